Context: an optimization exercise on an open-source flow, tuned for small area and a short achievable clock period. The choices shown serve that exercise and are no tape-out recipe. RTL that was checked went through simulation tests only; none was proved equivalent to the original. The runs stand in the order in which they began. Some may have run side by side, so a run need not build on the results above it, and the first need not be the original design. Some runs may be left out. An edit can pass the tests and still lose a function that they never use. For run 2, only the layout was checked, not whether the RTL still works. Power is estimated from default activity; no workload was simulated.

$ cat constraint.sdc
create_clock -name core_clock -period 13.0 [get_ports {clk}]
set_input_delay 2.6000 -clock core_clock [delete_from_list [all_inputs] [get_ports {clk}]]
set_output_delay 2.6000 -clock core_clock [all_outputs]
set_load 0.01 [all_outputs]
$ cat run.sh
#!/bin/bash
# synth_recipe.tcl (not shown) runs the flow's synth.tcl, then flattens the netlist and writes it again
# the make line also repeats each setting of config.mk as NAME=value (left out here)
make -C /OpenROAD-flow-scripts/flow DESIGN_CONFIG=/design/flow/config.mk WORK_HOME=/design/flow/orfs CLKGATE_MAP_FILE= SYNTH_SCRIPT=/design/flow/synth_recipe.tcl finish
$ cat design.v
module complex_mult #(
    parameter WIDTH = 16,
    parameter FRAC  = 11
)(
    input  wire signed [WIDTH-1:0] a_re, a_im,
    input  wire signed [WIDTH-1:0] b_re, b_im,
    output reg  signed [WIDTH-1:0] p_re, p_im
);
    wire signed [2*WIDTH-1:0] ac = a_re * b_re;
    wire signed [2*WIDTH-1:0] bd = a_im * b_im;
    wire signed [2*WIDTH-1:0] ad = a_re * b_im;
    wire signed [2*WIDTH-1:0] bc = a_im * b_re;
    wire signed [2*WIDTH:0] re_long = ac - bd;
    wire signed [2*WIDTH:0] im_long = ad + bc;
    wire signed [2*WIDTH:0] re_shifted = re_long >>> FRAC;
    wire signed [2*WIDTH:0] im_shifted = im_long >>> FRAC;
    localparam signed [WIDTH-1:0] MAX_VAL = {1'b0, {(WIDTH-1){1'b1}}};  
    localparam signed [WIDTH-1:0] MIN_VAL = {1'b1, {(WIDTH-1){1'b0}}};  
    always @(*) begin
        if (re_shifted > MAX_VAL)      p_re = MAX_VAL;
        else if (re_shifted < MIN_VAL) p_re = MIN_VAL;
        else                           p_re = re_shifted[WIDTH-1:0];
        if (im_shifted > MAX_VAL)      p_im = MAX_VAL;
        else if (im_shifted < MIN_VAL) p_im = MIN_VAL;
        else                           p_im = im_shifted[WIDTH-1:0];
    end
endmodule
module mimo_zf_2x2 #(
    parameter DATA_W = 16,
    parameter FRAC   = 11
)(
    input  wire                     clk,
    input  wire                     rst_n,
    input  wire                     in_valid,
    input  wire signed [DATA_W-1:0] Y1_re, Y1_im,
    input  wire signed [DATA_W-1:0] Y2_re, Y2_im,
    input  wire signed [DATA_W-1:0] h00_re, h00_im,  
    input  wire signed [DATA_W-1:0] h01_re, h01_im,  
    input  wire signed [DATA_W-1:0] h10_re, h10_im,  
    input  wire signed [DATA_W-1:0] h11_re, h11_im,  
    output reg                      out_valid,
    output reg signed [DATA_W-1:0] X1_re, X1_im,
    output reg signed [DATA_W-1:0] X2_re, X2_im
);
    wire signed [DATA_W-1:0] p00_re, p00_im;
    wire signed [DATA_W-1:0] p01_re, p01_im;
    wire signed [DATA_W-1:0] p10_re, p10_im;
    wire signed [DATA_W-1:0] p11_re, p11_im;
    complex_mult #(.WIDTH(DATA_W), .FRAC(FRAC)) u_mul_00 (
        .a_re(h00_re), .a_im(h00_im), .b_re(Y1_re), .b_im(Y1_im),
        .p_re(p00_re), .p_im(p00_im)
    );
    complex_mult #(.WIDTH(DATA_W), .FRAC(FRAC)) u_mul_01 (
        .a_re(h01_re), .a_im(h01_im), .b_re(Y2_re), .b_im(Y2_im),
        .p_re(p01_re), .p_im(p01_im)
    );
    complex_mult #(.WIDTH(DATA_W), .FRAC(FRAC)) u_mul_10 (
        .a_re(h10_re), .a_im(h10_im), .b_re(Y1_re), .b_im(Y1_im),
        .p_re(p10_re), .p_im(p10_im)
    );
    complex_mult #(.WIDTH(DATA_W), .FRAC(FRAC)) u_mul_11 (
        .a_re(h11_re), .a_im(h11_im), .b_re(Y2_re), .b_im(Y2_im),
        .p_re(p11_re), .p_im(p11_im)
    );
    function signed [DATA_W-1:0] sat_add;
        input signed [DATA_W-1:0] a;
        input signed [DATA_W-1:0] b;
        reg signed [DATA_W:0] sum;  
        reg signed [DATA_W:0] max_limit;
        reg signed [DATA_W:0] min_limit;
        begin
            sum = a + b;
            max_limit = $signed({1'b0, {(DATA_W-1){1'b1}}});  
            min_limit = $signed({1'b1, {(DATA_W-1){1'b0}}});  
            if (sum > max_limit)
                sat_add = max_limit[DATA_W-1:0];
            else if (sum < min_limit)
                sat_add = min_limit[DATA_W-1:0];
            else
                sat_add = sum[DATA_W-1:0];
        end
    endfunction
    always @(posedge clk or negedge rst_n) begin
        if (!rst_n) begin
            out_valid <= 1'b0;
            X1_re <= 0; X1_im <= 0;
            X2_re <= 0; X2_im <= 0;
        end else begin
            out_valid <= in_valid;
            if (in_valid) begin
                X1_re <= sat_add(p00_re, p01_re);
                X1_im <= sat_add(p00_im, p01_im);
                X2_re <= sat_add(p10_re, p11_re);
                X2_im <= sat_add(p10_im, p11_im);
            end else begin
                X1_re <= 0; X1_im <= 0;
                X2_re <= 0; X2_im <= 0;
            end
        end
    end
endmodule
$ cat config.mk
export PLATFORM = sky130hd
export DESIGN_NAME = mimo_zf_2x2
export DESIGN_NICKNAME = mimo_zf_2x2
export VERILOG_FILES = /design/flow/design.v
export SDC_FILE = /design/flow/constraint.sdc
export NUM_CORES = 4
export LEC_CHECK = 0
export CAP_MARGIN = 20
export CORE_MARGIN = 2
export CORE_UTILIZATION = 40
export SLEW_MARGIN = 20
==> results of run 1 <==
final timing paths:
check                           from                   to  slack [ns]  cells past startpoint
hold / removal                 rst_n  out_valid$_DFF_PN0_        2.25                      1
setup / recovery           h00_re[8]   X1_re[6]$_DFF_PN0_        0.19                     52
min in group core_clock     in_valid  out_valid$_DFF_PN0_        2.71                      2
max in group asynchronous      rst_n  X1_im[11]$_DFF_PN0_        9.85                      2
critical path: cells and delay by family:
| family | cells | cell delay [ns] |
|---|---|---|
| simple gates | 1 | 0.17 |
| fa+ha+maj | 10 | 4.35 |
| mux | 1 | 0.19 |
| buf+inv | 24 | 2.89 |
| xor+xnor | 1 | 0.17 |
| compound gates | 15 | 2.70 |
layout by cell type, fill, tap and decap left out, types with 78 or more instances in the layout:
| cell type | n |
|---|---|
| inv_1 | 5218 |
| fa_1 | 4587 |
| and2_1 | 2052 |
| buf_4 | 1921 |
| nand2_1 | 1818 |
| ha_1 | 1233 |
| buf_12 | 306 |
| nor2_1 | 279 |
| xnor2_1 | 254 |
| a21o_1 | 134 |
| a21oi_1 | 119 |
| buf_6 | 111 |
| fa_2 | 105 |
| xor2_1 | 104 |
| nand2b_1 | 102 |
| clkdlybuf4s50_1 | 91 |
| o21ai_0 | 78 |
metal layers:
layer	track usage	share of wire	vias up
li1	-	-	53400
met1	0.338	0.41	62900
met2	0.414	0.47	3473
met3	0.0359	0.064	800
met4	0.0916	0.049	6
met5	0	0.000056	-
metrics by stage:
stage                     setup TNS, ns  utilization  instances  hold slack (ns)
after floorplan                       0            -      17800             2.30
after global placement           -60.89        0.462      24700             2.69
after detailed placement         -63.99        0.462      24700             2.69
after CTS                       -0.0848        0.467      24900             2.24
after global routing              -8.52        0.478      25100             2.26
final                                 0        0.478      25100             2.25
cells in the mapped netlist (all sizes together) (35+ instances only):
library cell / count
and2: 2094
buf: 81
clkbuf: 784
o21a: 35
dfrtp: 65
nand3: 38
xor2: 108
nor3: 39
o21ai: 143
nor2b: 41
ha: 1272
nand2b: 106
xnor2: 266
a21o: 135
fa: 4692
nor2: 292
nand2: 1838
a21oi: 168
inv: 5278
cell type report:
class / instances / area, um2
Timing Repair Buffer: 2649 / 25600
Clock inverter: 5 / 55.1
Clock buffer: 11 / 243
Fill cell: 39100 / 216000
Sequential cell: 65 / 1630
Inverter: 5278 / 19800
Tap cell: 5474 / 6850
Multi-Input combinational cell: 11600 / 143000
Antenna cell: 26 / 65.1
cell families (layout without fill, tap and decap cells):
group                    after synthesis  in the layout
AO/OA/AOI/OAI                        689            689
AND/OR/NAND/NOR                     4538           4538
multiplexers                           8              8
other                                  0             26
buffers and inverters               6143           7943
XOR/XNOR                             374            374
flip-flops                            65             65
adder cells (fa/ha/maj)             5965           5965
sequential cells by signal (all words and copies together), names as in the netlist:
register,flops
out_valid,1
X1_re,16
X2_im,16
X1_im,16
X2_re,16
timing repair:
item | CTS | global route
hold buffers | 0 | 0
pin swaps | 127 | 372
endpoints found under the setup margin | 64 | 64
gates cloned | 11 | 23
setup buffers | 121 | 164
resized for setup | 298 | 737
==> flow_metrics.env, run 1 <==
export IMPL_status="complete, no violations"
export IMPL_synth_area_per_cell_um2=9.32
export IMPL_synthTopCellsByArea="fa_1, inv_1, ha_1"
export IMPL_vias=121000
export IMPL_drt_iter0_drc=7203
export IMPL_worst_path_largest_cell_delay_ns=0.53
export IMPL_synth_compound_area_share=0.0282
export IMPL_antenna_found_initial=37
export IMPL_overflow=0
export IMPL_crit_slowest_cell="fa_1"
export IMPL_fp_dieW_um=648
export IMPL_die_area_mm2=0.419
export IMPL_ys_seq_area_frac=0.00982
export IMPL_yosys_area_share_simple=0.139
export IMPL_root_buffer="clkbuf_16"
export IMPL_htree_levels=3
export IMPL_drt_antenna_violating_nets=0
export IMPL_core_area_mm2=0.413
export IMPL_crit_type="in -> reg"
export IMPL_die_y_um=648
export IMPL_area_delta_synth_final_pct=19.1
export IMPL_crit_arrival_ns=13.10
export IMPL_cp_max_fo=6
export IMPL_async_reset_ff_frac=1.00
export IMPL_cts_sinks=65
export IMPL_yosysUniqueCellTypes=95
export IMPL_drcViolationCount=0
export IMPL_synthAdderAreaFrac=0.663
export IMPL_grt_first_pass_wirelength_um=797000
export IMPL_synth_warnings=2
export IMPL_numCtsBuffers=9
export IMPL_synth_mux_area_fraction=0.000566
export IMPL_ys_seq_elements=65
export IMPL_synth_nets=23900
export IMPL_pre_cts_ws_ns=-1.20
export IMPL_finalHoldViolations=0
export IMPL_period_minus_slack_ns=12.81
export IMPL_relSlewSlack=0.430
export IMPL_hold_path_class="in -> async"
export IMPL_cp_start_kind="primary input"
export IMPL_ys_flop_type="dfrtp_1"
export IMPL_synth_top_family_by_area="adder cells"
export IMPL_synth_top_cell_by_area="fa_1"
export IMPL_grt_max_degree=38
export IMPL_cts_buffer_depth=2
export IMPL_slew_violations=0
export IMPL_end_kind="flop"
export IMPL_grt_pass1_vias=133000
export IMPL_dpl_instance_area_mm2=0.191
export IMPL_totalWireLength_um=513000
export IMPL_rsz0062_at_grt="yes"
export IMPL_maxCapViolations=0
export IMPL_tightest_slew_ns=0.848
export IMPL_nets=25700
export IMPL_start_util=0.401
export IMPL_syn_area_mm2=0.166
export IMPL_final_cell_area_mm2=0.197
export IMPL_track_usage=0.251
export IMPL_ios=260
export IMPL_fin_crit_sh=0.986
export IMPL_synth_xor_area_frac=0.0198
export IMPL_max_freq_ghz=0.0781
export IMPL_drive_above_1_share=0.152
export IMPL_dp_hpwl_um=440000
export IMPL_synth_top_area_share=0.567
export IMPL_synth_edf_count=0
export IMPL_portBuffers=259
export IMPL_cp_common_cell="buf_4"
export IMPL_setup_viol=0
export IMPL_wl_per_cell_um=20.5
export IMPL_syn_inst=17800
export IMPL_routed_via_density=4.81
export IMPL_cts_tree="yes"
export IMPL_first_pass_iters=6
export IMPL_clk_pin_slew_ns=0.08
export IMPL_finalWorstSetupSlack_ns=0.188
export IMPL_critPathRequiredTime_ns=13.29
export IMPL_place_congestion=0.972
export IMPL_fp_row_count=236
Power of run 1 is left out: the tool's default activity adds up to more than one toggle a clock period on the data nets, which glitch-free logic cannot reach.
==> inputs of run 2 (changes only) <==
==> design.v (replaced) <==
module zf_dot (
  input  wire [15:0] a, b,
  input  wire [7:0] ea_one, ea_two, ea_neg,
  input  wire [7:0] eb_one, eb_two, eb_neg,
  output wire [31:0] s0, s1
);
  wire pp0 = (ea_one[0] & a[0]) ^ ea_neg[0];
  wire pp1 = ((ea_one[0] & a[1]) | (ea_two[0] & a[0])) ^ ea_neg[0];
  wire pp2 = ((ea_one[0] & a[2]) | (ea_two[0] & a[1])) ^ ea_neg[0];
  wire pp3 = ((ea_one[0] & a[3]) | (ea_two[0] & a[2])) ^ ea_neg[0];
  wire pp4 = ((ea_one[0] & a[4]) | (ea_two[0] & a[3])) ^ ea_neg[0];
  wire pp5 = ((ea_one[0] & a[5]) | (ea_two[0] & a[4])) ^ ea_neg[0];
  wire pp6 = ((ea_one[0] & a[6]) | (ea_two[0] & a[5])) ^ ea_neg[0];
  wire pp7 = ((ea_one[0] & a[7]) | (ea_two[0] & a[6])) ^ ea_neg[0];
  wire pp8 = ((ea_one[0] & a[8]) | (ea_two[0] & a[7])) ^ ea_neg[0];
  wire pp9 = ((ea_one[0] & a[9]) | (ea_two[0] & a[8])) ^ ea_neg[0];
  wire pp10 = ((ea_one[0] & a[10]) | (ea_two[0] & a[9])) ^ ea_neg[0];
  wire pp11 = ((ea_one[0] & a[11]) | (ea_two[0] & a[10])) ^ ea_neg[0];
  wire pp12 = ((ea_one[0] & a[12]) | (ea_two[0] & a[11])) ^ ea_neg[0];
  wire pp13 = ((ea_one[0] & a[13]) | (ea_two[0] & a[12])) ^ ea_neg[0];
  wire pp14 = ((ea_one[0] & a[14]) | (ea_two[0] & a[13])) ^ ea_neg[0];
  wire pp15 = ((ea_one[0] & a[15]) | (ea_two[0] & a[14])) ^ ea_neg[0];
  wire pp16 = ~(((ea_one[0] & a[15]) | (ea_two[0] & a[15])) ^ ea_neg[0]);
  wire pp17 = (ea_one[1] & a[0]) ^ ea_neg[1];
  wire pp18 = ((ea_one[1] & a[1]) | (ea_two[1] & a[0])) ^ ea_neg[1];
  wire pp19 = ((ea_one[1] & a[2]) | (ea_two[1] & a[1])) ^ ea_neg[1];
  wire pp20 = ((ea_one[1] & a[3]) | (ea_two[1] & a[2])) ^ ea_neg[1];
  wire pp21 = ((ea_one[1] & a[4]) | (ea_two[1] & a[3])) ^ ea_neg[1];
  wire pp22 = ((ea_one[1] & a[5]) | (ea_two[1] & a[4])) ^ ea_neg[1];
  wire pp23 = ((ea_one[1] & a[6]) | (ea_two[1] & a[5])) ^ ea_neg[1];
  wire pp24 = ((ea_one[1] & a[7]) | (ea_two[1] & a[6])) ^ ea_neg[1];
  wire pp25 = ((ea_one[1] & a[8]) | (ea_two[1] & a[7])) ^ ea_neg[1];
  wire pp26 = ((ea_one[1] & a[9]) | (ea_two[1] & a[8])) ^ ea_neg[1];
  wire pp27 = ((ea_one[1] & a[10]) | (ea_two[1] & a[9])) ^ ea_neg[1];
  wire pp28 = ((ea_one[1] & a[11]) | (ea_two[1] & a[10])) ^ ea_neg[1];
  wire pp29 = ((ea_one[1] & a[12]) | (ea_two[1] & a[11])) ^ ea_neg[1];
  wire pp30 = ((ea_one[1] & a[13]) | (ea_two[1] & a[12])) ^ ea_neg[1];
  wire pp31 = ((ea_one[1] & a[14]) | (ea_two[1] & a[13])) ^ ea_neg[1];
  wire pp32 = ((ea_one[1] & a[15]) | (ea_two[1] & a[14])) ^ ea_neg[1];
  wire pp33 = ~(((ea_one[1] & a[15]) | (ea_two[1] & a[15])) ^ ea_neg[1]);
  wire pp34 = (ea_one[2] & a[0]) ^ ea_neg[2];
  wire pp35 = ((ea_one[2] & a[1]) | (ea_two[2] & a[0])) ^ ea_neg[2];
  wire pp36 = ((ea_one[2] & a[2]) | (ea_two[2] & a[1])) ^ ea_neg[2];
  wire pp37 = ((ea_one[2] & a[3]) | (ea_two[2] & a[2])) ^ ea_neg[2];
  wire pp38 = ((ea_one[2] & a[4]) | (ea_two[2] & a[3])) ^ ea_neg[2];
  wire pp39 = ((ea_one[2] & a[5]) | (ea_two[2] & a[4])) ^ ea_neg[2];
  wire pp40 = ((ea_one[2] & a[6]) | (ea_two[2] & a[5])) ^ ea_neg[2];
  wire pp41 = ((ea_one[2] & a[7]) | (ea_two[2] & a[6])) ^ ea_neg[2];
  wire pp42 = ((ea_one[2] & a[8]) | (ea_two[2] & a[7])) ^ ea_neg[2];
  wire pp43 = ((ea_one[2] & a[9]) | (ea_two[2] & a[8])) ^ ea_neg[2];
  wire pp44 = ((ea_one[2] & a[10]) | (ea_two[2] & a[9])) ^ ea_neg[2];
  wire pp45 = ((ea_one[2] & a[11]) | (ea_two[2] & a[10])) ^ ea_neg[2];
  wire pp46 = ((ea_one[2] & a[12]) | (ea_two[2] & a[11])) ^ ea_neg[2];
  wire pp47 = ((ea_one[2] & a[13]) | (ea_two[2] & a[12])) ^ ea_neg[2];
  wire pp48 = ((ea_one[2] & a[14]) | (ea_two[2] & a[13])) ^ ea_neg[2];
  wire pp49 = ((ea_one[2] & a[15]) | (ea_two[2] & a[14])) ^ ea_neg[2];
  wire pp50 = ~(((ea_one[2] & a[15]) | (ea_two[2] & a[15])) ^ ea_neg[2]);
  wire pp51 = (ea_one[3] & a[0]) ^ ea_neg[3];
  wire pp52 = ((ea_one[3] & a[1]) | (ea_two[3] & a[0])) ^ ea_neg[3];
  wire pp53 = ((ea_one[3] & a[2]) | (ea_two[3] & a[1])) ^ ea_neg[3];
  wire pp54 = ((ea_one[3] & a[3]) | (ea_two[3] & a[2])) ^ ea_neg[3];
  wire pp55 = ((ea_one[3] & a[4]) | (ea_two[3] & a[3])) ^ ea_neg[3];
  wire pp56 = ((ea_one[3] & a[5]) | (ea_two[3] & a[4])) ^ ea_neg[3];
  wire pp57 = ((ea_one[3] & a[6]) | (ea_two[3] & a[5])) ^ ea_neg[3];
  wire pp58 = ((ea_one[3] & a[7]) | (ea_two[3] & a[6])) ^ ea_neg[3];
  wire pp59 = ((ea_one[3] & a[8]) | (ea_two[3] & a[7])) ^ ea_neg[3];
  wire pp60 = ((ea_one[3] & a[9]) | (ea_two[3] & a[8])) ^ ea_neg[3];
  wire pp61 = ((ea_one[3] & a[10]) | (ea_two[3] & a[9])) ^ ea_neg[3];
  wire pp62 = ((ea_one[3] & a[11]) | (ea_two[3] & a[10])) ^ ea_neg[3];
  wire pp63 = ((ea_one[3] & a[12]) | (ea_two[3] & a[11])) ^ ea_neg[3];
  wire pp64 = ((ea_one[3] & a[13]) | (ea_two[3] & a[12])) ^ ea_neg[3];
  wire pp65 = ((ea_one[3] & a[14]) | (ea_two[3] & a[13])) ^ ea_neg[3];
  wire pp66 = ((ea_one[3] & a[15]) | (ea_two[3] & a[14])) ^ ea_neg[3];
  wire pp67 = ~(((ea_one[3] & a[15]) | (ea_two[3] & a[15])) ^ ea_neg[3]);
  wire pp68 = (ea_one[4] & a[0]) ^ ea_neg[4];
  wire pp69 = ((ea_one[4] & a[1]) | (ea_two[4] & a[0])) ^ ea_neg[4];
  wire pp70 = ((ea_one[4] & a[2]) | (ea_two[4] & a[1])) ^ ea_neg[4];
  wire pp71 = ((ea_one[4] & a[3]) | (ea_two[4] & a[2])) ^ ea_neg[4];
  wire pp72 = ((ea_one[4] & a[4]) | (ea_two[4] & a[3])) ^ ea_neg[4];
  wire pp73 = ((ea_one[4] & a[5]) | (ea_two[4] & a[4])) ^ ea_neg[4];
  wire pp74 = ((ea_one[4] & a[6]) | (ea_two[4] & a[5])) ^ ea_neg[4];
  wire pp75 = ((ea_one[4] & a[7]) | (ea_two[4] & a[6])) ^ ea_neg[4];
  wire pp76 = ((ea_one[4] & a[8]) | (ea_two[4] & a[7])) ^ ea_neg[4];
  wire pp77 = ((ea_one[4] & a[9]) | (ea_two[4] & a[8])) ^ ea_neg[4];
  wire pp78 = ((ea_one[4] & a[10]) | (ea_two[4] & a[9])) ^ ea_neg[4];
  wire pp79 = ((ea_one[4] & a[11]) | (ea_two[4] & a[10])) ^ ea_neg[4];
  wire pp80 = ((ea_one[4] & a[12]) | (ea_two[4] & a[11])) ^ ea_neg[4];
  wire pp81 = ((ea_one[4] & a[13]) | (ea_two[4] & a[12])) ^ ea_neg[4];
  wire pp82 = ((ea_one[4] & a[14]) | (ea_two[4] & a[13])) ^ ea_neg[4];
  wire pp83 = ((ea_one[4] & a[15]) | (ea_two[4] & a[14])) ^ ea_neg[4];
  wire pp84 = ~(((ea_one[4] & a[15]) | (ea_two[4] & a[15])) ^ ea_neg[4]);
  wire pp85 = (ea_one[5] & a[0]) ^ ea_neg[5];
  wire pp86 = ((ea_one[5] & a[1]) | (ea_two[5] & a[0])) ^ ea_neg[5];
  wire pp87 = ((ea_one[5] & a[2]) | (ea_two[5] & a[1])) ^ ea_neg[5];
  wire pp88 = ((ea_one[5] & a[3]) | (ea_two[5] & a[2])) ^ ea_neg[5];
  wire pp89 = ((ea_one[5] & a[4]) | (ea_two[5] & a[3])) ^ ea_neg[5];
  wire pp90 = ((ea_one[5] & a[5]) | (ea_two[5] & a[4])) ^ ea_neg[5];
  wire pp91 = ((ea_one[5] & a[6]) | (ea_two[5] & a[5])) ^ ea_neg[5];
  wire pp92 = ((ea_one[5] & a[7]) | (ea_two[5] & a[6])) ^ ea_neg[5];
  wire pp93 = ((ea_one[5] & a[8]) | (ea_two[5] & a[7])) ^ ea_neg[5];
  wire pp94 = ((ea_one[5] & a[9]) | (ea_two[5] & a[8])) ^ ea_neg[5];
  wire pp95 = ((ea_one[5] & a[10]) | (ea_two[5] & a[9])) ^ ea_neg[5];
  wire pp96 = ((ea_one[5] & a[11]) | (ea_two[5] & a[10])) ^ ea_neg[5];
  wire pp97 = ((ea_one[5] & a[12]) | (ea_two[5] & a[11])) ^ ea_neg[5];
  wire pp98 = ((ea_one[5] & a[13]) | (ea_two[5] & a[12])) ^ ea_neg[5];
  wire pp99 = ((ea_one[5] & a[14]) | (ea_two[5] & a[13])) ^ ea_neg[5];
  wire pp100 = ((ea_one[5] & a[15]) | (ea_two[5] & a[14])) ^ ea_neg[5];
  wire pp101 = ~(((ea_one[5] & a[15]) | (ea_two[5] & a[15])) ^ ea_neg[5]);
  wire pp102 = (ea_one[6] & a[0]) ^ ea_neg[6];
  wire pp103 = ((ea_one[6] & a[1]) | (ea_two[6] & a[0])) ^ ea_neg[6];
  wire pp104 = ((ea_one[6] & a[2]) | (ea_two[6] & a[1])) ^ ea_neg[6];
  wire pp105 = ((ea_one[6] & a[3]) | (ea_two[6] & a[2])) ^ ea_neg[6];
  wire pp106 = ((ea_one[6] & a[4]) | (ea_two[6] & a[3])) ^ ea_neg[6];
  wire pp107 = ((ea_one[6] & a[5]) | (ea_two[6] & a[4])) ^ ea_neg[6];
  wire pp108 = ((ea_one[6] & a[6]) | (ea_two[6] & a[5])) ^ ea_neg[6];
  wire pp109 = ((ea_one[6] & a[7]) | (ea_two[6] & a[6])) ^ ea_neg[6];
  wire pp110 = ((ea_one[6] & a[8]) | (ea_two[6] & a[7])) ^ ea_neg[6];
  wire pp111 = ((ea_one[6] & a[9]) | (ea_two[6] & a[8])) ^ ea_neg[6];
  wire pp112 = ((ea_one[6] & a[10]) | (ea_two[6] & a[9])) ^ ea_neg[6];
  wire pp113 = ((ea_one[6] & a[11]) | (ea_two[6] & a[10])) ^ ea_neg[6];
  wire pp114 = ((ea_one[6] & a[12]) | (ea_two[6] & a[11])) ^ ea_neg[6];
  wire pp115 = ((ea_one[6] & a[13]) | (ea_two[6] & a[12])) ^ ea_neg[6];
  wire pp116 = ((ea_one[6] & a[14]) | (ea_two[6] & a[13])) ^ ea_neg[6];
  wire pp117 = ((ea_one[6] & a[15]) | (ea_two[6] & a[14])) ^ ea_neg[6];
  wire pp118 = ~(((ea_one[6] & a[15]) | (ea_two[6] & a[15])) ^ ea_neg[6]);
  wire pp119 = (ea_one[7] & a[0]) ^ ea_neg[7];
  wire pp120 = ((ea_one[7] & a[1]) | (ea_two[7] & a[0])) ^ ea_neg[7];
  wire pp121 = ((ea_one[7] & a[2]) | (ea_two[7] & a[1])) ^ ea_neg[7];
  wire pp122 = ((ea_one[7] & a[3]) | (ea_two[7] & a[2])) ^ ea_neg[7];
  wire pp123 = ((ea_one[7] & a[4]) | (ea_two[7] & a[3])) ^ ea_neg[7];
  wire pp124 = ((ea_one[7] & a[5]) | (ea_two[7] & a[4])) ^ ea_neg[7];
  wire pp125 = ((ea_one[7] & a[6]) | (ea_two[7] & a[5])) ^ ea_neg[7];
  wire pp126 = ((ea_one[7] & a[7]) | (ea_two[7] & a[6])) ^ ea_neg[7];
  wire pp127 = ((ea_one[7] & a[8]) | (ea_two[7] & a[7])) ^ ea_neg[7];
  wire pp128 = ((ea_one[7] & a[9]) | (ea_two[7] & a[8])) ^ ea_neg[7];
  wire pp129 = ((ea_one[7] & a[10]) | (ea_two[7] & a[9])) ^ ea_neg[7];
  wire pp130 = ((ea_one[7] & a[11]) | (ea_two[7] & a[10])) ^ ea_neg[7];
  wire pp131 = ((ea_one[7] & a[12]) | (ea_two[7] & a[11])) ^ ea_neg[7];
  wire pp132 = ((ea_one[7] & a[13]) | (ea_two[7] & a[12])) ^ ea_neg[7];
  wire pp133 = ((ea_one[7] & a[14]) | (ea_two[7] & a[13])) ^ ea_neg[7];
  wire pp134 = ((ea_one[7] & a[15]) | (ea_two[7] & a[14])) ^ ea_neg[7];
  wire pp135 = ~(((ea_one[7] & a[15]) | (ea_two[7] & a[15])) ^ ea_neg[7]);
  wire pp136 = (eb_one[0] & b[0]) ^ eb_neg[0];
  wire pp137 = ((eb_one[0] & b[1]) | (eb_two[0] & b[0])) ^ eb_neg[0];
  wire pp138 = ((eb_one[0] & b[2]) | (eb_two[0] & b[1])) ^ eb_neg[0];
  wire pp139 = ((eb_one[0] & b[3]) | (eb_two[0] & b[2])) ^ eb_neg[0];
  wire pp140 = ((eb_one[0] & b[4]) | (eb_two[0] & b[3])) ^ eb_neg[0];
  wire pp141 = ((eb_one[0] & b[5]) | (eb_two[0] & b[4])) ^ eb_neg[0];
  wire pp142 = ((eb_one[0] & b[6]) | (eb_two[0] & b[5])) ^ eb_neg[0];
  wire pp143 = ((eb_one[0] & b[7]) | (eb_two[0] & b[6])) ^ eb_neg[0];
  wire pp144 = ((eb_one[0] & b[8]) | (eb_two[0] & b[7])) ^ eb_neg[0];
  wire pp145 = ((eb_one[0] & b[9]) | (eb_two[0] & b[8])) ^ eb_neg[0];
  wire pp146 = ((eb_one[0] & b[10]) | (eb_two[0] & b[9])) ^ eb_neg[0];
  wire pp147 = ((eb_one[0] & b[11]) | (eb_two[0] & b[10])) ^ eb_neg[0];
  wire pp148 = ((eb_one[0] & b[12]) | (eb_two[0] & b[11])) ^ eb_neg[0];
  wire pp149 = ((eb_one[0] & b[13]) | (eb_two[0] & b[12])) ^ eb_neg[0];
  wire pp150 = ((eb_one[0] & b[14]) | (eb_two[0] & b[13])) ^ eb_neg[0];
  wire pp151 = ((eb_one[0] & b[15]) | (eb_two[0] & b[14])) ^ eb_neg[0];
  wire pp152 = ~(((eb_one[0] & b[15]) | (eb_two[0] & b[15])) ^ eb_neg[0]);
  wire pp153 = (eb_one[1] & b[0]) ^ eb_neg[1];
  wire pp154 = ((eb_one[1] & b[1]) | (eb_two[1] & b[0])) ^ eb_neg[1];
  wire pp155 = ((eb_one[1] & b[2]) | (eb_two[1] & b[1])) ^ eb_neg[1];
  wire pp156 = ((eb_one[1] & b[3]) | (eb_two[1] & b[2])) ^ eb_neg[1];
  wire pp157 = ((eb_one[1] & b[4]) | (eb_two[1] & b[3])) ^ eb_neg[1];
  wire pp158 = ((eb_one[1] & b[5]) | (eb_two[1] & b[4])) ^ eb_neg[1];
  wire pp159 = ((eb_one[1] & b[6]) | (eb_two[1] & b[5])) ^ eb_neg[1];
  wire pp160 = ((eb_one[1] & b[7]) | (eb_two[1] & b[6])) ^ eb_neg[1];
  wire pp161 = ((eb_one[1] & b[8]) | (eb_two[1] & b[7])) ^ eb_neg[1];
  wire pp162 = ((eb_one[1] & b[9]) | (eb_two[1] & b[8])) ^ eb_neg[1];
  wire pp163 = ((eb_one[1] & b[10]) | (eb_two[1] & b[9])) ^ eb_neg[1];
  wire pp164 = ((eb_one[1] & b[11]) | (eb_two[1] & b[10])) ^ eb_neg[1];
  wire pp165 = ((eb_one[1] & b[12]) | (eb_two[1] & b[11])) ^ eb_neg[1];
  wire pp166 = ((eb_one[1] & b[13]) | (eb_two[1] & b[12])) ^ eb_neg[1];
  wire pp167 = ((eb_one[1] & b[14]) | (eb_two[1] & b[13])) ^ eb_neg[1];
  wire pp168 = ((eb_one[1] & b[15]) | (eb_two[1] & b[14])) ^ eb_neg[1];
  wire pp169 = ~(((eb_one[1] & b[15]) | (eb_two[1] & b[15])) ^ eb_neg[1]);
  wire pp170 = (eb_one[2] & b[0]) ^ eb_neg[2];
  wire pp171 = ((eb_one[2] & b[1]) | (eb_two[2] & b[0])) ^ eb_neg[2];
  wire pp172 = ((eb_one[2] & b[2]) | (eb_two[2] & b[1])) ^ eb_neg[2];
  wire pp173 = ((eb_one[2] & b[3]) | (eb_two[2] & b[2])) ^ eb_neg[2];
  wire pp174 = ((eb_one[2] & b[4]) | (eb_two[2] & b[3])) ^ eb_neg[2];
  wire pp175 = ((eb_one[2] & b[5]) | (eb_two[2] & b[4])) ^ eb_neg[2];
  wire pp176 = ((eb_one[2] & b[6]) | (eb_two[2] & b[5])) ^ eb_neg[2];
  wire pp177 = ((eb_one[2] & b[7]) | (eb_two[2] & b[6])) ^ eb_neg[2];
  wire pp178 = ((eb_one[2] & b[8]) | (eb_two[2] & b[7])) ^ eb_neg[2];
  wire pp179 = ((eb_one[2] & b[9]) | (eb_two[2] & b[8])) ^ eb_neg[2];
  wire pp180 = ((eb_one[2] & b[10]) | (eb_two[2] & b[9])) ^ eb_neg[2];
  wire pp181 = ((eb_one[2] & b[11]) | (eb_two[2] & b[10])) ^ eb_neg[2];
  wire pp182 = ((eb_one[2] & b[12]) | (eb_two[2] & b[11])) ^ eb_neg[2];
  wire pp183 = ((eb_one[2] & b[13]) | (eb_two[2] & b[12])) ^ eb_neg[2];
  wire pp184 = ((eb_one[2] & b[14]) | (eb_two[2] & b[13])) ^ eb_neg[2];
  wire pp185 = ((eb_one[2] & b[15]) | (eb_two[2] & b[14])) ^ eb_neg[2];
  wire pp186 = ~(((eb_one[2] & b[15]) | (eb_two[2] & b[15])) ^ eb_neg[2]);
  wire pp187 = (eb_one[3] & b[0]) ^ eb_neg[3];
  wire pp188 = ((eb_one[3] & b[1]) | (eb_two[3] & b[0])) ^ eb_neg[3];
  wire pp189 = ((eb_one[3] & b[2]) | (eb_two[3] & b[1])) ^ eb_neg[3];
  wire pp190 = ((eb_one[3] & b[3]) | (eb_two[3] & b[2])) ^ eb_neg[3];
  wire pp191 = ((eb_one[3] & b[4]) | (eb_two[3] & b[3])) ^ eb_neg[3];
  wire pp192 = ((eb_one[3] & b[5]) | (eb_two[3] & b[4])) ^ eb_neg[3];
  wire pp193 = ((eb_one[3] & b[6]) | (eb_two[3] & b[5])) ^ eb_neg[3];
  wire pp194 = ((eb_one[3] & b[7]) | (eb_two[3] & b[6])) ^ eb_neg[3];
  wire pp195 = ((eb_one[3] & b[8]) | (eb_two[3] & b[7])) ^ eb_neg[3];
  wire pp196 = ((eb_one[3] & b[9]) | (eb_two[3] & b[8])) ^ eb_neg[3];
  wire pp197 = ((eb_one[3] & b[10]) | (eb_two[3] & b[9])) ^ eb_neg[3];
  wire pp198 = ((eb_one[3] & b[11]) | (eb_two[3] & b[10])) ^ eb_neg[3];
  wire pp199 = ((eb_one[3] & b[12]) | (eb_two[3] & b[11])) ^ eb_neg[3];
  wire pp200 = ((eb_one[3] & b[13]) | (eb_two[3] & b[12])) ^ eb_neg[3];
  wire pp201 = ((eb_one[3] & b[14]) | (eb_two[3] & b[13])) ^ eb_neg[3];
  wire pp202 = ((eb_one[3] & b[15]) | (eb_two[3] & b[14])) ^ eb_neg[3];
  wire pp203 = ~(((eb_one[3] & b[15]) | (eb_two[3] & b[15])) ^ eb_neg[3]);
  wire pp204 = (eb_one[4] & b[0]) ^ eb_neg[4];
  wire pp205 = ((eb_one[4] & b[1]) | (eb_two[4] & b[0])) ^ eb_neg[4];
  wire pp206 = ((eb_one[4] & b[2]) | (eb_two[4] & b[1])) ^ eb_neg[4];
  wire pp207 = ((eb_one[4] & b[3]) | (eb_two[4] & b[2])) ^ eb_neg[4];
  wire pp208 = ((eb_one[4] & b[4]) | (eb_two[4] & b[3])) ^ eb_neg[4];
  wire pp209 = ((eb_one[4] & b[5]) | (eb_two[4] & b[4])) ^ eb_neg[4];
  wire pp210 = ((eb_one[4] & b[6]) | (eb_two[4] & b[5])) ^ eb_neg[4];
  wire pp211 = ((eb_one[4] & b[7]) | (eb_two[4] & b[6])) ^ eb_neg[4];
  wire pp212 = ((eb_one[4] & b[8]) | (eb_two[4] & b[7])) ^ eb_neg[4];
  wire pp213 = ((eb_one[4] & b[9]) | (eb_two[4] & b[8])) ^ eb_neg[4];
  wire pp214 = ((eb_one[4] & b[10]) | (eb_two[4] & b[9])) ^ eb_neg[4];
  wire pp215 = ((eb_one[4] & b[11]) | (eb_two[4] & b[10])) ^ eb_neg[4];
  wire pp216 = ((eb_one[4] & b[12]) | (eb_two[4] & b[11])) ^ eb_neg[4];
  wire pp217 = ((eb_one[4] & b[13]) | (eb_two[4] & b[12])) ^ eb_neg[4];
  wire pp218 = ((eb_one[4] & b[14]) | (eb_two[4] & b[13])) ^ eb_neg[4];
  wire pp219 = ((eb_one[4] & b[15]) | (eb_two[4] & b[14])) ^ eb_neg[4];
  wire pp220 = ~(((eb_one[4] & b[15]) | (eb_two[4] & b[15])) ^ eb_neg[4]);
  wire pp221 = (eb_one[5] & b[0]) ^ eb_neg[5];
  wire pp222 = ((eb_one[5] & b[1]) | (eb_two[5] & b[0])) ^ eb_neg[5];
  wire pp223 = ((eb_one[5] & b[2]) | (eb_two[5] & b[1])) ^ eb_neg[5];
  wire pp224 = ((eb_one[5] & b[3]) | (eb_two[5] & b[2])) ^ eb_neg[5];
  wire pp225 = ((eb_one[5] & b[4]) | (eb_two[5] & b[3])) ^ eb_neg[5];
  wire pp226 = ((eb_one[5] & b[5]) | (eb_two[5] & b[4])) ^ eb_neg[5];
  wire pp227 = ((eb_one[5] & b[6]) | (eb_two[5] & b[5])) ^ eb_neg[5];
  wire pp228 = ((eb_one[5] & b[7]) | (eb_two[5] & b[6])) ^ eb_neg[5];
  wire pp229 = ((eb_one[5] & b[8]) | (eb_two[5] & b[7])) ^ eb_neg[5];
  wire pp230 = ((eb_one[5] & b[9]) | (eb_two[5] & b[8])) ^ eb_neg[5];
  wire pp231 = ((eb_one[5] & b[10]) | (eb_two[5] & b[9])) ^ eb_neg[5];
  wire pp232 = ((eb_one[5] & b[11]) | (eb_two[5] & b[10])) ^ eb_neg[5];
  wire pp233 = ((eb_one[5] & b[12]) | (eb_two[5] & b[11])) ^ eb_neg[5];
  wire pp234 = ((eb_one[5] & b[13]) | (eb_two[5] & b[12])) ^ eb_neg[5];
  wire pp235 = ((eb_one[5] & b[14]) | (eb_two[5] & b[13])) ^ eb_neg[5];
  wire pp236 = ((eb_one[5] & b[15]) | (eb_two[5] & b[14])) ^ eb_neg[5];
  wire pp237 = ~(((eb_one[5] & b[15]) | (eb_two[5] & b[15])) ^ eb_neg[5]);
  wire pp238 = (eb_one[6] & b[0]) ^ eb_neg[6];
  wire pp239 = ((eb_one[6] & b[1]) | (eb_two[6] & b[0])) ^ eb_neg[6];
  wire pp240 = ((eb_one[6] & b[2]) | (eb_two[6] & b[1])) ^ eb_neg[6];
  wire pp241 = ((eb_one[6] & b[3]) | (eb_two[6] & b[2])) ^ eb_neg[6];
  wire pp242 = ((eb_one[6] & b[4]) | (eb_two[6] & b[3])) ^ eb_neg[6];
  wire pp243 = ((eb_one[6] & b[5]) | (eb_two[6] & b[4])) ^ eb_neg[6];
  wire pp244 = ((eb_one[6] & b[6]) | (eb_two[6] & b[5])) ^ eb_neg[6];
  wire pp245 = ((eb_one[6] & b[7]) | (eb_two[6] & b[6])) ^ eb_neg[6];
  wire pp246 = ((eb_one[6] & b[8]) | (eb_two[6] & b[7])) ^ eb_neg[6];
  wire pp247 = ((eb_one[6] & b[9]) | (eb_two[6] & b[8])) ^ eb_neg[6];
  wire pp248 = ((eb_one[6] & b[10]) | (eb_two[6] & b[9])) ^ eb_neg[6];
  wire pp249 = ((eb_one[6] & b[11]) | (eb_two[6] & b[10])) ^ eb_neg[6];
  wire pp250 = ((eb_one[6] & b[12]) | (eb_two[6] & b[11])) ^ eb_neg[6];
  wire pp251 = ((eb_one[6] & b[13]) | (eb_two[6] & b[12])) ^ eb_neg[6];
  wire pp252 = ((eb_one[6] & b[14]) | (eb_two[6] & b[13])) ^ eb_neg[6];
  wire pp253 = ((eb_one[6] & b[15]) | (eb_two[6] & b[14])) ^ eb_neg[6];
  wire pp254 = ~(((eb_one[6] & b[15]) | (eb_two[6] & b[15])) ^ eb_neg[6]);
  wire pp255 = (eb_one[7] & b[0]) ^ eb_neg[7];
  wire pp256 = ((eb_one[7] & b[1]) | (eb_two[7] & b[0])) ^ eb_neg[7];
  wire pp257 = ((eb_one[7] & b[2]) | (eb_two[7] & b[1])) ^ eb_neg[7];
  wire pp258 = ((eb_one[7] & b[3]) | (eb_two[7] & b[2])) ^ eb_neg[7];
  wire pp259 = ((eb_one[7] & b[4]) | (eb_two[7] & b[3])) ^ eb_neg[7];
  wire pp260 = ((eb_one[7] & b[5]) | (eb_two[7] & b[4])) ^ eb_neg[7];
  wire pp261 = ((eb_one[7] & b[6]) | (eb_two[7] & b[5])) ^ eb_neg[7];
  wire pp262 = ((eb_one[7] & b[7]) | (eb_two[7] & b[6])) ^ eb_neg[7];
  wire pp263 = ((eb_one[7] & b[8]) | (eb_two[7] & b[7])) ^ eb_neg[7];
  wire pp264 = ((eb_one[7] & b[9]) | (eb_two[7] & b[8])) ^ eb_neg[7];
  wire pp265 = ((eb_one[7] & b[10]) | (eb_two[7] & b[9])) ^ eb_neg[7];
  wire pp266 = ((eb_one[7] & b[11]) | (eb_two[7] & b[10])) ^ eb_neg[7];
  wire pp267 = ((eb_one[7] & b[12]) | (eb_two[7] & b[11])) ^ eb_neg[7];
  wire pp268 = ((eb_one[7] & b[13]) | (eb_two[7] & b[12])) ^ eb_neg[7];
  wire pp269 = ((eb_one[7] & b[14]) | (eb_two[7] & b[13])) ^ eb_neg[7];
  wire pp270 = ((eb_one[7] & b[15]) | (eb_two[7] & b[14])) ^ eb_neg[7];
  wire pp271 = ~(((eb_one[7] & b[15]) | (eb_two[7] & b[15])) ^ eb_neg[7]);
  wire s272 = ea_neg[5] ^ eb_neg[5] ^ pp10;
  wire c273 = (ea_neg[5] & eb_neg[5]) | (ea_neg[5] & pp10) | (eb_neg[5] & pp10);
  wire s274 = ea_neg[6] ^ eb_neg[6] ^ pp102;
  wire c275 = (ea_neg[6] & eb_neg[6]) | (ea_neg[6] & pp102) | (eb_neg[6] & pp102);
  wire s276 = pp12 ^ pp148 ^ pp163;
  wire c277 = (pp12 & pp148) | (pp12 & pp163) | (pp148 & pp163);
  wire s278 = pp103 ^ pp13 ^ pp149;
  wire c279 = (pp103 & pp13) | (pp103 & pp149) | (pp13 & pp149);
  wire s280 = pp164 ^ pp179 ^ pp194;
  wire c281 = (pp164 & pp179) | (pp164 & pp194) | (pp179 & pp194);
  wire s282 = ea_neg[7] ^ eb_neg[7] ^ pp104;
  wire c283 = (ea_neg[7] & eb_neg[7]) | (ea_neg[7] & pp104) | (eb_neg[7] & pp104);
  wire s284 = pp119 ^ pp14 ^ pp150;
  wire c285 = (pp119 & pp14) | (pp119 & pp150) | (pp14 & pp150);
  wire s286 = pp165 ^ pp180 ^ pp195;
  wire c287 = (pp165 & pp180) | (pp165 & pp195) | (pp180 & pp195);
  wire s288 = pp210 ^ pp225 ^ pp240;
  wire c289 = (pp210 & pp225) | (pp210 & pp240) | (pp225 & pp240);
  wire s290 = pp105 ^ pp120 ^ pp15;
  wire c291 = (pp105 & pp120) | (pp105 & pp15) | (pp120 & pp15);
  wire s292 = pp151 ^ pp166 ^ pp181;
  wire c293 = (pp151 & pp166) | (pp151 & pp181) | (pp166 & pp181);
  wire s294 = pp196 ^ pp211 ^ pp226;
  wire c295 = (pp196 & pp211) | (pp196 & pp226) | (pp211 & pp226);
  wire s296 = pp241 ^ pp256 ^ pp30;
  wire c297 = (pp241 & pp256) | (pp241 & pp30) | (pp256 & pp30);
  wire s298 = pp106 ^ pp121 ^ pp152;
  wire c299 = (pp106 & pp121) | (pp106 & pp152) | (pp121 & pp152);
  wire s300 = pp16 ^ pp167 ^ pp182;
  wire c301 = (pp16 & pp167) | (pp16 & pp182) | (pp167 & pp182);
  wire s302 = pp197 ^ pp212 ^ pp227;
  wire c303 = (pp197 & pp212) | (pp197 & pp227) | (pp212 & pp227);
  wire s304 = pp242 ^ pp257 ^ pp31;
  wire c305 = (pp242 & pp257) | (pp242 & pp31) | (pp257 & pp31);
  wire s306 = pp107 ^ pp122 ^ pp168;
  wire c307 = (pp107 & pp122) | (pp107 & pp168) | (pp122 & pp168);
  wire s308 = pp183 ^ pp198 ^ pp213;
  wire c309 = (pp183 & pp198) | (pp183 & pp213) | (pp198 & pp213);
  wire s310 = pp228 ^ pp243 ^ pp258;
  wire c311 = (pp228 & pp243) | (pp228 & pp258) | (pp243 & pp258);
  wire s312 = pp108 ^ pp123 ^ pp169;
  wire c313 = (pp108 & pp123) | (pp108 & pp169) | (pp123 & pp169);
  wire s314 = pp184 ^ pp199 ^ pp214;
  wire c315 = (pp184 & pp199) | (pp184 & pp214) | (pp199 & pp214);
  wire s316 = pp109 ^ pp124 ^ pp185;
  wire c317 = (pp109 & pp124) | (pp109 & pp185) | (pp124 & pp185);
  wire s318 = ea_neg[3] ^ eb_neg[3] ^ pp142;
  wire c319 = (ea_neg[3] & eb_neg[3]) | (ea_neg[3] & pp142) | (eb_neg[3] & pp142);
  wire s320 = ea_neg[4] ^ eb_neg[4] ^ pp144;
  wire c321 = (ea_neg[4] & eb_neg[4]) | (ea_neg[4] & pp144) | (eb_neg[4] & pp144);
  wire s322 = pp159 ^ pp174 ^ pp189;
  wire c323 = (pp159 & pp174) | (pp159 & pp189) | (pp174 & pp189);
  wire s324 = pp145 ^ pp160 ^ pp175;
  wire c325 = (pp145 & pp160) | (pp145 & pp175) | (pp160 & pp175);
  wire s326 = pp190 ^ pp205 ^ pp24;
  wire c327 = (pp190 & pp205) | (pp190 & pp24) | (pp205 & pp24);
  wire s328 = pp146 ^ pp161 ^ pp176;
  wire c329 = (pp146 & pp161) | (pp146 & pp176) | (pp161 & pp176);
  wire s330 = pp191 ^ pp206 ^ pp221;
  wire c331 = (pp191 & pp206) | (pp191 & pp221) | (pp206 & pp221);
  wire s332 = pp25 ^ pp40 ^ pp55;
  wire c333 = (pp25 & pp40) | (pp25 & pp55) | (pp40 & pp55);
  wire s334 = pp11 ^ pp147 ^ pp162;
  wire c335 = (pp11 & pp147) | (pp11 & pp162) | (pp147 & pp162);
  wire s336 = pp177 ^ pp192 ^ pp207;
  wire c337 = (pp177 & pp192) | (pp177 & pp207) | (pp192 & pp207);
  wire s338 = pp222 ^ pp26 ^ pp41;
  wire c339 = (pp222 & pp26) | (pp222 & pp41) | (pp26 & pp41);
  wire s340 = pp56 ^ pp71 ^ pp86;
  wire c341 = (pp56 & pp71) | (pp56 & pp86) | (pp71 & pp86);
  wire s342 = pp178 ^ pp193 ^ pp208;
  wire c343 = (pp178 & pp193) | (pp178 & pp208) | (pp193 & pp208);
  wire s344 = pp223 ^ pp238 ^ pp27;
  wire c345 = (pp223 & pp238) | (pp223 & pp27) | (pp238 & pp27);
  wire s346 = pp42 ^ pp57 ^ pp72;
  wire c347 = (pp42 & pp57) | (pp42 & pp72) | (pp57 & pp72);
  wire s348 = pp87 ^ s274 ^ s276;
  wire c349 = (pp87 & s274) | (pp87 & s276) | (s274 & s276);
  wire s350 = pp209 ^ pp224 ^ pp239;
  wire c351 = (pp209 & pp224) | (pp209 & pp239) | (pp224 & pp239);
  wire s352 = pp28 ^ pp43 ^ pp58;
  wire c353 = (pp28 & pp43) | (pp28 & pp58) | (pp43 & pp58);
  wire s354 = pp73 ^ pp88 ^ c275;
  wire c355 = (pp73 & pp88) | (pp73 & c275) | (pp88 & c275);
  wire s356 = c277 ^ s278 ^ s280;
  wire c357 = (c277 & s278) | (c277 & s280) | (s278 & s280);
  wire s358 = pp255 ^ pp29 ^ pp44;
  wire c359 = (pp255 & pp29) | (pp255 & pp44) | (pp29 & pp44);
  wire s360 = pp59 ^ pp74 ^ pp89;
  wire c361 = (pp59 & pp74) | (pp59 & pp89) | (pp74 & pp89);
  wire s362 = c279 ^ c281 ^ s282;
  wire c363 = (c279 & c281) | (c279 & s282) | (c281 & s282);
  wire s364 = s284 ^ s286 ^ s288;
  wire c365 = (s284 & s286) | (s284 & s288) | (s286 & s288);
  wire s366 = pp45 ^ pp60 ^ pp75;
  wire c367 = (pp45 & pp60) | (pp45 & pp75) | (pp60 & pp75);
  wire s368 = pp90 ^ c283 ^ c285;
  wire c369 = (pp90 & c283) | (pp90 & c285) | (c283 & c285);
  wire s370 = c287 ^ c289 ^ s290;
  wire c371 = (c287 & c289) | (c287 & s290) | (c289 & s290);
  wire s372 = s292 ^ s294 ^ s296;
  wire c373 = (s292 & s294) | (s292 & s296) | (s294 & s296);
  wire s374 = pp46 ^ pp61 ^ pp76;
  wire c375 = (pp46 & pp61) | (pp46 & pp76) | (pp61 & pp76);
  wire s376 = pp91 ^ c291 ^ c293;
  wire c377 = (pp91 & c291) | (pp91 & c293) | (c291 & c293);
  wire s378 = c295 ^ c297 ^ s298;
  wire c379 = (c295 & c297) | (c295 & s298) | (c297 & s298);
  wire s380 = s300 ^ s302 ^ s304;
  wire c381 = (s300 & s302) | (s300 & s304) | (s302 & s304);
  wire s382 = pp32 ^ pp47 ^ pp62;
  wire c383 = (pp32 & pp47) | (pp32 & pp62) | (pp47 & pp62);
  wire s384 = pp77 ^ pp92 ^ c299;
  wire c385 = (pp77 & pp92) | (pp77 & c299) | (pp92 & c299);
  wire s386 = c301 ^ c303 ^ c305;
  wire c387 = (c301 & c303) | (c301 & c305) | (c303 & c305);
  wire s388 = s306 ^ s308 ^ s310;
  wire c389 = (s306 & s308) | (s306 & s310) | (s308 & s310);
  wire s390 = pp229 ^ pp244 ^ pp259;
  wire c391 = (pp229 & pp244) | (pp229 & pp259) | (pp244 & pp259);
  wire s392 = pp33 ^ pp48 ^ pp63;
  wire c393 = (pp33 & pp48) | (pp33 & pp63) | (pp48 & pp63);
  wire s394 = pp78 ^ pp93 ^ c307;
  wire c395 = (pp78 & pp93) | (pp78 & c307) | (pp93 & c307);
  wire s396 = c309 ^ c311 ^ s312;
  wire c397 = (c309 & c311) | (c309 & s312) | (c311 & s312);
  wire s398 = pp200 ^ pp215 ^ pp230;
  wire c399 = (pp200 & pp215) | (pp200 & pp230) | (pp215 & pp230);
  wire s400 = pp245 ^ pp260 ^ pp49;
  wire c401 = (pp245 & pp260) | (pp245 & pp49) | (pp260 & pp49);
  wire s402 = pp64 ^ pp79 ^ pp94;
  wire c403 = (pp64 & pp79) | (pp64 & pp94) | (pp79 & pp94);
  wire s404 = c313 ^ c315 ^ s316;
  wire c405 = (c313 & c315) | (c313 & s316) | (c315 & s316);
  wire s406 = pp110 ^ pp125 ^ pp186;
  wire c407 = (pp110 & pp125) | (pp110 & pp186) | (pp125 & pp186);
  wire s408 = pp201 ^ pp216 ^ pp231;
  wire c409 = (pp201 & pp216) | (pp201 & pp231) | (pp216 & pp231);
  wire s410 = pp246 ^ pp261 ^ pp50;
  wire c411 = (pp246 & pp261) | (pp246 & pp50) | (pp261 & pp50);
  wire s412 = pp65 ^ pp80 ^ pp95;
  wire c413 = (pp65 & pp80) | (pp65 & pp95) | (pp80 & pp95);
  wire s414 = pp111 ^ pp126 ^ pp202;
  wire c415 = (pp111 & pp126) | (pp111 & pp202) | (pp126 & pp202);
  wire s416 = pp217 ^ pp232 ^ pp247;
  wire c417 = (pp217 & pp232) | (pp217 & pp247) | (pp232 & pp247);
  wire s418 = pp262 ^ pp66 ^ pp81;
  wire c419 = (pp262 & pp66) | (pp262 & pp81) | (pp66 & pp81);
  wire s420 = pp112 ^ pp127 ^ pp203;
  wire c421 = (pp112 & pp127) | (pp112 & pp203) | (pp127 & pp203);
  wire s422 = pp218 ^ pp233 ^ pp248;
  wire c423 = (pp218 & pp233) | (pp218 & pp248) | (pp233 & pp248);
  wire s424 = pp113 ^ pp128 ^ pp219;
  wire c425 = (pp113 & pp128) | (pp113 & pp219) | (pp128 & pp219);
  wire s426 = ea_neg[2] ^ eb_neg[2] ^ pp140;
  wire c427 = (ea_neg[2] & eb_neg[2]) | (ea_neg[2] & pp140) | (eb_neg[2] & pp140);
  wire s428 = pp141 ^ pp156 ^ pp171;
  wire c429 = (pp141 & pp156) | (pp141 & pp171) | (pp156 & pp171);
  wire s430 = pp157 ^ pp172 ^ pp187;
  wire c431 = (pp157 & pp172) | (pp157 & pp187) | (pp172 & pp187);
  wire s432 = pp21 ^ pp36 ^ pp51;
  wire c433 = (pp21 & pp36) | (pp21 & pp51) | (pp36 & pp51);
  wire s434 = pp143 ^ pp158 ^ pp173;
  wire c435 = (pp143 & pp158) | (pp143 & pp173) | (pp158 & pp173);
  wire s436 = pp188 ^ pp22 ^ pp37;
  wire c437 = (pp188 & pp22) | (pp188 & pp37) | (pp22 & pp37);
  wire s438 = pp52 ^ pp7 ^ c319;
  wire c439 = (pp52 & pp7) | (pp52 & c319) | (pp7 & c319);
  wire s440 = pp204 ^ pp23 ^ pp38;
  wire c441 = (pp204 & pp23) | (pp204 & pp38) | (pp23 & pp38);
  wire s442 = pp53 ^ pp68 ^ pp8;
  wire c443 = (pp53 & pp68) | (pp53 & pp8) | (pp68 & pp8);
  wire s444 = s320 ^ s322;
  wire c445 = s320 & s322;
  wire s446 = pp39 ^ pp54 ^ pp69;
  wire c447 = (pp39 & pp54) | (pp39 & pp69) | (pp54 & pp69);
  wire s448 = pp9 ^ c321 ^ c323;
  wire c449 = (pp9 & c321) | (pp9 & c323) | (c321 & c323);
  wire s450 = s324 ^ s326;
  wire c451 = s324 & s326;
  wire s452 = pp70 ^ pp85 ^ c325;
  wire c453 = (pp70 & pp85) | (pp70 & c325) | (pp85 & c325);
  wire s454 = c327 ^ s272 ^ s328;
  wire c455 = (c327 & s272) | (c327 & s328) | (s272 & s328);
  wire s456 = s330 ^ s332;
  wire c457 = s330 & s332;
  wire s458 = c273 ^ c329 ^ c331;
  wire c459 = (c273 & c329) | (c273 & c331) | (c329 & c331);
  wire s460 = c333 ^ s334 ^ s336;
  wire c461 = (c333 & s334) | (c333 & s336) | (s334 & s336);
  wire s462 = s338 ^ s340;
  wire c463 = s338 & s340;
  wire s464 = c335 ^ c337 ^ c339;
  wire c465 = (c335 & c337) | (c335 & c339) | (c337 & c339);
  wire s466 = c341 ^ s342 ^ s344;
  wire c467 = (c341 & s342) | (c341 & s344) | (s342 & s344);
  wire s468 = s346 ^ s348;
  wire c469 = s346 & s348;
  wire s470 = c343 ^ c345 ^ c347;
  wire c471 = (c343 & c345) | (c343 & c347) | (c345 & c347);
  wire s472 = s350 ^ s352 ^ s354;
  wire c473 = (s350 & s352) | (s350 & s354) | (s352 & s354);
  wire s474 = c349 ^ s356;
  wire c475 = c349 & s356;
  wire s476 = c351 ^ c353 ^ s358;
  wire c477 = (c351 & c353) | (c351 & s358) | (c353 & s358);
  wire s478 = s360 ^ c355 ^ c357;
  wire c479 = (s360 & c355) | (s360 & c357) | (c355 & c357);
  wire s480 = s362 ^ s364;
  wire c481 = s362 & s364;
  wire s482 = c359 ^ c361 ^ s366;
  wire c483 = (c359 & c361) | (c359 & s366) | (c361 & s366);
  wire s484 = s368 ^ c363 ^ c365;
  wire c485 = (s368 & c363) | (s368 & c365) | (c363 & c365);
  wire s486 = s370 ^ s372;
  wire c487 = s370 & s372;
  wire s488 = c367 ^ s374 ^ c369;
  wire c489 = (c367 & s374) | (c367 & c369) | (s374 & c369);
  wire s490 = s376 ^ c371 ^ c373;
  wire c491 = (s376 & c371) | (s376 & c373) | (c371 & c373);
  wire s492 = s378 ^ s380;
  wire c493 = s378 & s380;
  wire s494 = c375 ^ s382 ^ c377;
  wire c495 = (c375 & s382) | (c375 & c377) | (s382 & c377);
  wire s496 = s384 ^ s386 ^ c379;
  wire c497 = (s384 & s386) | (s384 & c379) | (s386 & c379);
  wire s498 = c381 ^ s388;
  wire c499 = c381 & s388;
  wire s500 = c383 ^ s314 ^ s390;
  wire c501 = (c383 & s314) | (c383 & s390) | (s314 & s390);
  wire s502 = s392 ^ c385 ^ c387;
  wire c503 = (s392 & c385) | (s392 & c387) | (c385 & c387);
  wire s504 = s394 ^ c389 ^ s396;
  wire c505 = (s394 & c389) | (s394 & s396) | (c389 & s396);
  wire s506 = c391 ^ c393 ^ s398;
  wire c507 = (c391 & c393) | (c391 & s398) | (c393 & s398);
  wire s508 = s400 ^ s402 ^ c395;
  wire c509 = (s400 & s402) | (s400 & c395) | (s402 & c395);
  wire s510 = c397 ^ s404;
  wire c511 = c397 & s404;
  wire s512 = c317 ^ c399 ^ c401;
  wire c513 = (c317 & c399) | (c317 & c401) | (c399 & c401);
  wire s514 = c403 ^ s406 ^ s408;
  wire c515 = (c403 & s406) | (c403 & s408) | (s406 & s408);
  wire s516 = s410 ^ s412 ^ c405;
  wire c517 = (s410 & s412) | (s410 & c405) | (s412 & c405);
  wire s518 = pp96 ^ c407 ^ c409;
  wire c519 = (pp96 & c407) | (pp96 & c409) | (c407 & c409);
  wire s520 = c411 ^ c413 ^ s414;
  wire c521 = (c411 & c413) | (c411 & s414) | (c413 & s414);
  wire s522 = s416 ^ s418;
  wire c523 = s416 & s418;
  wire s524 = pp263 ^ pp67 ^ pp82;
  wire c525 = (pp263 & pp67) | (pp263 & pp82) | (pp67 & pp82);
  wire s526 = pp97 ^ c415 ^ c417;
  wire c527 = (pp97 & c415) | (pp97 & c417) | (c415 & c417);
  wire s528 = c419 ^ s420 ^ s422;
  wire c529 = (c419 & s420) | (c419 & s422) | (s420 & s422);
  wire s530 = pp234 ^ pp249 ^ pp264;
  wire c531 = (pp234 & pp249) | (pp234 & pp264) | (pp249 & pp264);
  wire s532 = pp83 ^ pp98 ^ c421;
  wire c533 = (pp83 & pp98) | (pp83 & c421) | (pp98 & c421);
  wire s534 = c423 ^ s424;
  wire c535 = c423 & s424;
  wire s536 = pp114 ^ pp129 ^ pp220;
  wire c537 = (pp114 & pp129) | (pp114 & pp220) | (pp129 & pp220);
  wire s538 = pp235 ^ pp250 ^ pp265;
  wire c539 = (pp235 & pp250) | (pp235 & pp265) | (pp250 & pp265);
  wire s540 = pp84 ^ pp99 ^ c425;
  wire c541 = (pp84 & pp99) | (pp84 & c425) | (pp99 & c425);
  wire s542 = pp100 ^ pp115 ^ pp130;
  wire c543 = (pp100 & pp115) | (pp100 & pp130) | (pp115 & pp130);
  wire s544 = pp236 ^ pp251 ^ pp266;
  wire c545 = (pp236 & pp251) | (pp236 & pp266) | (pp251 & pp266);
  wire s546 = pp101 ^ pp116 ^ pp131;
  wire c547 = (pp101 & pp116) | (pp101 & pp131) | (pp116 & pp131);
  wire s548 = ea_neg[1] ^ eb_neg[1] ^ pp138;
  wire c549 = (ea_neg[1] & eb_neg[1]) | (ea_neg[1] & pp138) | (eb_neg[1] & pp138);
  wire s550 = pp139 ^ pp154 ^ pp18;
  wire c551 = (pp139 & pp154) | (pp139 & pp18) | (pp154 & pp18);
  wire s552 = pp155 ^ pp170 ^ pp19;
  wire c553 = (pp155 & pp170) | (pp155 & pp19) | (pp170 & pp19);
  wire s554 = pp34 ^ pp4 ^ s426;
  wire c555 = (pp34 & pp4) | (pp34 & s426) | (pp4 & s426);
  wire s556 = pp20 ^ pp35 ^ pp5;
  wire c557 = (pp20 & pp35) | (pp20 & pp5) | (pp35 & pp5);
  wire s558 = c427 ^ s428;
  wire c559 = c427 & s428;
  wire s560 = pp6 ^ c429 ^ s318;
  wire c561 = (pp6 & c429) | (pp6 & s318) | (c429 & s318);
  wire s562 = s430 ^ s432;
  wire c563 = s430 & s432;
  wire s564 = c431 ^ c433 ^ s434;
  wire c565 = (c431 & c433) | (c431 & s434) | (c433 & s434);
  wire s566 = s436 ^ s438;
  wire c567 = s436 & s438;
  wire s568 = c435 ^ c437 ^ s440;
  wire c569 = (c435 & c437) | (c435 & s440) | (c437 & s440);
  wire s570 = s442 ^ s444 ^ c439;
  wire c571 = (s442 & s444) | (s442 & c439) | (s444 & c439);
  wire s572 = c441 ^ c443 ^ s446;
  wire c573 = (c441 & c443) | (c441 & s446) | (c443 & s446);
  wire s574 = c445 ^ s450 ^ s448;
  wire c575 = (c445 & s450) | (c445 & s448) | (s450 & s448);
  wire s576 = c447 ^ c451 ^ s456;
  wire c577 = (c447 & c451) | (c447 & s456) | (c451 & s456);
  wire s578 = c449 ^ s452 ^ s454;
  wire c579 = (c449 & s452) | (c449 & s454) | (s452 & s454);
  wire s580 = c457 ^ s462 ^ c453;
  wire c581 = (c457 & s462) | (c457 & c453) | (s462 & c453);
  wire s582 = s458 ^ c455 ^ s460;
  wire c583 = (s458 & c455) | (s458 & s460) | (c455 & s460);
  wire s584 = c463 ^ c459 ^ s464;
  wire c585 = (c463 & c459) | (c463 & s464) | (c459 & s464);
  wire s586 = c461 ^ s466 ^ s468;
  wire c587 = (c461 & s466) | (c461 & s468) | (s466 & s468);
  wire s588 = c465 ^ s470 ^ c467;
  wire c589 = (c465 & s470) | (c465 & c467) | (s470 & c467);
  wire s590 = c469 ^ s474 ^ s472;
  wire c591 = (c469 & s474) | (c469 & s472) | (s474 & s472);
  wire s592 = c471 ^ s476 ^ c475;
  wire c593 = (c471 & s476) | (c471 & c475) | (s476 & c475);
  wire s594 = s480 ^ c473 ^ s478;
  wire c595 = (s480 & c473) | (s480 & s478) | (c473 & s478);
  wire s596 = c477 ^ s482 ^ c481;
  wire c597 = (c477 & s482) | (c477 & c481) | (s482 & c481);
  wire s598 = s486 ^ c479 ^ s484;
  wire c599 = (s486 & c479) | (s486 & s484) | (c479 & s484);
  wire s600 = c483 ^ c487 ^ s492;
  wire c601 = (c483 & c487) | (c483 & s492) | (c487 & s492);
  wire s602 = c485 ^ s488 ^ s490;
  wire c603 = (c485 & s488) | (c485 & s490) | (s488 & s490);
  wire s604 = c493 ^ c489 ^ s498;
  wire c605 = (c493 & c489) | (c493 & s498) | (c489 & s498);
  wire s606 = c491 ^ s494 ^ s496;
  wire c607 = (c491 & s494) | (c491 & s496) | (s494 & s496);
  wire s608 = s500 ^ c499 ^ c495;
  wire c609 = (s500 & c499) | (s500 & c495) | (c499 & c495);
  wire s610 = c497 ^ s502 ^ s504;
  wire c611 = (c497 & s502) | (c497 & s504) | (s502 & s504);
  wire s612 = c501 ^ s506 ^ c503;
  wire c613 = (c501 & s506) | (c501 & c503) | (s506 & c503);
  wire s614 = s510 ^ s508 ^ c505;
  wire c615 = (s510 & s508) | (s510 & c505) | (s508 & c505);
  wire s616 = s512 ^ c507 ^ s514;
  wire c617 = (s512 & c507) | (s512 & s514) | (c507 & s514);
  wire s618 = c511 ^ c509 ^ s516;
  wire c619 = (c511 & c509) | (c511 & s516) | (c509 & s516);
  wire s620 = s522 ^ c513 ^ s518;
  wire c621 = (s522 & c513) | (s522 & s518) | (c513 & s518);
  wire s622 = c515 ^ s520 ^ c517;
  wire c623 = (c515 & s520) | (c515 & c517) | (s520 & c517);
  wire s624 = s524 ^ c523 ^ c519;
  wire c625 = (s524 & c523) | (s524 & c519) | (c523 & c519);
  wire s626 = s526 ^ c521 ^ s528;
  wire c627 = (s526 & c521) | (s526 & s528) | (c521 & s528);
  wire s628 = c525 ^ s530 ^ s534;
  wire c629 = (c525 & s530) | (c525 & s534) | (s530 & s534);
  wire s630 = c527 ^ s532 ^ c529;
  wire c631 = (c527 & s532) | (c527 & c529) | (s532 & c529);
  wire s632 = c531 ^ s536 ^ s538;
  wire c633 = (c531 & s536) | (c531 & s538) | (s536 & s538);
  wire s634 = c535 ^ c533 ^ s540;
  wire c635 = (c535 & c533) | (c535 & s540) | (c533 & s540);
  wire s636 = c537 ^ c539 ^ s542;
  wire c637 = (c537 & c539) | (c537 & s542) | (c539 & s542);
  wire s638 = s544 ^ c541;
  wire c639 = s544 & c541;
  wire s640 = pp237 ^ pp252 ^ pp267;
  wire c641 = (pp237 & pp252) | (pp237 & pp267) | (pp252 & pp267);
  wire s642 = c543 ^ c545 ^ s546;
  wire c643 = (c543 & c545) | (c543 & s546) | (c545 & s546);
  wire s644 = pp117 ^ pp132 ^ pp253;
  wire c645 = (pp117 & pp132) | (pp117 & pp253) | (pp132 & pp253);
  wire s646 = pp268 ^ c547;
  wire c647 = pp268 & c547;
  wire s648 = pp118 ^ pp133 ^ pp254;
  wire c649 = (pp118 & pp133) | (pp118 & pp254) | (pp133 & pp254);
  wire s650 = ea_neg[0] ^ eb_neg[0] ^ pp0;
  wire c651 = (ea_neg[0] & eb_neg[0]) | (ea_neg[0] & pp0) | (eb_neg[0] & pp0);
  wire s652 = pp153 ^ pp17 ^ pp2;
  wire c653 = (pp153 & pp17) | (pp153 & pp2) | (pp17 & pp2);
  wire s654 = pp3 ^ c549 ^ s550;
  wire c655 = (pp3 & c549) | (pp3 & s550) | (c549 & s550);
  wire s656 = c551 ^ s552 ^ s554;
  wire c657 = (c551 & s552) | (c551 & s554) | (s552 & s554);
  wire s658 = c553 ^ s556 ^ s558;
  wire c659 = (c553 & s556) | (c553 & s558) | (s556 & s558);
  wire s660 = c557 ^ c559 ^ s562;
  wire c661 = (c557 & c559) | (c557 & s562) | (c559 & s562);
  wire s662 = c563 ^ c561 ^ s564;
  wire c663 = (c563 & c561) | (c563 & s564) | (c561 & s564);
  wire s664 = c565 ^ s568 ^ c567;
  wire c665 = (c565 & s568) | (c565 & c567) | (s568 & c567);
  wire s666 = c569 ^ s572 ^ c571;
  wire c667 = (c569 & s572) | (c569 & c571) | (s572 & c571);
  wire s668 = c573 ^ s576 ^ c575;
  wire c669 = (c573 & s576) | (c573 & c575) | (s576 & c575);
  wire s670 = c577 ^ s580 ^ c579;
  wire c671 = (c577 & s580) | (c577 & c579) | (s580 & c579);
  wire s672 = c581 ^ c583 ^ s584;
  wire c673 = (c581 & c583) | (c581 & s584) | (c583 & s584);
  wire s674 = c585 ^ s588 ^ c587;
  wire c675 = (c585 & s588) | (c585 & c587) | (s588 & c587);
  wire s676 = c589 ^ s592 ^ c591;
  wire c677 = (c589 & s592) | (c589 & c591) | (s592 & c591);
  wire s678 = c593 ^ s596 ^ c595;
  wire c679 = (c593 & s596) | (c593 & c595) | (s596 & c595);
  wire s680 = c597 ^ s600 ^ c599;
  wire c681 = (c597 & s600) | (c597 & c599) | (s600 & c599);
  wire s682 = c601 ^ s604 ^ c603;
  wire c683 = (c601 & s604) | (c601 & c603) | (s604 & c603);
  wire s684 = c605 ^ s608 ^ c607;
  wire c685 = (c605 & s608) | (c605 & c607) | (s608 & c607);
  wire s686 = c609 ^ s612 ^ c611;
  wire c687 = (c609 & s612) | (c609 & c611) | (s612 & c611);
  wire s688 = s616 ^ c613 ^ c615;
  wire c689 = (s616 & c613) | (s616 & c615) | (c613 & c615);
  wire s690 = c617 ^ s620 ^ c619;
  wire c691 = (c617 & s620) | (c617 & c619) | (s620 & c619);
  wire s692 = c621 ^ s624 ^ s626;
  wire c693 = (c621 & s624) | (c621 & s626) | (s624 & s626);
  wire s694 = c625 ^ s628 ^ c627;
  wire c695 = (c625 & s628) | (c625 & c627) | (s628 & c627);
  wire s696 = s632 ^ c629 ^ c631;
  wire c697 = (s632 & c629) | (s632 & c631) | (c629 & c631);
  wire s698 = c633 ^ s636 ^ s638;
  wire c699 = (c633 & s636) | (c633 & s638) | (s636 & s638);
  wire s700 = s640 ^ c637 ^ s642;
  wire c701 = (s640 & c637) | (s640 & s642) | (c637 & s642);
  wire s702 = c641 ^ s644 ^ s646;
  wire c703 = (c641 & s644) | (c641 & s646) | (s644 & s646);
  wire s704 = pp269 ^ c645 ^ s648;
  wire c705 = (pp269 & c645) | (pp269 & s648) | (c645 & s648);
  wire s706 = pp134 ^ pp270 ^ c649;
  wire c707 = (pp134 & pp270) | (pp134 & c649) | (pp270 & c649);
  wire s708 = pp1 ^ pp137 ^ c651;
  wire c709 = (pp1 & pp137) | (pp1 & c651) | (pp137 & c651);
  wire s710 = s548 ^ s652;
  wire c711 = s548 & s652;
  wire s712 = c653 ^ s654;
  wire c713 = c653 & s654;
  wire s714 = c655 ^ s656;
  wire c715 = c655 & s656;
  wire s716 = c555 ^ s658 ^ c657;
  wire c717 = (c555 & s658) | (c555 & c657) | (s658 & c657);
  wire s718 = s560 ^ c659 ^ s660;
  wire c719 = (s560 & c659) | (s560 & s660) | (c659 & s660);
  wire s720 = c661 ^ s566 ^ s662;
  wire c721 = (c661 & s566) | (c661 & s662) | (s566 & s662);
  wire s722 = s570 ^ c663 ^ s664;
  wire c723 = (s570 & c663) | (s570 & s664) | (c663 & s664);
  wire s724 = s574 ^ c665 ^ s666;
  wire c725 = (s574 & c665) | (s574 & s666) | (c665 & s666);
  wire s726 = s578 ^ c667 ^ s668;
  wire c727 = (s578 & c667) | (s578 & s668) | (c667 & s668);
  wire s728 = s582 ^ c669 ^ s670;
  wire c729 = (s582 & c669) | (s582 & s670) | (c669 & s670);
  wire s730 = s586 ^ c671 ^ s672;
  wire c731 = (s586 & c671) | (s586 & s672) | (c671 & s672);
  wire s732 = c673 ^ s590 ^ s674;
  wire c733 = (c673 & s590) | (c673 & s674) | (s590 & s674);
  wire s734 = s594 ^ c675 ^ s676;
  wire c735 = (s594 & c675) | (s594 & s676) | (c675 & s676);
  wire s736 = s598 ^ c677 ^ s678;
  wire c737 = (s598 & c677) | (s598 & s678) | (c677 & s678);
  wire s738 = s602 ^ c679 ^ s680;
  wire c739 = (s602 & c679) | (s602 & s680) | (c679 & s680);
  wire s740 = s606 ^ c681 ^ s682;
  wire c741 = (s606 & c681) | (s606 & s682) | (c681 & s682);
  wire s742 = s610 ^ c683 ^ s684;
  wire c743 = (s610 & c683) | (s610 & s684) | (c683 & s684);
  wire s744 = s614 ^ c685 ^ s686;
  wire c745 = (s614 & c685) | (s614 & s686) | (c685 & s686);
  wire s746 = s618 ^ c687 ^ s688;
  wire c747 = (s618 & c687) | (s618 & s688) | (c687 & s688);
  wire s748 = s622 ^ c689 ^ s690;
  wire c749 = (s622 & c689) | (s622 & s690) | (c689 & s690);
  wire s750 = c623 ^ s692 ^ c691;
  wire c751 = (c623 & s692) | (c623 & c691) | (s692 & c691);
  wire s752 = s630 ^ c693 ^ s694;
  wire c753 = (s630 & c693) | (s630 & s694) | (c693 & s694);
  wire s754 = s634 ^ c695 ^ s696;
  wire c755 = (s634 & c695) | (s634 & s696) | (c695 & s696);
  wire s756 = c635 ^ s698 ^ c697;
  wire c757 = (c635 & s698) | (c635 & c697) | (s698 & c697);
  wire s758 = c639 ^ s700 ^ c699;
  wire c759 = (c639 & s700) | (c639 & c699) | (s700 & c699);
  wire s760 = c643 ^ s702 ^ c701;
  wire c761 = (c643 & s702) | (c643 & c701) | (s702 & c701);
  wire s762 = c647 ^ s704 ^ c703;
  wire c763 = (c647 & s704) | (c647 & c703) | (s704 & c703);
  wire s764 = s706 ^ c705;
  wire c765 = s706 & c705;
  wire s766 = pp135 ^ pp271 ^ c707;
  wire c767 = (pp135 & pp271) | (pp135 & c707) | (pp271 & c707);
  assign s0 = {c767, c765, c763, c761, c759, c757, c755, c753, c751, c749, c747, c745, c743, c741, c739, c737, c735, c733, c731, c729, c727, c725, c723, c721, c719, c717, c715, c713, c711, c709, s708, pp136};
  assign s1 = {1'b0, s766, s764, s762, s760, s758, s756, s754, s752, s750, s748, s746, s744, s742, s740, s738, s736, s734, s732, s730, s728, s726, s724, s722, s720, s718, s716, s714, s712, s710, 1'b0, s650};
endmodule
module mimo_zf_2x2 #(
    parameter DATA_W = 16,
    parameter FRAC   = 11
)(
    input  wire                     clk,
    input  wire                     rst_n,
    input  wire                     in_valid,
    input  wire signed [DATA_W-1:0] Y1_re, Y1_im,
    input  wire signed [DATA_W-1:0] Y2_re, Y2_im,
    input  wire signed [DATA_W-1:0] h00_re, h00_im,
    input  wire signed [DATA_W-1:0] h01_re, h01_im,
    input  wire signed [DATA_W-1:0] h10_re, h10_im,
    input  wire signed [DATA_W-1:0] h11_re, h11_im,
    output reg                      out_valid,
    output reg signed [DATA_W-1:0] X1_re, X1_im,
    output reg signed [DATA_W-1:0] X2_re, X2_im
);
    function [23:0] booth_enc;    
        input [15:0] y;
        integer k;
        reg b0, b1, b2;
        begin
            for (k = 0; k < 8; k = k + 1) begin
                b2 = y[2*k+1];
                b1 = y[2*k];
                b0 = (k == 0) ? 1'b0 : y[2*k-1];
                booth_enc[k]      = b1 ^ b0;
                booth_enc[8 + k]  = (b2 & ~b1 & ~b0) | (~b2 & b1 & b0);
                booth_enc[16 + k] = b2;
            end
        end
    endfunction
    reg [23:0] e1r, e1i, e2r, e2i;
    reg [15:0] a00r, a00i, a01r, a01i, a10r, a10i, a11r, a11i;
    reg v1, v2;
    always @(posedge clk) begin
        e1r <= booth_enc(Y1_re);  e1i <= booth_enc(Y1_im);
        e2r <= booth_enc(Y2_re);  e2i <= booth_enc(Y2_im);
        a00r <= h00_re; a00i <= h00_im; a01r <= h01_re; a01i <= h01_im;
        a10r <= h10_re; a10i <= h10_im; a11r <= h11_re; a11i <= h11_im;
    end
    always @(posedge clk or negedge rst_n) begin
        if (!rst_n) begin
            v1 <= 1'b0;
            v2 <= 1'b0;
            out_valid <= 1'b0;
        end else begin
            v1 <= in_valid;
            v2 <= v1;
            out_valid <= v2;
        end
    end
    wire [31:0] c00r0, c00r1, c00i0, c00i1, c01r0, c01r1, c01i0, c01i1;
    wire [31:0] c10r0, c10r1, c10i0, c10i1, c11r0, c11r1, c11i0, c11i1;
    zf_dot d00r (.a(a00r), .b(a00i), .ea_one(e1r[7:0]), .ea_two(e1r[15:8]), .ea_neg(e1r[23:16]),
                 .eb_one(e1i[7:0]), .eb_two(e1i[15:8]), .eb_neg(~e1i[23:16]), .s0(c00r0), .s1(c00r1));
    zf_dot d00i (.a(a00r), .b(a00i), .ea_one(e1i[7:0]), .ea_two(e1i[15:8]), .ea_neg(e1i[23:16]),
                 .eb_one(e1r[7:0]), .eb_two(e1r[15:8]), .eb_neg(e1r[23:16]),  .s0(c00i0), .s1(c00i1));
    zf_dot d01r (.a(a01r), .b(a01i), .ea_one(e2r[7:0]), .ea_two(e2r[15:8]), .ea_neg(e2r[23:16]),
                 .eb_one(e2i[7:0]), .eb_two(e2i[15:8]), .eb_neg(~e2i[23:16]), .s0(c01r0), .s1(c01r1));
    zf_dot d01i (.a(a01r), .b(a01i), .ea_one(e2i[7:0]), .ea_two(e2i[15:8]), .ea_neg(e2i[23:16]),
                 .eb_one(e2r[7:0]), .eb_two(e2r[15:8]), .eb_neg(e2r[23:16]),  .s0(c01i0), .s1(c01i1));
    zf_dot d10r (.a(a10r), .b(a10i), .ea_one(e1r[7:0]), .ea_two(e1r[15:8]), .ea_neg(e1r[23:16]),
                 .eb_one(e1i[7:0]), .eb_two(e1i[15:8]), .eb_neg(~e1i[23:16]), .s0(c10r0), .s1(c10r1));
    zf_dot d10i (.a(a10r), .b(a10i), .ea_one(e1i[7:0]), .ea_two(e1i[15:8]), .ea_neg(e1i[23:16]),
                 .eb_one(e1r[7:0]), .eb_two(e1r[15:8]), .eb_neg(e1r[23:16]),  .s0(c10i0), .s1(c10i1));
    zf_dot d11r (.a(a11r), .b(a11i), .ea_one(e2r[7:0]), .ea_two(e2r[15:8]), .ea_neg(e2r[23:16]),
                 .eb_one(e2i[7:0]), .eb_two(e2i[15:8]), .eb_neg(~e2i[23:16]), .s0(c11r0), .s1(c11r1));
    zf_dot d11i (.a(a11r), .b(a11i), .ea_one(e2i[7:0]), .ea_two(e2i[15:8]), .ea_neg(e2i[23:16]),
                 .eb_one(e2r[7:0]), .eb_two(e2r[15:8]), .eb_neg(e2r[23:16]),  .s0(c11i0), .s1(c11i1));
    reg [31:0] q00r0, q00r1, q00i0, q00i1, q01r0, q01r1, q01i0, q01i1;
    reg [31:0] q10r0, q10r1, q10i0, q10i1, q11r0, q11r1, q11i0, q11i1;
    always @(posedge clk) begin
        q00r0 <= c00r0; q00r1 <= c00r1; q00i0 <= c00i0; q00i1 <= c00i1;
        q01r0 <= c01r0; q01r1 <= c01r1; q01i0 <= c01i0; q01i1 <= c01i1;
        q10r0 <= c10r0; q10r1 <= c10r1; q10i0 <= c10i0; q10i1 <= c10i1;
        q11r0 <= c11r0; q11r1 <= c11r1; q11i0 <= c11i0; q11i1 <= c11i1;
    end
    function [15:0] sat_prod;     
        input [31:0] r0, r1;
        reg [31:0] p;
        begin
            p = r0 + r1 + 32'h55560000;
            if (p[31:26] == 6'b000000 || p[31:26] == 6'b111111)
                sat_prod = p[26:11];
            else
                sat_prod = p[31] ? 16'h8000 : 16'h7fff;
        end
    endfunction
    function [15:0] sat_add;
        input [15:0] a, b;
        reg [16:0] s;
        begin
            s = {a[15], a} + {b[15], b};
            if (s[16] == s[15])
                sat_add = s[15:0];
            else
                sat_add = s[16] ? 16'h8000 : 16'h7fff;
        end
    endfunction
    always @(posedge clk) begin
        X1_re <= sat_add(sat_prod(q00r0, q00r1), sat_prod(q01r0, q01r1));
        X1_im <= sat_add(sat_prod(q00i0, q00i1), sat_prod(q01i0, q01i1));
        X2_re <= sat_add(sat_prod(q10r0, q10r1), sat_prod(q11r0, q11r1));
        X2_im <= sat_add(sat_prod(q10i0, q10i1), sat_prod(q11i0, q11i1));
    end
endmodule
==> flow/run.sh (new file) <==
#!/bin/bash
# Standard synthesis, then fixinv.py re-chooses full-adder and xor phases to
# drop most inverters (logic unchanged, registers untouched), then the
# standard layout, with repair_timing aiming below the clock period.
set -euo pipefail
R=$PWD/orfs/results/$FLOW_PLATFORM/mimo_zf_2x2/base
bash standard.sh synth > synth.log 2>&1
cp $R/1_2_yosys.v $R/1_2_yosys.std.v
python3 flow/fixinv.py $R/1_2_yosys.std.v $R/1_2_yosys.v > fixinv.log 2>&1
bash standard.sh SETUP_SLACK_MARGIN=${MARGIN:-9.2} finish > layout.log 2>&1
==> flow/fixinv.py (new file) <==
#!/usr/bin/env python3
"""Removes buffers, and inverters from a mapped sky130 netlist by re-choosing the phase
of full-adder cells (a full adder is self-dual: inverting all three inputs
inverts both outputs) and of xor2/xnor2 cells (swapping one for the other
inverts the output). Every signal is kept, in one phase or the other, and an
inverter is put back only where some load still needs the other phase.
usage: fixinv.py IN.v OUT.v
"""
import re, sys
from collections import defaultdict

src = open(sys.argv[1]).read()
m = re.search(r'\bmodule\b.*?\bendmodule\b', src, re.S)
body = m.group(0)
inst_re = re.compile(r'^\s*(sky130_fd_sc_hd__\w+)\s+(\\\S+\s|\S+)\s*\((.*?)\);\s*$', re.S | re.M)
pin_re = re.compile(r'\.(\w+)\(\s*(.*?)\s*\)\s*(?:,|$)', re.S)

cells = []
first = None
last = None
for mm in inst_re.finditer(body):
    if first is None:
        first = mm.start()
    last = mm.end()
    typ, name, pins = mm.group(1), mm.group(2).strip(), mm.group(3)
    conns = dict((p, n.strip()) for p, n in pin_re.findall(pins))
    cells.append({'type': typ, 'name': name, 'conns': conns})
head = body[:first]
tail = body[last:]
# sanity: nothing but cells between first and last
OUTS = {'X', 'Y', 'Q', 'Q_N', 'SUM', 'COUT', 'HI', 'LO'}

def is_inv(c):
    t = c['type'][len('sky130_fd_sc_hd__'):]
    return t.startswith('inv_') or t.startswith('clkinv_')

def is_buf(c):
    t = c['type'][len('sky130_fd_sc_hd__'):]
    return t.startswith('buf_') or t.startswith('clkbuf_')

def is_fa(c):
    return c['type'].startswith('sky130_fd_sc_hd__fa_')

def is_xor(c):
    t = c['type'][len('sky130_fd_sc_hd__'):]
    return t in ('xor2_1', 'xnor2_1')

port_nets = set()
for mm in re.finditer(r'^\s*(input|output|inout)\s+(\[[^\]]*\]\s*)?(\\\S+\s|\S+?)\s*;', head, re.M):
    port_nets.add(mm.group(3).strip())

def base(n):
    return re.sub(r'\s*\[\d+\]$', '', n)

driver = {}
loads = defaultdict(list)
for i, c in enumerate(cells):
    for p, n in c['conns'].items():
        if p in OUTS:
            driver[n] = (i, p)
        else:
            loads[n].append((i, p))

root = {}
def get_root(n):
    if n in root:
        return root[n]
    d = driver.get(n)
    if d is not None and (is_inv(cells[d[0]]) or is_buf(cells[d[0]])) and base(n) not in port_nets:
        r, q = get_root(cells[d[0]]['conns']['A'])
        res = (r, q ^ (1 if is_inv(cells[d[0]]) else 0))
    else:
        res = (n, 0)
    root[n] = res
    return res

# demands: every non-inverter load pin, plus port nets driven by inverters (kept)
flip = [0] * len(cells)
pins = []  # (cell, pin, root, par)
for n, ls in loads.items():
    r, q = get_root(n)
    for (i, p) in ls:
        if is_inv(cells[i]) and base(cells[i]['conns']['Y']) not in port_nets:
            continue
        if is_buf(cells[i]) and base(cells[i]['conns']['X']) not in port_nets:
            continue
        pins.append((i, p, r, q))

root_pins = defaultdict(list)   # root -> indices into pins
cell_pins = defaultdict(list)   # fa cell -> its input pin indices
for k, (i, p, r, q) in enumerate(pins):
    root_pins[r].append(k)
    if is_fa(cells[i]):
        cell_pins[i].append(k)

def phase(r):
    d = driver.get(r)
    if d is None:
        return 0
    return flip[d[0]]

def need(k):
    i, p, r, q = pins[k]
    if is_xor(cells[i]):
        return 0   # absorbed by choosing xor2 or xnor2
    f = flip[i] if is_fa(cells[i]) else 0
    return q ^ f ^ phase(r)

needcnt = defaultdict(int)
for k in range(len(pins)):
    if need(k):
        needcnt[pins[k][2]] += 1
def cost():
    return sum(1 for r, v in needcnt.items() if v > 0)

start = cost()
# initial phases: satisfy as many pin parities as possible with a parity
# union-find (pin k wants flip[load] ^ flip[driver] == q), then improve greedily
flippable = lambda i: is_fa(cells[i]) or is_xor(cells[i])
NONE = len(cells)
par_ = list(range(len(cells) + 1)); rel = [0] * (len(cells) + 1)
def find(x):
    if par_[x] == x:
        return x, 0
    r, p = find(par_[x])
    par_[x] = r; rel[x] ^= p
    return r, rel[x]
import sys as _s
_s.setrecursionlimit(100000)
cons = []
for k, (i, p, r, q) in enumerate(pins):
    a = i if is_fa(cells[i]) else NONE
    d = driver.get(r)
    b = d[0] if (d is not None and flippable(d[0])) else NONE
    if a == NONE and b == NONE:
        continue
    cons.append((0 if NONE in (a, b) else 1, a, b, q))
cons.sort(key=lambda t: t[0])
for _, a, b, q in cons:
    ra, pa = find(a); rb, pb = find(b)
    if ra != rb:
        par_[ra] = rb; rel[ra] = pa ^ pb ^ q
for i in range(len(cells)):
    if flippable(i):
        r, p = find(i)
        flip[i] = p ^ (0)  # NONE's root has phase 0
        rn, pn = find(NONE)
        if r == rn:
            flip[i] = p ^ pn
needcnt.clear()
for k in range(len(pins)):
    if need(k):
        needcnt[pins[k][2]] += 1
sys.stderr.write(f'fixinv: after parity assignment {cost()}\n')
cand = [i for i, c in enumerate(cells) if is_fa(c) or is_xor(c)]
def affected(i):
    ks = list(cell_pins.get(i, [])) if is_fa(cells[i]) else []
    for p in ('SUM', 'COUT', 'Y'):
        n = cells[i]['conns'].get(p)
        if n is not None:
            ks += root_pins.get(n, [])
    return ks
for it in range(20):
    changed = 0
    for i in cand:
        ks = affected(i)
        rs = set(pins[k][2] for k in ks)
        before = sum(1 for r in rs if needcnt[r] > 0)
        for k in ks:
            if need(k): needcnt[pins[k][2]] -= 1
        flip[i] ^= 1
        for k in ks:
            if need(k): needcnt[pins[k][2]] += 1
        after = sum(1 for r in rs if needcnt[r] > 0)
        if after < before:
            changed += 1
        else:
            for k in ks:
                if need(k): needcnt[pins[k][2]] -= 1
            flip[i] ^= 1
            for k in ks:
                if need(k): needcnt[pins[k][2]] += 1
    if not changed:
        break
end = cost()
ninv = sum(1 for c in cells if is_inv(c))
sys.stderr.write(f'fixinv: {ninv} inverters before, roots needing inversion {start} -> {end}\n')

# rebuild
def raw_need(k):
    i, p, r, q = pins[k]
    f = flip[i] if is_fa(cells[i]) else 0
    return q ^ f ^ phase(r)
xtog = defaultdict(int)
for i in cand:
    if is_xor(cells[i]):
        xtog[i] ^= flip[i]
for k, (i, p, r, q) in enumerate(pins):
    if is_xor(cells[i]):
        xtog[i] ^= raw_need(k)
for i, v in xtog.items():
    if v:
        t = cells[i]['type']
        cells[i]['type'] = t.replace('xnor2', 'XOR2') .replace('xor2', 'xnor2').replace('XOR2', 'xor2')
invnet = {}
newwires = []
newcells = []
def inv_of(r):
    if r not in invnet:
        nm = f'_fixinv_{len(invnet)}_'
        invnet[r] = nm
        newwires.append(nm)
        newcells.append({'type': 'sky130_fd_sc_hd__inv_1', 'name': f'_fixinv_c{len(invnet)}_',
                         'conns': {'A': r, 'Y': nm}})
    return invnet[r]
for k, (i, p, r, q) in enumerate(pins):
    cells[i]['conns'][p] = inv_of(r) if need(k) else r
keep = [c for c in cells if not (is_inv(c) and base(c['conns']['Y']) not in port_nets)
        and not (is_buf(c) and base(c['conns']['X']) not in port_nets)]
out = [head.rstrip('\n')]
for w in newwires:
    out.append(f'  wire {w};')
for c in keep + newcells:
    cs = ',\n'.join(f'    .{p}({n})' for p, n in c['conns'].items())
    out.append(f"  {c['type']} {c['name']} (\n{cs}\n  );")
out.append(tail.lstrip('\n'))
res = src[:m.start()] + '\n'.join(out) + src[m.end():]
open(sys.argv[2], 'w').write(res)
sys.stderr.write(f'fixinv: {len(keep) + len(newcells)} cells written, {len(newcells)} inverters\n')
==> standard.sh (new file) <==
#!/bin/bash
# synth_recipe.tcl (not shown) runs the flow's synth.tcl, then flattens the netlist and writes it again
# the make line also repeats each setting of config.mk as NAME=value (left out here)
make -C /OpenROAD-flow-scripts/flow DESIGN_CONFIG=/design/flow/config.mk WORK_HOME=/design/flow/orfs CLKGATE_MAP_FILE= SYNTH_SCRIPT=/design/flow/synth_recipe.tcl "${@:-finish}"
removed: run.sh
==> run 2 against run 1 <==
  * The flow now stops in 1_synth
==> flow_metrics.env, run 2 <==
export IMPL_error_message="[ERROR STA-0171] /design/flow/orfs/results/sky130hd/mimo_zf_2x2/base/1_2_yosys.v line 15403, syntax error"
export IMPL_synth_warnings=1
export IMPL_status="aborted with a tool error"
export IMPL_failed_stage="1_synth"
==> inputs of run 3 (changes only) <==
==> design.v (replaced) <==
module zf_dot (
  input  wire [15:0] a, b,
  input  wire [7:0] ea_one, ea_two, ea_neg,
  input  wire [7:0] eb_one, eb_two, eb_neg,
  output wire [21:0] s0, s1,
  output wire cy
);
  wire pp0 = (ea_one[0] & a[0]) ^ ea_neg[0];
  wire pp1 = ((ea_one[0] & a[1]) | (ea_two[0] & a[0])) ^ ea_neg[0];
  wire pp2 = ((ea_one[0] & a[2]) | (ea_two[0] & a[1])) ^ ea_neg[0];
  wire pp3 = ((ea_one[0] & a[3]) | (ea_two[0] & a[2])) ^ ea_neg[0];
  wire pp4 = ((ea_one[0] & a[4]) | (ea_two[0] & a[3])) ^ ea_neg[0];
  wire pp5 = ((ea_one[0] & a[5]) | (ea_two[0] & a[4])) ^ ea_neg[0];
  wire pp6 = ((ea_one[0] & a[6]) | (ea_two[0] & a[5])) ^ ea_neg[0];
  wire pp7 = ((ea_one[0] & a[7]) | (ea_two[0] & a[6])) ^ ea_neg[0];
  wire pp8 = ((ea_one[0] & a[8]) | (ea_two[0] & a[7])) ^ ea_neg[0];
  wire pp9 = ((ea_one[0] & a[9]) | (ea_two[0] & a[8])) ^ ea_neg[0];
  wire pp10 = ((ea_one[0] & a[10]) | (ea_two[0] & a[9])) ^ ea_neg[0];
  wire pp11 = ((ea_one[0] & a[11]) | (ea_two[0] & a[10])) ^ ea_neg[0];
  wire pp12 = ((ea_one[0] & a[12]) | (ea_two[0] & a[11])) ^ ea_neg[0];
  wire pp13 = ((ea_one[0] & a[13]) | (ea_two[0] & a[12])) ^ ea_neg[0];
  wire pp14 = ((ea_one[0] & a[14]) | (ea_two[0] & a[13])) ^ ea_neg[0];
  wire pp15 = ((ea_one[0] & a[15]) | (ea_two[0] & a[14])) ^ ea_neg[0];
  wire pp16 = ~(((ea_one[0] & a[15]) | (ea_two[0] & a[15])) ^ ea_neg[0]);
  wire pp17 = (ea_one[1] & a[0]) ^ ea_neg[1];
  wire pp18 = ((ea_one[1] & a[1]) | (ea_two[1] & a[0])) ^ ea_neg[1];
  wire pp19 = ((ea_one[1] & a[2]) | (ea_two[1] & a[1])) ^ ea_neg[1];
  wire pp20 = ((ea_one[1] & a[3]) | (ea_two[1] & a[2])) ^ ea_neg[1];
  wire pp21 = ((ea_one[1] & a[4]) | (ea_two[1] & a[3])) ^ ea_neg[1];
  wire pp22 = ((ea_one[1] & a[5]) | (ea_two[1] & a[4])) ^ ea_neg[1];
  wire pp23 = ((ea_one[1] & a[6]) | (ea_two[1] & a[5])) ^ ea_neg[1];
  wire pp24 = ((ea_one[1] & a[7]) | (ea_two[1] & a[6])) ^ ea_neg[1];
  wire pp25 = ((ea_one[1] & a[8]) | (ea_two[1] & a[7])) ^ ea_neg[1];
  wire pp26 = ((ea_one[1] & a[9]) | (ea_two[1] & a[8])) ^ ea_neg[1];
  wire pp27 = ((ea_one[1] & a[10]) | (ea_two[1] & a[9])) ^ ea_neg[1];
  wire pp28 = ((ea_one[1] & a[11]) | (ea_two[1] & a[10])) ^ ea_neg[1];
  wire pp29 = ((ea_one[1] & a[12]) | (ea_two[1] & a[11])) ^ ea_neg[1];
  wire pp30 = ((ea_one[1] & a[13]) | (ea_two[1] & a[12])) ^ ea_neg[1];
  wire pp31 = ((ea_one[1] & a[14]) | (ea_two[1] & a[13])) ^ ea_neg[1];
  wire pp32 = ((ea_one[1] & a[15]) | (ea_two[1] & a[14])) ^ ea_neg[1];
  wire pp33 = ~(((ea_one[1] & a[15]) | (ea_two[1] & a[15])) ^ ea_neg[1]);
  wire pp34 = (ea_one[2] & a[0]) ^ ea_neg[2];
  wire pp35 = ((ea_one[2] & a[1]) | (ea_two[2] & a[0])) ^ ea_neg[2];
  wire pp36 = ((ea_one[2] & a[2]) | (ea_two[2] & a[1])) ^ ea_neg[2];
  wire pp37 = ((ea_one[2] & a[3]) | (ea_two[2] & a[2])) ^ ea_neg[2];
  wire pp38 = ((ea_one[2] & a[4]) | (ea_two[2] & a[3])) ^ ea_neg[2];
  wire pp39 = ((ea_one[2] & a[5]) | (ea_two[2] & a[4])) ^ ea_neg[2];
  wire pp40 = ((ea_one[2] & a[6]) | (ea_two[2] & a[5])) ^ ea_neg[2];
  wire pp41 = ((ea_one[2] & a[7]) | (ea_two[2] & a[6])) ^ ea_neg[2];
  wire pp42 = ((ea_one[2] & a[8]) | (ea_two[2] & a[7])) ^ ea_neg[2];
  wire pp43 = ((ea_one[2] & a[9]) | (ea_two[2] & a[8])) ^ ea_neg[2];
  wire pp44 = ((ea_one[2] & a[10]) | (ea_two[2] & a[9])) ^ ea_neg[2];
  wire pp45 = ((ea_one[2] & a[11]) | (ea_two[2] & a[10])) ^ ea_neg[2];
  wire pp46 = ((ea_one[2] & a[12]) | (ea_two[2] & a[11])) ^ ea_neg[2];
  wire pp47 = ((ea_one[2] & a[13]) | (ea_two[2] & a[12])) ^ ea_neg[2];
  wire pp48 = ((ea_one[2] & a[14]) | (ea_two[2] & a[13])) ^ ea_neg[2];
  wire pp49 = ((ea_one[2] & a[15]) | (ea_two[2] & a[14])) ^ ea_neg[2];
  wire pp50 = ~(((ea_one[2] & a[15]) | (ea_two[2] & a[15])) ^ ea_neg[2]);
  wire pp51 = (ea_one[3] & a[0]) ^ ea_neg[3];
  wire pp52 = ((ea_one[3] & a[1]) | (ea_two[3] & a[0])) ^ ea_neg[3];
  wire pp53 = ((ea_one[3] & a[2]) | (ea_two[3] & a[1])) ^ ea_neg[3];
  wire pp54 = ((ea_one[3] & a[3]) | (ea_two[3] & a[2])) ^ ea_neg[3];
  wire pp55 = ((ea_one[3] & a[4]) | (ea_two[3] & a[3])) ^ ea_neg[3];
  wire pp56 = ((ea_one[3] & a[5]) | (ea_two[3] & a[4])) ^ ea_neg[3];
  wire pp57 = ((ea_one[3] & a[6]) | (ea_two[3] & a[5])) ^ ea_neg[3];
  wire pp58 = ((ea_one[3] & a[7]) | (ea_two[3] & a[6])) ^ ea_neg[3];
  wire pp59 = ((ea_one[3] & a[8]) | (ea_two[3] & a[7])) ^ ea_neg[3];
  wire pp60 = ((ea_one[3] & a[9]) | (ea_two[3] & a[8])) ^ ea_neg[3];
  wire pp61 = ((ea_one[3] & a[10]) | (ea_two[3] & a[9])) ^ ea_neg[3];
  wire pp62 = ((ea_one[3] & a[11]) | (ea_two[3] & a[10])) ^ ea_neg[3];
  wire pp63 = ((ea_one[3] & a[12]) | (ea_two[3] & a[11])) ^ ea_neg[3];
  wire pp64 = ((ea_one[3] & a[13]) | (ea_two[3] & a[12])) ^ ea_neg[3];
  wire pp65 = ((ea_one[3] & a[14]) | (ea_two[3] & a[13])) ^ ea_neg[3];
  wire pp66 = ((ea_one[3] & a[15]) | (ea_two[3] & a[14])) ^ ea_neg[3];
  wire pp67 = ~(((ea_one[3] & a[15]) | (ea_two[3] & a[15])) ^ ea_neg[3]);
  wire pp68 = (ea_one[4] & a[0]) ^ ea_neg[4];
  wire pp69 = ((ea_one[4] & a[1]) | (ea_two[4] & a[0])) ^ ea_neg[4];
  wire pp70 = ((ea_one[4] & a[2]) | (ea_two[4] & a[1])) ^ ea_neg[4];
  wire pp71 = ((ea_one[4] & a[3]) | (ea_two[4] & a[2])) ^ ea_neg[4];
  wire pp72 = ((ea_one[4] & a[4]) | (ea_two[4] & a[3])) ^ ea_neg[4];
  wire pp73 = ((ea_one[4] & a[5]) | (ea_two[4] & a[4])) ^ ea_neg[4];
  wire pp74 = ((ea_one[4] & a[6]) | (ea_two[4] & a[5])) ^ ea_neg[4];
  wire pp75 = ((ea_one[4] & a[7]) | (ea_two[4] & a[6])) ^ ea_neg[4];
  wire pp76 = ((ea_one[4] & a[8]) | (ea_two[4] & a[7])) ^ ea_neg[4];
  wire pp77 = ((ea_one[4] & a[9]) | (ea_two[4] & a[8])) ^ ea_neg[4];
  wire pp78 = ((ea_one[4] & a[10]) | (ea_two[4] & a[9])) ^ ea_neg[4];
  wire pp79 = ((ea_one[4] & a[11]) | (ea_two[4] & a[10])) ^ ea_neg[4];
  wire pp80 = ((ea_one[4] & a[12]) | (ea_two[4] & a[11])) ^ ea_neg[4];
  wire pp81 = ((ea_one[4] & a[13]) | (ea_two[4] & a[12])) ^ ea_neg[4];
  wire pp82 = ((ea_one[4] & a[14]) | (ea_two[4] & a[13])) ^ ea_neg[4];
  wire pp83 = ((ea_one[4] & a[15]) | (ea_two[4] & a[14])) ^ ea_neg[4];
  wire pp84 = ~(((ea_one[4] & a[15]) | (ea_two[4] & a[15])) ^ ea_neg[4]);
  wire pp85 = (ea_one[5] & a[0]) ^ ea_neg[5];
  wire pp86 = ((ea_one[5] & a[1]) | (ea_two[5] & a[0])) ^ ea_neg[5];
  wire pp87 = ((ea_one[5] & a[2]) | (ea_two[5] & a[1])) ^ ea_neg[5];
  wire pp88 = ((ea_one[5] & a[3]) | (ea_two[5] & a[2])) ^ ea_neg[5];
  wire pp89 = ((ea_one[5] & a[4]) | (ea_two[5] & a[3])) ^ ea_neg[5];
  wire pp90 = ((ea_one[5] & a[5]) | (ea_two[5] & a[4])) ^ ea_neg[5];
  wire pp91 = ((ea_one[5] & a[6]) | (ea_two[5] & a[5])) ^ ea_neg[5];
  wire pp92 = ((ea_one[5] & a[7]) | (ea_two[5] & a[6])) ^ ea_neg[5];
  wire pp93 = ((ea_one[5] & a[8]) | (ea_two[5] & a[7])) ^ ea_neg[5];
  wire pp94 = ((ea_one[5] & a[9]) | (ea_two[5] & a[8])) ^ ea_neg[5];
  wire pp95 = ((ea_one[5] & a[10]) | (ea_two[5] & a[9])) ^ ea_neg[5];
  wire pp96 = ((ea_one[5] & a[11]) | (ea_two[5] & a[10])) ^ ea_neg[5];
  wire pp97 = ((ea_one[5] & a[12]) | (ea_two[5] & a[11])) ^ ea_neg[5];
  wire pp98 = ((ea_one[5] & a[13]) | (ea_two[5] & a[12])) ^ ea_neg[5];
  wire pp99 = ((ea_one[5] & a[14]) | (ea_two[5] & a[13])) ^ ea_neg[5];
  wire pp100 = ((ea_one[5] & a[15]) | (ea_two[5] & a[14])) ^ ea_neg[5];
  wire pp101 = ~(((ea_one[5] & a[15]) | (ea_two[5] & a[15])) ^ ea_neg[5]);
  wire pp102 = (ea_one[6] & a[0]) ^ ea_neg[6];
  wire pp103 = ((ea_one[6] & a[1]) | (ea_two[6] & a[0])) ^ ea_neg[6];
  wire pp104 = ((ea_one[6] & a[2]) | (ea_two[6] & a[1])) ^ ea_neg[6];
  wire pp105 = ((ea_one[6] & a[3]) | (ea_two[6] & a[2])) ^ ea_neg[6];
  wire pp106 = ((ea_one[6] & a[4]) | (ea_two[6] & a[3])) ^ ea_neg[6];
  wire pp107 = ((ea_one[6] & a[5]) | (ea_two[6] & a[4])) ^ ea_neg[6];
  wire pp108 = ((ea_one[6] & a[6]) | (ea_two[6] & a[5])) ^ ea_neg[6];
  wire pp109 = ((ea_one[6] & a[7]) | (ea_two[6] & a[6])) ^ ea_neg[6];
  wire pp110 = ((ea_one[6] & a[8]) | (ea_two[6] & a[7])) ^ ea_neg[6];
  wire pp111 = ((ea_one[6] & a[9]) | (ea_two[6] & a[8])) ^ ea_neg[6];
  wire pp112 = ((ea_one[6] & a[10]) | (ea_two[6] & a[9])) ^ ea_neg[6];
  wire pp113 = ((ea_one[6] & a[11]) | (ea_two[6] & a[10])) ^ ea_neg[6];
  wire pp114 = ((ea_one[6] & a[12]) | (ea_two[6] & a[11])) ^ ea_neg[6];
  wire pp115 = ((ea_one[6] & a[13]) | (ea_two[6] & a[12])) ^ ea_neg[6];
  wire pp116 = ((ea_one[6] & a[14]) | (ea_two[6] & a[13])) ^ ea_neg[6];
  wire pp117 = ((ea_one[6] & a[15]) | (ea_two[6] & a[14])) ^ ea_neg[6];
  wire pp118 = ~(((ea_one[6] & a[15]) | (ea_two[6] & a[15])) ^ ea_neg[6]);
  wire pp119 = (ea_one[7] & a[0]) ^ ea_neg[7];
  wire pp120 = ((ea_one[7] & a[1]) | (ea_two[7] & a[0])) ^ ea_neg[7];
  wire pp121 = ((ea_one[7] & a[2]) | (ea_two[7] & a[1])) ^ ea_neg[7];
  wire pp122 = ((ea_one[7] & a[3]) | (ea_two[7] & a[2])) ^ ea_neg[7];
  wire pp123 = ((ea_one[7] & a[4]) | (ea_two[7] & a[3])) ^ ea_neg[7];
  wire pp124 = ((ea_one[7] & a[5]) | (ea_two[7] & a[4])) ^ ea_neg[7];
  wire pp125 = ((ea_one[7] & a[6]) | (ea_two[7] & a[5])) ^ ea_neg[7];
  wire pp126 = ((ea_one[7] & a[7]) | (ea_two[7] & a[6])) ^ ea_neg[7];
  wire pp127 = ((ea_one[7] & a[8]) | (ea_two[7] & a[7])) ^ ea_neg[7];
  wire pp128 = ((ea_one[7] & a[9]) | (ea_two[7] & a[8])) ^ ea_neg[7];
  wire pp129 = ((ea_one[7] & a[10]) | (ea_two[7] & a[9])) ^ ea_neg[7];
  wire pp130 = ((ea_one[7] & a[11]) | (ea_two[7] & a[10])) ^ ea_neg[7];
  wire pp131 = ((ea_one[7] & a[12]) | (ea_two[7] & a[11])) ^ ea_neg[7];
  wire pp132 = ((ea_one[7] & a[13]) | (ea_two[7] & a[12])) ^ ea_neg[7];
  wire pp133 = ((ea_one[7] & a[14]) | (ea_two[7] & a[13])) ^ ea_neg[7];
  wire pp134 = ((ea_one[7] & a[15]) | (ea_two[7] & a[14])) ^ ea_neg[7];
  wire pp135 = ~(((ea_one[7] & a[15]) | (ea_two[7] & a[15])) ^ ea_neg[7]);
  wire pp136 = (eb_one[0] & b[0]) ^ eb_neg[0];
  wire pp137 = ((eb_one[0] & b[1]) | (eb_two[0] & b[0])) ^ eb_neg[0];
  wire pp138 = ((eb_one[0] & b[2]) | (eb_two[0] & b[1])) ^ eb_neg[0];
  wire pp139 = ((eb_one[0] & b[3]) | (eb_two[0] & b[2])) ^ eb_neg[0];
  wire pp140 = ((eb_one[0] & b[4]) | (eb_two[0] & b[3])) ^ eb_neg[0];
  wire pp141 = ((eb_one[0] & b[5]) | (eb_two[0] & b[4])) ^ eb_neg[0];
  wire pp142 = ((eb_one[0] & b[6]) | (eb_two[0] & b[5])) ^ eb_neg[0];
  wire pp143 = ((eb_one[0] & b[7]) | (eb_two[0] & b[6])) ^ eb_neg[0];
  wire pp144 = ((eb_one[0] & b[8]) | (eb_two[0] & b[7])) ^ eb_neg[0];
  wire pp145 = ((eb_one[0] & b[9]) | (eb_two[0] & b[8])) ^ eb_neg[0];
  wire pp146 = ((eb_one[0] & b[10]) | (eb_two[0] & b[9])) ^ eb_neg[0];
  wire pp147 = ((eb_one[0] & b[11]) | (eb_two[0] & b[10])) ^ eb_neg[0];
  wire pp148 = ((eb_one[0] & b[12]) | (eb_two[0] & b[11])) ^ eb_neg[0];
  wire pp149 = ((eb_one[0] & b[13]) | (eb_two[0] & b[12])) ^ eb_neg[0];
  wire pp150 = ((eb_one[0] & b[14]) | (eb_two[0] & b[13])) ^ eb_neg[0];
  wire pp151 = ((eb_one[0] & b[15]) | (eb_two[0] & b[14])) ^ eb_neg[0];
  wire pp152 = ~(((eb_one[0] & b[15]) | (eb_two[0] & b[15])) ^ eb_neg[0]);
  wire pp153 = (eb_one[1] & b[0]) ^ eb_neg[1];
  wire pp154 = ((eb_one[1] & b[1]) | (eb_two[1] & b[0])) ^ eb_neg[1];
  wire pp155 = ((eb_one[1] & b[2]) | (eb_two[1] & b[1])) ^ eb_neg[1];
  wire pp156 = ((eb_one[1] & b[3]) | (eb_two[1] & b[2])) ^ eb_neg[1];
  wire pp157 = ((eb_one[1] & b[4]) | (eb_two[1] & b[3])) ^ eb_neg[1];
  wire pp158 = ((eb_one[1] & b[5]) | (eb_two[1] & b[4])) ^ eb_neg[1];
  wire pp159 = ((eb_one[1] & b[6]) | (eb_two[1] & b[5])) ^ eb_neg[1];
  wire pp160 = ((eb_one[1] & b[7]) | (eb_two[1] & b[6])) ^ eb_neg[1];
  wire pp161 = ((eb_one[1] & b[8]) | (eb_two[1] & b[7])) ^ eb_neg[1];
  wire pp162 = ((eb_one[1] & b[9]) | (eb_two[1] & b[8])) ^ eb_neg[1];
  wire pp163 = ((eb_one[1] & b[10]) | (eb_two[1] & b[9])) ^ eb_neg[1];
  wire pp164 = ((eb_one[1] & b[11]) | (eb_two[1] & b[10])) ^ eb_neg[1];
  wire pp165 = ((eb_one[1] & b[12]) | (eb_two[1] & b[11])) ^ eb_neg[1];
  wire pp166 = ((eb_one[1] & b[13]) | (eb_two[1] & b[12])) ^ eb_neg[1];
  wire pp167 = ((eb_one[1] & b[14]) | (eb_two[1] & b[13])) ^ eb_neg[1];
  wire pp168 = ((eb_one[1] & b[15]) | (eb_two[1] & b[14])) ^ eb_neg[1];
  wire pp169 = ~(((eb_one[1] & b[15]) | (eb_two[1] & b[15])) ^ eb_neg[1]);
  wire pp170 = (eb_one[2] & b[0]) ^ eb_neg[2];
  wire pp171 = ((eb_one[2] & b[1]) | (eb_two[2] & b[0])) ^ eb_neg[2];
  wire pp172 = ((eb_one[2] & b[2]) | (eb_two[2] & b[1])) ^ eb_neg[2];
  wire pp173 = ((eb_one[2] & b[3]) | (eb_two[2] & b[2])) ^ eb_neg[2];
  wire pp174 = ((eb_one[2] & b[4]) | (eb_two[2] & b[3])) ^ eb_neg[2];
  wire pp175 = ((eb_one[2] & b[5]) | (eb_two[2] & b[4])) ^ eb_neg[2];
  wire pp176 = ((eb_one[2] & b[6]) | (eb_two[2] & b[5])) ^ eb_neg[2];
  wire pp177 = ((eb_one[2] & b[7]) | (eb_two[2] & b[6])) ^ eb_neg[2];
  wire pp178 = ((eb_one[2] & b[8]) | (eb_two[2] & b[7])) ^ eb_neg[2];
  wire pp179 = ((eb_one[2] & b[9]) | (eb_two[2] & b[8])) ^ eb_neg[2];
  wire pp180 = ((eb_one[2] & b[10]) | (eb_two[2] & b[9])) ^ eb_neg[2];
  wire pp181 = ((eb_one[2] & b[11]) | (eb_two[2] & b[10])) ^ eb_neg[2];
  wire pp182 = ((eb_one[2] & b[12]) | (eb_two[2] & b[11])) ^ eb_neg[2];
  wire pp183 = ((eb_one[2] & b[13]) | (eb_two[2] & b[12])) ^ eb_neg[2];
  wire pp184 = ((eb_one[2] & b[14]) | (eb_two[2] & b[13])) ^ eb_neg[2];
  wire pp185 = ((eb_one[2] & b[15]) | (eb_two[2] & b[14])) ^ eb_neg[2];
  wire pp186 = ~(((eb_one[2] & b[15]) | (eb_two[2] & b[15])) ^ eb_neg[2]);
  wire pp187 = (eb_one[3] & b[0]) ^ eb_neg[3];
  wire pp188 = ((eb_one[3] & b[1]) | (eb_two[3] & b[0])) ^ eb_neg[3];
  wire pp189 = ((eb_one[3] & b[2]) | (eb_two[3] & b[1])) ^ eb_neg[3];
  wire pp190 = ((eb_one[3] & b[3]) | (eb_two[3] & b[2])) ^ eb_neg[3];
  wire pp191 = ((eb_one[3] & b[4]) | (eb_two[3] & b[3])) ^ eb_neg[3];
  wire pp192 = ((eb_one[3] & b[5]) | (eb_two[3] & b[4])) ^ eb_neg[3];
  wire pp193 = ((eb_one[3] & b[6]) | (eb_two[3] & b[5])) ^ eb_neg[3];
  wire pp194 = ((eb_one[3] & b[7]) | (eb_two[3] & b[6])) ^ eb_neg[3];
  wire pp195 = ((eb_one[3] & b[8]) | (eb_two[3] & b[7])) ^ eb_neg[3];
  wire pp196 = ((eb_one[3] & b[9]) | (eb_two[3] & b[8])) ^ eb_neg[3];
  wire pp197 = ((eb_one[3] & b[10]) | (eb_two[3] & b[9])) ^ eb_neg[3];
  wire pp198 = ((eb_one[3] & b[11]) | (eb_two[3] & b[10])) ^ eb_neg[3];
  wire pp199 = ((eb_one[3] & b[12]) | (eb_two[3] & b[11])) ^ eb_neg[3];
  wire pp200 = ((eb_one[3] & b[13]) | (eb_two[3] & b[12])) ^ eb_neg[3];
  wire pp201 = ((eb_one[3] & b[14]) | (eb_two[3] & b[13])) ^ eb_neg[3];
  wire pp202 = ((eb_one[3] & b[15]) | (eb_two[3] & b[14])) ^ eb_neg[3];
  wire pp203 = ~(((eb_one[3] & b[15]) | (eb_two[3] & b[15])) ^ eb_neg[3]);
  wire pp204 = (eb_one[4] & b[0]) ^ eb_neg[4];
  wire pp205 = ((eb_one[4] & b[1]) | (eb_two[4] & b[0])) ^ eb_neg[4];
  wire pp206 = ((eb_one[4] & b[2]) | (eb_two[4] & b[1])) ^ eb_neg[4];
  wire pp207 = ((eb_one[4] & b[3]) | (eb_two[4] & b[2])) ^ eb_neg[4];
  wire pp208 = ((eb_one[4] & b[4]) | (eb_two[4] & b[3])) ^ eb_neg[4];
  wire pp209 = ((eb_one[4] & b[5]) | (eb_two[4] & b[4])) ^ eb_neg[4];
  wire pp210 = ((eb_one[4] & b[6]) | (eb_two[4] & b[5])) ^ eb_neg[4];
  wire pp211 = ((eb_one[4] & b[7]) | (eb_two[4] & b[6])) ^ eb_neg[4];
  wire pp212 = ((eb_one[4] & b[8]) | (eb_two[4] & b[7])) ^ eb_neg[4];
  wire pp213 = ((eb_one[4] & b[9]) | (eb_two[4] & b[8])) ^ eb_neg[4];
  wire pp214 = ((eb_one[4] & b[10]) | (eb_two[4] & b[9])) ^ eb_neg[4];
  wire pp215 = ((eb_one[4] & b[11]) | (eb_two[4] & b[10])) ^ eb_neg[4];
  wire pp216 = ((eb_one[4] & b[12]) | (eb_two[4] & b[11])) ^ eb_neg[4];
  wire pp217 = ((eb_one[4] & b[13]) | (eb_two[4] & b[12])) ^ eb_neg[4];
  wire pp218 = ((eb_one[4] & b[14]) | (eb_two[4] & b[13])) ^ eb_neg[4];
  wire pp219 = ((eb_one[4] & b[15]) | (eb_two[4] & b[14])) ^ eb_neg[4];
  wire pp220 = ~(((eb_one[4] & b[15]) | (eb_two[4] & b[15])) ^ eb_neg[4]);
  wire pp221 = (eb_one[5] & b[0]) ^ eb_neg[5];
  wire pp222 = ((eb_one[5] & b[1]) | (eb_two[5] & b[0])) ^ eb_neg[5];
  wire pp223 = ((eb_one[5] & b[2]) | (eb_two[5] & b[1])) ^ eb_neg[5];
  wire pp224 = ((eb_one[5] & b[3]) | (eb_two[5] & b[2])) ^ eb_neg[5];
  wire pp225 = ((eb_one[5] & b[4]) | (eb_two[5] & b[3])) ^ eb_neg[5];
  wire pp226 = ((eb_one[5] & b[5]) | (eb_two[5] & b[4])) ^ eb_neg[5];
  wire pp227 = ((eb_one[5] & b[6]) | (eb_two[5] & b[5])) ^ eb_neg[5];
  wire pp228 = ((eb_one[5] & b[7]) | (eb_two[5] & b[6])) ^ eb_neg[5];
  wire pp229 = ((eb_one[5] & b[8]) | (eb_two[5] & b[7])) ^ eb_neg[5];
  wire pp230 = ((eb_one[5] & b[9]) | (eb_two[5] & b[8])) ^ eb_neg[5];
  wire pp231 = ((eb_one[5] & b[10]) | (eb_two[5] & b[9])) ^ eb_neg[5];
  wire pp232 = ((eb_one[5] & b[11]) | (eb_two[5] & b[10])) ^ eb_neg[5];
  wire pp233 = ((eb_one[5] & b[12]) | (eb_two[5] & b[11])) ^ eb_neg[5];
  wire pp234 = ((eb_one[5] & b[13]) | (eb_two[5] & b[12])) ^ eb_neg[5];
  wire pp235 = ((eb_one[5] & b[14]) | (eb_two[5] & b[13])) ^ eb_neg[5];
  wire pp236 = ((eb_one[5] & b[15]) | (eb_two[5] & b[14])) ^ eb_neg[5];
  wire pp237 = ~(((eb_one[5] & b[15]) | (eb_two[5] & b[15])) ^ eb_neg[5]);
  wire pp238 = (eb_one[6] & b[0]) ^ eb_neg[6];
  wire pp239 = ((eb_one[6] & b[1]) | (eb_two[6] & b[0])) ^ eb_neg[6];
  wire pp240 = ((eb_one[6] & b[2]) | (eb_two[6] & b[1])) ^ eb_neg[6];
  wire pp241 = ((eb_one[6] & b[3]) | (eb_two[6] & b[2])) ^ eb_neg[6];
  wire pp242 = ((eb_one[6] & b[4]) | (eb_two[6] & b[3])) ^ eb_neg[6];
  wire pp243 = ((eb_one[6] & b[5]) | (eb_two[6] & b[4])) ^ eb_neg[6];
  wire pp244 = ((eb_one[6] & b[6]) | (eb_two[6] & b[5])) ^ eb_neg[6];
  wire pp245 = ((eb_one[6] & b[7]) | (eb_two[6] & b[6])) ^ eb_neg[6];
  wire pp246 = ((eb_one[6] & b[8]) | (eb_two[6] & b[7])) ^ eb_neg[6];
  wire pp247 = ((eb_one[6] & b[9]) | (eb_two[6] & b[8])) ^ eb_neg[6];
  wire pp248 = ((eb_one[6] & b[10]) | (eb_two[6] & b[9])) ^ eb_neg[6];
  wire pp249 = ((eb_one[6] & b[11]) | (eb_two[6] & b[10])) ^ eb_neg[6];
  wire pp250 = ((eb_one[6] & b[12]) | (eb_two[6] & b[11])) ^ eb_neg[6];
  wire pp251 = ((eb_one[6] & b[13]) | (eb_two[6] & b[12])) ^ eb_neg[6];
  wire pp252 = ((eb_one[6] & b[14]) | (eb_two[6] & b[13])) ^ eb_neg[6];
  wire pp253 = ((eb_one[6] & b[15]) | (eb_two[6] & b[14])) ^ eb_neg[6];
  wire pp254 = ~(((eb_one[6] & b[15]) | (eb_two[6] & b[15])) ^ eb_neg[6]);
  wire pp255 = (eb_one[7] & b[0]) ^ eb_neg[7];
  wire pp256 = ((eb_one[7] & b[1]) | (eb_two[7] & b[0])) ^ eb_neg[7];
  wire pp257 = ((eb_one[7] & b[2]) | (eb_two[7] & b[1])) ^ eb_neg[7];
  wire pp258 = ((eb_one[7] & b[3]) | (eb_two[7] & b[2])) ^ eb_neg[7];
  wire pp259 = ((eb_one[7] & b[4]) | (eb_two[7] & b[3])) ^ eb_neg[7];
  wire pp260 = ((eb_one[7] & b[5]) | (eb_two[7] & b[4])) ^ eb_neg[7];
  wire pp261 = ((eb_one[7] & b[6]) | (eb_two[7] & b[5])) ^ eb_neg[7];
  wire pp262 = ((eb_one[7] & b[7]) | (eb_two[7] & b[6])) ^ eb_neg[7];
  wire pp263 = ((eb_one[7] & b[8]) | (eb_two[7] & b[7])) ^ eb_neg[7];
  wire pp264 = ((eb_one[7] & b[9]) | (eb_two[7] & b[8])) ^ eb_neg[7];
  wire pp265 = ((eb_one[7] & b[10]) | (eb_two[7] & b[9])) ^ eb_neg[7];
  wire pp266 = ((eb_one[7] & b[11]) | (eb_two[7] & b[10])) ^ eb_neg[7];
  wire pp267 = ((eb_one[7] & b[12]) | (eb_two[7] & b[11])) ^ eb_neg[7];
  wire pp268 = ((eb_one[7] & b[13]) | (eb_two[7] & b[12])) ^ eb_neg[7];
  wire pp269 = ((eb_one[7] & b[14]) | (eb_two[7] & b[13])) ^ eb_neg[7];
  wire pp270 = ((eb_one[7] & b[15]) | (eb_two[7] & b[14])) ^ eb_neg[7];
  wire pp271 = ~(((eb_one[7] & b[15]) | (eb_two[7] & b[15])) ^ eb_neg[7]);
  wire s272 = ea_neg[5] ^ eb_neg[5];
  wire c273 = ea_neg[5] & eb_neg[5];
  wire s274 = ea_neg[6] ^ eb_neg[6] ^ pp102;
  wire c275 = (ea_neg[6] & eb_neg[6]) | (ea_neg[6] & pp102) | (eb_neg[6] & pp102);
  wire s276 = pp12 ^ pp148;
  wire c277 = pp12 & pp148;
  wire s278 = pp103 ^ pp13 ^ pp149;
  wire c279 = (pp103 & pp13) | (pp103 & pp149) | (pp13 & pp149);
  wire s280 = pp164 ^ pp179;
  wire c281 = pp164 & pp179;
  wire s282 = ea_neg[7] ^ eb_neg[7] ^ pp104;
  wire c283 = (ea_neg[7] & eb_neg[7]) | (ea_neg[7] & pp104) | (eb_neg[7] & pp104);
  wire s284 = pp119 ^ pp14 ^ pp150;
  wire c285 = (pp119 & pp14) | (pp119 & pp150) | (pp14 & pp150);
  wire s286 = pp165 ^ pp180 ^ pp195;
  wire c287 = (pp165 & pp180) | (pp165 & pp195) | (pp180 & pp195);
  wire s288 = pp210 ^ pp225;
  wire c289 = pp210 & pp225;
  wire s290 = pp105 ^ pp120 ^ pp15;
  wire c291 = (pp105 & pp120) | (pp105 & pp15) | (pp120 & pp15);
  wire s292 = pp151 ^ pp166 ^ pp181;
  wire c293 = (pp151 & pp166) | (pp151 & pp181) | (pp166 & pp181);
  wire s294 = pp196 ^ pp211 ^ pp226;
  wire c295 = (pp196 & pp211) | (pp196 & pp226) | (pp211 & pp226);
  wire s296 = pp241 ^ pp256;
  wire c297 = pp241 & pp256;
  wire s298 = pp106 ^ pp121 ^ pp152;
  wire c299 = (pp106 & pp121) | (pp106 & pp152) | (pp121 & pp152);
  wire s300 = pp16 ^ pp167 ^ pp182;
  wire c301 = (pp16 & pp167) | (pp16 & pp182) | (pp167 & pp182);
  wire s302 = pp197 ^ pp212 ^ pp227;
  wire c303 = (pp197 & pp212) | (pp197 & pp227) | (pp212 & pp227);
  wire s304 = pp242 ^ pp257;
  wire c305 = pp242 & pp257;
  wire s306 = 1'b1 ^ pp107 ^ pp122;
  wire c307 = (1'b1 & pp107) | (1'b1 & pp122) | (pp107 & pp122);
  wire s308 = pp168 ^ pp183 ^ pp198;
  wire c309 = (pp168 & pp183) | (pp168 & pp198) | (pp183 & pp198);
  wire s310 = pp213 ^ pp228 ^ pp243;
  wire c311 = (pp213 & pp228) | (pp213 & pp243) | (pp228 & pp243);
  wire s312 = 1'b1 ^ pp108 ^ pp123;
  wire c313 = (1'b1 & pp108) | (1'b1 & pp123) | (pp108 & pp123);
  wire s314 = pp169 ^ pp184 ^ pp199;
  wire c315 = (pp169 & pp184) | (pp169 & pp199) | (pp184 & pp199);
  wire s316 = pp214 ^ pp229;
  wire c317 = pp214 & pp229;
  wire s318 = pp109 ^ pp124 ^ pp185;
  wire c319 = (pp109 & pp124) | (pp109 & pp185) | (pp124 & pp185);
  wire s320 = 1'b1 ^ pp110;
  wire c321 = 1'b1 & pp110;
  wire s322 = ea_neg[3] ^ eb_neg[3];
  wire c323 = ea_neg[3] & eb_neg[3];
  wire s324 = ea_neg[4] ^ eb_neg[4] ^ pp144;
  wire c325 = (ea_neg[4] & eb_neg[4]) | (ea_neg[4] & pp144) | (eb_neg[4] & pp144);
  wire s326 = pp159 ^ pp174;
  wire c327 = pp159 & pp174;
  wire s328 = pp145 ^ pp160 ^ pp175;
  wire c329 = (pp145 & pp160) | (pp145 & pp175) | (pp160 & pp175);
  wire s330 = pp190 ^ pp205;
  wire c331 = pp190 & pp205;
  wire s332 = s272 ^ pp10 ^ pp146;
  wire c333 = (s272 & pp10) | (s272 & pp146) | (pp10 & pp146);
  wire s334 = pp161 ^ pp176 ^ pp191;
  wire c335 = (pp161 & pp176) | (pp161 & pp191) | (pp176 & pp191);
  wire s336 = pp206 ^ pp221 ^ pp25;
  wire c337 = (pp206 & pp221) | (pp206 & pp25) | (pp221 & pp25);
  wire s338 = c273 ^ pp11 ^ pp147;
  wire c339 = (c273 & pp11) | (c273 & pp147) | (pp11 & pp147);
  wire s340 = pp162 ^ pp177 ^ pp192;
  wire c341 = (pp162 & pp177) | (pp162 & pp192) | (pp177 & pp192);
  wire s342 = pp207 ^ pp222 ^ pp26;
  wire c343 = (pp207 & pp222) | (pp207 & pp26) | (pp222 & pp26);
  wire s344 = pp41 ^ pp56;
  wire c345 = pp41 & pp56;
  wire s346 = pp163 ^ pp178 ^ pp193;
  wire c347 = (pp163 & pp178) | (pp163 & pp193) | (pp178 & pp193);
  wire s348 = pp208 ^ pp223 ^ pp238;
  wire c349 = (pp208 & pp223) | (pp208 & pp238) | (pp223 & pp238);
  wire s350 = pp27 ^ pp42 ^ pp57;
  wire c351 = (pp27 & pp42) | (pp27 & pp57) | (pp42 & pp57);
  wire s352 = pp72 ^ pp87 ^ s276;
  wire c353 = (pp72 & pp87) | (pp72 & s276) | (pp87 & s276);
  wire s354 = pp194 ^ pp209 ^ pp224;
  wire c355 = (pp194 & pp209) | (pp194 & pp224) | (pp209 & pp224);
  wire s356 = pp239 ^ pp28 ^ pp43;
  wire c357 = (pp239 & pp28) | (pp239 & pp43) | (pp28 & pp43);
  wire s358 = pp58 ^ pp73 ^ pp88;
  wire c359 = (pp58 & pp73) | (pp58 & pp88) | (pp73 & pp88);
  wire s360 = c277 ^ s280 ^ c275;
  wire c361 = (c277 & s280) | (c277 & c275) | (s280 & c275);
  wire s362 = pp240 ^ pp255 ^ pp29;
  wire c363 = (pp240 & pp255) | (pp240 & pp29) | (pp255 & pp29);
  wire s364 = pp44 ^ pp59 ^ pp74;
  wire c365 = (pp44 & pp59) | (pp44 & pp74) | (pp59 & pp74);
  wire s366 = pp89 ^ c281 ^ s288;
  wire c367 = (pp89 & c281) | (pp89 & s288) | (c281 & s288);
  wire s368 = c279 ^ s282 ^ s284;
  wire c369 = (c279 & s282) | (c279 & s284) | (s282 & s284);
  wire s370 = pp30 ^ pp45 ^ pp60;
  wire c371 = (pp30 & pp45) | (pp30 & pp60) | (pp45 & pp60);
  wire s372 = pp75 ^ pp90 ^ c289;
  wire c373 = (pp75 & pp90) | (pp75 & c289) | (pp90 & c289);
  wire s374 = s296 ^ c283 ^ c285;
  wire c375 = (s296 & c283) | (s296 & c285) | (c283 & c285);
  wire s376 = c287 ^ s290 ^ s292;
  wire c377 = (c287 & s290) | (c287 & s292) | (s290 & s292);
  wire s378 = pp31 ^ pp46 ^ pp61;
  wire c379 = (pp31 & pp46) | (pp31 & pp61) | (pp46 & pp61);
  wire s380 = pp76 ^ pp91 ^ c297;
  wire c381 = (pp76 & pp91) | (pp76 & c297) | (pp91 & c297);
  wire s382 = s304 ^ c291 ^ c293;
  wire c383 = (s304 & c291) | (s304 & c293) | (c291 & c293);
  wire s384 = c295 ^ s298 ^ s300;
  wire c385 = (c295 & s298) | (c295 & s300) | (s298 & s300);
  wire s386 = pp258 ^ pp32 ^ pp47;
  wire c387 = (pp258 & pp32) | (pp258 & pp47) | (pp32 & pp47);
  wire s388 = pp62 ^ pp77 ^ pp92;
  wire c389 = (pp62 & pp77) | (pp62 & pp92) | (pp77 & pp92);
  wire s390 = c305 ^ c299 ^ c301;
  wire c391 = (c305 & c299) | (c305 & c301) | (c299 & c301);
  wire s392 = c303 ^ s306 ^ s308;
  wire c393 = (c303 & s306) | (c303 & s308) | (s306 & s308);
  wire s394 = pp244 ^ pp259 ^ pp33;
  wire c395 = (pp244 & pp259) | (pp244 & pp33) | (pp259 & pp33);
  wire s396 = pp48 ^ pp63 ^ pp78;
  wire c397 = (pp48 & pp63) | (pp48 & pp78) | (pp63 & pp78);
  wire s398 = pp93 ^ s316 ^ c307;
  wire c399 = (pp93 & s316) | (pp93 & c307) | (s316 & c307);
  wire s400 = c309 ^ c311 ^ s312;
  wire c401 = (c309 & c311) | (c309 & s312) | (c311 & s312);
  wire s402 = pp200 ^ pp215 ^ pp230;
  wire c403 = (pp200 & pp215) | (pp200 & pp230) | (pp215 & pp230);
  wire s404 = pp245 ^ pp260 ^ pp49;
  wire c405 = (pp245 & pp260) | (pp245 & pp49) | (pp260 & pp49);
  wire s406 = pp64 ^ pp79 ^ pp94;
  wire c407 = (pp64 & pp79) | (pp64 & pp94) | (pp79 & pp94);
  wire s408 = c317 ^ c313 ^ c315;
  wire c409 = (c317 & c313) | (c317 & c315) | (c313 & c315);
  wire s410 = pp125 ^ pp186 ^ pp201;
  wire c411 = (pp125 & pp186) | (pp125 & pp201) | (pp186 & pp201);
  wire s412 = pp216 ^ pp231 ^ pp246;
  wire c413 = (pp216 & pp231) | (pp216 & pp246) | (pp231 & pp246);
  wire s414 = pp261 ^ pp50 ^ pp65;
  wire c415 = (pp261 & pp50) | (pp261 & pp65) | (pp50 & pp65);
  wire s416 = pp80 ^ pp95 ^ s320;
  wire c417 = (pp80 & pp95) | (pp80 & s320) | (pp95 & s320);
  wire s418 = pp111 ^ pp126 ^ pp202;
  wire c419 = (pp111 & pp126) | (pp111 & pp202) | (pp126 & pp202);
  wire s420 = pp217 ^ pp232 ^ pp247;
  wire c421 = (pp217 & pp232) | (pp217 & pp247) | (pp232 & pp247);
  wire s422 = pp262 ^ pp66 ^ pp81;
  wire c423 = (pp262 & pp66) | (pp262 & pp81) | (pp66 & pp81);
  wire s424 = 1'b1 ^ pp112 ^ pp127;
  wire c425 = (1'b1 & pp112) | (1'b1 & pp127) | (pp112 & pp127);
  wire s426 = pp203 ^ pp218 ^ pp233;
  wire c427 = (pp203 & pp218) | (pp203 & pp233) | (pp218 & pp233);
  wire s428 = pp248 ^ pp263;
  wire c429 = pp248 & pp263;
  wire s430 = pp113 ^ pp128 ^ pp219;
  wire c431 = (pp113 & pp128) | (pp113 & pp219) | (pp128 & pp219);
  wire s432 = 1'b1 ^ pp114;
  wire c433 = 1'b1 & pp114;
  wire s434 = ea_neg[2] ^ eb_neg[2] ^ pp140;
  wire c435 = (ea_neg[2] & eb_neg[2]) | (ea_neg[2] & pp140) | (eb_neg[2] & pp140);
  wire s436 = pp141 ^ pp156;
  wire c437 = pp141 & pp156;
  wire s438 = s322 ^ pp142 ^ pp157;
  wire c439 = (s322 & pp142) | (s322 & pp157) | (pp142 & pp157);
  wire s440 = pp172 ^ pp187 ^ pp21;
  wire c441 = (pp172 & pp187) | (pp172 & pp21) | (pp187 & pp21);
  wire s442 = c323 ^ pp143 ^ pp158;
  wire c443 = (c323 & pp143) | (c323 & pp158) | (pp143 & pp158);
  wire s444 = pp173 ^ pp188 ^ pp22;
  wire c445 = (pp173 & pp188) | (pp173 & pp22) | (pp188 & pp22);
  wire s446 = pp37 ^ pp52;
  wire c447 = pp37 & pp52;
  wire s448 = pp189 ^ pp204 ^ pp23;
  wire c449 = (pp189 & pp204) | (pp189 & pp23) | (pp204 & pp23);
  wire s450 = pp38 ^ pp53 ^ pp68;
  wire c451 = (pp38 & pp53) | (pp38 & pp68) | (pp53 & pp68);
  wire s452 = pp8 ^ s326 ^ s324;
  wire c453 = (pp8 & s326) | (pp8 & s324) | (s326 & s324);
  wire s454 = pp24 ^ pp39 ^ pp54;
  wire c455 = (pp24 & pp39) | (pp24 & pp54) | (pp39 & pp54);
  wire s456 = pp69 ^ pp9 ^ c327;
  wire c457 = (pp69 & pp9) | (pp69 & c327) | (pp9 & c327);
  wire s458 = s330 ^ c325 ^ s328;
  wire c459 = (s330 & c325) | (s330 & s328) | (c325 & s328);
  wire s460 = pp40 ^ pp55 ^ pp70;
  wire c461 = (pp40 & pp55) | (pp40 & pp70) | (pp55 & pp70);
  wire s462 = pp85 ^ c331 ^ c329;
  wire c463 = (pp85 & c331) | (pp85 & c329) | (c331 & c329);
  wire s464 = s332 ^ s334 ^ s336;
  wire c465 = (s332 & s334) | (s332 & s336) | (s334 & s336);
  wire s466 = pp71 ^ pp86 ^ s344;
  wire c467 = (pp71 & pp86) | (pp71 & s344) | (pp86 & s344);
  wire s468 = c333 ^ c335 ^ c337;
  wire c469 = (c333 & c335) | (c333 & c337) | (c335 & c337);
  wire s470 = s338 ^ s340 ^ s342;
  wire c471 = (s338 & s340) | (s338 & s342) | (s340 & s342);
  wire s472 = c345 ^ c339 ^ c341;
  wire c473 = (c345 & c339) | (c345 & c341) | (c339 & c341);
  wire s474 = c343 ^ s274 ^ s346;
  wire c475 = (c343 & s274) | (c343 & s346) | (s274 & s346);
  wire s476 = s348 ^ s350 ^ s352;
  wire c477 = (s348 & s350) | (s348 & s352) | (s350 & s352);
  wire s478 = c347 ^ c349 ^ c351;
  wire c479 = (c347 & c349) | (c347 & c351) | (c349 & c351);
  wire s480 = s278 ^ s354 ^ s356;
  wire c481 = (s278 & s354) | (s278 & s356) | (s354 & s356);
  wire s482 = s358 ^ c353 ^ s360;
  wire c483 = (s358 & c353) | (s358 & s360) | (c353 & s360);
  wire s484 = c355 ^ c357 ^ c359;
  wire c485 = (c355 & c357) | (c355 & c359) | (c357 & c359);
  wire s486 = s286 ^ s362 ^ s364;
  wire c487 = (s286 & s362) | (s286 & s364) | (s362 & s364);
  wire s488 = s366 ^ c361 ^ s368;
  wire c489 = (s366 & c361) | (s366 & s368) | (c361 & s368);
  wire s490 = c363 ^ c365 ^ s294;
  wire c491 = (c363 & c365) | (c363 & s294) | (c365 & s294);
  wire s492 = s370 ^ s372 ^ c367;
  wire c493 = (s370 & s372) | (s370 & c367) | (s372 & c367);
  wire s494 = s374 ^ c369 ^ s376;
  wire c495 = (s374 & c369) | (s374 & s376) | (c369 & s376);
  wire s496 = c371 ^ s302 ^ s378;
  wire c497 = (c371 & s302) | (c371 & s378) | (s302 & s378);
  wire s498 = c373 ^ s380 ^ c375;
  wire c499 = (c373 & s380) | (c373 & c375) | (s380 & c375);
  wire s500 = s382 ^ c377 ^ s384;
  wire c501 = (s382 & c377) | (s382 & s384) | (c377 & s384);
  wire s502 = c379 ^ s310 ^ s386;
  wire c503 = (c379 & s310) | (c379 & s386) | (s310 & s386);
  wire s504 = s388 ^ c381 ^ c383;
  wire c505 = (s388 & c381) | (s388 & c383) | (c381 & c383);
  wire s506 = s390 ^ c385 ^ s392;
  wire c507 = (s390 & c385) | (s390 & s392) | (c385 & s392);
  wire s508 = c387 ^ c389 ^ s314;
  wire c509 = (c387 & c389) | (c387 & s314) | (c389 & s314);
  wire s510 = s394 ^ s396 ^ c391;
  wire c511 = (s394 & s396) | (s394 & c391) | (s396 & c391);
  wire s512 = s398 ^ c393 ^ s400;
  wire c513 = (s398 & c393) | (s398 & s400) | (c393 & s400);
  wire s514 = c395 ^ c397 ^ s318;
  wire c515 = (c395 & c397) | (c395 & s318) | (c397 & s318);
  wire s516 = s402 ^ s404 ^ s406;
  wire c517 = (s402 & s404) | (s402 & s406) | (s404 & s406);
  wire s518 = c399 ^ s408 ^ c401;
  wire c519 = (c399 & s408) | (c399 & c401) | (s408 & c401);
  wire s520 = c319 ^ c403 ^ c405;
  wire c521 = (c319 & c403) | (c319 & c405) | (c403 & c405);
  wire s522 = c407 ^ s410 ^ s412;
  wire c523 = (c407 & s410) | (c407 & s412) | (s410 & s412);
  wire s524 = s414 ^ s416 ^ c409;
  wire c525 = (s414 & s416) | (s414 & c409) | (s416 & c409);
  wire s526 = pp96 ^ c321 ^ c411;
  wire c527 = (pp96 & c321) | (pp96 & c411) | (c321 & c411);
  wire s528 = c413 ^ c415 ^ s418;
  wire c529 = (c413 & c415) | (c413 & s418) | (c415 & s418);
  wire s530 = s420 ^ s422 ^ c417;
  wire c531 = (s420 & s422) | (s420 & c417) | (s422 & c417);
  wire s532 = pp67 ^ pp82 ^ pp97;
  wire c533 = (pp67 & pp82) | (pp67 & pp97) | (pp82 & pp97);
  wire s534 = s428 ^ c419 ^ c421;
  wire c535 = (s428 & c419) | (s428 & c421) | (c419 & c421);
  wire s536 = c423 ^ s424 ^ s426;
  wire c537 = (c423 & s424) | (c423 & s426) | (s424 & s426);
  wire s538 = pp234 ^ pp249 ^ pp264;
  wire c539 = (pp234 & pp249) | (pp234 & pp264) | (pp249 & pp264);
  wire s540 = pp83 ^ pp98 ^ c429;
  wire c541 = (pp83 & pp98) | (pp83 & c429) | (pp98 & c429);
  wire s542 = c425 ^ c427 ^ s430;
  wire c543 = (c425 & c427) | (c425 & s430) | (c427 & s430);
  wire s544 = pp129 ^ pp220 ^ pp235;
  wire c545 = (pp129 & pp220) | (pp129 & pp235) | (pp220 & pp235);
  wire s546 = pp250 ^ pp265 ^ pp84;
  wire c547 = (pp250 & pp265) | (pp250 & pp84) | (pp265 & pp84);
  wire s548 = pp99 ^ s432 ^ c431;
  wire c549 = (pp99 & s432) | (pp99 & c431) | (s432 & c431);
  wire s550 = pp100 ^ pp115 ^ pp130;
  wire c551 = (pp100 & pp115) | (pp100 & pp130) | (pp115 & pp130);
  wire s552 = pp236 ^ pp251 ^ pp266;
  wire c553 = (pp236 & pp251) | (pp236 & pp266) | (pp251 & pp266);
  wire s554 = 1'b1 ^ pp101 ^ pp116;
  wire c555 = (1'b1 & pp101) | (1'b1 & pp116) | (pp101 & pp116);
  wire s556 = pp131 ^ pp237;
  wire c557 = pp131 & pp237;
  wire s558 = ea_neg[1] ^ eb_neg[1] ^ pp138;
  wire c559 = (ea_neg[1] & eb_neg[1]) | (ea_neg[1] & pp138) | (eb_neg[1] & pp138);
  wire s560 = pp139 ^ pp154;
  wire c561 = pp139 & pp154;
  wire s562 = pp155 ^ pp170 ^ pp19;
  wire c563 = (pp155 & pp170) | (pp155 & pp19) | (pp170 & pp19);
  wire s564 = pp34 ^ pp4;
  wire c565 = pp34 & pp4;
  wire s566 = pp171 ^ pp20 ^ pp35;
  wire c567 = (pp171 & pp20) | (pp171 & pp35) | (pp20 & pp35);
  wire s568 = pp5 ^ s436 ^ c435;
  wire c569 = (pp5 & s436) | (pp5 & c435) | (s436 & c435);
  wire s570 = pp36 ^ pp51 ^ pp6;
  wire c571 = (pp36 & pp51) | (pp36 & pp6) | (pp51 & pp6);
  wire s572 = c437 ^ s438 ^ s440;
  wire c573 = (c437 & s438) | (c437 & s440) | (s438 & s440);
  wire s574 = pp7 ^ s446 ^ c439;
  wire c575 = (pp7 & s446) | (pp7 & c439) | (s446 & c439);
  wire s576 = c441 ^ s442 ^ s444;
  wire c577 = (c441 & s442) | (c441 & s444) | (s442 & s444);
  wire s578 = c447 ^ c443 ^ c445;
  wire c579 = (c447 & c443) | (c447 & c445) | (c443 & c445);
  wire s580 = s448 ^ s450 ^ s452;
  wire c581 = (s448 & s450) | (s448 & s452) | (s450 & s452);
  wire s582 = c449 ^ c451 ^ s454;
  wire c583 = (c449 & c451) | (c449 & s454) | (c451 & s454);
  wire s584 = s456 ^ c453 ^ s458;
  wire c585 = (s456 & c453) | (s456 & s458) | (c453 & s458);
  wire s586 = c455 ^ s460 ^ c457;
  wire c587 = (c455 & s460) | (c455 & c457) | (s460 & c457);
  wire s588 = s462 ^ c459 ^ s464;
  wire c589 = (s462 & c459) | (s462 & s464) | (c459 & s464);
  wire s590 = c461 ^ s466 ^ c463;
  wire c591 = (c461 & s466) | (c461 & c463) | (s466 & c463);
  wire s592 = s468 ^ c465 ^ s470;
  wire c593 = (s468 & c465) | (s468 & s470) | (c465 & s470);
  wire s594 = c467 ^ c469 ^ s472;
  wire c595 = (c467 & c469) | (c467 & s472) | (c469 & s472);
  wire s596 = c471 ^ s474 ^ s476;
  wire c597 = (c471 & s474) | (c471 & s476) | (s474 & s476);
  wire s598 = c473 ^ s478 ^ c475;
  wire c599 = (c473 & s478) | (c473 & c475) | (s478 & c475);
  wire s600 = s480 ^ c477 ^ s482;
  wire c601 = (s480 & c477) | (s480 & s482) | (c477 & s482);
  wire s602 = c479 ^ s484 ^ c481;
  wire c603 = (c479 & s484) | (c479 & c481) | (s484 & c481);
  wire s604 = s486 ^ c483 ^ s488;
  wire c605 = (s486 & c483) | (s486 & s488) | (c483 & s488);
  wire s606 = c485 ^ c487 ^ s490;
  wire c607 = (c485 & c487) | (c485 & s490) | (c487 & s490);
  wire s608 = s492 ^ c489 ^ s494;
  wire c609 = (s492 & c489) | (s492 & s494) | (c489 & s494);
  wire s610 = c491 ^ s496 ^ c493;
  wire c611 = (c491 & s496) | (c491 & c493) | (s496 & c493);
  wire s612 = s498 ^ c495 ^ s500;
  wire c613 = (s498 & c495) | (s498 & s500) | (c495 & s500);
  wire s614 = c497 ^ s502 ^ c499;
  wire c615 = (c497 & s502) | (c497 & c499) | (s502 & c499);
  wire s616 = s504 ^ c501 ^ s506;
  wire c617 = (s504 & c501) | (s504 & s506) | (c501 & s506);
  wire s618 = c503 ^ s508 ^ c505;
  wire c619 = (c503 & s508) | (c503 & c505) | (s508 & c505);
  wire s620 = s510 ^ c507 ^ s512;
  wire c621 = (s510 & c507) | (s510 & s512) | (c507 & s512);
  wire s622 = c509 ^ s514 ^ s516;
  wire c623 = (c509 & s514) | (c509 & s516) | (s514 & s516);
  wire s624 = c511 ^ c513 ^ s518;
  wire c625 = (c511 & c513) | (c511 & s518) | (c513 & s518);
  wire s626 = s520 ^ c515 ^ c517;
  wire c627 = (s520 & c515) | (s520 & c517) | (c515 & c517);
  wire s628 = s522 ^ c519 ^ s524;
  wire c629 = (s522 & c519) | (s522 & s524) | (c519 & s524);
  wire s630 = c521 ^ s526 ^ c523;
  wire c631 = (c521 & s526) | (c521 & c523) | (s526 & c523);
  wire s632 = s528 ^ s530 ^ c525;
  wire c633 = (s528 & s530) | (s528 & c525) | (s530 & c525);
  wire s634 = s532 ^ c527 ^ s534;
  wire c635 = (s532 & c527) | (s532 & s534) | (c527 & s534);
  wire s636 = c529 ^ s536 ^ c531;
  wire c637 = (c529 & s536) | (c529 & c531) | (s536 & c531);
  wire s638 = c533 ^ s538 ^ s540;
  wire c639 = (c533 & s538) | (c533 & s540) | (s538 & s540);
  wire s640 = c535 ^ c537 ^ s542;
  wire c641 = (c535 & c537) | (c535 & s542) | (c537 & s542);
  wire s642 = c539 ^ s544 ^ s546;
  wire c643 = (c539 & s544) | (c539 & s546) | (s544 & s546);
  wire s644 = c541 ^ s548 ^ c543;
  wire c645 = (c541 & s548) | (c541 & c543) | (s548 & c543);
  wire s646 = c433 ^ c545 ^ c547;
  wire c647 = (c433 & c545) | (c433 & c547) | (c545 & c547);
  wire s648 = s550 ^ s552 ^ c549;
  wire c649 = (s550 & s552) | (s550 & c549) | (s552 & c549);
  wire s650 = pp252 ^ pp267 ^ s556;
  wire c651 = (pp252 & pp267) | (pp252 & s556) | (pp267 & s556);
  wire s652 = c551 ^ c553 ^ s554;
  wire c653 = (c551 & c553) | (c551 & s554) | (c553 & s554);
  wire s654 = pp117 ^ pp132 ^ pp253;
  wire c655 = (pp117 & pp132) | (pp117 & pp253) | (pp132 & pp253);
  wire s656 = pp268 ^ c557 ^ c555;
  wire c657 = (pp268 & c557) | (pp268 & c555) | (c557 & c555);
  wire s658 = 1'b1 ^ pp118 ^ pp133;
  wire c659 = (1'b1 & pp118) | (1'b1 & pp133) | (pp118 & pp133);
  wire s660 = pp254 ^ pp269;
  wire c661 = pp254 & pp269;
  wire s662 = ea_neg[0] ^ eb_neg[0];
  wire c663 = ea_neg[0] & eb_neg[0];
  wire s664 = pp153 ^ pp17;
  wire c665 = pp153 & pp17;
  wire s666 = pp18 ^ pp3 ^ s560;
  wire c667 = (pp18 & pp3) | (pp18 & s560) | (pp3 & s560);
  wire s668 = c561 ^ s564 ^ s434;
  wire c669 = (c561 & s564) | (c561 & s434) | (s564 & s434);
  wire s670 = c565 ^ c563 ^ s566;
  wire c671 = (c565 & c563) | (c565 & s566) | (c563 & s566);
  wire s672 = c567 ^ s570 ^ c569;
  wire c673 = (c567 & s570) | (c567 & c569) | (s570 & c569);
  wire s674 = c571 ^ s574 ^ c573;
  wire c675 = (c571 & s574) | (c571 & c573) | (s574 & c573);
  wire s676 = c575 ^ s578 ^ c577;
  wire c677 = (c575 & s578) | (c575 & c577) | (s578 & c577);
  wire s678 = c579 ^ s582 ^ c581;
  wire c679 = (c579 & s582) | (c579 & c581) | (s582 & c581);
  wire s680 = c583 ^ s586 ^ c585;
  wire c681 = (c583 & s586) | (c583 & c585) | (s586 & c585);
  wire s682 = c587 ^ s590 ^ c589;
  wire c683 = (c587 & s590) | (c587 & c589) | (s590 & c589);
  wire s684 = c591 ^ c593 ^ s594;
  wire c685 = (c591 & c593) | (c591 & s594) | (c593 & s594);
  wire s686 = c595 ^ s598 ^ c597;
  wire c687 = (c595 & s598) | (c595 & c597) | (s598 & c597);
  wire s688 = c599 ^ s602 ^ c601;
  wire c689 = (c599 & s602) | (c599 & c601) | (s602 & c601);
  wire s690 = c603 ^ s606 ^ c605;
  wire c691 = (c603 & s606) | (c603 & c605) | (s606 & c605);
  wire s692 = c607 ^ s610 ^ c609;
  wire c693 = (c607 & s610) | (c607 & c609) | (s610 & c609);
  wire s694 = c611 ^ s614 ^ c613;
  wire c695 = (c611 & s614) | (c611 & c613) | (s614 & c613);
  wire s696 = c615 ^ s618 ^ c617;
  wire c697 = (c615 & s618) | (c615 & c617) | (s618 & c617);
  wire s698 = s622 ^ c619 ^ c621;
  wire c699 = (s622 & c619) | (s622 & c621) | (c619 & c621);
  wire s700 = c623 ^ s626 ^ c625;
  wire c701 = (c623 & s626) | (c623 & c625) | (s626 & c625);
  wire s702 = c627 ^ s630 ^ c629;
  wire c703 = (c627 & s630) | (c627 & c629) | (s630 & c629);
  wire s704 = c631 ^ s634 ^ s636;
  wire c705 = (c631 & s634) | (c631 & s636) | (s634 & s636);
  wire s706 = s638 ^ c635 ^ s640;
  wire c707 = (s638 & c635) | (s638 & s640) | (c635 & s640);
  wire s708 = s642 ^ c639 ^ c641;
  wire c709 = (s642 & c639) | (s642 & c641) | (c639 & c641);
  wire s710 = s646 ^ c643 ^ c645;
  wire c711 = (s646 & c643) | (s646 & c645) | (c643 & c645);
  wire s712 = s650 ^ c647 ^ s652;
  wire c713 = (s650 & c647) | (s650 & s652) | (c647 & s652);
  wire s714 = s654 ^ c651 ^ s656;
  wire c715 = (s654 & c651) | (s654 & s656) | (c651 & s656);
  wire s716 = s660 ^ c655 ^ s658;
  wire c717 = (s660 & c655) | (s660 & s658) | (c655 & s658);
  wire s718 = pp134 ^ pp270 ^ c661;
  wire c719 = (pp134 & pp270) | (pp134 & c661) | (pp270 & c661);
  wire s720 = 1'b1 ^ pp135;
  wire c721 = 1'b1 & pp135;
  wire s722 = s662 ^ pp0;
  wire c723 = s662 & pp0;
  wire s724 = c663 ^ pp1 ^ pp137;
  wire c725 = (c663 & pp1) | (c663 & pp137) | (pp1 & pp137);
  wire s726 = pp2 ^ s664 ^ s558;
  wire c727 = (pp2 & s664) | (pp2 & s558) | (s664 & s558);
  wire s728 = c665 ^ c559 ^ s666;
  wire c729 = (c665 & c559) | (c665 & s666) | (c559 & s666);
  wire s730 = s562 ^ c667 ^ s668;
  wire c731 = (s562 & c667) | (s562 & s668) | (c667 & s668);
  wire s732 = s568 ^ c669 ^ s670;
  wire c733 = (s568 & c669) | (s568 & s670) | (c669 & s670);
  wire s734 = c671 ^ s572 ^ s672;
  wire c735 = (c671 & s572) | (c671 & s672) | (s572 & s672);
  wire s736 = s576 ^ c673 ^ s674;
  wire c737 = (s576 & c673) | (s576 & s674) | (c673 & s674);
  wire s738 = c675 ^ s676 ^ s580;
  wire c739 = (c675 & s676) | (c675 & s580) | (s676 & s580);
  wire s740 = c677 ^ s584 ^ s678;
  wire c741 = (c677 & s584) | (c677 & s678) | (s584 & s678);
  wire s742 = s588 ^ c679 ^ s680;
  wire c743 = (s588 & c679) | (s588 & s680) | (c679 & s680);
  wire s744 = s592 ^ c681 ^ s682;
  wire c745 = (s592 & c681) | (s592 & s682) | (c681 & s682);
  wire s746 = s596 ^ c683 ^ s684;
  wire c747 = (s596 & c683) | (s596 & s684) | (c683 & s684);
  wire s748 = c685 ^ s600 ^ s686;
  wire c749 = (c685 & s600) | (c685 & s686) | (s600 & s686);
  wire s750 = s604 ^ c687 ^ s688;
  wire c751 = (s604 & c687) | (s604 & s688) | (c687 & s688);
  wire s752 = s608 ^ c689 ^ s690;
  wire c753 = (s608 & c689) | (s608 & s690) | (c689 & s690);
  wire s754 = s612 ^ c691 ^ s692;
  wire c755 = (s612 & c691) | (s612 & s692) | (c691 & s692);
  wire s756 = s616 ^ c693 ^ s694;
  wire c757 = (s616 & c693) | (s616 & s694) | (c693 & s694);
  wire s758 = s620 ^ c695 ^ s696;
  wire c759 = (s620 & c695) | (s620 & s696) | (c695 & s696);
  wire s760 = s624 ^ c697 ^ s698;
  wire c761 = (s624 & c697) | (s624 & s698) | (c697 & s698);
  wire s762 = s628 ^ c699 ^ s700;
  wire c763 = (s628 & c699) | (s628 & s700) | (c699 & s700);
  wire s764 = s632 ^ c701 ^ s702;
  wire c765 = (s632 & c701) | (s632 & s702) | (c701 & s702);
  wire s766 = c633 ^ s704 ^ c703;
  wire c767 = (c633 & s704) | (c633 & c703) | (s704 & c703);
  wire s768 = c637 ^ s706 ^ c705;
  wire c769 = (c637 & s706) | (c637 & c705) | (s706 & c705);
  wire s770 = s644 ^ c707 ^ s708;
  wire c771 = (s644 & c707) | (s644 & s708) | (c707 & s708);
  wire s772 = s648 ^ c709 ^ s710;
  wire c773 = (s648 & c709) | (s648 & s710) | (c709 & s710);
  wire s774 = c649 ^ s712 ^ c711;
  wire c775 = (c649 & s712) | (c649 & c711) | (s712 & c711);
  wire s776 = c653 ^ c713 ^ s714;
  wire c777 = (c653 & c713) | (c653 & s714) | (c713 & s714);
  wire s778 = c657 ^ s716 ^ c715;
  wire c779 = (c657 & s716) | (c657 & c715) | (s716 & c715);
  wire s780 = c659 ^ s718 ^ c717;
  wire c781 = (c659 & s718) | (c659 & c717) | (s718 & c717);
  wire s782 = pp271 ^ s720 ^ c719;
  wire c783 = (pp271 & s720) | (pp271 & c719) | (s720 & c719);
  wire [10:0] l0 = {c741, c739, c737, c735, c733, c731, c729, c727, c725, c723, pp136};
  wire [10:0] l1 = {s742, s740, s738, s736, s734, s732, s730, s728, s726, s724, s722};
  wire [11:0] lsum = {1'b0, l0} + {1'b0, l1};
  assign cy = lsum[11];
  assign s0 = {1'b1, c721, s782, s780, c777, s776, c773, c771, s770, s768, c765, c763, c761, c759, c757, c755, c753, c751, c749, c747, c745, c743};
  assign s1 = {1'b0, c783, c781, c779, s778, c775, s774, s772, c769, c767, s766, s764, s762, s760, s758, s756, s754, s752, s750, s748, s746, s744};
endmodule
module mimo_zf_2x2 #(
    parameter DATA_W = 16,
    parameter FRAC   = 11
)(
    input  wire                     clk,
    input  wire                     rst_n,
    input  wire                     in_valid,
    input  wire signed [DATA_W-1:0] Y1_re, Y1_im,
    input  wire signed [DATA_W-1:0] Y2_re, Y2_im,
    input  wire signed [DATA_W-1:0] h00_re, h00_im,
    input  wire signed [DATA_W-1:0] h01_re, h01_im,
    input  wire signed [DATA_W-1:0] h10_re, h10_im,
    input  wire signed [DATA_W-1:0] h11_re, h11_im,
    output reg                      out_valid,
    output reg signed [DATA_W-1:0] X1_re, X1_im,
    output reg signed [DATA_W-1:0] X2_re, X2_im
);
    function [23:0] booth_enc;    
        input [15:0] y;
        integer k;
        reg b0, b1, b2;
        begin
            for (k = 0; k < 8; k = k + 1) begin
                b2 = y[2*k+1];
                b1 = y[2*k];
                b0 = (k == 0) ? 1'b0 : y[2*k-1];
                booth_enc[k]      = b1 ^ b0;
                booth_enc[8 + k]  = (b2 & ~b1 & ~b0) | (~b2 & b1 & b0);
                booth_enc[16 + k] = b2;
            end
        end
    endfunction
    reg [23:0] e1r, e1i, e2r, e2i;
    reg [15:0] y1r, y1i, y2r, y2i;
    reg [23:0] g10r, g10i, g11r, g11i;
    reg [15:0] a00r, a00i, a01r, a01i;
    reg v1, v2, v3;
    always @(posedge clk) begin
        e1r <= booth_enc(Y1_re);  e1i <= booth_enc(Y1_im);
        e2r <= booth_enc(Y2_re);  e2i <= booth_enc(Y2_im);
        a00r <= h00_re; a00i <= h00_im; a01r <= h01_re; a01i <= h01_im;
        y1r <= Y1_re;  y1i <= Y1_im;  y2r <= Y2_re;  y2i <= Y2_im;
        g10r <= booth_enc(h10_re);  g10i <= booth_enc(h10_im);
        g11r <= booth_enc(h11_re);  g11i <= booth_enc(h11_im);
    end
    always @(posedge clk or negedge rst_n) begin
        if (!rst_n) begin
            v1 <= 1'b0;
            v2 <= 1'b0;
            v3 <= 1'b0;
            out_valid <= 1'b0;
        end else begin
            v1 <= in_valid;
            v2 <= v1;
            v3 <= v2;
            out_valid <= v3;
        end
    end
    wire [21:0] c00r0, c00r1, c00i0, c00i1, c01r0, c01r1, c01i0, c01i1;
    wire [21:0] c10r0, c10r1, c10i0, c10i1, c11r0, c11r1, c11i0, c11i1;
    wire k00r, k00i, k01r, k01i, k10r, k10i, k11r, k11i;
    zf_dot d00r (.a(a00r), .b(a00i), .ea_one(e1r[7:0]), .ea_two(e1r[15:8]), .ea_neg(e1r[23:16]),
                 .eb_one(e1i[7:0]), .eb_two(e1i[15:8]), .eb_neg(~e1i[23:16]), .s0(c00r0), .s1(c00r1), .cy(k00r));
    zf_dot d00i (.a(a00r), .b(a00i), .ea_one(e1i[7:0]), .ea_two(e1i[15:8]), .ea_neg(e1i[23:16]),
                 .eb_one(e1r[7:0]), .eb_two(e1r[15:8]), .eb_neg(e1r[23:16]),  .s0(c00i0), .s1(c00i1), .cy(k00i));
    zf_dot d01r (.a(a01r), .b(a01i), .ea_one(e2r[7:0]), .ea_two(e2r[15:8]), .ea_neg(e2r[23:16]),
                 .eb_one(e2i[7:0]), .eb_two(e2i[15:8]), .eb_neg(~e2i[23:16]), .s0(c01r0), .s1(c01r1), .cy(k01r));
    zf_dot d01i (.a(a01r), .b(a01i), .ea_one(e2i[7:0]), .ea_two(e2i[15:8]), .ea_neg(e2i[23:16]),
                 .eb_one(e2r[7:0]), .eb_two(e2r[15:8]), .eb_neg(e2r[23:16]),  .s0(c01i0), .s1(c01i1), .cy(k01i));
    zf_dot d10r (.a(y1r), .b(y1i), .ea_one(g10r[7:0]), .ea_two(g10r[15:8]), .ea_neg(g10r[23:16]),
                 .eb_one(g10i[7:0]), .eb_two(g10i[15:8]), .eb_neg(~g10i[23:16]), .s0(c10r0), .s1(c10r1), .cy(k10r));
    zf_dot d10i (.a(y1i), .b(y1r), .ea_one(g10r[7:0]), .ea_two(g10r[15:8]), .ea_neg(g10r[23:16]),
                 .eb_one(g10i[7:0]), .eb_two(g10i[15:8]), .eb_neg(g10i[23:16]),  .s0(c10i0), .s1(c10i1), .cy(k10i));
    zf_dot d11r (.a(y2r), .b(y2i), .ea_one(g11r[7:0]), .ea_two(g11r[15:8]), .ea_neg(g11r[23:16]),
                 .eb_one(g11i[7:0]), .eb_two(g11i[15:8]), .eb_neg(~g11i[23:16]), .s0(c11r0), .s1(c11r1), .cy(k11r));
    zf_dot d11i (.a(y2i), .b(y2r), .ea_one(g11r[7:0]), .ea_two(g11r[15:8]), .ea_neg(g11r[23:16]),
                 .eb_one(g11i[7:0]), .eb_two(g11i[15:8]), .eb_neg(g11i[23:16]),  .s0(c11i0), .s1(c11i1), .cy(k11i));
    reg [21:0] q00r0, q00r1, q00i0, q00i1, q01r0, q01r1, q01i0, q01i1;
    reg [21:0] q10r0, q10r1, q10i0, q10i1, q11r0, q11r1, q11i0, q11i1;
    reg j00r, j00i, j01r, j01i, j10r, j10i, j11r, j11i;
    always @(posedge clk) begin
        q00r0 <= c00r0; q00r1 <= c00r1; q00i0 <= c00i0; q00i1 <= c00i1;
        q01r0 <= c01r0; q01r1 <= c01r1; q01i0 <= c01i0; q01i1 <= c01i1;
        q10r0 <= c10r0; q10r1 <= c10r1; q10i0 <= c10i0; q10i1 <= c10i1;
        q11r0 <= c11r0; q11r1 <= c11r1; q11i0 <= c11i0; q11i1 <= c11i1;
        j00r <= k00r; j00i <= k00i; j01r <= k01r; j01i <= k01i;
        j10r <= k10r; j10i <= k10i; j11r <= k11r; j11i <= k11i;
    end
    function [15:0] sat_prod;     
        input [21:0] r0, r1;      
        input c;
        reg [22:0] p;
        begin
            p = {r0, 1'b1} + {r1, c};     
            if (p[22:16] == 7'b0000000 || p[22:16] == 7'b1111111)
                sat_prod = p[16:1];
            else
                sat_prod = p[22] ? 16'h8000 : 16'h7fff;
        end
    endfunction
    function [15:0] sat_add;
        input [15:0] a, b;
        reg [16:0] s;
        begin
            s = {a[15], a} + {b[15], b};
            if (s[16] == s[15])
                sat_add = s[15:0];
            else
                sat_add = s[16] ? 16'h8000 : 16'h7fff;
        end
    endfunction
    reg [15:0] p00r, p00i, p01r, p01i, p10r, p10i, p11r, p11i;
    always @(posedge clk) begin
        p00r <= sat_prod(q00r0, q00r1, j00r);
        p00i <= sat_prod(q00i0, q00i1, j00i);
        p01r <= sat_prod(q01r0, q01r1, j01r);
        p01i <= sat_prod(q01i0, q01i1, j01i);
        p10r <= sat_prod(q10r0, q10r1, j10r);
        p10i <= sat_prod(q10i0, q10i1, j10i);
        p11r <= sat_prod(q11r0, q11r1, j11r);
        p11i <= sat_prod(q11i0, q11i1, j11i);
    end
    always @(posedge clk) begin
        X1_re <= sat_add(p00r, p01r);
        X1_im <= sat_add(p00i, p01i);
        X2_re <= sat_add(p10r, p11r);
        X2_im <= sat_add(p10i, p11i);
    end
endmodule
==> flow/run.sh (replaced) <==
#!/bin/bash
# Standard synthesis, then fixinv.py re-chooses full-adder and xor phases to
# drop most inverters (logic unchanged, registers untouched), then the
# standard layout with buf_2 port buffers and repair_timing aiming below the
# clock period (SETUP_SLACK_MARGIN).
set -euo pipefail
R=$PWD/orfs/results/$FLOW_PLATFORM/mimo_zf_2x2/base
bash standard.sh synth > synth.log 2>&1
cp $R/1_2_yosys.v $R/1_2_yosys.std.v
python3 flow/fixinv.py $R/1_2_yosys.std.v $R/1_2_yosys.v > fixinv.log 2>&1
bash standard.sh SETUP_SLACK_MARGIN=$(cat flow/margin) \
  "BUFFER_PORTS_ARGS=-buffer_cell sky130_fd_sc_hd__buf_2" finish > layout.log 2>&1
--- a/flow/fixinv.py
+++ b/flow/fixinv.py
@@ -155,33 +155,45 @@
 cand = [i for i, c in enumerate(cells) if is_fa(c) or is_xor(c)]
 def affected(i):
     ks = list(cell_pins.get(i, [])) if is_fa(cells[i]) else []
-    for p in ('SUM', 'COUT', 'Y'):
+    for p in ('SUM', 'COUT', 'Y', 'X'):
         n = cells[i]['conns'].get(p)
         if n is not None:
             ks += root_pins.get(n, [])
     return ks
-for it in range(20):
-    changed = 0
-    for i in cand:
-        ks = affected(i)
-        rs = set(pins[k][2] for k in ks)
-        before = sum(1 for r in rs if needcnt[r] > 0)
-        for k in ks:
-            if need(k): needcnt[pins[k][2]] -= 1
-        flip[i] ^= 1
-        for k in ks:
-            if need(k): needcnt[pins[k][2]] += 1
-        after = sum(1 for r in rs if needcnt[r] > 0)
-        if after < before:
-            changed += 1
+import random, math
+random.seed(1)
+aff = {i: affected(i) for i in cand}
+def try_flip(i):
+    ks = aff[i]
+    rs = set(pins[k][2] for k in ks)
+    before = sum(1 for r in rs if needcnt[r] > 0)
+    for k in ks:
+        if need(k): needcnt[pins[k][2]] -= 1
+    flip[i] ^= 1
+    for k in ks:
+        if need(k): needcnt[pins[k][2]] += 1
+    return sum(1 for r in rs if needcnt[r] > 0) - before
+def undo(i):
+    try_flip(i)
+cur = cost(); best = cur; best_flip = flip[:]
+T = 0.6
+for it in range(60):
+    order = cand[:]
+    random.shuffle(order)
+    for i in order:
+        dlt = try_flip(i)
+        if dlt < 0 or (dlt == 0 and random.random() < 0.5) or (dlt > 0 and random.random() < math.exp(-dlt / T)):
+            cur += dlt
+            if cur < best:
+                best = cur; best_flip = flip[:]
         else:
-            for k in ks:
-                if need(k): needcnt[pins[k][2]] -= 1
-            flip[i] ^= 1
-            for k in ks:
-                if need(k): needcnt[pins[k][2]] += 1
-    if not changed:
-        break
+            undo(i)
+    T *= 0.9
+flip[:] = best_flip
+needcnt.clear()
+for k in range(len(pins)):
+    if need(k):
+        needcnt[pins[k][2]] += 1
 end = cost()
 ninv = sum(1 for c in cells if is_inv(c))
 sys.stderr.write(f'fixinv: {ninv} inverters before, roots needing inversion {start} -> {end}\n')
@@ -200,8 +212,13 @@
         xtog[i] ^= raw_need(k)
 for i, v in xtog.items():
     if v:
-        t = cells[i]['type']
-        cells[i]['type'] = t.replace('xnor2', 'XOR2') .replace('xor2', 'xnor2').replace('XOR2', 'xor2')
+        c = cells[i]
+        if 'xnor2' in c['type']:
+            c['type'] = c['type'].replace('xnor2', 'xor2')
+            c['conns']['X'] = c['conns'].pop('Y')
+        else:
+            c['type'] = c['type'].replace('xor2', 'xnor2')
+            c['conns']['Y'] = c['conns'].pop('X')
 invnet = {}
 newwires = []
 newcells = []
@@ -221,7 +238,8 @@
 for w in newwires:
     out.append(f'  wire {w};')
 for c in keep + newcells:
-    cs = ',\n'.join(f'    .{p}({n})' for p, n in c['conns'].items())
+    cs = ',\n'.join(f'    .{p}({n}' + (' )' if n.startswith('\\') else ')')
+                     for p, n in c['conns'].items())
     out.append(f"  {c['type']} {c['name']} (\n{cs}\n  );")
 out.append(tail.lstrip('\n'))
 res = src[:m.start()] + '\n'.join(out) + src[m.end():]
==> flow/margin (new file) <==
8.6
--- a/config.mk
+++ b/config.mk
@@ -7,5 +7,7 @@
 export LEC_CHECK = 0
 export CAP_MARGIN = 20
 export CORE_MARGIN = 2
-export CORE_UTILIZATION = 40
+export CORE_UTILIZATION = 50
+export CTS_CLUSTER_DIAMETER = 100
+export CTS_CLUSTER_SIZE = 20
 export SLEW_MARGIN = 20
==> run 3 against run 2 <==
  * Now clean on timing, DRC and antenna
==> flow_metrics.env, run 3 <==
export IMPL_routed_via_density=6.72
export IMPL_portBuffers=259
export IMPL_syn_inst=9751
export IMPL_core_area_mm2=0.213
export IMPL_totalWireLength_um=421000
export IMPL_grt_max_degree=51
export IMPL_seq_area_mm2=0.0169
export IMPL_mostFrequentLayoutCell="a22oi_1"
export IMPL_vias=90400
export IMPL_tightest_slew_ns=0.989
export IMPL_synth_warnings=1
export IMPL_drt_iter0_drc=11200
export IMPL_rsz0062_at_grt="yes"
export IMPL_critPathBufInv=0
export IMPL_htree_levels=2
export IMPL_drive_above_1_share=0.103
export IMPL_fp_dieW_um=467
export IMPL_multi_input_area_mm2=0.0894
export IMPL_grt_pass1_vias=96000
export IMPL_max_freq_ghz=0.226
export IMPL_grt_first_pass_wirelength_um=619000
export IMPL_place_congestion=0.912
export IMPL_cts_buffer_depth=3
export IMPL_root_buffer="clkbuf_16"
export IMPL_dpl_instance_area_mm2=0.114
export IMPL_cts_tree="yes"
export IMPL_crit_arrival_ns=5.10
export IMPL_start_util=0.504
export IMPL_crit_slowest_cell="dfxtp_4"
export IMPL_clk_pin_slew_ns=0.08
export IMPL_cp_common_cell="fa_1"
export IMPL_utilization=0.572
export IMPL_drcViolationCount=0
export IMPL_end_kind="flop"
export IMPL_r2r_cells=11
export IMPL_cts_sinks=824
export IMPL_drt_antenna_violating_nets=0
export IMPL_worst_r2r_endpoint="j11i$_DFF_P_"
export IMPL_die_area_mm2=0.218
export IMPL_crit_family="adder cells"
export IMPL_clkLatencyLatePin_ns=0.80
export IMPL_setup_viol=0
export IMPL_crit_type="reg -> reg"
export IMPL_fp_row_count=169
export IMPL_min_to="v3$_DFF_PN0_"
export IMPL_cp_start_kind="flop"
export IMPL_min_from="v2$_DFF_PN0_"
export IMPL_synth_nets=12300
export IMPL_antenna_found_initial=23
export IMPL_period_minus_slack_ns=4.43
export IMPL_track_usage=0.377
export IMPL_ios=260
export IMPL_nFillCells=18200
export IMPL_slew_violations=0
export IMPL_reg2reg_slack_ns=8.57
export IMPL_area_delta_synth_final_pct=13.4
export IMPL_hold_path_class="reg -> reg"
export IMPL_die_y_um=467
export IMPL_status="complete, no violations"
export IMPL_syn_area_mm2=0.107
export IMPL_maxCapViolations=0
export IMPL_overflow=0
export IMPL_r2r_start="y2r[4]$_DFF_P_"
export IMPL_postCtsHoldBufs=0
export IMPL_finalSetupTns_ns=0
export IMPL_wl_per_cell_um=31.3
export IMPL_dp_hpwl_um=246000
export IMPL_fin_crit_sh=0.341
export IMPL_critPathRequiredTime_ns=13.67
export IMPL_first_pass_iters=8
export IMPL_final_cell_mix="a22oi_1, fa_1, xnor2_1"
export IMPL_clock_skew_ns=0.0436
export IMPL_min_path_cells=0
export IMPL_finalHoldViolations=0
export IMPL_cp_depth=11
export IMPL_final_cell_area_mm2=0.122
export IMPL_relSlewSlack=0.332
export IMPL_numCtsBuffers=59
export IMPL_cp_cell_sequence="a22oi_2, xnor2_1, fa_1, fa_1, fa_2, fa_1, fa_1, ha_2, or4_1, a21oi_1, nor3_1"
export IMPL_worst_path_largest_cell_delay_ns=0.70
export IMPL_nets=13100
export IMPL_cp_max_fo=32
export IMPL_synth_area_per_cell_um2=11.0
run 3: final cells by class:
cell class                      instances  share of cell area
Tap cell                             2821              0.0290
Inverter                              416              0.0128
Multi-Input combinational cell       8511               0.735
Timing Repair Buffer                  759              0.0673
Antenna cell                           17            0.000350
Clock buffer                           72              0.0130
Clock inverter                         28             0.00331
Sequential cell                       824               0.139
run 3: timing repair:
item,in CTS,in global routing
buffers inserted,146,77
pin swaps,9,37
setup endpoints to repair,232,106
resized for setup,261,295
gates cloned,7,15
run 3: per-layer routing:
layer / vias to the layer above / wire length, um / track usage
met5: - / 100 / 0
met4: 14 / 28000 / 0.208
met3: 1705 / 55900 / 0.116
met2: 6765 / 183000 / 0.570
met1: 45300 / 154000 / 0.480
li1: 36600 / - / -
run 3: through the flow:
step	cells	hold slack [ns]	setup WS, ns
2_1_floorplan	9751	0.331	8.41
3_3_place_gp	13100	0.337	7.80
3_5_place_dp	13100	0.336	7.76
4_1_cts	13300	0.352	8.50
5_1_grt	13400	0.366	8.47
6_report	13400	0.349	8.57
run 3: worst max path at each step:
| stage | start | endpoint | slack, ns |
|---|---|---|---|
| 2_1_floorplan | y1r[9]$_DFF_P_ | j10i$_DFF_P_ | 8.41 |
| 3_3_place_gp | y2r[7]$_DFF_P_ | j11i$_DFF_P_ | 7.80 |
| 3_5_place_dp | y2r[7]$_DFF_P_ | j11i$_DFF_P_ | 7.76 |
| 4_1_cts | g11r[21]$_DFF_P_ | j11i$_DFF_P_ | 8.50 |
| 5_1_grt | g11i[0]$_DFF_P_ | j11i$_DFF_P_ | 8.47 |
| 6_report | y2r[4]$_DFF_P_ | j11i$_DFF_P_ | 8.57 |
Power of run 3 is not shown: the default activity estimate is doubtful for this run.
==> inputs of run 4 (changes only) <==
--- a/design.v
+++ b/design.v
@@ -829,17 +829,13 @@
         end
     endfunction
     reg [23:0] e1r, e1i, e2r, e2i;
-    reg [15:0] y1r, y1i, y2r, y2i;
-    reg [23:0] g10r, g10i, g11r, g11i;
-    reg [15:0] a00r, a00i, a01r, a01i;
+    reg [15:0] a00r, a00i, a01r, a01i, a10r, a10i, a11r, a11i;
     reg v1, v2, v3;
     always @(posedge clk) begin
         e1r <= booth_enc(Y1_re);  e1i <= booth_enc(Y1_im);
         e2r <= booth_enc(Y2_re);  e2i <= booth_enc(Y2_im);
         a00r <= h00_re; a00i <= h00_im; a01r <= h01_re; a01i <= h01_im;
-        y1r <= Y1_re;  y1i <= Y1_im;  y2r <= Y2_re;  y2i <= Y2_im;
-        g10r <= booth_enc(h10_re);  g10i <= booth_enc(h10_im);
-        g11r <= booth_enc(h11_re);  g11i <= booth_enc(h11_im);
+        a10r <= h10_re; a10i <= h10_im; a11r <= h11_re; a11i <= h11_im;
     end
     always @(posedge clk or negedge rst_n) begin
         if (!rst_n) begin
@@ -865,14 +861,14 @@
                  .eb_one(e2i[7:0]), .eb_two(e2i[15:8]), .eb_neg(~e2i[23:16]), .s0(c01r0), .s1(c01r1), .cy(k01r));
     zf_dot d01i (.a(a01r), .b(a01i), .ea_one(e2i[7:0]), .ea_two(e2i[15:8]), .ea_neg(e2i[23:16]),
                  .eb_one(e2r[7:0]), .eb_two(e2r[15:8]), .eb_neg(e2r[23:16]),  .s0(c01i0), .s1(c01i1), .cy(k01i));
-    zf_dot d10r (.a(y1r), .b(y1i), .ea_one(g10r[7:0]), .ea_two(g10r[15:8]), .ea_neg(g10r[23:16]),
-                 .eb_one(g10i[7:0]), .eb_two(g10i[15:8]), .eb_neg(~g10i[23:16]), .s0(c10r0), .s1(c10r1), .cy(k10r));
-    zf_dot d10i (.a(y1i), .b(y1r), .ea_one(g10r[7:0]), .ea_two(g10r[15:8]), .ea_neg(g10r[23:16]),
-                 .eb_one(g10i[7:0]), .eb_two(g10i[15:8]), .eb_neg(g10i[23:16]),  .s0(c10i0), .s1(c10i1), .cy(k10i));
-    zf_dot d11r (.a(y2r), .b(y2i), .ea_one(g11r[7:0]), .ea_two(g11r[15:8]), .ea_neg(g11r[23:16]),
-                 .eb_one(g11i[7:0]), .eb_two(g11i[15:8]), .eb_neg(~g11i[23:16]), .s0(c11r0), .s1(c11r1), .cy(k11r));
-    zf_dot d11i (.a(y2i), .b(y2r), .ea_one(g11r[7:0]), .ea_two(g11r[15:8]), .ea_neg(g11r[23:16]),
-                 .eb_one(g11i[7:0]), .eb_two(g11i[15:8]), .eb_neg(g11i[23:16]),  .s0(c11i0), .s1(c11i1), .cy(k11i));
+    zf_dot d10r (.a(a10r), .b(a10i), .ea_one(e1r[7:0]), .ea_two(e1r[15:8]), .ea_neg(e1r[23:16]),
+                 .eb_one(e1i[7:0]), .eb_two(e1i[15:8]), .eb_neg(~e1i[23:16]), .s0(c10r0), .s1(c10r1), .cy(k10r));
+    zf_dot d10i (.a(a10r), .b(a10i), .ea_one(e1i[7:0]), .ea_two(e1i[15:8]), .ea_neg(e1i[23:16]),
+                 .eb_one(e1r[7:0]), .eb_two(e1r[15:8]), .eb_neg(e1r[23:16]),  .s0(c10i0), .s1(c10i1), .cy(k10i));
+    zf_dot d11r (.a(a11r), .b(a11i), .ea_one(e2r[7:0]), .ea_two(e2r[15:8]), .ea_neg(e2r[23:16]),
+                 .eb_one(e2i[7:0]), .eb_two(e2i[15:8]), .eb_neg(~e2i[23:16]), .s0(c11r0), .s1(c11r1), .cy(k11r));
+    zf_dot d11i (.a(a11r), .b(a11i), .ea_one(e2i[7:0]), .ea_two(e2i[15:8]), .ea_neg(e2i[23:16]),
+                 .eb_one(e2r[7:0]), .eb_two(e2r[15:8]), .eb_neg(e2r[23:16]),  .s0(c11i0), .s1(c11i1), .cy(k11i));
     reg [21:0] q00r0, q00r1, q00i0, q00i1, q01r0, q01r1, q01i0, q01i1;
     reg [21:0] q10r0, q10r1, q10i0, q10i1, q11r0, q11r1, q11i0, q11i1;
     reg j00r, j00i, j01r, j01i, j10r, j10i, j11r, j11i;
==> flow/margin (replaced) <==
8.7
--- a/config.mk
+++ b/config.mk
@@ -8,6 +8,4 @@
 export CAP_MARGIN = 20
 export CORE_MARGIN = 2
 export CORE_UTILIZATION = 50
-export CTS_CLUSTER_DIAMETER = 100
-export CTS_CLUSTER_SIZE = 20
 export SLEW_MARGIN = 20
==> run 4 against run 3 <==
  * Worst hold slack worse by 0.0022 ns
  * Clock skew is 0.026 ns higher
  * Highest routed layer unchanged
  * Critical endpoint is now p11r[8]$_DFF_P_
  * Register-to-register slack better by 0.09 ns
  * Synthesized cell count decreased by 1.1%
  * Maximum frequency grew 2.1%
  * Critical path depth shrank 1
  * Sequential share of layout area decreased by 1.5 points
  * Still clean on timing, DRC and antenna
==> flow_metrics.env, run 4 <==
export IMPL_fin_crit_sh=0.334
export IMPL_tightest_slew_ns=1.10
export IMPL_wl_per_cell_um=34.6
export IMPL_synth_warnings=1
export IMPL_track_usage=0.413
export IMPL_critPathBufInv=0
export IMPL_nFillCells=17300
export IMPL_portBuffers=259
export IMPL_cp_common_cell="a21oi_1"
export IMPL_numCtsBuffers=94
export IMPL_finalSetupTns_ns=0
export IMPL_worst_path_largest_cell_delay_ns=0.89
export IMPL_routed_via_density=7.03
export IMPL_drt_antenna_violating_nets=0
export IMPL_die_area_mm2=0.215
export IMPL_crit_family="compound AO/OA/AOI/OAI gates"
export IMPL_seq_area_mm2=0.0158
export IMPL_multi_input_area_mm2=0.0898
export IMPL_maxCapViolations=0
export IMPL_clkLatencyLatePin_ns=0.82
export IMPL_max_freq_ghz=0.231
export IMPL_die_y_um=464
export IMPL_cts_sinks=764
export IMPL_drive_above_1_share=0.143
export IMPL_rsz0062_at_grt="yes"
export IMPL_drcViolationCount=0
export IMPL_cp_start_kind="flop"
export IMPL_crit_type="reg -> reg"
export IMPL_setup_viol=0
export IMPL_place_congestion=0.944
export IMPL_crit_slowest_cell="o21ai_0"
export IMPL_root_buffer="clkbuf_16"
export IMPL_grt_pass1_vias=97100
export IMPL_core_area_mm2=0.210
export IMPL_status="complete, no violations"
export IMPL_cp_cell_sequence="ha_1, a211oi_1, o21ai_1, o311ai_1, a31oi_1, o211ai_1, a21oi_1, xor2_1, a21oi_1, o21ai_0"
export IMPL_start_util=0.504
export IMPL_syn_inst=9648
export IMPL_crit_arrival_ns=4.91
export IMPL_first_pass_iters=12
export IMPL_relSlewSlack=0.265
export IMPL_slew_violations=0
export IMPL_synth_nets=12200
export IMPL_htree_levels=3
export IMPL_ios=260
export IMPL_end_kind="flop"
export IMPL_antenna_found_initial=31
export IMPL_clock_skew_ns=0.0692
export IMPL_clk_pin_slew_ns=0.07
export IMPL_period_minus_slack_ns=4.34
export IMPL_syn_area_mm2=0.106
export IMPL_grt_first_pass_wirelength_um=660000
export IMPL_final_cell_mix="a22oi_1, fa_1, xnor2_1"
export IMPL_vias=96000
export IMPL_mostFrequentLayoutCell="a22oi_1"
export IMPL_cts_tree="yes"
export IMPL_drt_iter0_drc=15500
export IMPL_synth_area_per_cell_um2=11.0
export IMPL_fp_row_count=168
export IMPL_dp_hpwl_um=252000
export IMPL_cts_buffer_depth=3
export IMPL_fp_dieW_um=464
export IMPL_overflow=0
export IMPL_cp_max_fo=12
export IMPL_nets=13300
export IMPL_critPathRequiredTime_ns=13.58
export IMPL_totalWireLength_um=473000
export IMPL_grt_max_degree=49
export IMPL_finalHoldViolations=0
export IMPL_area_delta_synth_final_pct=20.1
export IMPL_hold_path_class="reg -> reg"
-- run 4: worst reg2reg max path, stage by stage (launching register included) --
cell	delay, ns
dfxtp_1	0.46
ha_1	0.29
a211oi_1	0.24
o21ai_1	0.21
o311ai_1	0.42
a31oi_1	0.25
o211ai_1	0.24
a21oi_1	0.10
xor2_1	0.57
a21oi_1	0.42
o21ai_0	0.89
-- run 4: area by class of cell --
type,count,share of cell area
Clock inverter,55,0.00430
Sequential cell,764,0.124
Multi-Input combinational cell,8467,0.706
Inverter,417,0.0124
Antenna cell,13,0.000256
Timing Repair Buffer,1020,0.104
Tap cell,2805,0.0276
Clock buffer,119,0.0207
-- run 4: metrics by stage --
step	setup slack (ns)	std cells	instance area [um2]	utilization	hold WS (ns)
after floorplan	8.66	9648	107000	-	0.331
after global placement	7.72	13000	113000	0.539	0.344
after detailed placement	7.74	13000	113000	0.539	0.337
after CTS	8.65	13400	123000	0.586	0.350
after global routing	8.51	13700	127000	0.605	0.365
final	8.66	13700	127000	0.605	0.347
-- run 4: metal layers --
layer / global-route usage / vias to the layer above / wire [um]
met4: 0.256 / 28 / 39800
met3: 0.171 / 2617 / 80400
li1: - / 37200 / -
met2: 0.581 / 8626 / 188000
met1: 0.525 / 47600 / 164000
met5: 0.00847 / - / 551
-- run 4: worst paths after layout --
check / from / end / slack, ns / cells after the start
worst max-delay path: q11r1[0]$_DFF_P_ / p11r[8]$_DFF_P_ / 8.66 / 10
worst min register to register: v1$_DFF_PN0_ / v2$_DFF_PN0_ / 0.35 / 0
min in group asynchronous: rst_n / v1$_DFF_PN0_ / 1.64 / 1
max in group asynchronous: rst_n / out_valid$_DFF_PN0_ / 11.25 / 1
worst max register to register: q11r1[0]$_DFF_P_ / p11r[8]$_DFF_P_ / 8.66 / 10
worst min-delay path: v1$_DFF_PN0_ / v2$_DFF_PN0_ / 0.35 / 0
-- run 4: timing repair --
item,4_1_cts,5_1_grt
endpoints found under the setup margin,259,140
hold buffers,0,0
buffers inserted,260,157
pin swaps,5,105
gates resized for setup,503,316
gates cloned,41,60
Power of run 4 is not shown: the default activity estimate is doubtful for this run.
==> inputs of run 5 (changes only) <==
==> design.v: back to that of run 3 <==
==> flow/margin (replaced) <==
8.8
--- a/config.mk
+++ b/config.mk
@@ -8,4 +8,6 @@
 export CAP_MARGIN = 20
 export CORE_MARGIN = 2
 export CORE_UTILIZATION = 50
+export CTS_CLUSTER_DIAMETER = 100
+export CTS_CLUSTER_SIZE = 20
 export SLEW_MARGIN = 20
==> run 5 against run 4 <==
  * Critical path depth up 1
  * Final cell count is 0.44% lower
  * Synthesized cell count increased by 1.1%
  * Via count fell by 3.1%
  * Largest cell class unchanged
  * Sequential share of layout area grew 1.2 points
  * Die area rose by 1.3%
  * Wire length is 6.0% lower
==> flow_metrics.env, run 5 <==
export IMPL_leakage_nw=49.3
export IMPL_area_delta_synth_final_pct=17.1
export IMPL_first_pass_iters=11
export IMPL_wl_per_cell_um=32.7
export IMPL_fin_crit_sh=0.333
export IMPL_grt_max_degree=44
export IMPL_fp_row_count=169
export IMPL_power_net_switching_mw=17.9
export IMPL_cts_buffer_depth=3
export IMPL_drcViolationCount=0
export IMPL_hold_path_class="reg -> reg"
export IMPL_dp_hpwl_um=243000
export IMPL_vias=93100
export IMPL_maxCapViolations=0
export IMPL_core_area_mm2=0.213
export IMPL_crit_type="reg -> reg"
export IMPL_worst_path_largest_cell_delay_ns=0.54
export IMPL_mostFrequentLayoutCell="a22oi_1"
export IMPL_fp_dieW_um=467
export IMPL_synth_warnings=1
export IMPL_relSlewSlack=0.340
export IMPL_start_util=0.504
export IMPL_synth_area_per_cell_um2=11.0
export IMPL_drt_iter0_drc=13100
export IMPL_cp_max_fo=36
export IMPL_ios=260
export IMPL_total_power_mw=35.6
export IMPL_pwr_share_comb=0.812
export IMPL_max_freq_ghz=0.231
export IMPL_end_kind="flop"
export IMPL_finalHoldViolations=0
export IMPL_dpl_instance_area_mm2=0.115
export IMPL_htree_levels=2
export IMPL_overflow=0
export IMPL_portBuffers=259
export IMPL_nFillCells=17700
export IMPL_final_cell_area_mm2=0.126
export IMPL_synth_nets=12300
export IMPL_drt_antenna_violating_nets=0
export IMPL_track_usage=0.391
export IMPL_holdWs_ns=0.351
export IMPL_fin_cells=13600
export IMPL_switching_share=0.502
export IMPL_pre_cts_ws_ns=7.88
export IMPL_clock_skew_ns=0.0539
export IMPL_rsz0062_at_grt="yes"
export IMPL_tightest_slew_ns=0.982
export IMPL_cp_common_cell="fa_1"
export IMPL_cp_cell_sequence="buf_6, ha_1, inv_1, fa_1, fa_1, fa_1, fa_1, ha_1, or4_4, a21oi_2, nor3_1"
export IMPL_cts_sinks=824
export IMPL_status="complete, no violations"
export IMPL_clkLatencyLatePin_ns=0.80
export IMPL_p_seq_frac=0.131
export IMPL_die_area_mm2=0.218
export IMPL_setup_viol=0
export IMPL_critPathRequiredTime_ns=13.67
export IMPL_peakVddDrop_mv=0.354
export IMPL_routed_via_density=6.84
export IMPL_finalSetupTns_ns=0
export IMPL_clkPwrFrac=0.057
export IMPL_syn_inst=9751
export IMPL_drive_above_1_share=0.139
export IMPL_root_buffer="clkbuf_16"
export IMPL_dp_cells=13100
export IMPL_grt_first_pass_wirelength_um=638000
export IMPL_slew_violations=0
export IMPL_p_int_mw=17.7
export IMPL_powerDensity_mw_per_mm2=283
export IMPL_period_minus_slack_ns=4.33
export IMPL_nets=13300
export IMPL_cp_start_kind="flop"
export IMPL_antenna_found_initial=35
export IMPL_numCtsBuffers=58
export IMPL_clk_pin_slew_ns=0.08
export IMPL_totalWireLength_um=445000
export IMPL_cts_tree="yes"
export IMPL_final_cell_mix="a22oi_1, fa_1, xnor2_1"
export IMPL_syn_area_mm2=0.107
export IMPL_finalWorstSetupSlack_ns=8.67
export IMPL_place_congestion=0.920
export IMPL_die_y_um=467
export IMPL_crit_slowest_cell="or4_4"
export IMPL_utilization=0.590
export IMPL_grt_pass1_vias=97200
export IMPL_crit_arrival_ns=5.00
-- run 5: cell type report --
type                            instances  area (um2)  area share
Multi-Input combinational cell       8511       90200       0.719
Antenna cell                           24        60.1    0.000478
Timing Repair Buffer                  906       11100      0.0887
Clock inverter                         26         342     0.00272
Clock buffer                           72        1600      0.0127
Tap cell                             2821        3530      0.0281
Inverter                              416        1560      0.0124
Sequential cell                       824       17100       0.136
-- run 5: path summary, 6_finish.rpt --
check                                 start                   to  slack, ns  depth (start not counted)
setup / recovery           g11r[19]$_DFF_P_         j11i$_DFF_P_       8.67                         11
hold / removal                 v1$_DFF_PN0_         v2$_DFF_PN0_       0.35                          0
setup reg to reg           g11r[19]$_DFF_P_         j11i$_DFF_P_       8.67                         11
hold reg to reg                v1$_DFF_PN0_         v2$_DFF_PN0_       0.35                          0
max in group asynchronous             rst_n  out_valid$_DFF_PN0_      11.28                          1
min in group asynchronous             rst_n         v2$_DFF_PN0_       1.61                          1
-- run 5: timing repair --
action	in CTS	in global routing
endpoints found under the setup margin	254	153
pin swaps	17	144
buffers inserted	226	132
gates cloned	19	35
hold endpoints to repair	0	0
resized for setup	415	395
hold buffers	0	0
-- run 5: power groups by stage --
| stage | clock, mW | sequential, mW | combinational, mW |
|---|---|---|---|
| 6_report | 2.02 | 4.66 | 28.9 |
| 5_1_grt | 2.15 | 4.72 | 32.5 |
| 4_1_cts | 2.06 | 4.66 | 28.4 |
| 3_5_place_dp | 0 | 4.83 | 27.6 |
| 3_3_place_gp | 0 | 4.83 | 27.0 |
| 2_1_floorplan | 0 | 4.90 | 19.0 |
-- run 5: layer usage --
layer  vias to the layer above  GRT usage  routed length, um  part of all wire
met3                      2112      0.129              63800              0.14
met4                        22      0.228              33500             0.075
met1                     46300      0.497             159000              0.36
met5                         -          0                297           0.00067
li1                      36900          -                  -                 -
met2                      7723      0.582             188000              0.42
-- run 5: worst max-delay path: cells and delay by family, from the launching register on --
family,cells,cell delay (ns)
compound gates,1,0.12
fa+ha+maj,6,2.52
buf+inv,2,0.65
flops,1,0.33
simple gates,2,0.60
==> inputs of run 6 (changes only) <==
--- a/config.mk
+++ b/config.mk
@@ -7,7 +7,7 @@
 export LEC_CHECK = 0
 export CAP_MARGIN = 20
 export CORE_MARGIN = 2
-export CORE_UTILIZATION = 50
+export CORE_UTILIZATION = 60
 export CTS_CLUSTER_DIAMETER = 100
 export CTS_CLUSTER_SIZE = 20
 export SLEW_MARGIN = 20
==> run 6 against run 5 <==
  * Still clean on timing, DRC and antenna
  * Critical path depth increased by 1
  * Die area decreased by 17%
  * Setup slack got worse by 0.15 ns
  * Synthesized cell count unchanged
  * Non-clock buffer count increased by 33
  * Count of clock-buffer cells in the layout decreased by 4
  * Clock skew decreased by 0.027 ns
  * First-iteration DRC count increased by 16%
  * Maximum frequency decreased by 3.4%
  * Sequential power increased by 1%
  * Final cell count decreased by 3.3%
  * Largest cell class unchanged
  * Largest power group unchanged
  * Highest routed layer unchanged
==> flow_metrics.env, run 6 <==
export IMPL_status="complete, no violations"
export IMPL_root_buffer="clkbuf_16"
export IMPL_portBuffers=259
export IMPL_routed_via_density=7.21
export IMPL_finalSetupTns_ns=0
export IMPL_core_area_mm2=0.178
export IMPL_utilization=0.703
export IMPL_maxCapViolations=0
export IMPL_peakVddDrop_mv=0.222
export IMPL_period_minus_slack_ns=4.49
export IMPL_overflow=0
export IMPL_start_util=0.602
export IMPL_tightest_slew_ns=1.07
export IMPL_syn_inst=9751
export IMPL_wl_per_cell_um=33.5
export IMPL_fin_crit_sh=0.345
export IMPL_fp_dieW_um=427
export IMPL_drcViolationCount=0
export IMPL_place_congestion=0.925
export IMPL_grt_first_pass_wirelength_um=623000
export IMPL_leakage_nw=49.4
export IMPL_die_y_um=427
export IMPL_relSlewSlack=0.284
export IMPL_track_usage=0.458
export IMPL_numCtsBuffers=55
export IMPL_nets=13300
export IMPL_critPathRequiredTime_ns=13.67
export IMPL_fp_row_count=155
export IMPL_cts_buffer_depth=3
export IMPL_ios=260
export IMPL_slew_violations=0
export IMPL_drt_iter0_drc=15200
export IMPL_htree_levels=2
export IMPL_postCtsHoldBufs=0
export IMPL_synth_nets=12300
export IMPL_final_cell_mix="a22oi_1, fa_1, xnor2_1"
export IMPL_first_pass_iters=27
export IMPL_drive_above_1_share=0.141
export IMPL_syn_area_mm2=0.107
export IMPL_drt_antenna_violating_nets=0
export IMPL_end_kind="flop"
export IMPL_cp_start_kind="flop"
export IMPL_totalWireLength_um=440000
export IMPL_clock_skew_ns=0.0270
export IMPL_hold_path_class="reg -> reg"
export IMPL_clkLatencyLatePin_ns=0.78
export IMPL_vias=94800
export IMPL_clk_pin_slew_ns=0.09
export IMPL_antenna_found_initial=27
export IMPL_cts_sinks=824
export IMPL_powerDensity_mw_per_mm2=281
export IMPL_grt_max_degree=46
export IMPL_rsz0062_at_grt="yes"
export IMPL_crit_type="reg -> reg"
export IMPL_cp_max_fo=11
export IMPL_setup_viol=0
export IMPL_dp_hpwl_um=237000
export IMPL_grt_pass1_vias=97800
export IMPL_area_delta_synth_final_pct=16.7
export IMPL_max_freq_ghz=0.223
export IMPL_die_area_mm2=0.182
export IMPL_mostFrequentLayoutCell="a22oi_1"
export IMPL_synth_area_per_cell_um2=11.0
export IMPL_finalHoldViolations=0
export IMPL_crit_arrival_ns=5.16
export IMPL_synth_warnings=1
export IMPL_cts_tree="yes"
## run 6: through the flow
step,worst slack (ns),total power [mW],cells,hold slack [ns],instance area (um2)
floorplan,8.64,23.9,9751,0.331,108000
global placement,7.99,31.1,12600,0.337,114000
detailed placement,7.97,32.0,12600,0.343,114000
CTS,8.73,34.5,12900,0.362,121000
global route,8.40,38.8,13100,0.374,125000
finish,8.51,35.1,13200,0.360,125000
## run 6: layout make-up
| class | instances | area, um2 |
|---|---|---|
| Antenna cell | 22 | 55.1 |
| Clock buffer | 68 | 1460 |
| Clock inverter | 19 | 260 |
| Fill cell | 13100 | 52900 |
| Inverter | 416 | 1560 |
| Multi-Input combinational cell | 8511 | 90200 |
| Sequential cell | 824 | 17100 |
| Tap cell | 2355 | 2950 |
| Timing Repair Buffer | 939 | 11600 |
## run 6: where the power goes
part | switching, mW | internal (mW) | total [mW]
registers | 0.623 | 4.10 | 4.72
clock network | 1.07 | 0.840 | 1.91
logic | 15.9 | 12.6 | 28.5
total | 17.6 | 17.5 | 35.1
## run 6: path summary, 6_finish.rpt
check	end	start	cells past startpoint	slack, ns
hold / removal	v2$_DFF_PN0_	v1$_DFF_PN0_	0	0.36
min in group asynchronous	v2$_DFF_PN0_	rst_n	1	1.61
setup / recovery	j01i$_DFF_P_	e2i[3]$_DFF_P_	12	8.51
hold reg to reg	v2$_DFF_PN0_	v1$_DFF_PN0_	0	0.36
max in group asynchronous	v3$_DFF_PN0_	rst_n	1	11.27
setup reg to reg	j01i$_DFF_P_	e2i[3]$_DFF_P_	12	8.51
## run 6: what timing repair did
item,4_1_cts,5_1_grt
pin swaps,18,130
cloned,16,35
endpoints found under the setup margin,258,140
gates resized for setup,438,386
setup buffers,256,152
## run 6: critical path: stages (launching register included)
cell and delay, ns:
dfxtp_4 0.43, buf_12 0.18, buf_4 0.16, a22oi_1 0.11, xnor2_1 0.52, fa_1 0.62, fa_1 0.52, fa_1 0.52
fa_1 0.42, ha_2 0.22, or4_4 0.49, a21oi_2 0.11, nor3_1 0.06
## run 6: per-layer routing
layer / up-vias / global-route usage / routed length (um)
met5: - / 0.000794 / 363
met4: 26 / 0.282 / 38800
met3: 2663 / 0.171 / 69800
met2: 8686 / 0.669 / 180000
met1: 46500 / 0.575 / 151000
li1: 37000 / - / -
==> inputs of run 7 (changes only) <==
==> flow/margin (replaced) <==
8.5
--- a/config.mk
+++ b/config.mk
@@ -7,7 +7,7 @@
 export LEC_CHECK = 0
 export CAP_MARGIN = 20
 export CORE_MARGIN = 2
-export CORE_UTILIZATION = 60
+export CORE_UTILIZATION = 50
 export CTS_CLUSTER_DIAMETER = 100
 export CTS_CLUSTER_SIZE = 20
 export SLEW_MARGIN = 20
==> run 7 against run 6 <==
  * Count of clock-buffer cells in the layout increased by 3
  * Utilization shrank 14 points
  * Setup slack got worse by 0.019 ns
  * Non-clock buffer count down 238
  * Final cell count grew 1.8%
  * Area after synthesis is the same
  * Sequential cell count is the same
  * Synthesized cell count stayed put
  * Critical path depth unchanged
  * Via count down 4.8%
  * First-iteration DRC count down 23%
  * Largest cell class unchanged
==> flow_metrics.env, run 7 <==
export IMPL_routed_via_density=6.74
export IMPL_synth_area_per_cell_um2=11.0
export IMPL_wl_per_cell_um=31.0
export IMPL_root_buffer="clkbuf_16"
export IMPL_rsz0062_at_grt="yes"
export IMPL_place_congestion=0.908
export IMPL_dp_hpwl_um=245000
export IMPL_syn_inst=9751
export IMPL_clkLatencyLatePin_ns=0.81
export IMPL_htree_levels=2
export IMPL_fin_crit_sh=0.347
export IMPL_core_area_mm2=0.213
export IMPL_totalWireLength_um=416000
export IMPL_tightest_slew_ns=0.975
export IMPL_crit_arrival_ns=5.15
export IMPL_finalHoldViolations=0
export IMPL_crit_slowest_cell="or4_1"
export IMPL_end_kind="flop"
export IMPL_slew_violations=0
export IMPL_nets=13000
export IMPL_status="complete, no violations"
export IMPL_syn_area_mm2=0.107
export IMPL_portBuffers=259
export IMPL_reg2reg_slack_ns=8.49
export IMPL_mostFrequentLayoutCell="a22oi_1"
export IMPL_crit_type="reg -> reg"
export IMPL_critPathRequiredTime_ns=13.65
export IMPL_area_delta_synth_final_pct=12.2
export IMPL_routed_wl_met3_um=54700
export IMPL_die_area_mm2=0.218
export IMPL_setup_viol=0
export IMPL_relSlewSlack=0.342
export IMPL_met1_length_um=151000
export IMPL_fp_row_count=169
export IMPL_fp_dieW_um=467
export IMPL_cp_cell_sequence="buf_12, a22oi_1, xnor2_1, fa_1, fa_1, fa_2, fa_1, fa_1, ha_1, or4_1, a21oi_2, nor3_1"
export IMPL_dp_cells=13100
export IMPL_grt_max_degree=52
export IMPL_first_pass_iters=9
export IMPL_maxCapViolations=0
export IMPL_fin_cells=13400
export IMPL_drt_iter0_drc=11700
export IMPL_cp_start_kind="flop"
export IMPL_cts_sinks=824
export IMPL_cts_buffer_depth=3
export IMPL_synth_nets=12300
export IMPL_drcViolationCount=0
export IMPL_maxUsedRoutingLayer="met4"
export IMPL_utilization=0.566
export IMPL_hold_path_class="reg -> reg"
export IMPL_met2_length_um=180000
export IMPL_grt_pass1_vias=95500
export IMPL_max_freq_ghz=0.222
export IMPL_antenna_found_initial=14
export IMPL_vias=90200
export IMPL_die_y_um=467
export IMPL_cp_common_cell="fa_1"
export IMPL_drt_antenna_violating_nets=0
export IMPL_clock_skew_ns=0.0568
export IMPL_overflow=0
export IMPL_final_cell_mix="a22oi_1, fa_1, xnor2_1"
export IMPL_postCtsHoldBufs=0
export IMPL_drive_above_1_share=0.0942
export IMPL_track_usage=0.371
export IMPL_cp_max_fo=32
export IMPL_period_minus_slack_ns=4.51
export IMPL_clk_pin_slew_ns=0.10
export IMPL_finalSetupTns_ns=0
export IMPL_grt_first_pass_wirelength_um=611000
export IMPL_worst_path_largest_cell_delay_ns=0.53
export IMPL_start_util=0.504
export IMPL_ios=260
export IMPL_cts_tree="yes"
export IMPL_synth_warnings=1
export IMPL_numCtsBuffers=59
[run 7: worst paths after layout]
check / cells past startpoint / start / endpoint
setup / recovery: 12 / y1r[5]$_DFF_P_ / j10i$_DFF_P_
hold / removal: 0 / v3$_DFF_PN0_ / out_valid$_DFF_PN0_
setup reg to reg: 12 / y1r[5]$_DFF_P_ / j10i$_DFF_P_
hold reg to reg: 0 / v3$_DFF_PN0_ / out_valid$_DFF_PN0_
max in group asynchronous: 1 / rst_n / out_valid$_DFF_PN0_
min in group asynchronous: 1 / rst_n / v2$_DFF_PN0_
[run 7: final cells by class]
cell class              instances  area [um2]
flip-flops and latches        824       16900
repair buffers                701        7070
clock inverters                28         382
well taps                    2821        3530
multi-input cells            8511       89300
clock buffers                  71        1600
fillers                     18300       92400
diodes                         17        42.5
inverters                     416        1560
[run 7: metal layers]
layer | vias to the layer above | track usage
li1 | 36400 | -
met1 | 45200 | 0.474
met2 | 6794 | 0.562
met3 | 1776 | 0.109
met4 | 0 | 0.210
met5 | - | 0
[run 7: timing repair]
item	CTS	global route
endpoints found under the setup margin	173	81
setup buffers	76	85
resized for setup	192	216
cloned	2	17
pin swaps	4	24
[run 7: metrics by stage]
step	hold slack, ns	setup WS (ns)	cell area (um2)
finish	0.355	8.49	120000
global route	0.362	8.41	120000
CTS	0.360	8.39	118000
detailed placement	0.343	7.58	114000
global placement	0.338	7.65	114000
floorplan	0.331	8.31	107000
[run 7: worst max-delay path, delay by kind of cell, from the launching register on]
kind	cells	cell delay [ns]
AND/OR/NAND/NOR	2	0.59
buffers and inverters	1	0.23
XOR/XNOR	1	0.23
adder cells (fa/ha/maj)	6	2.61
flip-flops	1	0.40
AO/OA/AOI/OAI	2	0.27
Power of run 7 is not shown: the default activity estimate is doubtful for this run.

## what the ideal ports hide
No port has a modelled driver above. Below, the same layouts with a new extraction and two added sets of constraints. Step 1, drivers: a clkbuf_16 drives clk and a buf_2 each remaining input, both assumed. Step 2, shift: input delay + t, output delay - t, t = (earliest + latest rising clock arrival at the registers) / 2. This alone moves slack from input paths to output paths. a / b / c = no drivers / after step 1 / after step 2; a / b = the first two.
run	t, ns	slack for setup (ns)	worst setup path at the end
run 1	0.477	0.188 / 0.179 / -0.298	input to register
run 3	0.879	8.570 / 8.570 / 8.570	register to register
run 4	0.869	8.663 / 8.663 / 8.663	register to register
run 5	0.868	8.665 / 8.665 / 8.665	register to register
run 6	0.869	8.514 / 8.514 / 8.514	register to register
run 7	0.872	8.495 / 8.495 / 8.495	register to register
Met with ideal ports but missed after step 2: setup timing in run 1. The setup slack of run 1, which loses most, moves by -0.009 ns with the drivers and by -0.486 ns with both steps.
